Source: an optimization exercise on an open RTL-to-GDS flow (aim: small area, a short achievable clock period and few clock cycles per item). Production flows keep margins and buffers that such runs may drop. The RTL was checked by simulation tests, not by an equivalence proof against the original design. Runs are listed by start time; runs that overlapped did not see each other's results, and the first one shown may already differ from the original design. Not every run is shown, and edits may drop behaviour that the tests do not exercise. No activity file was given, so power comes from the tool's default toggle rates.

==> flow/design.v <==
module Reg_0 (
    input wire clk,
    input wire rst,
    input wire en_0,
    input wire [15:0] d_in,
    output reg [15:0] d_out
);
    always @(posedge clk or posedge rst) begin
        if (rst) begin
            d_out <= 16'b0;
        end else if (en_0) begin
            d_out <= d_in;
        end
    end
endmodule
module mux (
    input [3:0] sel,          
    input [15:0] d_out_0,     
    input [15:0] d_out_1,     
    input [15:0] d_out_2,     
    input [15:0] d_out_3,     
    input [15:0] d_out_4,     
    input [15:0] d_out_5,     
    input [15:0] d_out_6,     
    input [15:0] d_out_7,     
    input [15:0] immediate_value,
    output reg [15:0] out     
);
  always @(*) begin
    case (sel)
        4'b0000: out = d_out_0;
        4'b0001: out = d_out_1;
        4'b0010: out = d_out_2;
        4'b0011: out = d_out_3;
        4'b0100: out = d_out_4;
        4'b0101: out = d_out_5;
        4'b0110: out = d_out_6;
        4'b0111: out = d_out_7;
        4'b1000: out = immediate_value;
        default: out = 16'hFFFF;
    endcase
  end
endmodule
module ARITHM(
  input wire [15:0] in_a,
  input wire [15:0] in_b,
  input wire [2:0] select,
  output reg [15:0] alu_out
);
  reg [15:0] temp_result;
always @(*) begin      
    temp_result = 16'b0;
case (select)
    3'b000: temp_result = (in_a) + (in_b);
    3'b001: temp_result = (in_a) - (in_b);
    3'b010: temp_result = (in_a) & (in_b);
    3'b011: temp_result = (in_a) | (in_b);
    3'b100: temp_result = (in_a) ^ (in_b);
    3'b101: temp_result = (in_a) << (in_b);
    3'b110: temp_result = (in_a) >> (in_b);
    3'b111: begin
    if (in_a == in_b) temp_result = 16'd0;
    else if (in_a > in_b) temp_result = 16'd1;
    else if (in_a < in_b) temp_result = 16'd2;
    end
    default: temp_result = 16'b0;
    endcase
    alu_out = temp_result;
end
  endmodule
module Control_Unit(
    input clk,
    input rst,
    input [15:0] instruction,
    output reg [2:0] alu_sel,
    output reg [3:0] mux_sel,
    output reg ctrl_enable_0,
    output reg ctrl_enable_1,
    output reg ctrl_enable_2,
    output reg ctrl_enable_3,
    output reg ctrl_enable_4,
    output reg ctrl_enable_5,
    output reg ctrl_enable_6,
    output reg ctrl_enable_7,
    output reg ctrl_enable_i,
    output reg ctrl_enable_s,
    output reg ctrl_enable_c,
    output reg [15:0] immediate_value,
    output reg ctrl_done_out
);
	wire run;
    parameter STATE_0 = 2'b00;
    parameter STATE_1 = 2'b01;
    parameter STATE_2 = 2'b10;
    parameter STATE_3 = 2'b11;
    reg [1:0] current_state, next_state;
    reg [3:0] mux_sel_rx;  
    assign run = instruction[1:0]!=2'b10;
    always @(posedge clk or posedge rst) begin
        if (rst) begin
            current_state <= STATE_0;
        end else begin
            current_state <= next_state;
        end
    end
    always @(*) begin
    case (current_state)
        STATE_0: begin
            if (run)
                next_state = STATE_1;
            else
                next_state = STATE_0;  
        end
        STATE_1: next_state = STATE_2;
        STATE_2: next_state = STATE_3;
        STATE_3: next_state = STATE_0;
        default: next_state = STATE_0;
    endcase
end
    always @(*) begin
        ctrl_done_out = 1'b0;
        ctrl_enable_0 = 1'b0;
        ctrl_enable_1 = 1'b0;
        ctrl_enable_2 = 1'b0;
        ctrl_enable_3 = 1'b0;
        ctrl_enable_4 = 1'b0;
        ctrl_enable_5 = 1'b0;
        ctrl_enable_6 = 1'b0;
        ctrl_enable_7 = 1'b0;
        ctrl_enable_s = 1'b0;
        ctrl_enable_c = 1'b0;
        ctrl_enable_i = 1'b0;
        immediate_value = 16'b0;
        mux_sel_rx = 4'b0000;
        mux_sel = 4'b0000;
        alu_sel = 3'b000;
        case (current_state)
            STATE_0: begin
            if (run) begin
                ctrl_enable_i = 1'b1;
                ctrl_enable_s = 1'b1;
                mux_sel = {1'b0, instruction[15:13]};
                end
            end
            STATE_1: begin
                ctrl_enable_c = 1'b1;
                alu_sel = instruction[4:2];
                if (instruction[1:0] == 2'b01) begin
                    immediate_value[15:0] = {{8{1'b0}}, instruction[12:5]};
                    mux_sel = 4'b1000;
                end else if (instruction[1:0] == 2'b10) begin
                    immediate_value[15:0] = {8'b0, instruction[11:4]};
                end else begin
                    mux_sel = {1'b0, instruction[12:10]};
                end
            end
            STATE_2: begin
                mux_sel_rx = instruction[15:13];
                case (mux_sel_rx)
                    4'b0000: ctrl_enable_0 = 1'b1;
                    4'b0001: ctrl_enable_1 = 1'b1;
                    4'b0010: ctrl_enable_2 = 1'b1;
                    4'b0011: ctrl_enable_3 = 1'b1;
                    4'b0100: ctrl_enable_4 = 1'b1;
                    4'b0101: ctrl_enable_5 = 1'b1;
                    4'b0110: ctrl_enable_6 = 1'b1;
                    4'b0111: ctrl_enable_7 = 1'b1;
                endcase
            end
            STATE_3: begin
                ctrl_done_out = 1'b1;
            end
            default: begin
                ctrl_done_out = 1'b0;  
            end
        endcase
    end
endmodule
module top (
  input wire clk,        
  input wire reset,             
  input wire [15:0] instruction, 
  output done,
  	output wire [15:0] d_out_c,
	 output wire [15:0] d_out_0,
   	 output wire [15:0] d_out_1,
   	 output wire [15:0] d_out_2,
   	 output wire [15:0] d_out_3,
   	 output wire [15:0] d_out_4,
   	 output wire [15:0] d_out_5,
   	 output wire [15:0] d_out_6,
  	 output wire [15:0] d_out_7
);
	wire [15:0] immediate_value;
	wire [15:0] d_out_i;
   	wire [15:0] mux_out_rx;
   	wire [2:0] alu_sel;
   	wire [3:0] mux_sel;
 	wire [15:0] d_out_s;
	wire [15:0] alu_out;
  	wire ctrl_enable_0, ctrl_enable_7;
   	wire ctrl_enable_i, ctrl_enable_s, ctrl_enable_c;
	wire ctrl_enable_1, ctrl_enable_2, ctrl_enable_3, ctrl_enable_4, ctrl_enable_5, ctrl_enable_6;
Control_Unit control_unit (
    .clk(clk),
    .rst(reset),
    .immediate_value(immediate_value),
    .ctrl_done_out(done),
    .instruction(instruction),
    .mux_sel(mux_sel),
    .alu_sel(alu_sel),
    .ctrl_enable_0(ctrl_enable_0),
    .ctrl_enable_1(ctrl_enable_1),
    .ctrl_enable_2(ctrl_enable_2),
    .ctrl_enable_3(ctrl_enable_3),
    .ctrl_enable_4(ctrl_enable_4),
    .ctrl_enable_5(ctrl_enable_5),
    .ctrl_enable_6(ctrl_enable_6),
    .ctrl_enable_7(ctrl_enable_7),   
    .ctrl_enable_i(ctrl_enable_i),
    .ctrl_enable_s(ctrl_enable_s),
    .ctrl_enable_c(ctrl_enable_c)
);
  Reg_0 reg0 (.clk(clk), .rst(reset), .en_0(ctrl_enable_0), .d_in(d_out_c), .d_out(d_out_0));
  Reg_0 reg1 (.clk(clk), .rst(reset), .en_0(ctrl_enable_1), .d_in(d_out_c), .d_out(d_out_1));
  Reg_0 reg2 (.clk(clk), .rst(reset), .en_0(ctrl_enable_2), .d_in(d_out_c), .d_out(d_out_2));
  Reg_0 reg3 (.clk(clk), .rst(reset), .en_0(ctrl_enable_3), .d_in(d_out_c), .d_out(d_out_3));
  Reg_0 reg4 (.clk(clk), .rst(reset), .en_0(ctrl_enable_4), .d_in(d_out_c), .d_out(d_out_4));
  Reg_0 reg5 (.clk(clk), .rst(reset), .en_0(ctrl_enable_5), .d_in(d_out_c), .d_out(d_out_5));
  Reg_0 reg6 (.clk(clk), .rst(reset), .en_0(ctrl_enable_6), .d_in(d_out_c), .d_out(d_out_6));
  Reg_0 reg7 (.clk(clk), .rst(reset), .en_0(ctrl_enable_7), .d_in(d_out_c), .d_out(d_out_7));
  Reg_0 regS (.clk(clk), .rst(reset), .en_0(ctrl_enable_s), .d_in(mux_out_rx), .d_out(d_out_s));
  Reg_0 regC (.clk(clk), .rst(reset), .en_0(ctrl_enable_c), .d_in(alu_out), .d_out(d_out_c));
  Reg_0 regi (.clk(clk), .rst(reset), .en_0(ctrl_enable_i), .d_in(instruction), .d_out(d_out_i));
  mux my_mux_rx (
    .sel(mux_sel),
    .d_out_0(d_out_0),
    .d_out_1(d_out_1),
    .d_out_2(d_out_2),
    .d_out_3(d_out_3),
    .d_out_4(d_out_4),
    .d_out_5(d_out_5),
    .d_out_6(d_out_6),
    .d_out_7(d_out_7),
    .immediate_value(immediate_value),
    .out(mux_out_rx)
);
ARITHM my_alu (
    .in_a(d_out_s),      
    .in_b(mux_out_rx),       
    .select(alu_sel),     
    .alu_out(alu_out)
);
endmodule
==> flow/run.sh <==
#!/bin/bash
# synth_recipe.tcl (not shown) runs the flow's synth.tcl, then flattens the netlist and writes it again
# the make line also repeats each setting of config.mk as NAME=value (left out here)
make -C /OpenROAD-flow-scripts/flow DESIGN_CONFIG=/design/flow/config.mk WORK_HOME=/design/flow/orfs CLKGATE_MAP_FILE= SYNTH_SCRIPT=/design/flow/synth_recipe.tcl finish
==> flow/config.mk <==
export PLATFORM = sky130hd
export DESIGN_NAME = top
export DESIGN_NICKNAME = top
export VERILOG_FILES = /design/flow/design.v
export SDC_FILE = /design/flow/constraint.sdc
export NUM_CORES = 4
export LEC_CHECK = 0
export CAP_MARGIN = 20
export CORE_MARGIN = 2
export CORE_UTILIZATION = 40
export SLEW_MARGIN = 20
==> flow/constraint.sdc <==
create_clock -name core_clock -period 6.0 [get_ports {clk}]
set_input_delay 1.2000 -clock core_clock [delete_from_list [all_inputs] [get_ports {clk}]]
set_output_delay 1.2000 -clock core_clock [all_outputs]
set_load 0.01 [all_outputs]
==> run summary, run 1 <==
* Buffers and inverters on the worst path at 3
* Routed WL per cell at 25.16 um
* GR Overflow Total at 0
* # nets final at 1502
* Final hold violations at 0
* Routed vias/inst at 6.147
* Initial Util at 0.4045
* Clk latency of the worst-skew pair at 440 ps
* Area share of the largest cell type after synthesis at 0.3618
* RSZ-0062 raised after global routing: no
* DRT Wirelength at 46050 um
* Min-Delay Path Class: register to register
* Setup WS pre-CTS at -158.0 ps
* Top Ports at 163
* Cts hold-fix bufs at 0
* # H-tree levels at 4
* CP arrival at 6030 ps
* Multi-input gate area at 6701 um2
* Fmax at 174.8 MHz
* Least-Margin Pin Slew at 1171 ps
* CP endpoint kind: register
* Gpl congestion at 1.017
* Final critical-path required period at 5722 ps
* YS warnings at 4
* Max stage delay cell, worst path: clkdlybuf4s50_1
* Crit path cell chain: clkdlybuf4s50_1, nand2_1, o21ai_1, buf_4, nand3_1, a21oi_1, o32a_1, nor2_4, ha_1, o21bai_1, a21oi_1, o21bai_1, a21oi_1, and2_1, o32a_1, o32ai_1, buf_4, nand3_1, a31oi_2, xnor2_1, a221oi_1, a21oi_1
* EDFF count, synth at 0
* Post-Synth Adder-Cell Area at 0.05270
* GRT Resource Usage Total at 0.3149
* Mux share of post-synthesis cell area at 0.1578
* Post-cts resize count at 0
* Startpoint Class: input pin
* Largest net degree at the start of global routing at 100
* Clk sink count at 162
* Die H at 171.4 um
* Die W at 171.4 um
* Register area at 4054 um2
* Port Buffers at 162
* Net Count, Synth at 1273
* Slowest stage delay, CP at 710 ps
* Final period utilization at 0.9537
* Post-synthesis compound-gate area fraction at 0.2357
* Area growth syn-to-layout at 30.67%
* Mapped Avg Cell Area at 9.269 um2
* Required time of the worst setup path at 6310 ps
* Synth top area cells: dfrtp_1, mux2_2, ha_1
* Layout cells sized above 1 at 0.2323
* Largest family of logic cells by synthesized area: compound AO/OA/AOI/OAI gates
* Cell mode on critical path: a21oi_1
* Core area at 27710 um2
* Area share of xor/xnor cells in the synthesized design at 0.01407
* Root buffer cell: clkbuf_16
* Max-slew violations at 0
* Worst Clk Skew at 12.27 ps
* Max_slew headroom at 0.2194
* Cell count after synthesis at 1209
* Pre-antenna DRT Iters at 7
* Buffer depth of the longest clock path at 2
* Initial antenna violation count at 0
* Total CTS buffers at 17
* # Post-CTS Setup Buffers at 0
* Asr flop ratio synth at 1.000
* CTS tree: built
* Top FF cell, synth: dfrtp_1
* Sequential fraction of the synthesis area at 0.3618
* Largest area contributor in the synthesized netlist: dfrtp_1
* Die ar. at 29370 um2
* Final WS setup at 277.7 ps
* Simple-gate area share of the yosys netlist at 0.1312
* Netlist cell types at 87
* CP Class: input pin to register
* Fillers at 2623
* Most frequent cells in the layout: dfrtp_1, clkdlybuf4s50_1, mux2_2, buf_4, nand2_1
* Worst-path fanout max at 6
* First-pass GRT wire length at 68900 um
* Number of global-route vias before repair at 10843
* Setup violations, final at 0
* CP top delay family: compound AO/OA/AOI/OAI gates
* Detail Route Antenna Nets at 0
* Clock-pin slew on the worst setup and hold paths at 70 ps
* Yosys reg bits at 162
* Cell area after synthesis at 11210 um2
* DP Wirelength at 34630 um
* Via count at 11249
* Max-Cap Viols at 0
* DRC at 0
* # rows at 61
* Outcome: timing/DRC/antenna clean
* Initial DRC Count at 1080
-- state kept, by name (all words and copies together) (netlist names) --
signal / flops
control_unit.current_state: 2
regS.d_out: 16
reg4.d_out: 16
reg2.d_out: 16
reg1.d_out: 16
reg3.d_out: 16
regC.d_out: 16
reg0.d_out: 16
reg7.d_out: 16
reg6.d_out: 16
reg5.d_out: 16
-- final cells by class --
| class | instances | area share |
|---|---|---|
| clock buffers | 18 | 0.02931 |
| well taps | 378 | 0.03230 |
| clock inverters | 14 | 0.01179 |
| flip-flops and latches | 162 | 0.2769 |
| diodes | 1 | 0.0001709 |
| multi-input cells | 916 | 0.4577 |
| inverters | 56 | 0.01470 |
| repair buffers | 285 | 0.1772 |
-- stage by stage --
stage / instances / utilization / setup TNS (ps) / instance area (um2) / hold WS, ps
after floorplan: 1209 / - / 0 / 11210 / 520.7
after global placement: 1797 / 0.5054 / -420.2 / 14000 / 514.0
after detailed placement: 1797 / 0.5054 / -475.2 / 14000 / 518.9
after CTS: 1829 / 0.5272 / 0 / 14610 / 533.6
after global routing: 1829 / 0.5284 / 0 / 14640 / 550.9
final: 1830 / 0.5285 / 0 / 14640 / 533.6
-- cell usage after synthesis (all sizes together) (7+ instances only) --
cell    count
dfrtp     162
mux2      131
o21ai      99
nand2      92
a21oi      87
nor2       81
inv        55
clkbuf     50
ha         44
nand3      40
buf        25
a31oi      22
a22oi      21
mux2i      18
nor3       18
o211ai     15
xnor2      15
and3       13
a211oi     12
a221oi     11
a22o       11
nor2b      11
o22ai      11
a32o        9
o221ai      9
a21o        8
and2        8
nand4       8
o21bai      8
or3         8
or2         7
-- path summary, 6_finish.rpt --
path | startpoint | to | slack [ps] | cells past startpoint
worst min-delay path | reg7.d_out[3] | reg7.d_out[3] | 530 | 1
max in group asynchronous | reset | reg0.d_out[14] | 3800 | 3
worst min register to register | reg7.d_out[3] | reg7.d_out[3] | 530 | 1
worst max-delay path | instruction[12] | regC.d_out[15] | 280 | 22
min in group asynchronous | reset | reg3.d_out[7] | 1230 | 2
worst max register to register | control_unit.current_state[1] | regC.d_out[15] | 680 | 24
-- cell families (layout without fill, tap and decap cells) --
family                   after synthesis  after routing
adder cells (fa/ha/maj)               46             46
other                                  0              1
multiplexers                         154            154
AND/OR/NAND/NOR                      306            306
AO/OA/AOI/OAI                        392            392
buffers and inverters                131            373
flip-flops                           162            162
XOR/XNOR                              18             18
-- worst register-to-register path, stage by stage (launching register included) --
cell	delay, ps
dfrtp_1	400
inv_1	90
ha_2	320
buf_4	300
nand2_1	90
o21ai_1	410
buf_4	240
nand3_1	80
a21oi_1	160
o32a_1	250
nor2_4	80
ha_1	360
o21bai_1	160
a21oi_1	130
o21bai_1	150
a21oi_1	90
and2_1	160
o32a_1	320
o32ai_1	340
buf_4	190
nand3_1	130
a31oi_2	220
xnor2_1	100
a221oi_1	310
a21oi_1	120
-- layer usage --
metal / wire (um) / up-vias / track usage / part of all wire
met1: 20230 / 5597 / 0.4357 / 0.44
met2: 21060 / 555 / 0.5019 / 0.46
met3: 3257 / 109 / 0.04832 / 0.071
met5: 0 / - / 0 / 0
li1: - / 4988 / - / -
met4: 1497 / 0 / 0.1105 / 0.033
Testbench counts, summed over its fixed seeds: cycles 12,800, insns 3,200.
Power of run 1 is not shown: the default activity estimate is doubtful for this run.
==> run 2: changes to the inputs <==
==> flow/design.v (replaced) <==
module Reg_0 (
  input  wire        clk,
  input  wire        rst,
  input  wire        en_0,
  input  wire [15:0] d_in,
  output reg  [15:0] q,
  output wire [15:0] d_out
);
  assign d_out = en_0 ? d_in : q;
  always @(posedge clk or posedge rst) begin
    if (rst)
      q <= 16'b0;
    else
      q <= d_out;
  end
endmodule
module mux (
  input  wire [2:0]  sel,
  input  wire        imm_sel,
  input  wire [7:0]  imm,
  input  wire [15:0] d0, d1, d2, d3, d4, d5, d6, d7,
  output reg  [15:0] out
);
  always @(*) begin
    if (imm_sel)
      out = {8'b0, imm};
    else
      case (sel)
        3'd0: out = d0;
        3'd1: out = d1;
        3'd2: out = d2;
        3'd3: out = d3;
        3'd4: out = d4;
        3'd5: out = d5;
        3'd6: out = d6;
        default: out = d7;
      endcase
  end
endmodule
module ARITHM (
  input  wire [15:0] in_a,
  input  wire [15:0] in_b,
  input  wire [2:0]  select,
  output reg  [15:0] alu_out
);
  always @(*) begin
    case (select)
      3'd0: alu_out = in_a + in_b;
      3'd1: alu_out = in_a - in_b;
      3'd2: alu_out = in_a & in_b;
      3'd3: alu_out = in_a | in_b;
      3'd4: alu_out = in_a ^ in_b;
      3'd5: alu_out = in_a << in_b;
      3'd6: alu_out = in_a >> in_b;
      default: alu_out = (in_a == in_b) ? 16'd0 : ((in_a > in_b) ? 16'd1 : 16'd2);
    endcase
  end
endmodule
module Control_Unit (
  input  wire        rst,
  input  wire [15:0] instruction,
  output wire [7:0]  wr_en,
  output wire        wr_c,
  output wire        use_imm,
  output wire [2:0]  alu_sel,
  output wire        done
);
  wire run = (instruction[1:0] != 2'b10) & ~rst;
  assign done    = run;
  assign wr_c    = run;
  assign wr_en   = {8{run}} & (8'b1 << instruction[15:13]);
  assign use_imm = instruction[0] & ~instruction[1];
  assign alu_sel = instruction[4:2];
endmodule
module top (
  input  wire        clk,
  input  wire        reset,
  input  wire [15:0] instruction,
  output wire        done,
  output wire [15:0] d_out_c,
  output wire [15:0] d_out_0,
  output wire [15:0] d_out_1,
  output wire [15:0] d_out_2,
  output wire [15:0] d_out_3,
  output wire [15:0] d_out_4,
  output wire [15:0] d_out_5,
  output wire [15:0] d_out_6,
  output wire [15:0] d_out_7
);
  wire [7:0]  wr_en;
  wire        wr_c;
  wire        use_imm;
  wire [2:0]  alu_sel;
  wire [15:0] q0, q1, q2, q3, q4, q5, q6, q7, qc;
  wire [15:0] a, b, alu_out;
  Control_Unit control_unit (
    .rst(reset), .instruction(instruction),
    .wr_en(wr_en), .wr_c(wr_c), .use_imm(use_imm), .alu_sel(alu_sel),
    .done(done)
  );
  mux mux_a (.sel(instruction[15:13]), .imm_sel(1'b0), .imm(8'b0),
             .d0(q0), .d1(q1), .d2(q2), .d3(q3), .d4(q4), .d5(q5), .d6(q6), .d7(q7),
             .out(a));
  mux mux_b (.sel(instruction[12:10]), .imm_sel(use_imm), .imm(instruction[12:5]),
             .d0(q0), .d1(q1), .d2(q2), .d3(q3), .d4(q4), .d5(q5), .d6(q6), .d7(q7),
             .out(b));
  ARITHM my_alu (.in_a(a), .in_b(b), .select(alu_sel), .alu_out(alu_out));
  Reg_0 reg0 (.clk(clk), .rst(reset), .en_0(wr_en[0]), .d_in(alu_out), .q(q0), .d_out(d_out_0));
  Reg_0 reg1 (.clk(clk), .rst(reset), .en_0(wr_en[1]), .d_in(alu_out), .q(q1), .d_out(d_out_1));
  Reg_0 reg2 (.clk(clk), .rst(reset), .en_0(wr_en[2]), .d_in(alu_out), .q(q2), .d_out(d_out_2));
  Reg_0 reg3 (.clk(clk), .rst(reset), .en_0(wr_en[3]), .d_in(alu_out), .q(q3), .d_out(d_out_3));
  Reg_0 reg4 (.clk(clk), .rst(reset), .en_0(wr_en[4]), .d_in(alu_out), .q(q4), .d_out(d_out_4));
  Reg_0 reg5 (.clk(clk), .rst(reset), .en_0(wr_en[5]), .d_in(alu_out), .q(q5), .d_out(d_out_5));
  Reg_0 reg6 (.clk(clk), .rst(reset), .en_0(wr_en[6]), .d_in(alu_out), .q(q6), .d_out(d_out_6));
  Reg_0 reg7 (.clk(clk), .rst(reset), .en_0(wr_en[7]), .d_in(alu_out), .q(q7), .d_out(d_out_7));
  Reg_0 regC (.clk(clk), .rst(reset), .en_0(wr_c),     .d_in(alu_out), .q(qc), .d_out(d_out_c));
endmodule
==> run summary, run 2 <==
* GRT Resource Usage Total at 0.4165 (+0.1016)
* Required time of the worst setup path at 4800 ps (-1510 ps)
* Reg-to-Reg End: reg2.q[7]
* Die ar. at 34200 um2 (+16%)
* Sequential fraction of the synthesis area at 0.2752 (-0.08659)
* Max-slew violations at 0 (unchanged)
* Number of global-route vias before repair at 16837 (+55%)
* Routed vias/inst at 6.423 (+4.5%)
* Routed WL per cell at 27.24 um (+8.3%)
* Final period utilization at 1.056 (+0.1025)
* CP startpoint: instruction[15]
* Inst Count DP at 2499 (+39%)
* CP Class: input pin to output pin
* Buffer depth of the longest clock path at 2 (unchanged)
* DP Wirelength at 49340 um (+42%)
* Layout Cells excl Fill at 2764 (+51%)
* Final critical-path required period at 6337 ps (+615.1 ps)
* Initial Util at 0.4045 (about the same)
* Final WS setup at -337.4 ps (-615.1 ps)
* Asr flop ratio synth at 1.000 (unchanged)
* Initial antenna violation count at 1 (+1)
* DRC at 0 (unchanged)
* Peak supply drop at 313.2 uV
* Min-Delay Path Class: register to register
* Violated checks: negative setup slack
* Area share of the largest cell type after synthesis at 0.2752 (-0.08659)
* Clk latency of the worst-skew pair at 440 ps (about the same)
* Clock-pin slew on the worst setup and hold paths at 60 ps (about the same)
* Fmax at 157.8 MHz (-9.7%)
* GR Overflow Total at 0 (unchanged)
* Total CTS buffers at 17 (unchanged)
* # H-tree levels at 4 (unchanged)
* Layout cells sized above 1 at 0.5730 (+0.3408)
* Power per cell area at 401.6 nW/um2
* Max-Cap Viols at 0 (unchanged)
* Cell count after synthesis at 1586 (+31%)
* Startpoint Class: input pin
* CP endpoint kind: output pin
* Most common cell after layout, fill and taps aside: buf_4
* Netlist cell types at 92 (+5.7%)
* Mapped Avg Cell Area at 8.257 um2 (-11%)
* Largest area contributor in the synthesized netlist: dfrtp_1
* # rows at 66 (+8.2%)
* DRT Wirelength at 75300 um (+64%)
* Worst-path fanout max at 7 (+1)
* Initial DRC Count at 2092 (+94%)
* Setup WS pre-CTS at -1250 ps (-1092 ps)
* R2R Path Start: reg7.q[3]
* Clk sink count at 144 (-11%)
* Setup violations, final at 123 (+123)
* Die W at 184.9 um (+7.9%)
* Worst reg2reg setup slack at 510 ps (-170 ps)
* Commonest cells in the netlist: nor2_1, dfrtp_1, mux2i_1, a21oi_1, nand2_1
* Cell area after synthesis at 13100 um2 (+17%)
* EDFF count, synth at 0 (unchanged)
* Least-Margin Pin Slew at 1238 ps (+67.44 ps)
* YS warnings at 3 (-1)
* Largest net degree at the start of global routing at 108 (+8.0%)
* Slowest stage delay, CP at 350 ps (-360 ps)
* RSZ-0062 raised after global routing: yes
* Via count at 17753 (+58%)
* Core area at 32370 um2 (+17%)
* Top Ports at 163 (unchanged)
* Area growth syn-to-layout at 83.02%
* Total power at 9.626 mW
* Outcome: complete, but fails checks
* Worst Clk Skew at 7.841 ps (-4.432 ps)
* # nets final at 2379 (+58%)
* Most frequent cells in the layout: buf_4, dfrtp_1, buf_6, nor2_1, mux2i_1
* Max stage delay cell, worst path: fa_2
* Top FF cell, synth: dfrtp_1
* Die H at 184.9 um (+7.9%)
* CP endpoint: d_out_4[12]
* Most frequent cell after synthesis: nor2_1
* Gpl congestion at 0.9873 (-3.0%)
* Root buffer cell: clkbuf_16
* First-pass GRT wire length at 105700 um (+53%)
* Crit path cell chain: buf_8, buf_12, a21boi_1, a211o_1, a31oi_1, buf_4, buf_6, ha_4, inv_2, fa_2, o21ba_4, nor4_4, o311ai_4, a211oi_2, buf_4, nor2_1, o211a_1, o31ai_4, buf_6, o31ai_4, buf_4, mux2_4, buf_6
* Leak at 10.27 nW
* Detail Route Antenna Nets at 0 (unchanged)
* CTS tree: built
* Synth top area cells: dfrtp_1, mux2i_1, ha_1
* Port Buffers at 162 (unchanged)
* Net Count, Synth at 1656 (+30%)
* Yosys reg bits at 144 (-11%)
* Max_slew headroom at 0.1744 (-0.04496)
* Pre-antenna DRT Iters at 6 (-1)
* Final hold violations at 0 (unchanged)
* CP arrival at 5140 ps (-890 ps)
* R2R depth at 33 (+38%)
-- run 2: changes by cell type after synthesis, sizes merged, moves of 14 or more --
| cell | previous run | this run |
|---|---|---|
| nand3 | 40 | 67 |
| nor2 | 81 | 167 |
| a21oi | 87 | 116 |
| o211ai | 15 | 74 |
| nor3 | 18 | 61 |
| o22ai | 11 | 25 |
| mux2i | 18 | 111 |
| dfrtp | 162 | 144 |
| mux2 | 131 | 29 |
| o31ai | 4 | 44 |
| buf | 25 | 54 |
| clkbuf | 50 | 66 |
-- run 2: power breakdown --
group	total (mW)	switching, mW	internal [mW]	leakage (nW)
Clock	1.03	0.445	0.586	0.261
Combinational	6.86	3.55	3.31	8.24
Sequential	1.73	0.401	1.33	1.77
-- run 2: kinds of logic (layout without fill, tap and decap cells) --
family                     Yosys count  after routing  synth area share
other                                0              1                 0
AOI/OAI and AO/OA                  539            542            0.2978
DFF                                144            144            0.2752
muxes                              148            148            0.1241
xor gates and xnor gates             6              6          0.004013
adders and majority gates           52             52           0.05083
and+or+nand+nor                    505            506            0.1850
buffers and inverters              192            923           0.06306
-- run 2: area by class of cell --
class                      count  area, um2
clock buffer                  21      460.4
sequential                   144       3603
inverter                      72      291.5
antenna                        1      2.502
fill                        2306       8404
timing repair buffer         820       7111
multi-input combinational   1254      11860
tap                          442      553.0
clock inverter                10      88.84
-- run 2: worst min path at each step --
stage | end | slack (ps) | from | depth (start not counted)
after floorplan | regC.q[13] | 490 | regC.q[13] | 2
after global placement | regC.q[0] | 460 | regC.q[0] | 2
after detailed placement | regC.q[8] | 470 | regC.q[8] | 2
after CTS | regC.q[7] | 490 | regC.q[7] | 2
after global routing | regC.q[4] | 510 | regC.q[4] | 2
final | regC.q[4] | 490 | regC.q[4] | 2
-- run 2: per-layer routing --
| metal | share of wire | track usage |
|---|---|---|
| met4 | 0.064 | 0.2400 |
| met2 | 0.46 | 0.6509 |
| met3 | 0.10 | 0.09261 |
| met5 | 0 | 0 |
| met1 | 0.38 | 0.5298 |
-- run 2: through the flow --
step                      area, um2  TNS, ps  utilization  hold slack [ps]
after global placement        18540  -133020       0.5727            459.7
after floorplan               13490    -2305            -            486.3
final                         23970   -20410       0.7404            491.3
after detailed placement      18540  -138040       0.5727            472.8
after global routing          23960   -30140       0.7403            513.7
after CTS                     22220   -12700       0.6864            488.7
-- run 2: repair_timing --
item,4_1_cts,5_1_grt
endpoints found under the hold margin,0,0
buffers inserted,155,94
cloned,18,2
hold buffers,0,0
endpoints found under the setup margin,144,146
gates resized for setup,1025,271
pin swaps,157,127
-- run 2: critical path, delay by kind of cell --
family | cells | cell delay, ps
buf+inv | 9 | 1160
simple gates | 2 | 280
mux | 1 | 260
compound gates | 9 | 1760
fa+ha+maj | 2 | 470
Testbench counts for the RTL of run 2, summed over its fixed seeds: cycles 3,200, insns 3,200.
==> run 3: changes to the inputs <==
--- a/flow/design.v
+++ b/flow/design.v
@@ -19,42 +19,73 @@
   input  wire        imm_sel,
   input  wire [7:0]  imm,
   input  wire [15:0] d0, d1, d2, d3, d4, d5, d6, d7,
-  output reg  [15:0] out
+  output wire [15:0] out
 );
-  always @(*) begin
-    if (imm_sel)
-      out = {8'b0, imm};
-    else
-      case (sel)
-        3'd0: out = d0;
-        3'd1: out = d1;
-        3'd2: out = d2;
-        3'd3: out = d3;
-        3'd4: out = d4;
-        3'd5: out = d5;
-        3'd6: out = d6;
-        default: out = d7;
-      endcase
-  end
+  wire [7:0] oh = imm_sel ? 8'b0 : (8'b1 << sel);
+  assign out = ({16{oh[0]}} & d0) | ({16{oh[1]}} & d1) | ({16{oh[2]}} & d2) |
+               ({16{oh[3]}} & d3) | ({16{oh[4]}} & d4) | ({16{oh[5]}} & d5) |
+               ({16{oh[6]}} & d6) | ({16{oh[7]}} & d7) |
+               {8'b0, imm_sel ? imm : 8'b0};
 endmodule
 module ARITHM (
   input  wire [15:0] in_a,
   input  wire [15:0] in_b,
   input  wire [2:0]  select,
-  output reg  [15:0] alu_out
+  output wire [15:0] alu_out
 );
+  wire op_add = select == 3'd0;
+  wire op_sub = select == 3'd1;
+  wire op_and = select == 3'd2;
+  wire op_or  = select == 3'd3;
+  wire op_xor = select == 3'd4;
+  wire op_shl = select == 3'd5;
+  wire op_shr = select == 3'd6;
+  wire op_cmp = select == 3'd7;
+  wire        sub = op_sub | op_cmp;
+  wire [15:0] bx  = in_b ^ {16{sub}};
+  wire [15:0] g0  = in_a & bx;
+  wire [15:0] p0  = in_a ^ bx;
+  reg [15:0] g, p, gn, pn;
+  integer i, l;
   always @(*) begin
-    case (select)
-      3'd0: alu_out = in_a + in_b;
-      3'd1: alu_out = in_a - in_b;
-      3'd2: alu_out = in_a & in_b;
-      3'd3: alu_out = in_a | in_b;
-      3'd4: alu_out = in_a ^ in_b;
-      3'd5: alu_out = in_a << in_b;
-      3'd6: alu_out = in_a >> in_b;
-      default: alu_out = (in_a == in_b) ? 16'd0 : ((in_a > in_b) ? 16'd1 : 16'd2);
-    endcase
+    g = g0; p = p0;
+    for (l = 0; l < 4; l = l + 1) begin
+      gn = g; pn = p;
+      for (i = 0; i < 16; i = i + 1)
+        if ((i >> l) & 1) begin
+          gn[i] = g[i] | (p[i] & g[((i >> l) << l) - 1]);
+          pn[i] = p[i] & p[((i >> l) << l) - 1];
+        end
+      g = gn; p = pn;
+    end
   end
+  wire [15:0] c   = {g[14:0] | (p[14:0] & {15{sub}}), sub};
+  wire [15:0] sum = p0 ^ c;
+  wire        gt  = g[15];               
+  wire        eq  = p[15];               
+  wire        lt  = ~(g[15] | p[15]);
+  wire [15:0] ar;
+  wire [15:0] sr;
+  genvar k;
+  generate
+    for (k = 0; k < 16; k = k + 1) begin : rev
+      assign ar[k] = op_shl ? in_a[15-k] : in_a[k];
+    end
+  endgenerate
+  assign sr = ar >> in_b[3:0];
+  wire big = |in_b[15:4];
+  wire [15:0] srl;
+  generate
+    for (k = 0; k < 16; k = k + 1) begin : rev2
+      assign srl[k] = sr[15-k];
+    end
+  endgenerate
+  assign alu_out = ({16{op_add | op_sub}} & sum) |
+                   ({16{op_and | op_or}} & g0) |
+                   ({16{op_or | op_xor}} & p0) |
+                   ({16{op_shr & ~big}} & sr) |
+                   ({16{op_shl & ~big}} & srl) |
+                   {14'b0, op_cmp & lt, op_cmp & gt};
 endmodule
 module Control_Unit (
   input  wire        rst,
==> flow/flow/run.sh (new file) <==
#!/bin/bash
set -euo pipefail
export BUFFER_PORTS_ARGS="-buffer_cell sky130_fd_sc_hd__buf_1"
bash standard.sh > flow_standard.log 2>&1
==> flow/standard.sh (new file) <==
#!/bin/bash
# synth_recipe.tcl (not shown) runs the flow's synth.tcl, then flattens the netlist and writes it again
# the make line also repeats each setting of config.mk as NAME=value (left out here)
make -C /OpenROAD-flow-scripts/flow DESIGN_CONFIG=/design/flow/config.mk WORK_HOME=/design/flow/orfs CLKGATE_MAP_FILE= SYNTH_SCRIPT=/design/flow/synth_recipe.tcl "${@:-finish}"
removed: flow/run.sh
==> run summary, run 3 <==
* Area growth syn-to-layout at 56.42%
* Root buffer cell: clkbuf_16
* Fmax at 153.6 MHz (-2.7%)
* Clock power share at 0.139 (+0.032)
* GR Overflow Total at 0 (unchanged)
* Sw Share at 0.4430 (-0.01344)
* Leak at 7.185 nW (-30%)
* # nets final at 1461 (-39%)
* Number of global-route vias before repair at 10959 (-35%)
* Port Buffers at 162 (unchanged)
* Clk latency of the worst-skew pair at 450 ps (about the same)
* Mapped Avg Cell Area at 10.00 um2 (+21%)
* Pre-antenna DRT Iters at 5 (-1)
* Required time of the worst setup path at 4800 ps (about the same)
* Mux share of post-synthesis cell area at 0.2478 (+0.1237)
* Max-Cap Viols at 0 (unchanged)
* YS warnings at 2 (-1)
* Routed WL per cell at 26.66 um (-2.1%)
* Initial DRC Count at 1282 (-39%)
* Setup violations, final at 144 (+17%)
* Final hold violations at 0 (unchanged)
* Outcome: complete, but fails checks
* Layout Cells excl Fill at 1770 (-36%)
* Sequential Power Share at 0.213 (+0.033)
* Synth top area cells: dfrtp_1, mux2_2, mux4_2
* Startpoint Class: input pin
* DRC at 0 (unchanged)
* Cts hold-fix bufs at 0 (unchanged)
* Clock-pin slew on the worst setup and hold paths at 70 ps (about the same)
* Detail Route Antenna Nets at 0 (unchanged)
* # H-tree levels at 4 (unchanged)
* R2R Path Start: reg4.q[4]
* Cell count after synthesis at 1027 (-35%)
* Final WS setup at -512.5 ps (-175.1 ps)
* # rows at 58 (-12%)
* Die ar. at 26980 um2 (-21%)
* Fillers at 1906 (-17%)
* Hold path endpoint: regC.q[7]
* Final critical-path required period at 6512 ps (+175.1 ps)
* Most common cell after layout, fill and taps aside: buf_4
* Violated checks: negative setup slack
* Total power at 8.177 mW (-15%)
* CP Class: input pin to output pin
* Setup WS pre-CTS at -813.2 ps (+436.9 ps)
* P_sw at 3.623 mW (-18%)
* Layout cells sized above 1 at 0.5410 (-0.03206)
* CP endpoint kind: output pin
* Gpl congestion at 0.9977 (+1.1%)
* DRT Wirelength at 47190 um (-37%)
* Post-layout util at 0.6382 (-0.1022)
* Worst reg2reg setup slack at 1540 ps (+1030 ps)
* Max-slew violations at 0 (unchanged)
* Power per cell area at 508.8 nW/um2 (+27%)
* Sequential fraction of the synthesis area at 0.3507 (+0.07557)
* Netlist cell types at 82 (-11%)
* Die H at 164.3 um (-11%)
* Total CTS buffers at 17 (unchanged)
* Combinational fraction of design power at 0.647 (-0.066)
* Multi-input gate area at 7560 um2 (-36%)
* GRT Resource Usage Total at 0.3356 (-0.08092)
* Final period utilization at 1.085 (+0.02918)
* Cell area after synthesis at 10270 um2 (-22%)
* Area share of xor/xnor cells in the synthesized design at 0.02387 (+0.01986)
* HP Start: regC.q[7]
* Worst-path fanout max at 6 (-1)
* Post-Synth Adder-Cell Area at 0.01949 (-0.03135)
* Least-Margin Pin Slew at 1036 ps (-202.0 ps)
* Post-synthesis compound-gate area fraction at 0.1789 (-0.1189)
* Top Ports at 163 (unchanged)
* Core area at 25180 um2 (-22%)
* DP Wirelength at 32540 um (-34%)
* Worst Clk Skew at 19.06 ps (+11.21 ps)
* Peak supply drop at 285.6 uV (-8.8%)
* Net Count, Synth at 1061 (-36%)
* Most frequent cells in the layout: buf_4, dfrtp_1, buf_6, nor2_1, mux2_2
* R2R depth at 18 (-45%)
* Largest area contributor in the synthesized netlist: dfrtp_1
* Commonest cells in the netlist: dfrtp_1, mux2_2, a21oi_1, nor2_1, nand2_1
* Asr flop ratio synth at 1.000 (unchanged)
* Reg-to-Reg End: reg7.q[10]
* EDFF count, synth at 0 (unchanged)
* First-pass GRT wire length at 67260 um (-36%)
* Area share of the largest cell type after synthesis at 0.3507 (+0.07557)
* Initial antenna violation count at 0 (-1)
* Cell Int Power at 4.554 mW (-13%)
* CTS tree: built
* Largest net degree at the start of global routing at 95 (-12%)
* Initial Util at 0.4080 (+0.003450)
* Buffer depth of the longest clock path at 2 (unchanged)
* Inst Count DP at 1664 (-33%)
* Routed vias/inst at 6.389 (-0.53%)
* N_diodes at 0 (-1)
* Via count at 11308 (-36%)
* Largest family of logic cells by synthesized area: multiplexers
* Min-Delay Path Class: register to register
* Simple-gate area share of the yosys netlist at 0.1413 (-0.04371)
* Clk sink count at 144 (unchanged)
* Most frequent cell after synthesis: dfrtp_1
* Die W at 164.3 um (-11%)
* CP arrival at 5310 ps (+170 ps)
* Top FF cell, synth: dfrtp_1
* Hold Path Cell Cnt at 2 (unchanged)
* Yosys reg bits at 144 (unchanged)
* Max_slew headroom at 0.3069 (+0.1325)
* RSZ-0062 raised after global routing: yes
* Register area at 3603 um2 (unchanged)
-- run 3: changes by cell type after synthesis, sizes merged, moves of 35 or more --
cell and delta:
nor2 -81, nand2 -36, o21ai -56, nand3 -45
inv -62, mux2i -67, mux2 +80, o211ai -61
nor3 -35
-- run 3: critical path, stage by stage --
cell and delay, ps:
clkbuf_16 140, buf_12 140, buf_6 120, mux2_4 300
a32oi_1 180, nor2_1 110, a211o_1 340, xnor2_2 170
ha_1 320, nand4_1 130, or2_4 290, or4_4 480
nor4b_4 150, a2111oi_4 240, buf_4 180, o31ai_4 60
a211oi_4 320, buf_12 180, a21oi_4 60, buf_2 170
-- run 3: area by class of cell --
type                            count  area share
Clock inverter                     15     0.01137
Multi-Input combinational cell    795      0.4704
Tap cell                          330     0.02569
Timing Repair Buffer              462      0.2399
Sequential cell                   144      0.2242
Clock buffer                       17     0.02647
Inverter                            7    0.001946
-- run 3: routing by layer --
layer  track usage  up-vias  wire length [um]
met1        0.4548     5595             18410
met4        0.1559        0              2630
li1              -     4750                 -
met3       0.05505      214              4508
met5             0        -                 0
met2        0.5261      749             21640
-- run 3: worst max path at each step --
stage	from	endpoint	depth (start not counted)
floorplan	instruction[10]	d_out_0[12]	19
global placement	instruction[11]	d_out_3[14]	18
detailed placement	instruction[11]	d_out_3[14]	18
CTS	instruction[0]	d_out_6[10]	21
global route	instruction[12]	d_out_7[1]	20
finish	instruction[12]	d_out_7[1]	20
-- run 3: power groups by stage --
stage                     Sequential, mW  Combinational [mW]  Clock (mW)
final                               1.75                5.29        1.14
after global routing                1.77                5.55        1.18
after CTS                           1.71                4.58        1.14
after detailed placement            1.72                4.01           0
after global placement              1.70                3.98           0
after floorplan                     1.55                2.42           0
-- run 3: kinds of logic (layout without fill, tap and decap cells) --
kind of cell               after synthesis  after routing
AOI/OAI and AO/OA                      271            272
adders and majority gates               16             16
muxes                                  192            192
buffers and inverters                   90            501
and+or+nand+nor                        286            287
xor gates and xnor gates                28             28
DFF                                    144            144
-- run 3: timing repair --
action | CTS | global route
pin swaps | 57 | 66
setup buffers | 43 | 22
endpoints found under the hold margin | 0 | 0
endpoints found under the setup margin | 144 | 144
cloned | 8 | 6
gates resized for setup | 191 | 278
-- run 3: through the flow --
stage | setup TNS (ps) | hold WS, ps | instance area [um2]
after floorplan | -1372 | 476.7 | 10670
after global placement | -74030 | 446.9 | 13150
after global routing | -55180 | 499.7 | 16070
after CTS | -27180 | 477.3 | 14980
final | -42170 | 478.4 | 16070
after detailed placement | -76370 | 455.4 | 13150
Testbench counts for the RTL of run 3, summed over its fixed seeds: cycles 3,200, insns 3,200.
==> run 4: changes to the inputs <==
--- a/flow/config.mk
+++ b/flow/config.mk
@@ -5,7 +5,9 @@
 export SDC_FILE = /design/flow/constraint.sdc
 export NUM_CORES = 4
 export LEC_CHECK = 0
+export ABC_AREA = 1
 export CAP_MARGIN = 20
 export CORE_MARGIN = 2
 export CORE_UTILIZATION = 40
+export SETUP_SLACK_MARGIN = 0.5
 export SLEW_MARGIN = 20
==> run summary, run 4 <==
* Routed vias/inst at 5.641 (-12%)
* Cell mode on critical path: nand2_4
* Area share of the largest cell type after synthesis at 0.3459 (-0.004845)
* Most frequent cell after synthesis: nand2_1
* Leak at 7.633 nW (+6.2%)
* CP endpoint kind: output pin
* Design area at 14300 um2 (-11%)
* Cts hold-fix bufs at 0 (unchanged)
* Max-slew violations at 0 (unchanged)
* Final WS setup at 285.4 ps (+797.9 ps)
* Core area at 25840 um2 (+2.6%)
* Clk sink count at 144 (unchanged)
* Cell area after synthesis at 10420 um2 (+1.4%)
* Mapped Avg Cell Area at 6.223 um2 (-38%)
* # H-tree levels at 4 (unchanged)
* Post-layout util at 0.5536 (-0.08462)
* Sequential fraction of the synthesis area at 0.3459 (-0.004845)
* Largest area contributor in the synthesized netlist: dfrtp_1
* Top FF cell, synth: dfrtp_1
* Placed cell area at 11710 um2 (-11%)
* Peak supply drop at 267.9 uV (-6.2%)
* DRC at 0 (unchanged)
* First-pass GRT wire length at 69550 um (+3.4%)
* Die W at 165.4 um (+0.68%)
* Slowest stage delay, CP at 310 ps (-170 ps)
* Max-Cap Viols at 0 (unchanged)
* Fmax at 175.0 MHz (+14%)
* Net Count, Synth at 1708 (+61%)
* Number of global-route vias before repair at 11355 (+3.6%)
* RSZ-0062 raised after global routing: yes
* Cell count after synthesis at 1674 (+63%)
* Register area at 3603 um2 (unchanged)
* EDFF count, synth at 0 (unchanged)
* Final hold violations at 0 (unchanged)
* CTS tree: built
* Port Buffers at 162 (unchanged)
* DP Wirelength at 34350 um (+5.6%)
* Via count at 12776 (+13%)
* Total power at 6.374 mW (-22%)
* Setup violations, final at 0 (-100%)
* Most frequent cells in the layout: nand2_1, nand3_1, dfrtp_1, buf_4, nand2_2
* YS warnings at 2 (unchanged)
* Die ar. at 27350 um2 (+1.4%)
* Buffer depth of the longest clock path at 2 (unchanged)
* Die H at 165.4 um (+0.68%)
* Power per cell area at 445.7 nW/um2 (-12%)
* GRT Resource Usage Total at 0.3412 (+0.005626)
* Commonest cells in the netlist: nand2_1, nand3_1, dfrtp_1, nor2_1, inv_1
* Max_slew headroom at 0.4348 (+0.1279)
* # nets final at 1951 (+34%)
* Netlist cell types at 40 (-51%)
* Initial Util at 0.4032 (-0.004784)
* Pre-antenna DRT Iters at 5 (unchanged)
* Max stage delay cell, worst path: ha_1
* Routed WL per cell at 21.17 um (-21%)
* N_diodes at 0 (unchanged)
* Worst-path fanout max at 7 (+1)
* Clk latency of the worst-skew pair at 430 ps (-20 ps)
* Asr flop ratio synth at 1.000 (unchanged)
* Final critical-path required period at 5715 ps (-797.9 ps)
* Final period utilization at 0.9524 (-0.1330)
* Root buffer cell: clkbuf_16
* Synth top area cells: dfrtp_1, nand2_1, nand3_1
* Gpl congestion at 0.9806 (-1.7%)
* GR Overflow Total at 0 (unchanged)
* Setup WS pre-CTS at -24.56 ps (+788.6 ps)
* R2R depth at 21 (+3)
* Initial DRC Count at 1670 (+30%)
* DRT Wirelength at 47960 um (+1.6%)
* Clock-pin slew on the worst setup and hold paths at 70 ps (about the same)
* Area growth syn-to-layout at 37.29%
* Hold Path Cell Cnt at 2 (unchanged)
* Required time of the worst setup path at 4800 ps (about the same)
* Most common cell after layout, fill and taps aside: nand2_1
* # rows at 59 (+1.7%)
* Total CTS buffers at 17 (unchanged)
* CP Class: input pin to output pin
* Detail Route Antenna Nets at 0 (unchanged)
* CP arrival at 4510 ps (-800 ps)
* Layout cells sized above 1 at 0.2725 (-0.2684)
* Largest net degree at the start of global routing at 90 (-5.3%)
* Startpoint Class: input pin
* Outcome: timing/DRC/antenna clean
* Multi-input gate area at 7246 um2 (-4.2%)
* Yosys reg bits at 144 (unchanged)
* Least-Margin Pin Slew at 845.5 ps (-190.9 ps)
* Worst Clk Skew at 10.62 ps (-8.439 ps)
* Fillers at 2639 (+38%)
* Initial antenna violation count at 0 (unchanged)
* Top Ports at 163 (unchanged)
* Min-Delay Path Class: register to register
-- run 4: cell types whose count changed in the layout (fill, tap and decap cells not counted), sizes merged, moves of 56 or more --
cell and change:
nand2 +757, buf -159, nand3 +154, mux2 -109, inv +94, a21oi -77
nand4 +63, nor2 +56
-- run 4: worst max-delay path, delay by kind of cell --
| kind | cells | cell delay (ps) |
|---|---|---|
| AO/OA/AOI/OAI | 4 | 570 |
| adder cells (fa/ha/maj) | 1 | 310 |
| XOR/XNOR | 1 | 210 |
| AND/OR/NAND/NOR | 15 | 1240 |
| buffers and inverters | 8 | 950 |
-- run 4: logic make-up after synthesis --
| group | share of synthesized area |
|---|---|
| compound gates | 0.06101 |
| fa+ha+maj | 0.01922 |
| simple gates | 0.4891 |
| buf+inv | 0.07218 |
| xor+xnor | 0.01261 |
| flops | 0.3459 |
-- run 4: routing by layer --
| layer | track usage | vias to the layer above | wire [um] |
|---|---|---|---|
| li1 | - | 5885 | - |
| met1 | 0.4698 | 6135 | 20150 |
| met2 | 0.5409 | 665 | 21840 |
| met3 | 0.06394 | 91 | 4376 |
| met4 | 0.1132 | 0 | 1597 |
| met5 | 0 | - | 0 |
-- run 4: final timing paths --
path	startpoint	end	slack [ps]
setup reg to reg	reg2.q[3]	reg4.q[10]	2660
setup / recovery	instruction[1]	d_out_6[14]	290
max in group asynchronous	reset	reg1.q[5]	3840
hold reg to reg	regC.q[11]	regC.q[11]	480
min in group asynchronous	reset	regC.q[7]	940
hold / removal	regC.q[11]	regC.q[11]	480
-- run 4: what timing repair did --
action / in CTS / in global routing
setup endpoints to repair: 144 / 144
gates cloned: 6 / 3
pin swaps: 56 / 95
resized for setup: 207 / 307
buffers inserted: 25 / 21
-- run 4: final cells by class --
cell class / instances / share of cell area
multi-input cells: 1363 / 0.5066
flip-flops and latches: 144 / 0.2519
repair buffers: 288 / 0.1418
clock buffers: 17 / 0.02974
well taps: 335 / 0.02931
inverters: 103 / 0.02922
clock inverters: 15 / 0.01137
-- run 4: power by group --
group          internal (mW)  switching [mW]  total (mW)  leakage [nW]
Combinational           1.26            2.28        3.55          5.43
Clock                  0.593           0.507        1.10         0.289
Sequential              1.35           0.380        1.73          1.92
-- run 4: metrics by stage --
step / TNS, ps / hold WS [ps] / std cells
after global placement: -36.68 / 457.9 / 2178
after detailed placement: -32.07 / 461.7 / 2178
after CTS: 0 / 479.6 / 2241
after global routing: 0 / 492.2 / 2265
after floorplan: 0 / 505.7 / 1674
final: 0 / 478.4 / 2265
==> run 5: changes to the inputs <==
--- a/flow/config.mk
+++ b/flow/config.mk
@@ -8,6 +8,6 @@
 export ABC_AREA = 1
 export CAP_MARGIN = 20
 export CORE_MARGIN = 2
-export CORE_UTILIZATION = 40
-export SETUP_SLACK_MARGIN = 0.5
+export CORE_UTILIZATION = 50
+export SETUP_SLACK_MARGIN = 0.3
 export SLEW_MARGIN = 20
==> run summary, run 5 <==
* Most frequent cells in the layout: nand2_1, nand3_1, dfrtp_1, buf_1, nor2_1
* Clock-pin slew on the worst setup and hold paths at 80 ps (about the same)
* Sequential fraction of the synthesis area at 0.3459 (unchanged)
* Outcome: timing/DRC/antenna clean
* Final critical-path required period at 5640 ps (-74.68 ps)
* Initial Util at 0.5116 (+0.1084)
* Routed vias/inst at 5.986 (+6.1%)
* DRC at 0 (unchanged)
* Largest family of logic cells by synthesized area: simple AND/OR/NAND/NOR gates
* Final hold violations at 0 (unchanged)
* Cell Int Power at 2.848 mW (-11%)
* Commonest cells in the netlist: nand2_1, nand3_1, dfrtp_1, nor2_1, inv_1
* # H-tree levels at 4 (unchanged)
* Most frequent cell after synthesis: nand2_1
* Hold Path Cell Cnt at 2 (unchanged)
* P_sw at 3.036 mW (-4.2%)
* R2R depth at 19 (-9.5%)
* Clk sink count at 144 (unchanged)
* Mapped Avg Cell Area at 6.223 um2 (unchanged)
* # rows at 52 (-12%)
* DRT Wirelength at 46120 um (-3.8%)
* # nets final at 1896 (-2.8%)
* Netlist cell types at 40 (unchanged)
* CP top delay family: simple AND/OR/NAND/NOR gates
* Area share of the largest cell type after synthesis at 0.3459 (unchanged)
* Net Count, Synth at 1708 (unchanged)
* Least-Margin Pin Slew at 845.1 ps (-0.3592 ps)
* YS warnings at 2 (unchanged)
* Die ar. at 22010 um2 (-20%)
* Setup violations, final at 0 (unchanged)
* Slowest stage delay, CP at 370 ps (+60 ps)
* Peak supply drop at 329.3 uV (+23%)
* Post-Synth Adder-Cell Area at 0.01922 (unchanged)
* Top FF cell, synth: dfrtp_1
* Initial DRC Count at 1467 (-12%)
* Post-synthesis compound-gate area fraction at 0.06101 (unchanged)
* Total CTS buffers at 17 (unchanged)
* Largest net degree at the start of global routing at 93 (+3.3%)
* Detail Route Antenna Nets at 0 (unchanged)
* DP Wirelength at 33690 um (-1.9%)
* Port Buffers at 162 (unchanged)
* Final period utilization at 0.9400 (-0.01245)
* Max stage delay cell, worst path: ha_1
* Startpoint Class: input pin
* CP Class: input pin to output pin
* Pre-antenna DRT Iters at 5 (unchanged)
* GRT Resource Usage Total at 0.4044 (+0.06313)
* Sw Share at 0.5160 (+0.01869)
* Max-slew violations at 0 (unchanged)
* Buffers and inverters on the worst path at 6 (-2)
* Area growth syn-to-layout at 24.32%
* HP Start: regC.q[1]
* Mux share of post-synthesis cell area at 0 (unchanged)
* Area share of xor/xnor cells in the synthesized design at 0.01261 (unchanged)
* Most common cell after layout, fill and taps aside: nand2_1
* Core area at 20360 um2 (-21%)
* Power per cell area at 454.3 nW/um2 (+1.9%)
* Fmax at 177.3 MHz (+1.3%)
* Gpl congestion at 1.091 (+11%)
* Largest area contributor in the synthesized netlist: dfrtp_1
* Worst reg2reg setup slack at 2750 ps (+90 ps)
* Buffer depth of the longest clock path at 2 (unchanged)
* Number of global-route vias before repair at 11750 (+3.5%)
* Required time of the worst setup path at 4800 ps (about the same)
* Layout cells sized above 1 at 0.1573 (-0.1152)
* Combinational fraction of design power at 0.510 (-0.046)
* Die H at 148.3 um (-10%)
* Max_slew headroom at 0.4366 (+0.001819)
* Sequential Power Share at 0.301 (+0.030)
* EDFF count, synth at 0 (unchanged)
* Crit path cell chain: buf_2, nor2_2, buf_12, nand3_1, nand2_1, nor2_2, nand2_1, ha_1, a21oi_2, o21ai_4, inv_1, o21ai_1, buf_4, a21o_1, nand2_1, nand2_1, o21ai_2, inv_2, nand3_4, nand2_1, nand2_1, buf_1
* Worst-path fanout max at 24 (+17)
* Max-Cap Viols at 0 (unchanged)
* CP endpoint kind: output pin
* Clk latency of the worst-skew pair at 440 ps (about the same)
* Via count at 12839 (+0.49%)
* Initial antenna violation count at 0 (unchanged)
* Simple-gate area share of the yosys netlist at 0.4891 (unchanged)
* Post-layout util at 0.6360 (+0.08241)
* Cell area after synthesis at 10420 um2 (unchanged)
* Hold path endpoint: regC.q[1]
* Leak at 6.875 nW (-9.9%)
* Cell mode on critical path: nand2_1
* Fillers at 1944 (-26%)
* Setup TNS at 0 ps (unchanged)
* GR Overflow Total at 0 (unchanged)
* Die W at 148.3 um (-10%)
* Yosys reg bits at 144 (unchanged)
* Routed WL per cell at 21.50 um (+1.5%)
* Cell count after synthesis at 1674 (unchanged)
* CTS tree: built
* Root buffer cell: clkbuf_16
* R2R Path Start: reg4.q[7]
* Clock power share at 0.189 (+0.016)
* Worst Clk Skew at 15.82 ps (+5.208 ps)
* N_diodes at 0 (unchanged)
* RSZ-0062 raised after global routing: yes
* Worst hold slack at 476.0 ps (-2.412 ps)
* Cts hold-fix bufs at 0 (unchanged)
* First-pass GRT wire length at 68120 um (-2.1%)
* Reg-to-Reg End: reg4.q[14]
* Top Ports at 163 (unchanged)
* CP arrival at 4440 ps (-70 ps)
* Asr flop ratio synth at 1.000 (unchanged)
* Synth top area cells: dfrtp_1, nand2_1, nand3_1
* Min-Delay Path Class: register to register
run 5: kinds of logic (layout without fill, tap and decap cells):
| family | Yosys count | after routing |
|---|---|---|
| AND/OR/NAND/NOR | 1210 | 1215 |
| buffers and inverters | 176 | 372 |
| flip-flops | 144 | 144 |
| AO/OA/AOI/OAI | 113 | 113 |
| adder cells (fa/ha/maj) | 16 | 16 |
| XOR/XNOR | 15 | 15 |
run 5: power groups by stage:
stage	Combinational, mW	Sequential, mW	Clock (mW)
detailed placement	2.57	1.75	0
CTS	2.65	1.74	1.12
global placement	2.55	1.75	0
global route	3.25	1.79	1.15
finish	3.00	1.77	1.11
floorplan	1.69	1.56	0
run 5: per-stage QoR:
step           setup WS [ps]  power [mW]  area (um2)  std cells
2_1_floorplan          603.5       3.248       10420       1674
3_3_place_gp           40.54       4.301       11400       2082
3_5_place_dp           12.54       4.317       11400       2082
4_1_cts                297.9       5.505       12180       2120
5_1_grt                179.1       6.189       12950       2145
6_report               360.1       5.884       12950       2145
run 5: worst max path at each step:
stage                     from     endpoint  slack, ps  depth (start not counted)
4_1_cts         instruction[1]  d_out_4[10]        300                         28
3_3_place_gp   instruction[11]   d_out_4[8]         40                         24
6_report       instruction[13]   d_out_0[8]        360                         22
3_5_place_dp   instruction[11]   d_out_4[8]         10                         24
5_1_grt        instruction[11]  d_out_4[15]        180                         25
2_1_floorplan   instruction[4]  d_out_c[11]        600                         23
run 5: final cells by class:
class | instances | area, um2 | share of cell area
multi-input combinational | 1359 | 6653 | 0.5137
inverter | 103 | 425.4 | 0.03285
clock buffer | 17 | 425.4 | 0.03285
tap | 270 | 337.8 | 0.02608
clock inverter | 15 | 180.2 | 0.01391
timing repair buffer | 237 | 1326 | 0.1024
sequential | 144 | 3603 | 0.2782
run 5: per-layer routing:
layer  track usage  vias to the layer above  part of all wire
met4        0.2014                        0             0.053
met1        0.5634                     5976              0.40
met5             0                        -                 0
li1              -                     5777                 -
met2        0.6021                      924              0.43
met3       0.07914                      162              0.12
run 5: repair_timing:
action	4_1_cts	5_1_grt
gates cloned	2	4
pin swaps	7	48
resized for setup	36	186
buffers inserted	4	21
endpoints found under the setup margin	111	135
run 5: worst register-to-register path, cell delays in order, from the launching register on:
cell and delay [ps]:
dfrtp_1 450, a21oi_1 190, o21ai_0 170, nor2_1 120
nand2_1 110, xor2_1 160, ha_2 400, buf_6 110
nand3_2 80, nor3_2 140, buf_4 190, nand3_4 80
nand3_2 70, nand2_2 50, nand3_2 50, o211ai_1 130
nor2_4 230, nand2_4 160, nand2_2 120, nand2_2 100
==> run 6: changes to the inputs <==
--- a/flow/design.v
+++ b/flow/design.v
@@ -2,11 +2,17 @@
   input  wire        clk,
   input  wire        rst,
   input  wire        en_0,
+  input  wire        en_n,
   input  wire [15:0] d_in,
   output reg  [15:0] q,
   output wire [15:0] d_out
 );
-  assign d_out = en_0 ? d_in : q;
+  genvar i;
+  generate
+    for (i = 0; i < 16; i = i + 1) begin : bit_
+      cell_ao22 u (.a1(en_0), .a2(d_in[i]), .b1(en_n), .b2(q[i]), .y(d_out[i]));
+    end
+  endgenerate
   always @(posedge clk or posedge rst) begin
     if (rst)
       q <= 16'b0;
@@ -14,18 +20,39 @@
       q <= d_out;
   end
 endmodule
-module mux (
-  input  wire [2:0]  sel,
-  input  wire        imm_sel,
-  input  wire [7:0]  imm,
+module mux #(parameter EXT = 1) (
+  input  wire [7:0]  oh,
+  input  wire        ext_sel,
+  input  wire [7:0]  ext,
   input  wire [15:0] d0, d1, d2, d3, d4, d5, d6, d7,
   output wire [15:0] out
 );
-  wire [7:0] oh = imm_sel ? 8'b0 : (8'b1 << sel);
-  assign out = ({16{oh[0]}} & d0) | ({16{oh[1]}} & d1) | ({16{oh[2]}} & d2) |
-               ({16{oh[3]}} & d3) | ({16{oh[4]}} & d4) | ({16{oh[5]}} & d5) |
-               ({16{oh[6]}} & d6) | ({16{oh[7]}} & d7) |
-               {8'b0, imm_sel ? imm : 8'b0};
+  genvar i;
+  generate
+    for (i = 0; i < 16; i = i + 1) begin : bit_
+      wire n0, n1, n2;
+      cell_ao222n u0 (.a1(oh[0]), .a2(d0[i]), .b1(oh[1]), .b2(d1[i]), .c1(oh[2]), .c2(d2[i]), .y(n0));
+      cell_ao222n u1 (.a1(oh[3]), .a2(d3[i]), .b1(oh[4]), .b2(d4[i]), .c1(oh[5]), .c2(d5[i]), .y(n1));
+      if (EXT && i < 8) begin : lo
+        cell_ao222n u2 (.a1(oh[6]), .a2(d6[i]), .b1(oh[7]), .b2(d7[i]), .c1(ext_sel), .c2(ext[i]), .y(n2));
+      end else begin : hi
+        cell_ao22n  u2 (.a1(oh[6]), .a2(d6[i]), .b1(oh[7]), .b2(d7[i]), .y(n2));
+      end
+      cell_nand3 u3 (.a(n0), .b(n1), .c(n2), .y(out[i]));
+    end
+  endgenerate
+endmodule
+module cell_ao222n (input wire a1, a2, b1, b2, c1, c2, output wire y);
+  assign y = ~((a1 & a2) | (b1 & b2) | (c1 & c2));
+endmodule
+module cell_ao22n (input wire a1, a2, b1, b2, output wire y);
+  assign y = ~((a1 & a2) | (b1 & b2));
+endmodule
+module cell_ao22 (input wire a1, a2, b1, b2, output wire y);
+  assign y = (a1 & a2) | (b1 & b2);
+endmodule
+module cell_nand3 (input wire a, b, c, output wire y);
+  assign y = ~(a & b & c);
 endmodule
 module ARITHM (
   input  wire [15:0] in_a,
@@ -91,16 +118,24 @@
   input  wire        rst,
   input  wire [15:0] instruction,
   output wire [7:0]  wr_en,
+  output wire [7:0]  wr_en_n,
   output wire        wr_c,
+  output wire        wr_c_n,
+  output wire [7:0]  oh_a,
+  output wire [7:0]  oh_b,
   output wire        use_imm,
   output wire [2:0]  alu_sel,
   output wire        done
 );
   wire run = (instruction[1:0] != 2'b10) & ~rst;
+  assign use_imm = instruction[0] & ~instruction[1];
+  assign oh_a    = 8'b1 << instruction[15:13];
+  assign oh_b    = use_imm ? 8'b0 : (8'b1 << instruction[12:10]);
   assign done    = run;
   assign wr_c    = run;
-  assign wr_en   = {8{run}} & (8'b1 << instruction[15:13]);
-  assign use_imm = instruction[0] & ~instruction[1];
+  assign wr_c_n  = ~run;
+  assign wr_en   = {8{run}} & oh_a;
+  assign wr_en_n = ~wr_en;
   assign alu_sel = instruction[4:2];
 endmodule
 module top (
@@ -118,31 +153,32 @@
   output wire [15:0] d_out_6,
   output wire [15:0] d_out_7
 );
-  wire [7:0]  wr_en;
-  wire        wr_c;
+  wire [7:0]  wr_en, wr_en_n, oh_a, oh_b;
+  wire        wr_c, wr_c_n;
   wire        use_imm;
   wire [2:0]  alu_sel;
   wire [15:0] q0, q1, q2, q3, q4, q5, q6, q7, qc;
   wire [15:0] a, b, alu_out;
   Control_Unit control_unit (
     .rst(reset), .instruction(instruction),
-    .wr_en(wr_en), .wr_c(wr_c), .use_imm(use_imm), .alu_sel(alu_sel),
+    .wr_en(wr_en), .wr_en_n(wr_en_n), .wr_c(wr_c), .wr_c_n(wr_c_n),
+    .oh_a(oh_a), .oh_b(oh_b), .use_imm(use_imm), .alu_sel(alu_sel),
     .done(done)
   );
-  mux mux_a (.sel(instruction[15:13]), .imm_sel(1'b0), .imm(8'b0),
+  mux #(.EXT(0)) mux_a (.oh(oh_a), .ext_sel(1'b0), .ext(8'b0),
              .d0(q0), .d1(q1), .d2(q2), .d3(q3), .d4(q4), .d5(q5), .d6(q6), .d7(q7),
              .out(a));
-  mux mux_b (.sel(instruction[12:10]), .imm_sel(use_imm), .imm(instruction[12:5]),
+  mux mux_b (.oh(oh_b), .ext_sel(use_imm), .ext(instruction[12:5]),
              .d0(q0), .d1(q1), .d2(q2), .d3(q3), .d4(q4), .d5(q5), .d6(q6), .d7(q7),
              .out(b));
   ARITHM my_alu (.in_a(a), .in_b(b), .select(alu_sel), .alu_out(alu_out));
-  Reg_0 reg0 (.clk(clk), .rst(reset), .en_0(wr_en[0]), .d_in(alu_out), .q(q0), .d_out(d_out_0));
-  Reg_0 reg1 (.clk(clk), .rst(reset), .en_0(wr_en[1]), .d_in(alu_out), .q(q1), .d_out(d_out_1));
-  Reg_0 reg2 (.clk(clk), .rst(reset), .en_0(wr_en[2]), .d_in(alu_out), .q(q2), .d_out(d_out_2));
-  Reg_0 reg3 (.clk(clk), .rst(reset), .en_0(wr_en[3]), .d_in(alu_out), .q(q3), .d_out(d_out_3));
-  Reg_0 reg4 (.clk(clk), .rst(reset), .en_0(wr_en[4]), .d_in(alu_out), .q(q4), .d_out(d_out_4));
-  Reg_0 reg5 (.clk(clk), .rst(reset), .en_0(wr_en[5]), .d_in(alu_out), .q(q5), .d_out(d_out_5));
-  Reg_0 reg6 (.clk(clk), .rst(reset), .en_0(wr_en[6]), .d_in(alu_out), .q(q6), .d_out(d_out_6));
-  Reg_0 reg7 (.clk(clk), .rst(reset), .en_0(wr_en[7]), .d_in(alu_out), .q(q7), .d_out(d_out_7));
-  Reg_0 regC (.clk(clk), .rst(reset), .en_0(wr_c),     .d_in(alu_out), .q(qc), .d_out(d_out_c));
+  Reg_0 reg0 (.clk(clk), .rst(reset), .en_0(wr_en[0]), .en_n(wr_en_n[0]), .d_in(alu_out), .q(q0), .d_out(d_out_0));
+  Reg_0 reg1 (.clk(clk), .rst(reset), .en_0(wr_en[1]), .en_n(wr_en_n[1]), .d_in(alu_out), .q(q1), .d_out(d_out_1));
+  Reg_0 reg2 (.clk(clk), .rst(reset), .en_0(wr_en[2]), .en_n(wr_en_n[2]), .d_in(alu_out), .q(q2), .d_out(d_out_2));
+  Reg_0 reg3 (.clk(clk), .rst(reset), .en_0(wr_en[3]), .en_n(wr_en_n[3]), .d_in(alu_out), .q(q3), .d_out(d_out_3));
+  Reg_0 reg4 (.clk(clk), .rst(reset), .en_0(wr_en[4]), .en_n(wr_en_n[4]), .d_in(alu_out), .q(q4), .d_out(d_out_4));
+  Reg_0 reg5 (.clk(clk), .rst(reset), .en_0(wr_en[5]), .en_n(wr_en_n[5]), .d_in(alu_out), .q(q5), .d_out(d_out_5));
+  Reg_0 reg6 (.clk(clk), .rst(reset), .en_0(wr_en[6]), .en_n(wr_en_n[6]), .d_in(alu_out), .q(q6), .d_out(d_out_6));
+  Reg_0 reg7 (.clk(clk), .rst(reset), .en_0(wr_en[7]), .en_n(wr_en_n[7]), .d_in(alu_out), .q(q7), .d_out(d_out_7));
+  Reg_0 regC (.clk(clk), .rst(reset), .en_0(wr_c),     .en_n(wr_c_n),     .d_in(alu_out), .q(qc), .d_out(d_out_c));
 endmodule
==> flow/flow/run.sh (replaced) <==
#!/bin/bash
# The standard layout (standard.sh), with two changes:
#  - synthesis first maps the design's small AND-OR cells (cell_* modules in
#    rtl/mux.v) one-to-one onto library cells (flow/cells_map.v); the rest of
#    synthesis is ORFS's synth.tcl run by the standard flow's own synth_recipe.tcl, so the
#    registers and their names are those of the standard synthesis;
#  - the port buffers are plain buf_1 cells (repair may resize them).
set -euo pipefail
W=$(pwd)
F=$W/flow
sed "/^hierarchy -check -top/a techmap -map $F/cells_map.v" \
  "$FLOW_HOME/scripts/synth.tcl" > "$W/synth_cells.tcl"
grep -q "cells_map.v" "$W/synth_cells.tcl"
sed "s#source \$::env(SCRIPTS_DIR)/synth.tcl#source $W/synth_cells.tcl#" \
  "$W/synth_recipe.tcl" > "$W/synth_top.tcl"
grep -q "synth_cells.tcl" "$W/synth_top.tcl"
sed "s#SYNTH_SCRIPT=[^ ]*#SYNTH_SCRIPT=$W/synth_top.tcl#" "$W/standard.sh" > "$W/standard_cells.sh"
grep -q "synth_top.tcl" "$W/standard_cells.sh"
export BUFFER_PORTS_ARGS="-buffer_cell sky130_fd_sc_hd__buf_1"
bash "$W/standard_cells.sh" > "$W/flow_layout.log" 2>&1
==> flow/flow/cells_map.v (new file) <==
// Maps the design's small AND-OR cells onto library cells before synthesis.
module cell_ao222n (input wire a1, a2, b1, b2, c1, c2, output wire y);
  sky130_fd_sc_hd__a222oi_1 _TECHMAP_REPLACE_ (.A1(a1), .A2(a2), .B1(b1), .B2(b2), .C1(c1), .C2(c2), .Y(y));
endmodule
module cell_ao22n (input wire a1, a2, b1, b2, output wire y);
  sky130_fd_sc_hd__a22oi_1 _TECHMAP_REPLACE_ (.A1(a1), .A2(a2), .B1(b1), .B2(b2), .Y(y));
endmodule
module cell_ao22 (input wire a1, a2, b1, b2, output wire y);
  sky130_fd_sc_hd__a22o_1 _TECHMAP_REPLACE_ (.A1(a1), .A2(a2), .B1(b1), .B2(b2), .X(y));
endmodule
module cell_nand3 (input wire a, b, c, output wire y);
  sky130_fd_sc_hd__nand3_1 _TECHMAP_REPLACE_ (.A(a), .B(b), .C(c), .Y(y));
endmodule
==> run summary, run 6 <==
* Gpl congestion at 0.9346 (-14%)
* Mux share of post-synthesis cell area at 0 (unchanged)
* HP Start: regC.q[6]
* CP endpoint kind: output pin
* Final critical-path required period at 6225 ps (+584.6 ps)
* Root buffer cell: clkbuf_16
* Largest area contributor in the synthesized netlist: dfrtp_1
* Synth top area cells: dfrtp_1, a22o_1, nand3_1
* Peak supply drop at 373.6 uV (+13%)
* Clock-pin slew on the worst setup and hold paths at 70 ps (about the same)
* EDFF count, synth at 0 (unchanged)
* Core area at 17780 um2 (-13%)
* Die W at 138.1 um (-6.9%)
* Via count at 10788 (-16%)
* Sequential fraction of the synthesis area at 0.4009 (+0.05504)
* CP arrival at 5020 ps (+580 ps)
* CP startpoint: instruction[0]
* Max_slew headroom at 0.3722 (-0.06439)
* Detail Route Antenna Nets at 0 (unchanged)
* Asr flop ratio synth at 1.000 (unchanged)
* Initial DRC Count at 1816 (+24%)
* Layout Cells excl Fill at 1619 (-25%)
* Top Ports at 163 (unchanged)
* Net Count, Synth at 1036 (-39%)
* Worst Clk Skew at 10.25 ps (-5.573 ps)
* RSZ-0062 raised after global routing: yes
* Area share of the largest cell type after synthesis at 0.4009 (+0.05504)
* Cell count after synthesis at 1002 (-40%)
* Max-Cap Viols at 0 (unchanged)
* DRT Wirelength at 39490 um (-14%)
* Routed WL per cell at 24.39 um (+13%)
* First-pass GRT wire length at 59110 um (-13%)
* Most frequent cells in the layout: buf_4, nand2_1, dfrtp_1, nand3_1, a22o_1
* Cell area after synthesis at 8987 um2 (-14%)
* Netlist cell types at 39 (-2.5%)
* Required time of the worst setup path at 4800 ps (about the same)
* Leak at 6.931 nW (+0.83%)
* Mapped Avg Cell Area at 8.969 um2 (+44%)
* Top FF cell, synth: dfrtp_1
* Area share of xor/xnor cells in the synthesized design at 0.01462 (+0.002007)
* Most common cell after layout, fill and taps aside: buf_4
* Post-Synth Adder-Cell Area at 0.02227 (+0.003058)
* Cts hold-fix bufs at 0 (unchanged)
* Most frequent cell after synthesis: nand2_1
* Pre-antenna DRT Iters at 10 (+5)
* Final WS setup at -224.6 ps (-584.6 ps)
* Fmax at 160.7 MHz (-9.4%)
* Die H at 138.1 um (-6.9%)
* Power per cell area at 574.2 nW/um2 (+26%)
* GRT Resource Usage Total at 0.3945 (-0.009818)
* R2R Path Start: reg3.q[3]
* Total CTS buffers at 17 (unchanged)
* Outcome: complete, but fails checks
* Buffer depth of the longest clock path at 2 (unchanged)
* Die ar. at 19060 um2 (-13%)
* Min-Delay Path Class: register to register
* Violated checks: negative setup slack
* Post-synthesis compound-gate area fraction at 0.2697 (+0.2087)
* GR Overflow Total at 0 (unchanged)
* Simple-gate area share of the yosys netlist at 0.2354 (-0.2537)
* Worst-path fanout max at 6 (-75%)
* DP Wirelength at 27170 um (-19%)
* YS warnings at 2 (unchanged)
* Total power at 7.571 mW (+29%)
* Routed vias/inst at 6.663 (+11%)
* Largest family of logic cells by synthesized area: compound AO/OA/AOI/OAI gates
* Max-slew violations at 0 (unchanged)
* Least-Margin Pin Slew at 941.7 ps (+96.58 ps)
* Clk sink count at 144 (unchanged)
* Post-layout util at 0.7416 (+0.1056)
* Layout cells sized above 1 at 0.3885 (+0.2312)
* Initial Util at 0.5055 (-0.006062)
* Commonest cells in the netlist: nand2_1, nand3_1, a22o_1, dfrtp_1, inv_1
* Setup violations, final at 116 (+116)
* Area growth syn-to-layout at 46.71%
* Inst Count DP at 1538 (-26%)
* CTS tree: built
* DRC at 0 (unchanged)
* CP Class: input pin to output pin
* Number of global-route vias before repair at 10266 (-13%)
* Initial antenna violation count at 0 (unchanged)
* Startpoint Class: input pin
* Final hold violations at 0 (unchanged)
* N_diodes at 0 (unchanged)
* # H-tree levels at 4 (unchanged)
* Yosys reg bits at 144 (unchanged)
* # nets final at 1411 (-26%)
* Clk latency of the worst-skew pair at 430 ps (about the same)
* Final period utilization at 1.037 (+0.09744)
* Largest net degree at the start of global routing at 104 (+12%)
* Port Buffers at 162 (unchanged)
* # rows at 49 (-5.8%)
-- run 6: cell types whose count changed after synthesis, sizes merged, moves of 5 or more --
cell,before,now
nand4,71,17
nor3,4,10
nand3,174,166
inv,102,78
o21ai,64,8
a21oi,23,18
a22o,0,145
a22oi,9,31
nand2,816,194
buf,39,22
clkbuf,34,4
a222oi,0,72
nor2,142,49
-- run 6: cell type report --
type / count / area (um2)
clock buffers: 18 / 439.2
clock inverters: 14 / 133.9
fillers: 1349 / 4594
inverters: 79 / 304.0
multi-input cells: 754 / 5528
flip-flops and latches: 144 / 3603
well taps: 229 / 286.5
repair buffers: 381 / 2890
-- run 6: metal layers --
metal / vias to the layer above / routed length, um / global-route usage
li1: 4623 / - / -
met3: 159 / 4519 / 0.07932
met5: - / 0 / 0
met1: 5149 / 15310 / 0.5355
met4: 0 / 1925 / 0.1719
met2: 857 / 17740 / 0.6178
-- run 6: cells by family (layout without fill, tap and decap cells) --
group | after synthesis | in the layout
AO/OA/AOI/OAI | 284 | 284
XOR/XNOR | 15 | 15
adder cells (fa/ha/maj) | 16 | 16
buffers and inverters | 105 | 492
flip-flops | 144 | 144
AND/OR/NAND/NOR | 438 | 439
-- run 6: critical path: stages --
cell and delay [ps]:
buf_1 100, inv_2 60, buf_6 120, nor2_4 80, or2_4 160, nor2_4 70, buf_4 160, a222oi_1 440
nand3_1 290, xor2_1 240, ha_1 310, nand2_2 110, inv_1 80, a21oi_4 240, nand3_4 180, buf_12 190
nand2_4 50, nand2_1 40, nand3_1 70, nand2_1 70, inv_2 80, nand3_4 100, buf_6 160, a22o_1 270
buf_2 150
-- run 6: what timing repair did --
action / 4_1_cts / 5_1_grt
cloned: 7 / 4
resized for setup: 221 / 108
setup endpoints to repair: 144 / 144
pin swaps: 67 / 41
hold endpoints to repair: 0 / 0
buffers inserted: 25 / 13
-- run 6: final timing paths --
check                              end  slack [ps]  cells past startpoint
min                          regC.q[6]         490                      1
min reg2reg                  regC.q[6]         490                      1
max reg2reg                 reg3.q[13]        2320                     20
max                        d_out_6[11]        -220                     25
min in group asynchronous    reg4.q[8]        1010                      2
max in group asynchronous   reg2.q[11]        3830                      3
-- run 6: report_power, final --
part / internal, mW / switching [mW]
combinational: 2.11 / 2.54
clock: 0.563 / 0.484
sequential: 1.44 / 0.443
-- run 6: stage by stage --
stage                     worst slack (ps)  cell area, um2  TNS, ps  hold slack (ps)
after floorplan                      319.5            9025        0            532.3
after global placement              -447.5           11170   -35600            479.4
after detailed placement            -514.1           11170   -43310            481.7
after CTS                           -9.219           12690   -11.09            497.5
after global routing                -346.3           13190   -33870            512.8
final                               -224.6           13190   -14700            493.9
Testbench counts for the RTL of run 6, summed over its fixed seeds: cycles 3,200, insns 3,200.
==> run 7: changes to the inputs <==
==> flow/design.v (replaced) <==
module Reg_0 (
  input  wire        clk,
  input  wire        rst,
  input  wire        en_0,
  input  wire        en_n,
  input  wire [15:0] d_in,
  output reg  [15:0] q,
  output wire [15:0] d_out
);
  genvar i;
  generate
    for (i = 0; i < 16; i = i + 1) begin : bit_
      cell_a22o u (.A1(en_0), .A2(d_in[i]), .B1(en_n), .B2(q[i]), .X(d_out[i]));
    end
  endgenerate
  always @(posedge clk or posedge rst) begin
    if (rst)
      q <= 16'b0;
    else
      q <= d_out;
  end
endmodule
module mux #(parameter EXT = 1) (
  input  wire [7:0]  oh,
  input  wire        ext_sel,
  input  wire [7:0]  ext,
  input  wire [15:0] d0, d1, d2, d3, d4, d5, d6, d7,
  output wire [15:0] out
);
  genvar i;
  generate
    for (i = 0; i < 16; i = i + 1) begin : bit_
      wire n0, n1, n2;
      cell_a222oi u0 (.A1(oh[0]), .A2(d0[i]), .B1(oh[1]), .B2(d1[i]), .C1(oh[2]), .C2(d2[i]), .Y(n0));
      cell_a222oi u1 (.A1(oh[3]), .A2(d3[i]), .B1(oh[4]), .B2(d4[i]), .C1(oh[5]), .C2(d5[i]), .Y(n1));
      if (EXT && i < 8) begin : lo
        cell_a222oi u2 (.A1(oh[6]), .A2(d6[i]), .B1(oh[7]), .B2(d7[i]), .C1(ext_sel), .C2(ext[i]), .Y(n2));
      end else begin : hi
        cell_a22oi  u2 (.A1(oh[6]), .A2(d6[i]), .B1(oh[7]), .B2(d7[i]), .Y(n2));
      end
      cell_nand3 u3 (.A(n0), .B(n1), .C(n2), .Y(out[i]));
    end
  endgenerate
endmodule
module ARITHM (
  input  wire [15:0] in_a,
  input  wire [15:0] in_b,
  input  wire [2:0]  select,
  output wire [15:0] alu_out
);
  wire op_shl  = select == 3'd5;
  wire op_shr  = select == 3'd6;
  wire op_cmp  = select == 3'd7;
  wire sub     = (select == 3'd1) | op_cmp;
  wire sub_n   = ~sub;
  wire arith   = ~select[2] & ~select[1];         
  wire c_and_n = ~((select == 3'd2) | (select == 3'd3));
  wire c_xor_n = ~((select == 3'd3) | (select == 3'd4));
  wire big     = |in_b[15:4];                     
  wire shr_e   = op_shr & ~big;
  wire shl_e   = op_shl & ~big;
  wire bx0;
  wire pn0;
  wire gn0;
  wire bx1;
  wire pn1;
  wire gn1;
  wire bx2;
  wire pn2;
  wire gn2;
  wire bx3;
  wire pn3;
  wire gn3;
  wire bx4;
  wire pn4;
  wire gn4;
  wire bx5;
  wire pn5;
  wire gn5;
  wire bx6;
  wire pn6;
  wire gn6;
  wire bx7;
  wire pn7;
  wire gn7;
  wire bx8;
  wire pn8;
  wire gn8;
  wire bx9;
  wire pn9;
  wire gn9;
  wire bx10;
  wire pn10;
  wire gn10;
  wire bx11;
  wire pn11;
  wire gn11;
  wire bx12;
  wire pn12;
  wire gn12;
  wire bx13;
  wire pn13;
  wire gn13;
  wire bx14;
  wire pn14;
  wire gn14;
  wire bx15;
  wire pn15;
  wire gn15;
  wire G0;
  wire G1_1;
  wire G1_3;
  wire P1_3;
  wire G1_5;
  wire P1_5;
  wire G1_7;
  wire P1_7;
  wire G1_9;
  wire P1_9;
  wire G1_11;
  wire P1_11;
  wire G1_13;
  wire P1_13;
  wire G1_15;
  wire P1_15;
  wire i_2_2_hg;
  wire i_2_2_hp;
  wire G2_2;
  wire G2_3;
  wire i_2_6_hg;
  wire i_2_6_hp;
  wire G2_6;
  wire P2_6;
  wire G2_7;
  wire P2_7;
  wire i_2_10_hg;
  wire i_2_10_hp;
  wire G2_10;
  wire P2_10;
  wire G2_11;
  wire P2_11;
  wire i_2_14_hg;
  wire i_2_14_hp;
  wire G2_14;
  wire P2_14;
  wire G2_15;
  wire P2_15;
  wire G3_4;
  wire i_3_5_hg;
  wire i_3_5_hp;
  wire G3_5;
  wire G3_6;
  wire G3_7;
  wire G3_12;
  wire P3_12;
  wire i_3_13_hg;
  wire i_3_13_hp;
  wire G3_13;
  wire P3_13;
  wire G3_14;
  wire P3_14;
  wire G3_15;
  wire P3_15;
  wire i_4_8_hg;
  wire i_4_8_hp;
  wire G4_8;
  wire G4_9;
  wire i_4_10_hg;
  wire i_4_10_hp;
  wire G4_10;
  wire i_4_11_hg;
  wire i_4_11_hp;
  wire G4_11;
  wire G4_12;
  wire G4_13;
  wire G4_14;
  wire G4_15;
  wire s0;
  wire s1;
  wire s2;
  wire s3;
  wire s4;
  wire s5;
  wire s6;
  wire s7;
  wire s8;
  wire s9;
  wire s10;
  wire s11;
  wire s12;
  wire s13;
  wire s14;
  wire s15;
  wire rv0;
  wire rv1;
  wire rv2;
  wire rv3;
  wire rv4;
  wire rv5;
  wire rv6;
  wire rv7;
  wire rv8;
  wire rv9;
  wire rv10;
  wire rv11;
  wire rv12;
  wire rv13;
  wire rv14;
  wire rv15;
  wire sh0_0;
  wire sh0_1;
  wire sh0_2;
  wire sh0_3;
  wire sh0_4;
  wire sh0_5;
  wire sh0_6;
  wire sh0_7;
  wire sh0_8;
  wire sh0_9;
  wire sh0_10;
  wire sh0_11;
  wire sh0_12;
  wire sh0_13;
  wire sh0_14;
  wire sh0_15;
  wire sh1_0;
  wire sh1_1;
  wire sh1_2;
  wire sh1_3;
  wire sh1_4;
  wire sh1_5;
  wire sh1_6;
  wire sh1_7;
  wire sh1_8;
  wire sh1_9;
  wire sh1_10;
  wire sh1_11;
  wire sh1_12;
  wire sh1_13;
  wire sh1_14;
  wire sh1_15;
  wire sh2_0;
  wire sh2_1;
  wire sh2_2;
  wire sh2_3;
  wire sh2_4;
  wire sh2_5;
  wire sh2_6;
  wire sh2_7;
  wire sh2_8;
  wire sh2_9;
  wire sh2_10;
  wire sh2_11;
  wire sh2_12;
  wire sh2_13;
  wire sh2_14;
  wire sh2_15;
  wire sh3_0;
  wire sh3_1;
  wire sh3_2;
  wire sh3_3;
  wire sh3_4;
  wire sh3_5;
  wire sh3_6;
  wire sh3_7;
  wire sh3_8;
  wire sh3_9;
  wire sh3_10;
  wire sh3_11;
  wire sh3_12;
  wire sh3_13;
  wire sh3_14;
  wire sh3_15;
  wire tl0;
  wire ts0;
  wire ta0;
  wire tl1;
  wire ts1;
  wire ta1;
  wire tl2;
  wire ts2;
  wire ta2;
  wire tl3;
  wire ts3;
  wire ta3;
  wire tl4;
  wire ts4;
  wire ta4;
  wire tl5;
  wire ts5;
  wire ta5;
  wire tl6;
  wire ts6;
  wire ta6;
  wire tl7;
  wire ts7;
  wire ta7;
  wire tl8;
  wire ts8;
  wire ta8;
  wire tl9;
  wire ts9;
  wire ta9;
  wire tl10;
  wire ts10;
  wire ta10;
  wire tl11;
  wire ts11;
  wire ta11;
  wire tl12;
  wire ts12;
  wire ta12;
  wire tl13;
  wire ts13;
  wire ta13;
  wire tl14;
  wire ts14;
  wire ta14;
  wire tl15;
  wire ts15;
  wire ta15;
  cell_xor2 u_bx0 (.A(in_b[0]), .B(sub), .X(bx0));
  cell_xnor2 u_pn0 (.A(in_a[0]), .B(bx0), .Y(pn0));
  cell_nand2 u_gn0 (.A(in_a[0]), .B(bx0), .Y(gn0));
  cell_xor2 u_bx1 (.A(in_b[1]), .B(sub), .X(bx1));
  cell_xnor2 u_pn1 (.A(in_a[1]), .B(bx1), .Y(pn1));
  cell_nand2 u_gn1 (.A(in_a[1]), .B(bx1), .Y(gn1));
  cell_xor2 u_bx2 (.A(in_b[2]), .B(sub), .X(bx2));
  cell_xnor2 u_pn2 (.A(in_a[2]), .B(bx2), .Y(pn2));
  cell_nand2 u_gn2 (.A(in_a[2]), .B(bx2), .Y(gn2));
  cell_xor2 u_bx3 (.A(in_b[3]), .B(sub), .X(bx3));
  cell_xnor2 u_pn3 (.A(in_a[3]), .B(bx3), .Y(pn3));
  cell_nand2 u_gn3 (.A(in_a[3]), .B(bx3), .Y(gn3));
  cell_xor2 u_bx4 (.A(in_b[4]), .B(sub), .X(bx4));
  cell_xnor2 u_pn4 (.A(in_a[4]), .B(bx4), .Y(pn4));
  cell_nand2 u_gn4 (.A(in_a[4]), .B(bx4), .Y(gn4));
  cell_xor2 u_bx5 (.A(in_b[5]), .B(sub), .X(bx5));
  cell_xnor2 u_pn5 (.A(in_a[5]), .B(bx5), .Y(pn5));
  cell_nand2 u_gn5 (.A(in_a[5]), .B(bx5), .Y(gn5));
  cell_xor2 u_bx6 (.A(in_b[6]), .B(sub), .X(bx6));
  cell_xnor2 u_pn6 (.A(in_a[6]), .B(bx6), .Y(pn6));
  cell_nand2 u_gn6 (.A(in_a[6]), .B(bx6), .Y(gn6));
  cell_xor2 u_bx7 (.A(in_b[7]), .B(sub), .X(bx7));
  cell_xnor2 u_pn7 (.A(in_a[7]), .B(bx7), .Y(pn7));
  cell_nand2 u_gn7 (.A(in_a[7]), .B(bx7), .Y(gn7));
  cell_xor2 u_bx8 (.A(in_b[8]), .B(sub), .X(bx8));
  cell_xnor2 u_pn8 (.A(in_a[8]), .B(bx8), .Y(pn8));
  cell_nand2 u_gn8 (.A(in_a[8]), .B(bx8), .Y(gn8));
  cell_xor2 u_bx9 (.A(in_b[9]), .B(sub), .X(bx9));
  cell_xnor2 u_pn9 (.A(in_a[9]), .B(bx9), .Y(pn9));
  cell_nand2 u_gn9 (.A(in_a[9]), .B(bx9), .Y(gn9));
  cell_xor2 u_bx10 (.A(in_b[10]), .B(sub), .X(bx10));
  cell_xnor2 u_pn10 (.A(in_a[10]), .B(bx10), .Y(pn10));
  cell_nand2 u_gn10 (.A(in_a[10]), .B(bx10), .Y(gn10));
  cell_xor2 u_bx11 (.A(in_b[11]), .B(sub), .X(bx11));
  cell_xnor2 u_pn11 (.A(in_a[11]), .B(bx11), .Y(pn11));
  cell_nand2 u_gn11 (.A(in_a[11]), .B(bx11), .Y(gn11));
  cell_xor2 u_bx12 (.A(in_b[12]), .B(sub), .X(bx12));
  cell_xnor2 u_pn12 (.A(in_a[12]), .B(bx12), .Y(pn12));
  cell_nand2 u_gn12 (.A(in_a[12]), .B(bx12), .Y(gn12));
  cell_xor2 u_bx13 (.A(in_b[13]), .B(sub), .X(bx13));
  cell_xnor2 u_pn13 (.A(in_a[13]), .B(bx13), .Y(pn13));
  cell_nand2 u_gn13 (.A(in_a[13]), .B(bx13), .Y(gn13));
  cell_xor2 u_bx14 (.A(in_b[14]), .B(sub), .X(bx14));
  cell_xnor2 u_pn14 (.A(in_a[14]), .B(bx14), .Y(pn14));
  cell_nand2 u_gn14 (.A(in_a[14]), .B(bx14), .Y(gn14));
  cell_xor2 u_bx15 (.A(in_b[15]), .B(sub), .X(bx15));
  cell_xnor2 u_pn15 (.A(in_a[15]), .B(bx15), .Y(pn15));
  cell_nand2 u_gn15 (.A(in_a[15]), .B(bx15), .Y(gn15));
  cell_o21a u_G0 (.A1(pn0), .A2(sub_n), .B1(gn0), .X(G0));
  cell_o21ai u_G1_1 (.A1(pn1), .A2(G0), .B1(gn1), .Y(G1_1));
  cell_o21ai u_G1_3 (.A1(pn3), .A2(gn2), .B1(gn3), .Y(G1_3));
  cell_nor2 u_P1_3 (.A(pn3), .B(pn2), .Y(P1_3));
  cell_o21ai u_G1_5 (.A1(pn5), .A2(gn4), .B1(gn5), .Y(G1_5));
  cell_nor2 u_P1_5 (.A(pn5), .B(pn4), .Y(P1_5));
  cell_o21ai u_G1_7 (.A1(pn7), .A2(gn6), .B1(gn7), .Y(G1_7));
  cell_nor2 u_P1_7 (.A(pn7), .B(pn6), .Y(P1_7));
  cell_o21ai u_G1_9 (.A1(pn9), .A2(gn8), .B1(gn9), .Y(G1_9));
  cell_nor2 u_P1_9 (.A(pn9), .B(pn8), .Y(P1_9));
  cell_o21ai u_G1_11 (.A1(pn11), .A2(gn10), .B1(gn11), .Y(G1_11));
  cell_nor2 u_P1_11 (.A(pn11), .B(pn10), .Y(P1_11));
  cell_o21ai u_G1_13 (.A1(pn13), .A2(gn12), .B1(gn13), .Y(G1_13));
  cell_nor2 u_P1_13 (.A(pn13), .B(pn12), .Y(P1_13));
  cell_o21ai u_G1_15 (.A1(pn15), .A2(gn14), .B1(gn15), .Y(G1_15));
  cell_nor2 u_P1_15 (.A(pn15), .B(pn14), .Y(P1_15));
  cell_inv u_i_2_2_hg (.A(gn2), .Y(i_2_2_hg));
  cell_inv u_i_2_2_hp (.A(pn2), .Y(i_2_2_hp));
  cell_a21oi u_G2_2 (.A1(i_2_2_hp), .A2(G1_1), .B1(i_2_2_hg), .Y(G2_2));
  cell_a21oi u_G2_3 (.A1(P1_3), .A2(G1_1), .B1(G1_3), .Y(G2_3));
  cell_inv u_i_2_6_hg (.A(gn6), .Y(i_2_6_hg));
  cell_inv u_i_2_6_hp (.A(pn6), .Y(i_2_6_hp));
  cell_a21oi u_G2_6 (.A1(i_2_6_hp), .A2(G1_5), .B1(i_2_6_hg), .Y(G2_6));
  cell_nand2 u_P2_6 (.A(i_2_6_hp), .B(P1_5), .Y(P2_6));
  cell_a21oi u_G2_7 (.A1(P1_7), .A2(G1_5), .B1(G1_7), .Y(G2_7));
  cell_nand2 u_P2_7 (.A(P1_7), .B(P1_5), .Y(P2_7));
  cell_inv u_i_2_10_hg (.A(gn10), .Y(i_2_10_hg));
  cell_inv u_i_2_10_hp (.A(pn10), .Y(i_2_10_hp));
  cell_a21oi u_G2_10 (.A1(i_2_10_hp), .A2(G1_9), .B1(i_2_10_hg), .Y(G2_10));
  cell_nand2 u_P2_10 (.A(i_2_10_hp), .B(P1_9), .Y(P2_10));
  cell_a21oi u_G2_11 (.A1(P1_11), .A2(G1_9), .B1(G1_11), .Y(G2_11));
  cell_nand2 u_P2_11 (.A(P1_11), .B(P1_9), .Y(P2_11));
  cell_inv u_i_2_14_hg (.A(gn14), .Y(i_2_14_hg));
  cell_inv u_i_2_14_hp (.A(pn14), .Y(i_2_14_hp));
  cell_a21oi u_G2_14 (.A1(i_2_14_hp), .A2(G1_13), .B1(i_2_14_hg), .Y(G2_14));
  cell_nand2 u_P2_14 (.A(i_2_14_hp), .B(P1_13), .Y(P2_14));
  cell_a21oi u_G2_15 (.A1(P1_15), .A2(G1_13), .B1(G1_15), .Y(G2_15));
  cell_nand2 u_P2_15 (.A(P1_15), .B(P1_13), .Y(P2_15));
  cell_o21ai u_G3_4 (.A1(pn4), .A2(G2_3), .B1(gn4), .Y(G3_4));
  cell_inv u_i_3_5_hg (.A(G1_5), .Y(i_3_5_hg));
  cell_inv u_i_3_5_hp (.A(P1_5), .Y(i_3_5_hp));
  cell_o21ai u_G3_5 (.A1(i_3_5_hp), .A2(G2_3), .B1(i_3_5_hg), .Y(G3_5));
  cell_o21ai u_G3_6 (.A1(P2_6), .A2(G2_3), .B1(G2_6), .Y(G3_6));
  cell_o21ai u_G3_7 (.A1(P2_7), .A2(G2_3), .B1(G2_7), .Y(G3_7));
  cell_o21ai u_G3_12 (.A1(pn12), .A2(G2_11), .B1(gn12), .Y(G3_12));
  cell_nor2 u_P3_12 (.A(pn12), .B(P2_11), .Y(P3_12));
  cell_inv u_i_3_13_hg (.A(G1_13), .Y(i_3_13_hg));
  cell_inv u_i_3_13_hp (.A(P1_13), .Y(i_3_13_hp));
  cell_o21ai u_G3_13 (.A1(i_3_13_hp), .A2(G2_11), .B1(i_3_13_hg), .Y(G3_13));
  cell_nor2 u_P3_13 (.A(i_3_13_hp), .B(P2_11), .Y(P3_13));
  cell_o21ai u_G3_14 (.A1(P2_14), .A2(G2_11), .B1(G2_14), .Y(G3_14));
  cell_nor2 u_P3_14 (.A(P2_14), .B(P2_11), .Y(P3_14));
  cell_o21ai u_G3_15 (.A1(P2_15), .A2(G2_11), .B1(G2_15), .Y(G3_15));
  cell_nor2 u_P3_15 (.A(P2_15), .B(P2_11), .Y(P3_15));
  cell_inv u_i_4_8_hg (.A(gn8), .Y(i_4_8_hg));
  cell_inv u_i_4_8_hp (.A(pn8), .Y(i_4_8_hp));
  cell_a21oi u_G4_8 (.A1(i_4_8_hp), .A2(G3_7), .B1(i_4_8_hg), .Y(G4_8));
  cell_a21oi u_G4_9 (.A1(P1_9), .A2(G3_7), .B1(G1_9), .Y(G4_9));
  cell_inv u_i_4_10_hg (.A(G2_10), .Y(i_4_10_hg));
  cell_inv u_i_4_10_hp (.A(P2_10), .Y(i_4_10_hp));
  cell_a21oi u_G4_10 (.A1(i_4_10_hp), .A2(G3_7), .B1(i_4_10_hg), .Y(G4_10));
  cell_inv u_i_4_11_hg (.A(G2_11), .Y(i_4_11_hg));
  cell_inv u_i_4_11_hp (.A(P2_11), .Y(i_4_11_hp));
  cell_a21oi u_G4_11 (.A1(i_4_11_hp), .A2(G3_7), .B1(i_4_11_hg), .Y(G4_11));
  cell_a21oi u_G4_12 (.A1(P3_12), .A2(G3_7), .B1(G3_12), .Y(G4_12));
  cell_a21oi u_G4_13 (.A1(P3_13), .A2(G3_7), .B1(G3_13), .Y(G4_13));
  cell_a21oi u_G4_14 (.A1(P3_14), .A2(G3_7), .B1(G3_14), .Y(G4_14));
  cell_a21oi u_G4_15 (.A1(P3_15), .A2(G3_7), .B1(G3_15), .Y(G4_15));
  cell_xnor2 u_s0 (.A(pn0), .B(sub), .Y(s0));
  cell_xor2 u_s1 (.A(pn1), .B(G0), .X(s1));
  cell_xnor2 u_s2 (.A(pn2), .B(G1_1), .Y(s2));
  cell_xor2 u_s3 (.A(pn3), .B(G2_2), .X(s3));
  cell_xor2 u_s4 (.A(pn4), .B(G2_3), .X(s4));
  cell_xnor2 u_s5 (.A(pn5), .B(G3_4), .Y(s5));
  cell_xnor2 u_s6 (.A(pn6), .B(G3_5), .Y(s6));
  cell_xnor2 u_s7 (.A(pn7), .B(G3_6), .Y(s7));
  cell_xnor2 u_s8 (.A(pn8), .B(G3_7), .Y(s8));
  cell_xor2 u_s9 (.A(pn9), .B(G4_8), .X(s9));
  cell_xor2 u_s10 (.A(pn10), .B(G4_9), .X(s10));
  cell_xor2 u_s11 (.A(pn11), .B(G4_10), .X(s11));
  cell_xor2 u_s12 (.A(pn12), .B(G4_11), .X(s12));
  cell_xor2 u_s13 (.A(pn13), .B(G4_12), .X(s13));
  cell_xor2 u_s14 (.A(pn14), .B(G4_13), .X(s14));
  cell_xor2 u_s15 (.A(pn15), .B(G4_14), .X(s15));
  cell_mux2 u_rv0 (.A0(in_a[0]), .A1(in_a[15]), .S(op_shl), .X(rv0));
  cell_mux2 u_rv1 (.A0(in_a[1]), .A1(in_a[14]), .S(op_shl), .X(rv1));
  cell_mux2 u_rv2 (.A0(in_a[2]), .A1(in_a[13]), .S(op_shl), .X(rv2));
  cell_mux2 u_rv3 (.A0(in_a[3]), .A1(in_a[12]), .S(op_shl), .X(rv3));
  cell_mux2 u_rv4 (.A0(in_a[4]), .A1(in_a[11]), .S(op_shl), .X(rv4));
  cell_mux2 u_rv5 (.A0(in_a[5]), .A1(in_a[10]), .S(op_shl), .X(rv5));
  cell_mux2 u_rv6 (.A0(in_a[6]), .A1(in_a[9]), .S(op_shl), .X(rv6));
  cell_mux2 u_rv7 (.A0(in_a[7]), .A1(in_a[8]), .S(op_shl), .X(rv7));
  cell_mux2 u_rv8 (.A0(in_a[8]), .A1(in_a[7]), .S(op_shl), .X(rv8));
  cell_mux2 u_rv9 (.A0(in_a[9]), .A1(in_a[6]), .S(op_shl), .X(rv9));
  cell_mux2 u_rv10 (.A0(in_a[10]), .A1(in_a[5]), .S(op_shl), .X(rv10));
  cell_mux2 u_rv11 (.A0(in_a[11]), .A1(in_a[4]), .S(op_shl), .X(rv11));
  cell_mux2 u_rv12 (.A0(in_a[12]), .A1(in_a[3]), .S(op_shl), .X(rv12));
  cell_mux2 u_rv13 (.A0(in_a[13]), .A1(in_a[2]), .S(op_shl), .X(rv13));
  cell_mux2 u_rv14 (.A0(in_a[14]), .A1(in_a[1]), .S(op_shl), .X(rv14));
  cell_mux2 u_rv15 (.A0(in_a[15]), .A1(in_a[0]), .S(op_shl), .X(rv15));
  cell_mux2 u_sh0_0 (.A0(rv0), .A1(rv1), .S(in_b[0]), .X(sh0_0));
  cell_mux2 u_sh0_1 (.A0(rv1), .A1(rv2), .S(in_b[0]), .X(sh0_1));
  cell_mux2 u_sh0_2 (.A0(rv2), .A1(rv3), .S(in_b[0]), .X(sh0_2));
  cell_mux2 u_sh0_3 (.A0(rv3), .A1(rv4), .S(in_b[0]), .X(sh0_3));
  cell_mux2 u_sh0_4 (.A0(rv4), .A1(rv5), .S(in_b[0]), .X(sh0_4));
  cell_mux2 u_sh0_5 (.A0(rv5), .A1(rv6), .S(in_b[0]), .X(sh0_5));
  cell_mux2 u_sh0_6 (.A0(rv6), .A1(rv7), .S(in_b[0]), .X(sh0_6));
  cell_mux2 u_sh0_7 (.A0(rv7), .A1(rv8), .S(in_b[0]), .X(sh0_7));
  cell_mux2 u_sh0_8 (.A0(rv8), .A1(rv9), .S(in_b[0]), .X(sh0_8));
  cell_mux2 u_sh0_9 (.A0(rv9), .A1(rv10), .S(in_b[0]), .X(sh0_9));
  cell_mux2 u_sh0_10 (.A0(rv10), .A1(rv11), .S(in_b[0]), .X(sh0_10));
  cell_mux2 u_sh0_11 (.A0(rv11), .A1(rv12), .S(in_b[0]), .X(sh0_11));
  cell_mux2 u_sh0_12 (.A0(rv12), .A1(rv13), .S(in_b[0]), .X(sh0_12));
  cell_mux2 u_sh0_13 (.A0(rv13), .A1(rv14), .S(in_b[0]), .X(sh0_13));
  cell_mux2 u_sh0_14 (.A0(rv14), .A1(rv15), .S(in_b[0]), .X(sh0_14));
  cell_and2b u_sh0_15 (.A_N(in_b[0]), .B(rv15), .X(sh0_15));
  cell_mux2 u_sh1_0 (.A0(sh0_0), .A1(sh0_2), .S(in_b[1]), .X(sh1_0));
  cell_mux2 u_sh1_1 (.A0(sh0_1), .A1(sh0_3), .S(in_b[1]), .X(sh1_1));
  cell_mux2 u_sh1_2 (.A0(sh0_2), .A1(sh0_4), .S(in_b[1]), .X(sh1_2));
  cell_mux2 u_sh1_3 (.A0(sh0_3), .A1(sh0_5), .S(in_b[1]), .X(sh1_3));
  cell_mux2 u_sh1_4 (.A0(sh0_4), .A1(sh0_6), .S(in_b[1]), .X(sh1_4));
  cell_mux2 u_sh1_5 (.A0(sh0_5), .A1(sh0_7), .S(in_b[1]), .X(sh1_5));
  cell_mux2 u_sh1_6 (.A0(sh0_6), .A1(sh0_8), .S(in_b[1]), .X(sh1_6));
  cell_mux2 u_sh1_7 (.A0(sh0_7), .A1(sh0_9), .S(in_b[1]), .X(sh1_7));
  cell_mux2 u_sh1_8 (.A0(sh0_8), .A1(sh0_10), .S(in_b[1]), .X(sh1_8));
  cell_mux2 u_sh1_9 (.A0(sh0_9), .A1(sh0_11), .S(in_b[1]), .X(sh1_9));
  cell_mux2 u_sh1_10 (.A0(sh0_10), .A1(sh0_12), .S(in_b[1]), .X(sh1_10));
  cell_mux2 u_sh1_11 (.A0(sh0_11), .A1(sh0_13), .S(in_b[1]), .X(sh1_11));
  cell_mux2 u_sh1_12 (.A0(sh0_12), .A1(sh0_14), .S(in_b[1]), .X(sh1_12));
  cell_mux2 u_sh1_13 (.A0(sh0_13), .A1(sh0_15), .S(in_b[1]), .X(sh1_13));
  cell_and2b u_sh1_14 (.A_N(in_b[1]), .B(sh0_14), .X(sh1_14));
  cell_and2b u_sh1_15 (.A_N(in_b[1]), .B(sh0_15), .X(sh1_15));
  cell_mux2 u_sh2_0 (.A0(sh1_0), .A1(sh1_4), .S(in_b[2]), .X(sh2_0));
  cell_mux2 u_sh2_1 (.A0(sh1_1), .A1(sh1_5), .S(in_b[2]), .X(sh2_1));
  cell_mux2 u_sh2_2 (.A0(sh1_2), .A1(sh1_6), .S(in_b[2]), .X(sh2_2));
  cell_mux2 u_sh2_3 (.A0(sh1_3), .A1(sh1_7), .S(in_b[2]), .X(sh2_3));
  cell_mux2 u_sh2_4 (.A0(sh1_4), .A1(sh1_8), .S(in_b[2]), .X(sh2_4));
  cell_mux2 u_sh2_5 (.A0(sh1_5), .A1(sh1_9), .S(in_b[2]), .X(sh2_5));
  cell_mux2 u_sh2_6 (.A0(sh1_6), .A1(sh1_10), .S(in_b[2]), .X(sh2_6));
  cell_mux2 u_sh2_7 (.A0(sh1_7), .A1(sh1_11), .S(in_b[2]), .X(sh2_7));
  cell_mux2 u_sh2_8 (.A0(sh1_8), .A1(sh1_12), .S(in_b[2]), .X(sh2_8));
  cell_mux2 u_sh2_9 (.A0(sh1_9), .A1(sh1_13), .S(in_b[2]), .X(sh2_9));
  cell_mux2 u_sh2_10 (.A0(sh1_10), .A1(sh1_14), .S(in_b[2]), .X(sh2_10));
  cell_mux2 u_sh2_11 (.A0(sh1_11), .A1(sh1_15), .S(in_b[2]), .X(sh2_11));
  cell_and2b u_sh2_12 (.A_N(in_b[2]), .B(sh1_12), .X(sh2_12));
  cell_and2b u_sh2_13 (.A_N(in_b[2]), .B(sh1_13), .X(sh2_13));
  cell_and2b u_sh2_14 (.A_N(in_b[2]), .B(sh1_14), .X(sh2_14));
  cell_and2b u_sh2_15 (.A_N(in_b[2]), .B(sh1_15), .X(sh2_15));
  cell_mux2 u_sh3_0 (.A0(sh2_0), .A1(sh2_8), .S(in_b[3]), .X(sh3_0));
  cell_mux2 u_sh3_1 (.A0(sh2_1), .A1(sh2_9), .S(in_b[3]), .X(sh3_1));
  cell_mux2 u_sh3_2 (.A0(sh2_2), .A1(sh2_10), .S(in_b[3]), .X(sh3_2));
  cell_mux2 u_sh3_3 (.A0(sh2_3), .A1(sh2_11), .S(in_b[3]), .X(sh3_3));
  cell_mux2 u_sh3_4 (.A0(sh2_4), .A1(sh2_12), .S(in_b[3]), .X(sh3_4));
  cell_mux2 u_sh3_5 (.A0(sh2_5), .A1(sh2_13), .S(in_b[3]), .X(sh3_5));
  cell_mux2 u_sh3_6 (.A0(sh2_6), .A1(sh2_14), .S(in_b[3]), .X(sh3_6));
  cell_mux2 u_sh3_7 (.A0(sh2_7), .A1(sh2_15), .S(in_b[3]), .X(sh3_7));
  cell_and2b u_sh3_8 (.A_N(in_b[3]), .B(sh2_8), .X(sh3_8));
  cell_and2b u_sh3_9 (.A_N(in_b[3]), .B(sh2_9), .X(sh3_9));
  cell_and2b u_sh3_10 (.A_N(in_b[3]), .B(sh2_10), .X(sh3_10));
  cell_and2b u_sh3_11 (.A_N(in_b[3]), .B(sh2_11), .X(sh3_11));
  cell_and2b u_sh3_12 (.A_N(in_b[3]), .B(sh2_12), .X(sh3_12));
  cell_and2b u_sh3_13 (.A_N(in_b[3]), .B(sh2_13), .X(sh3_13));
  cell_and2b u_sh3_14 (.A_N(in_b[3]), .B(sh2_14), .X(sh3_14));
  cell_and2b u_sh3_15 (.A_N(in_b[3]), .B(sh2_15), .X(sh3_15));
  cell_o22a u_tl0 (.A1(c_and_n), .A2(gn0), .B1(c_xor_n), .B2(pn0), .X(tl0));
  cell_a22oi u_ts0 (.A1(shr_e), .A2(sh3_0), .B1(shl_e), .B2(sh3_15), .Y(ts0));
  cell_nand2 u_ta0 (.A(arith), .B(s0), .Y(ta0));
  cell_nand4 u_r0 (.A(tl0), .B(ts0), .C(ta0), .D(tc0), .Y(alu_out[0]));
  cell_o22a u_tl1 (.A1(c_and_n), .A2(gn1), .B1(c_xor_n), .B2(pn1), .X(tl1));
  cell_a22oi u_ts1 (.A1(shr_e), .A2(sh3_1), .B1(shl_e), .B2(sh3_14), .Y(ts1));
  cell_nand2 u_ta1 (.A(arith), .B(s1), .Y(ta1));
  cell_nand4 u_r1 (.A(tl1), .B(ts1), .C(ta1), .D(tc1), .Y(alu_out[1]));
  cell_o22a u_tl2 (.A1(c_and_n), .A2(gn2), .B1(c_xor_n), .B2(pn2), .X(tl2));
  cell_a22oi u_ts2 (.A1(shr_e), .A2(sh3_2), .B1(shl_e), .B2(sh3_13), .Y(ts2));
  cell_nand2 u_ta2 (.A(arith), .B(s2), .Y(ta2));
  cell_nand3 u_r2 (.A(tl2), .B(ts2), .C(ta2), .Y(alu_out[2]));
  cell_o22a u_tl3 (.A1(c_and_n), .A2(gn3), .B1(c_xor_n), .B2(pn3), .X(tl3));
  cell_a22oi u_ts3 (.A1(shr_e), .A2(sh3_3), .B1(shl_e), .B2(sh3_12), .Y(ts3));
  cell_nand2 u_ta3 (.A(arith), .B(s3), .Y(ta3));
  cell_nand3 u_r3 (.A(tl3), .B(ts3), .C(ta3), .Y(alu_out[3]));
  cell_o22a u_tl4 (.A1(c_and_n), .A2(gn4), .B1(c_xor_n), .B2(pn4), .X(tl4));
  cell_a22oi u_ts4 (.A1(shr_e), .A2(sh3_4), .B1(shl_e), .B2(sh3_11), .Y(ts4));
  cell_nand2 u_ta4 (.A(arith), .B(s4), .Y(ta4));
  cell_nand3 u_r4 (.A(tl4), .B(ts4), .C(ta4), .Y(alu_out[4]));
  cell_o22a u_tl5 (.A1(c_and_n), .A2(gn5), .B1(c_xor_n), .B2(pn5), .X(tl5));
  cell_a22oi u_ts5 (.A1(shr_e), .A2(sh3_5), .B1(shl_e), .B2(sh3_10), .Y(ts5));
  cell_nand2 u_ta5 (.A(arith), .B(s5), .Y(ta5));
  cell_nand3 u_r5 (.A(tl5), .B(ts5), .C(ta5), .Y(alu_out[5]));
  cell_o22a u_tl6 (.A1(c_and_n), .A2(gn6), .B1(c_xor_n), .B2(pn6), .X(tl6));
  cell_a22oi u_ts6 (.A1(shr_e), .A2(sh3_6), .B1(shl_e), .B2(sh3_9), .Y(ts6));
  cell_nand2 u_ta6 (.A(arith), .B(s6), .Y(ta6));
  cell_nand3 u_r6 (.A(tl6), .B(ts6), .C(ta6), .Y(alu_out[6]));
  cell_o22a u_tl7 (.A1(c_and_n), .A2(gn7), .B1(c_xor_n), .B2(pn7), .X(tl7));
  cell_a22oi u_ts7 (.A1(shr_e), .A2(sh3_7), .B1(shl_e), .B2(sh3_8), .Y(ts7));
  cell_nand2 u_ta7 (.A(arith), .B(s7), .Y(ta7));
  cell_nand3 u_r7 (.A(tl7), .B(ts7), .C(ta7), .Y(alu_out[7]));
  cell_o22a u_tl8 (.A1(c_and_n), .A2(gn8), .B1(c_xor_n), .B2(pn8), .X(tl8));
  cell_a22oi u_ts8 (.A1(shr_e), .A2(sh3_8), .B1(shl_e), .B2(sh3_7), .Y(ts8));
  cell_nand2 u_ta8 (.A(arith), .B(s8), .Y(ta8));
  cell_nand3 u_r8 (.A(tl8), .B(ts8), .C(ta8), .Y(alu_out[8]));
  cell_o22a u_tl9 (.A1(c_and_n), .A2(gn9), .B1(c_xor_n), .B2(pn9), .X(tl9));
  cell_a22oi u_ts9 (.A1(shr_e), .A2(sh3_9), .B1(shl_e), .B2(sh3_6), .Y(ts9));
  cell_nand2 u_ta9 (.A(arith), .B(s9), .Y(ta9));
  cell_nand3 u_r9 (.A(tl9), .B(ts9), .C(ta9), .Y(alu_out[9]));
  cell_o22a u_tl10 (.A1(c_and_n), .A2(gn10), .B1(c_xor_n), .B2(pn10), .X(tl10));
  cell_a22oi u_ts10 (.A1(shr_e), .A2(sh3_10), .B1(shl_e), .B2(sh3_5), .Y(ts10));
  cell_nand2 u_ta10 (.A(arith), .B(s10), .Y(ta10));
  cell_nand3 u_r10 (.A(tl10), .B(ts10), .C(ta10), .Y(alu_out[10]));
  cell_o22a u_tl11 (.A1(c_and_n), .A2(gn11), .B1(c_xor_n), .B2(pn11), .X(tl11));
  cell_a22oi u_ts11 (.A1(shr_e), .A2(sh3_11), .B1(shl_e), .B2(sh3_4), .Y(ts11));
  cell_nand2 u_ta11 (.A(arith), .B(s11), .Y(ta11));
  cell_nand3 u_r11 (.A(tl11), .B(ts11), .C(ta11), .Y(alu_out[11]));
  cell_o22a u_tl12 (.A1(c_and_n), .A2(gn12), .B1(c_xor_n), .B2(pn12), .X(tl12));
  cell_a22oi u_ts12 (.A1(shr_e), .A2(sh3_12), .B1(shl_e), .B2(sh3_3), .Y(ts12));
  cell_nand2 u_ta12 (.A(arith), .B(s12), .Y(ta12));
  cell_nand3 u_r12 (.A(tl12), .B(ts12), .C(ta12), .Y(alu_out[12]));
  cell_o22a u_tl13 (.A1(c_and_n), .A2(gn13), .B1(c_xor_n), .B2(pn13), .X(tl13));
  cell_a22oi u_ts13 (.A1(shr_e), .A2(sh3_13), .B1(shl_e), .B2(sh3_2), .Y(ts13));
  cell_nand2 u_ta13 (.A(arith), .B(s13), .Y(ta13));
  cell_nand3 u_r13 (.A(tl13), .B(ts13), .C(ta13), .Y(alu_out[13]));
  cell_o22a u_tl14 (.A1(c_and_n), .A2(gn14), .B1(c_xor_n), .B2(pn14), .X(tl14));
  cell_a22oi u_ts14 (.A1(shr_e), .A2(sh3_14), .B1(shl_e), .B2(sh3_1), .Y(ts14));
  cell_nand2 u_ta14 (.A(arith), .B(s14), .Y(ta14));
  cell_nand3 u_r14 (.A(tl14), .B(ts14), .C(ta14), .Y(alu_out[14]));
  cell_o22a u_tl15 (.A1(c_and_n), .A2(gn15), .B1(c_xor_n), .B2(pn15), .X(tl15));
  cell_a22oi u_ts15 (.A1(shr_e), .A2(sh3_15), .B1(shl_e), .B2(sh3_0), .Y(ts15));
  cell_nand2 u_ta15 (.A(arith), .B(s15), .Y(ta15));
  cell_nand3 u_r15 (.A(tl15), .B(ts15), .C(ta15), .Y(alu_out[15]));
  wire ge = ~G4_15;
  wire eq = ~|{pn15, pn14, pn13, pn12, pn11, pn10, pn9, pn8, pn7, pn6, pn5, pn4, pn3, pn2, pn1, pn0};
  wire tc0 = ~(op_cmp & ge & ~eq);                
  wire tc1 = ~(op_cmp & ~ge);                     
endmodule
module cell_inv (input wire A, output wire Y);
  assign Y = ~A;
endmodule
module cell_nand2 (input wire A, B, output wire Y);
  assign Y = ~(A & B);
endmodule
module cell_nor2 (input wire A, B, output wire Y);
  assign Y = ~(A | B);
endmodule
module cell_and2 (input wire A, B, output wire X);
  assign X = A & B;
endmodule
module cell_and2b (input wire A_N, B, output wire X);
  assign X = ~A_N & B;
endmodule
module cell_nand2b (input wire A_N, B, output wire Y);
  assign Y = A_N | ~B;
endmodule
module cell_xor2 (input wire A, B, output wire X);
  assign X = A ^ B;
endmodule
module cell_xnor2 (input wire A, B, output wire Y);
  assign Y = ~(A ^ B);
endmodule
module cell_nand3 (input wire A, B, C, output wire Y);
  assign Y = ~(A & B & C);
endmodule
module cell_nand4 (input wire A, B, C, D, output wire Y);
  assign Y = ~(A & B & C & D);
endmodule
module cell_and3 (input wire A, B, C, output wire X);
  assign X = A & B & C;
endmodule
module cell_and4 (input wire A, B, C, D, output wire X);
  assign X = A & B & C & D;
endmodule
module cell_a21oi (input wire A1, A2, B1, output wire Y);
  assign Y = ~((A1 & A2) | B1);
endmodule
module cell_o21ai (input wire A1, A2, B1, output wire Y);
  assign Y = ~((A1 | A2) & B1);
endmodule
module cell_a22oi (input wire A1, A2, B1, B2, output wire Y);
  assign Y = ~((A1 & A2) | (B1 & B2));
endmodule
module cell_a22o (input wire A1, A2, B1, B2, output wire X);
  assign X = (A1 & A2) | (B1 & B2);
endmodule
module cell_o21a (input wire A1, A2, B1, output wire X);
  assign X = (A1 | A2) & B1;
endmodule
module cell_o22a (input wire A1, A2, B1, B2, output wire X);
  assign X = (A1 | A2) & (B1 | B2);
endmodule
module cell_a222oi (input wire A1, A2, B1, B2, C1, C2, output wire Y);
  assign Y = ~((A1 & A2) | (B1 & B2) | (C1 & C2));
endmodule
module cell_mux2 (input wire A0, A1, S, output wire X);
  assign X = S ? A1 : A0;
endmodule
module Control_Unit (
  input  wire        rst,
  input  wire [15:0] instruction,
  output wire [7:0]  wr_en,
  output wire [7:0]  wr_en_n,
  output wire        wr_c,
  output wire        wr_c_n,
  output wire [7:0]  oh_a,
  output wire [7:0]  oh_b,
  output wire        use_imm,
  output wire [2:0]  alu_sel,
  output wire        done
);
  wire run = (instruction[1:0] != 2'b10) & ~rst;
  wire reg_fmt;                        
  wire [2:0] rx = instruction[15:13], ry = instruction[12:10];
  wire [2:0] rx_n, ry_n;
  cell_nand2b u_fmt (.A_N(instruction[1]), .B(instruction[0]), .Y(reg_fmt));
  genvar j, k;
  generate
    for (j = 0; j < 3; j = j + 1) begin : lit
      cell_inv u_rx (.A(rx[j]), .Y(rx_n[j]));
      cell_inv u_ry (.A(ry[j]), .Y(ry_n[j]));
    end
    for (k = 0; k < 8; k = k + 1) begin : dec
      cell_and3 u_a (.A(k & 1 ? rx[0] : rx_n[0]), .B(k & 2 ? rx[1] : rx_n[1]),
                     .C(k & 4 ? rx[2] : rx_n[2]), .X(oh_a[k]));
      cell_and4 u_b (.A(k & 1 ? ry[0] : ry_n[0]), .B(k & 2 ? ry[1] : ry_n[1]),
                     .C(k & 4 ? ry[2] : ry_n[2]), .D(reg_fmt), .X(oh_b[k]));
    end
  endgenerate
  assign use_imm = ~reg_fmt;
  assign done    = run;
  assign wr_c    = run;
  assign wr_c_n  = ~run;
  assign wr_en   = {8{run}} & oh_a;
  assign wr_en_n = ~wr_en;
  assign alu_sel = instruction[4:2];
endmodule
module top (
  input  wire        clk,
  input  wire        reset,
  input  wire [15:0] instruction,
  output wire        done,
  output wire [15:0] d_out_c,
  output wire [15:0] d_out_0,
  output wire [15:0] d_out_1,
  output wire [15:0] d_out_2,
  output wire [15:0] d_out_3,
  output wire [15:0] d_out_4,
  output wire [15:0] d_out_5,
  output wire [15:0] d_out_6,
  output wire [15:0] d_out_7
);
  wire [7:0]  wr_en, wr_en_n, oh_a, oh_b;
  wire        wr_c, wr_c_n;
  wire        use_imm;
  wire [2:0]  alu_sel;
  wire [15:0] q0, q1, q2, q3, q4, q5, q6, q7, qc;
  wire [15:0] a, b, alu_out;
  Control_Unit control_unit (
    .rst(reset), .instruction(instruction),
    .wr_en(wr_en), .wr_en_n(wr_en_n), .wr_c(wr_c), .wr_c_n(wr_c_n),
    .oh_a(oh_a), .oh_b(oh_b), .use_imm(use_imm), .alu_sel(alu_sel),
    .done(done)
  );
  mux #(.EXT(0)) mux_a (.oh(oh_a), .ext_sel(1'b0), .ext(8'b0),
             .d0(q0), .d1(q1), .d2(q2), .d3(q3), .d4(q4), .d5(q5), .d6(q6), .d7(q7),
             .out(a));
  mux mux_b (.oh(oh_b), .ext_sel(use_imm), .ext(instruction[12:5]),
             .d0(q0), .d1(q1), .d2(q2), .d3(q3), .d4(q4), .d5(q5), .d6(q6), .d7(q7),
             .out(b));
  ARITHM my_alu (.in_a(a), .in_b(b), .select(alu_sel), .alu_out(alu_out));
  Reg_0 reg0 (.clk(clk), .rst(reset), .en_0(wr_en[0]), .en_n(wr_en_n[0]), .d_in(alu_out), .q(q0), .d_out(d_out_0));
  Reg_0 reg1 (.clk(clk), .rst(reset), .en_0(wr_en[1]), .en_n(wr_en_n[1]), .d_in(alu_out), .q(q1), .d_out(d_out_1));
  Reg_0 reg2 (.clk(clk), .rst(reset), .en_0(wr_en[2]), .en_n(wr_en_n[2]), .d_in(alu_out), .q(q2), .d_out(d_out_2));
  Reg_0 reg3 (.clk(clk), .rst(reset), .en_0(wr_en[3]), .en_n(wr_en_n[3]), .d_in(alu_out), .q(q3), .d_out(d_out_3));
  Reg_0 reg4 (.clk(clk), .rst(reset), .en_0(wr_en[4]), .en_n(wr_en_n[4]), .d_in(alu_out), .q(q4), .d_out(d_out_4));
  Reg_0 reg5 (.clk(clk), .rst(reset), .en_0(wr_en[5]), .en_n(wr_en_n[5]), .d_in(alu_out), .q(q5), .d_out(d_out_5));
  Reg_0 reg6 (.clk(clk), .rst(reset), .en_0(wr_en[6]), .en_n(wr_en_n[6]), .d_in(alu_out), .q(q6), .d_out(d_out_6));
  Reg_0 reg7 (.clk(clk), .rst(reset), .en_0(wr_en[7]), .en_n(wr_en_n[7]), .d_in(alu_out), .q(q7), .d_out(d_out_7));
  Reg_0 regC (.clk(clk), .rst(reset), .en_0(wr_c),     .en_n(wr_c_n),     .d_in(alu_out), .q(qc), .d_out(d_out_c));
endmodule
==> flow/flow/cells_map.v (replaced) <==
// Maps each cell_* module of the design onto its library cell.
module cell_inv (input wire A, output wire Y);
  sky130_fd_sc_hd__inv_1 _TECHMAP_REPLACE_ (.A(A), .Y(Y));
endmodule
module cell_nand2 (input wire A, B, output wire Y);
  sky130_fd_sc_hd__nand2_1 _TECHMAP_REPLACE_ (.A(A), .B(B), .Y(Y));
endmodule
module cell_nor2 (input wire A, B, output wire Y);
  sky130_fd_sc_hd__nor2_1 _TECHMAP_REPLACE_ (.A(A), .B(B), .Y(Y));
endmodule
module cell_and2 (input wire A, B, output wire X);
  sky130_fd_sc_hd__and2_1 _TECHMAP_REPLACE_ (.A(A), .B(B), .X(X));
endmodule
module cell_and2b (input wire A_N, B, output wire X);
  sky130_fd_sc_hd__and2b_1 _TECHMAP_REPLACE_ (.A_N(A_N), .B(B), .X(X));
endmodule
module cell_nand2b (input wire A_N, B, output wire Y);
  sky130_fd_sc_hd__nand2b_1 _TECHMAP_REPLACE_ (.A_N(A_N), .B(B), .Y(Y));
endmodule
module cell_xor2 (input wire A, B, output wire X);
  sky130_fd_sc_hd__xor2_1 _TECHMAP_REPLACE_ (.A(A), .B(B), .X(X));
endmodule
module cell_xnor2 (input wire A, B, output wire Y);
  sky130_fd_sc_hd__xnor2_1 _TECHMAP_REPLACE_ (.A(A), .B(B), .Y(Y));
endmodule
module cell_nand3 (input wire A, B, C, output wire Y);
  sky130_fd_sc_hd__nand3_1 _TECHMAP_REPLACE_ (.A(A), .B(B), .C(C), .Y(Y));
endmodule
module cell_nand4 (input wire A, B, C, D, output wire Y);
  sky130_fd_sc_hd__nand4_1 _TECHMAP_REPLACE_ (.A(A), .B(B), .C(C), .D(D), .Y(Y));
endmodule
module cell_and3 (input wire A, B, C, output wire X);
  sky130_fd_sc_hd__and3_1 _TECHMAP_REPLACE_ (.A(A), .B(B), .C(C), .X(X));
endmodule
module cell_and4 (input wire A, B, C, D, output wire X);
  sky130_fd_sc_hd__and4_1 _TECHMAP_REPLACE_ (.A(A), .B(B), .C(C), .D(D), .X(X));
endmodule
module cell_a21oi (input wire A1, A2, B1, output wire Y);
  sky130_fd_sc_hd__a21oi_1 _TECHMAP_REPLACE_ (.A1(A1), .A2(A2), .B1(B1), .Y(Y));
endmodule
module cell_o21ai (input wire A1, A2, B1, output wire Y);
  sky130_fd_sc_hd__o21ai_1 _TECHMAP_REPLACE_ (.A1(A1), .A2(A2), .B1(B1), .Y(Y));
endmodule
module cell_a22oi (input wire A1, A2, B1, B2, output wire Y);
  sky130_fd_sc_hd__a22oi_1 _TECHMAP_REPLACE_ (.A1(A1), .A2(A2), .B1(B1), .B2(B2), .Y(Y));
endmodule
module cell_a22o (input wire A1, A2, B1, B2, output wire X);
  sky130_fd_sc_hd__a22o_1 _TECHMAP_REPLACE_ (.A1(A1), .A2(A2), .B1(B1), .B2(B2), .X(X));
endmodule
module cell_o21a (input wire A1, A2, B1, output wire X);
  sky130_fd_sc_hd__o21a_1 _TECHMAP_REPLACE_ (.A1(A1), .A2(A2), .B1(B1), .X(X));
endmodule
module cell_o22a (input wire A1, A2, B1, B2, output wire X);
  sky130_fd_sc_hd__o22a_1 _TECHMAP_REPLACE_ (.A1(A1), .A2(A2), .B1(B1), .B2(B2), .X(X));
endmodule
module cell_a222oi (input wire A1, A2, B1, B2, C1, C2, output wire Y);
  sky130_fd_sc_hd__a222oi_1 _TECHMAP_REPLACE_ (.A1(A1), .A2(A2), .B1(B1), .B2(B2), .C1(C1), .C2(C2), .Y(Y));
endmodule
module cell_mux2 (input wire A0, A1, S, output wire X);
  sky130_fd_sc_hd__mux2_1 _TECHMAP_REPLACE_ (.A0(A0), .A1(A1), .S(S), .X(X));
endmodule
==> run summary, run 7 <==
* CP arrival at 5030 ps (about the same)
* Area growth syn-to-layout at 56.37%
* Largest net degree at the start of global routing at 88 (-15%)
* DRC at 0 (unchanged)
* Most common cell after layout, fill and taps aside: dfrtp_1
* Layout cells sized above 1 at 0.4728 (+0.08435)
* Gpl congestion at 0.9401 (+0.59%)
* Outcome: complete, but fails checks
* Detail Route Antenna Nets at 0 (unchanged)
* Pre-antenna DRT Iters at 14 (+4)
* DP Wirelength at 24390 um (-10%)
* Largest family of logic cells by synthesized area: compound AO/OA/AOI/OAI gates
* Startpoint Class: input pin
* Worst Clk Skew at 11.58 ps (+1.332 ps)
* Routed vias/inst at 7.186 (+7.8%)
* Fmax at 160.6 MHz (about the same)
* Routed WL per cell at 28.25 um (+16%)
* CTS tree: built
* Initial DRC Count at 1961 (+8.0%)
* Required time of the worst setup path at 4800 ps (about the same)
* Top FF cell, synth: dfrtp_1
* Die H at 133.4 um (-3.4%)
* Crit path cell chain: buf_2, inv_1, and4_4, buf_6, a222oi_1, buf_4, nand3_1, xor2_1, xnor2_1, nor2_1, nand2_1, o21ai_4, buf_12, buf_6, a21oi_4, xor2_1, nand2_1, nand3_2, buf_6, a22o_1, clkbuf_2
* Die W at 133.4 um (-3.4%)
* Slowest stage delay, CP at 470 ps (+30 ps)
* Final hold violations at 0 (unchanged)
* # nets final at 1183 (-16%)
* Total CTS buffers at 17 (unchanged)
* GRT Resource Usage Total at 0.4118 (+0.01725)
* Clock-pin slew on the worst setup and hold paths at 60 ps (about the same)
* DRT Wirelength at 39490 um (unchanged)
* Cts hold-fix bufs at 0 (unchanged)
* Yosys reg bits at 144 (unchanged)
* Min-Delay Path Class: register to register
* Max-slew violations at 0 (unchanged)
* Layout Cells excl Fill at 1398 (-14%)
* CP endpoint kind: output pin
* Net Count, Synth at 798 (-23%)
* Area share of the largest cell type after synthesis at 0.4304 (+0.02948)
* CP Class: input pin to output pin
* Final critical-path required period at 6227 ps (+1.955 ps)
* Largest area contributor in the synthesized netlist: dfrtp_1
* Final WS setup at -226.5 ps (-1.955 ps)
* Sequential fraction of the synthesis area at 0.4304 (+0.02948)
* Leak at 6.558 nW (-5.4%)
* YS warnings at 1 (-1)
* Port Buffers at 162 (unchanged)
* RSZ-0062 raised after global routing: yes
* Max-Cap Viols at 0 (unchanged)
* Clk latency of the worst-skew pair at 420 ps (about the same)
* First-pass GRT wire length at 55900 um (-5.4%)
* Power per cell area at 568.2 nW/um2 (-1.1%)
* Inst Count DP at 1285 (-16%)
* Initial Util at 0.5084 (+0.002946)
* Number of global-route vias before repair at 9408 (-8.4%)
* Max_slew headroom at 0.3315 (-0.04068)
* Synth top area cells: dfrtp_1, a22o_1, mux2_1
* Commonest cells in the netlist: a22o_1, dfrtp_1, a222oi_1, mux2_1, nand2_1
* # H-tree levels at 4 (unchanged)
* Simple-gate area share of the yosys netlist at 0.1045 (-0.1309)
* Setup violations, final at 144 (+24%)
* Via count at 10046 (-6.9%)
* Final period utilization at 1.038 (about the same)
* Die ar. at 17790 um2 (-6.7%)
* Post-Synth Adder-Cell Area at 0 (-0.02227)
* GR Overflow Total at 0 (unchanged)
* Violated checks: negative setup slack
* Mapped Avg Cell Area at 10.73 um2 (+20%)
* Peak supply drop at 396.3 uV (+6.1%)
* Cell mode on critical path: buf_6
* Design area at 13090 um2 (-0.71%)
* # rows at 47 (-4.1%)
* Cell area after synthesis at 8372 um2 (-6.8%)
* Cell count after synthesis at 780 (-22%)
* Asr flop ratio synth at 1.000 (unchanged)
* Placed cell area at 10460 um2 (-6.4%)
* Mux share of post-synthesis cell area at 0.08743 (+0.08743)
* Clk sink count at 144 (unchanged)
* Root buffer cell: clkbuf_16
* EDFF count, synth at 0 (unchanged)
* Netlist cell types at 27 (-31%)
* N_diodes at 0 (unchanged)
* Worst-path fanout max at 12 (+6)
* Least-Margin Pin Slew at 1002 ps (+59.91 ps)
* Area share of xor/xnor cells in the synthesized design at 0.05022 (+0.03560)
* Core area at 16470 um2 (-7.4%)
* Max stage delay cell, worst path: xor2_1
* Post-synthesis compound-gate area fraction at 0.3100 (+0.04030)
* Most frequent cells in the layout: dfrtp_1, buf_4, a22o_1, buf_2, a222oi_1
* Initial antenna violation count at 0 (unchanged)
* Buffer depth of the longest clock path at 2 (unchanged)
* Top Ports at 163 (unchanged)
* Fillers at 1042 (-23%)
* Setup WS pre-CTS at -480.1 ps (+33.99 ps)
run 7: changes by cell type in the layout (fill, tap and decap cells not counted), moves of 16 or more:
cell | previous run | this run
buf_4 | 168 | 140
inv_1 | 66 | 33
nand2_1 | 144 | 44
nand2_2 | 36 | 7
nand3_1 | 138 | 29
o22a_1 | 0 | 16
ha_1 | 16 | 0
clkbuf_2 | 30 | 49
mux2_4 | 0 | 59
run 7: kinds of logic after synthesis:
group / Yosys count
buffers and inverters: 39
multiplexers: 65
AO/OA/AOI/OAI: 306
XOR/XNOR: 48
flip-flops: 144
AND/OR/NAND/NOR: 178
run 7: repair_timing:
action                     CTS  global route
pin swaps                   58            61
gates resized for setup    237           195
gates cloned                 8             6
setup endpoints to repair  144           144
setup buffers               34            33
run 7: worst paths after layout:
kind | from | cells past startpoint | endpoint | slack (ps)
setup / recovery | instruction[12] | 21 | d_out_0[15] | -230
setup reg to reg | reg3.q[13] | 14 | reg4.q[0] | 2090
hold reg to reg | regC.q[4] | 1 | regC.q[4] | 500
hold / removal | regC.q[4] | 1 | regC.q[4] | 500
max in group asynchronous | reset | 4 | reg0.q[1] | 3720
min in group asynchronous | reset | 3 | regC.q[7] | 1030
run 7: where the power goes:
part	total [mW]	leakage, nW	internal [mW]	switching [mW]
Combinational	4.59	4.41	2.29	2.30
Clock	1.06	0.259	0.614	0.442
Sequential	1.79	1.89	1.38	0.409
Total	7.44	6.56	4.29	3.15
run 7: final cells by class:
cell class	instances	area, um2	share of cell area
flip-flops and latches	144	3603	0.2753
well taps	220	275.3	0.02103
clock buffers	20	436.7	0.03336
clock inverters	12	136.4	0.01042
multi-input cells	597	5602	0.4279
inverters	39	176.4	0.01348
repair buffers	366	2861	0.2186
run 7: through the flow:
| stage | utilization | TNS, ps | total power [mW] | hold slack (ps) |
|---|---|---|---|---|
| finish | 0.7951 | -18110 | 7.438 | 500.6 |
| global placement | 0.6353 | -34970 | 4.799 | 480.9 |
| global route | 0.7951 | -23910 | 7.719 | 520.9 |
| CTS | 0.7386 | -747.3 | 6.648 | 501.3 |
| floorplan | - | -42850 | 3.468 | 532.3 |
| detailed placement | 0.6353 | -39860 | 4.854 | 478.7 |
run 7: per-layer routing:
layer  global-route usage  vias up  part of all wire
met5                    0        -                 0
met4               0.1939        0             0.070
met3               0.1008      241              0.12
met2               0.6521      920              0.45
met1               0.5346     4884              0.36
li1                     -     4001                 -
run 7: critical path: cells and delay by family:
| kind | cells | cell delay (ps) |
|---|---|---|
| compound gates | 4 | 990 |
| xor+xnor | 3 | 770 |
| buf+inv | 8 | 1190 |
| simple gates | 6 | 850 |
Testbench counts for the RTL of run 7, summed over its fixed seeds: cycles 3,200, insns 3,200.
==> run 8: changes to the inputs <==
--- a/flow/design.v
+++ b/flow/design.v
@@ -30,15 +30,16 @@
   genvar i;
   generate
     for (i = 0; i < 16; i = i + 1) begin : bit_
-      wire n0, n1, n2;
-      cell_a222oi u0 (.A1(oh[0]), .A2(d0[i]), .B1(oh[1]), .B2(d1[i]), .C1(oh[2]), .C2(d2[i]), .Y(n0));
-      cell_a222oi u1 (.A1(oh[3]), .A2(d3[i]), .B1(oh[4]), .B2(d4[i]), .C1(oh[5]), .C2(d5[i]), .Y(n1));
+      wire n0, n1, n2, n3;
+      cell_a22oi u0 (.A1(oh[0]), .A2(d0[i]), .B1(oh[1]), .B2(d1[i]), .Y(n0));
+      cell_a22oi u1 (.A1(oh[2]), .A2(d2[i]), .B1(oh[3]), .B2(d3[i]), .Y(n1));
+      cell_a22oi u2 (.A1(oh[4]), .A2(d4[i]), .B1(oh[5]), .B2(d5[i]), .Y(n2));
       if (EXT && i < 8) begin : lo
-        cell_a222oi u2 (.A1(oh[6]), .A2(d6[i]), .B1(oh[7]), .B2(d7[i]), .C1(ext_sel), .C2(ext[i]), .Y(n2));
+        cell_a222oi u3 (.A1(oh[6]), .A2(d6[i]), .B1(oh[7]), .B2(d7[i]), .C1(ext_sel), .C2(ext[i]), .Y(n3));
       end else begin : hi
-        cell_a22oi  u2 (.A1(oh[6]), .A2(d6[i]), .B1(oh[7]), .B2(d7[i]), .Y(n2));
+        cell_a22oi  u3 (.A1(oh[6]), .A2(d6[i]), .B1(oh[7]), .B2(d7[i]), .Y(n3));
       end
-      cell_nand3 u3 (.A(n0), .B(n1), .C(n2), .Y(out[i]));
+      cell_nand4 u4 (.A(n0), .B(n1), .C(n2), .D(n3), .Y(out[i]));
     end
   endgenerate
 endmodule
==> run summary, run 8 <==
* Outcome: complete, but fails checks
* Violated checks: negative setup slack
* N_diodes at 0 (unchanged)
* Leak at 6.308 nW (-3.8%)
* RSZ-0062 raised after global routing: yes
* Top FF cell, synth: dfrtp_1
* CP endpoint kind: output pin
* Largest net degree at the start of global routing at 78 (-11%)
* Worst Clk Skew at 9.048 ps (-2.536 ps)
* YS warnings at 1 (unchanged)
* Sequential Power Share at 0.256 (+0.015)
* Final period utilization at 1.008 (-0.03019)
* Die H at 134.3 um (+0.69%)
* Least-Margin Pin Slew at 1049 ps (+47.77 ps)
* Layout Cells excl Fill at 1398 (unchanged)
* GR Overflow Total at 0 (unchanged)
* Cell Int Power at 4.029 mW (-6.1%)
* Buffer depth of the longest clock path at 2 (unchanged)
* Setup violations, final at 16 (-89%)
* Clock power share at 0.161 (+0.019)
* Fmax at 165.4 MHz (+3.0%)
* Synth top area cells: dfrtp_1, a22o_1, a22oi_1
* Total CTS buffers at 17 (unchanged)
* Yosys reg bits at 144 (unchanged)
* Power per cell area at 551.2 nW/um2 (-3.0%)
* Max_slew headroom at 0.2996 (-0.03189)
* Sw Share at 0.4302 (+0.007177)
* Peak supply drop at 419.0 uV (+5.7%)
* Post-layout util at 0.7736 (-0.02148)
* Min-Delay Path Class: register to register
* Inst Count DP at 1277 (-0.62%)
* Initial Util at 0.5121 (+0.003637)
* Cts hold-fix bufs at 0 (unchanged)
* Initial antenna violation count at 0 (unchanged)
* Die ar. at 18040 um2 (+1.4%)
* # rows at 47 (unchanged)
* Most common cell after layout, fill and taps aside: dfrtp_1
* Startpoint Class: input pin
* Sequential fraction of the synthesis area at 0.4243 (-0.006088)
* Port Buffers at 162 (unchanged)
* CP startpoint: instruction[13]
* Cell area after synthesis at 8492 um2 (+1.4%)
* DP Wirelength at 24680 um (+1.2%)
* Core area at 16580 um2 (+0.71%)
* Required time of the worst setup path at 4800 ps (about the same)
* Final hold violations at 0 (unchanged)
* Cell count after synthesis at 812 (+4.1%)
* Asr flop ratio synth at 1.000 (unchanged)
* Detail Route Antenna Nets at 0 (unchanged)
* Initial DRC Count at 1421 (-28%)
* Pre-antenna DRT Iters at 8 (-6)
* Commonest cells in the netlist: a22o_1, dfrtp_1, a22oi_1, mux2_1, nand2_1
* CP arrival at 4850 ps (-180 ps)
* # H-tree levels at 4 (unchanged)
* CP Class: input pin to output pin
* GRT Resource Usage Total at 0.4399 (+0.02808)
* Routed WL per cell at 29.88 um (+5.8%)
* # nets final at 1183 (unchanged)
* Routed vias/inst at 7.197 (+0.15%)
* Root buffer cell: clkbuf_16
* First-pass GRT wire length at 59110 um (+5.7%)
* DRC at 0 (unchanged)
* R2R depth at 15 (+1)
* Clock-pin slew on the worst setup and hold paths at 70 ps (about the same)
* Final WS setup at -45.40 ps (+181.1 ps)
* R2R Path Start: reg6.q[0]
* Clk sink count at 144 (unchanged)
* Max-slew violations at 0 (unchanged)
* Largest area contributor in the synthesized netlist: dfrtp_1
* CTS tree: built
* Top Ports at 163 (unchanged)
* Design area at 12830 um2 (-2.0%)
* Reg-to-Reg End: reg5.q[1]
* Combinational fraction of design power at 0.583 (-0.034)
* Max-Cap Viols at 0 (unchanged)
* Netlist cell types at 27 (unchanged)
* Placed cell area at 10300 um2 (-1.6%)
* Net Count, Synth at 830 (+4.0%)
* Clk latency of the worst-skew pair at 440 ps (+20 ps)
* Worst reg2reg setup slack at 2190 ps (+100 ps)
* Number of global-route vias before repair at 9859 (+4.8%)
* Die W at 134.3 um (+0.69%)
* Final critical-path required period at 6045 ps (-181.1 ps)
* Mapped Avg Cell Area at 10.46 um2 (-2.6%)
* Area share of the largest cell type after synthesis at 0.4243 (-0.006088)
* CP endpoint: d_out_6[0]
* Via count at 10061 (+0.15%)
* EDFF count, synth at 0 (unchanged)
* Worst-path fanout max at 17 (+5)
* Layout cells sized above 1 at 0.4474 (-0.02547)
* Gpl congestion at 0.9870 (+5.0%)
* Setup TNS at -350.3 ps (+17760 ps)
* Area growth syn-to-layout at 51.07%
* DRT Wirelength at 41780 um (+5.8%)
* P_sw at 3.042 mW (-3.3%)
* Most frequent cells in the layout: dfrtp_1, a22o_1, buf_2, buf_4, a22oi_1
==> run 8: cell types whose count changed in the layout (fill, tap and decap cells not counted), moves of 16 or more <==
cell / change
a222oi_1: -64
a22oi_1: +73
a22oi_2: +23
buf_2: +37
buf_4: -26
buf_6: -16
clkbuf_2: -24
nand3_1: -26
nand4_1: +32
==> run 8: what timing repair did <==
item,CTS,global route
gates cloned,8,8
endpoints found under the setup margin,144,144
resized for setup,179,300
pin swaps,51,63
buffers inserted,32,41
==> run 8: worst max-delay path: stages <==
cell and delay [ps]:
buf_6 90, inv_1 80, and3_1 190, buf_12 170
a22oi_1 190, nand4_1 290, mux2_4 380, mux2_2 300
mux2_4 270, mux2_4 270, mux2_4 290, a22oi_2 280
nand4_1 230, buf_2 210, a22o_1 250, buf_2 150
==> run 8: logic make-up after synthesis <==
group | share of synthesized area
simple gates | 0.1077
buf+inv | 0.01724
mux | 0.08619
compound gates | 0.3150
xor+xnor | 0.04951
flops | 0.4243
==> run 8: cell type report <==
class	count	area, um2
Inverter	39	176.4
Clock buffer	17	425.4
Tap cell	220	275.3
Sequential cell	144	3603
Multi-Input combinational cell	632	5633
Fill cell	1111	3755
Clock inverter	15	190.2
Timing Repair Buffer	331	2525
==> run 8: worst min-delay path by stage <==
stage                    from   endpoint  depth (start not counted)
detailed placement  regC.q[0]  regC.q[0]                          1
CTS                 regC.q[0]  regC.q[0]                          1
finish              regC.q[4]  regC.q[4]                          1
global placement    regC.q[6]  regC.q[6]                          1
floorplan           regC.q[0]  regC.q[0]                          1
global route        regC.q[0]  regC.q[0]                          1
==> run 8: routing by layer <==
metal	part of all wire	GRT usage	up-vias
met5	0	0	-
met4	0.068	0.2427	0
met3	0.15	0.1776	272
met2	0.43	0.6624	933
met1	0.35	0.5388	4846
li1	-	-	4010
==> run 8: per-stage QoR <==
step | power [mW] | hold slack (ps) | setup slack, ps
finish | 7.071 | 503.2 | -45.40
detailed placement | 4.652 | 478.8 | -288.7
floorplan | 3.484 | 532.3 | -347.3
global placement | 4.607 | 480.4 | -341.6
CTS | 6.331 | 503.3 | 97.32
global route | 7.335 | 512.8 | -90.29
==> run 8: power by group through the flow <==
stage | Clock, mW | Sequential [mW] | Combinational [mW]
2_1_floorplan | 0 | 1.62 | 1.86
3_3_place_gp | 0 | 1.74 | 2.86
3_5_place_dp | 0 | 1.75 | 2.90
4_1_cts | 1.14 | 1.76 | 3.44
5_1_grt | 1.18 | 1.84 | 4.31
6_report | 1.13 | 1.81 | 4.12
Testbench counts for the RTL of run 8, summed over its fixed seeds: cycles 3,200, insns 3,200.
==> run 9: changes to the inputs <==
==> flow/design.v (replaced) <==
module Reg_0 (
  input  wire        clk,
  input  wire        rst,
  input  wire        en_0,
  input  wire        en_n,
  input  wire [15:0] d_in,
  output reg  [15:0] q,
  output wire [15:0] d_out
);
  genvar i;
  generate
    for (i = 0; i < 16; i = i + 1) begin : bit_
      cell_a22o u (.A1(en_0), .A2(d_in[i]), .B1(en_n), .B2(q[i]), .X(d_out[i]));
    end
  endgenerate
  always @(posedge clk or posedge rst) begin
    if (rst)
      q <= 16'b0;
    else
      q <= d_out;
  end
endmodule
module mux #(parameter EXT = 1) (
  input  wire [7:0]  oh,
  input  wire        ext_sel,
  input  wire [7:0]  ext,
  input  wire [15:0] d0, d1, d2, d3, d4, d5, d6, d7,
  output wire [15:0] out
);
  genvar i;
  generate
    for (i = 0; i < 16; i = i + 1) begin : bit_
      wire n0, n1, n2, n3;
      cell_a22oi u0 (.A1(oh[0]), .A2(d0[i]), .B1(oh[1]), .B2(d1[i]), .Y(n0));
      cell_a22oi u1 (.A1(oh[2]), .A2(d2[i]), .B1(oh[3]), .B2(d3[i]), .Y(n1));
      cell_a22oi u2 (.A1(oh[4]), .A2(d4[i]), .B1(oh[5]), .B2(d5[i]), .Y(n2));
      if (EXT && i < 8) begin : lo
        cell_a222oi u3 (.A1(oh[6]), .A2(d6[i]), .B1(oh[7]), .B2(d7[i]), .C1(ext_sel), .C2(ext[i]), .Y(n3));
      end else begin : hi
        cell_a22oi  u3 (.A1(oh[6]), .A2(d6[i]), .B1(oh[7]), .B2(d7[i]), .Y(n3));
      end
      cell_nand4 u4 (.A(n0), .B(n1), .C(n2), .D(n3), .Y(out[i]));
    end
  endgenerate
endmodule
module ARITHM (
  input  wire [15:0] in_a,
  input  wire [15:0] in_b,
  input  wire [2:0]  select,
  output wire [15:0] alu_out
);
  wire op_add = select == 3'd0;
  wire op_sub = select == 3'd1;
  wire op_and = select == 3'd2;
  wire op_or  = select == 3'd3;
  wire op_xor = select == 3'd4;
  wire op_shl = select == 3'd5;
  wire op_shr = select == 3'd6;
  wire op_cmp = select == 3'd7;
  wire        sub = op_sub | op_cmp;
  wire [15:0] bx  = in_b ^ {16{sub}};
  wire [15:0] g0  = in_a & bx;
  wire [15:0] p0  = in_a ^ bx;
  reg [15:0] g, p, gn, pn;
  integer i, l;
  always @(*) begin
    g = g0; p = p0;
    for (l = 0; l < 4; l = l + 1) begin
      gn = g; pn = p;
      for (i = 0; i < 16; i = i + 1)
        if ((i >> l) & 1) begin
          gn[i] = g[i] | (p[i] & g[((i >> l) << l) - 1]);
          pn[i] = p[i] & p[((i >> l) << l) - 1];
        end
      g = gn; p = pn;
    end
  end
  wire [15:0] c   = {g[14:0] | (p[14:0] & {15{sub}}), sub};
  wire [15:0] sum = p0 ^ c;
  wire        gt  = g[15];               
  wire        eq  = p[15];               
  wire        lt  = ~(g[15] | p[15]);
  wire [15:0] ar;
  wire [15:0] sr;
  genvar k;
  generate
    for (k = 0; k < 16; k = k + 1) begin : rev
      assign ar[k] = op_shl ? in_a[15-k] : in_a[k];
    end
  endgenerate
  assign sr = ar >> in_b[3:0];
  wire big = |in_b[15:4];
  wire [15:0] srl;
  generate
    for (k = 0; k < 16; k = k + 1) begin : rev2
      assign srl[k] = sr[15-k];
    end
  endgenerate
  assign alu_out = ({16{op_add | op_sub}} & sum) |
                   ({16{op_and | op_or}} & g0) |
                   ({16{op_or | op_xor}} & p0) |
                   ({16{op_shr & ~big}} & sr) |
                   ({16{op_shl & ~big}} & srl) |
                   {14'b0, op_cmp & lt, op_cmp & gt};
endmodule
module cell_inv (input wire A, output wire Y);
  assign Y = ~A;
endmodule
module cell_nand2 (input wire A, B, output wire Y);
  assign Y = ~(A & B);
endmodule
module cell_nor2 (input wire A, B, output wire Y);
  assign Y = ~(A | B);
endmodule
module cell_and2 (input wire A, B, output wire X);
  assign X = A & B;
endmodule
module cell_and2b (input wire A_N, B, output wire X);
  assign X = ~A_N & B;
endmodule
module cell_nand2b (input wire A_N, B, output wire Y);
  assign Y = A_N | ~B;
endmodule
module cell_xor2 (input wire A, B, output wire X);
  assign X = A ^ B;
endmodule
module cell_xnor2 (input wire A, B, output wire Y);
  assign Y = ~(A ^ B);
endmodule
module cell_nand3 (input wire A, B, C, output wire Y);
  assign Y = ~(A & B & C);
endmodule
module cell_nand4 (input wire A, B, C, D, output wire Y);
  assign Y = ~(A & B & C & D);
endmodule
module cell_and3 (input wire A, B, C, output wire X);
  assign X = A & B & C;
endmodule
module cell_and4 (input wire A, B, C, D, output wire X);
  assign X = A & B & C & D;
endmodule
module cell_a21oi (input wire A1, A2, B1, output wire Y);
  assign Y = ~((A1 & A2) | B1);
endmodule
module cell_o21ai (input wire A1, A2, B1, output wire Y);
  assign Y = ~((A1 | A2) & B1);
endmodule
module cell_a22oi (input wire A1, A2, B1, B2, output wire Y);
  assign Y = ~((A1 & A2) | (B1 & B2));
endmodule
module cell_a22o (input wire A1, A2, B1, B2, output wire X);
  assign X = (A1 & A2) | (B1 & B2);
endmodule
module cell_o21a (input wire A1, A2, B1, output wire X);
  assign X = (A1 | A2) & B1;
endmodule
module cell_o22a (input wire A1, A2, B1, B2, output wire X);
  assign X = (A1 | A2) & (B1 | B2);
endmodule
module cell_a222oi (input wire A1, A2, B1, B2, C1, C2, output wire Y);
  assign Y = ~((A1 & A2) | (B1 & B2) | (C1 & C2));
endmodule
module cell_mux2 (input wire A0, A1, S, output wire X);
  assign X = S ? A1 : A0;
endmodule
module Control_Unit (
  input  wire        rst,
  input  wire [15:0] instruction,
  output wire [7:0]  wr_en,
  output wire [7:0]  wr_en_n,
  output wire        wr_c,
  output wire        wr_c_n,
  output wire [7:0]  oh_a,
  output wire [7:0]  oh_b,
  output wire        use_imm,
  output wire [2:0]  alu_sel,
  output wire        done
);
  wire run = (instruction[1:0] != 2'b10) & ~rst;
  wire reg_fmt;                        
  wire [2:0] rx = instruction[15:13], ry = instruction[12:10];
  wire [2:0] rx_n, ry_n;
  cell_nand2b u_fmt (.A_N(instruction[1]), .B(instruction[0]), .Y(reg_fmt));
  genvar j, k;
  generate
    for (j = 0; j < 3; j = j + 1) begin : lit
      cell_inv u_rx (.A(rx[j]), .Y(rx_n[j]));
      cell_inv u_ry (.A(ry[j]), .Y(ry_n[j]));
    end
    for (k = 0; k < 8; k = k + 1) begin : dec
      cell_and3 u_a (.A(k & 1 ? rx[0] : rx_n[0]), .B(k & 2 ? rx[1] : rx_n[1]),
                     .C(k & 4 ? rx[2] : rx_n[2]), .X(oh_a[k]));
      cell_and4 u_b (.A(k & 1 ? ry[0] : ry_n[0]), .B(k & 2 ? ry[1] : ry_n[1]),
                     .C(k & 4 ? ry[2] : ry_n[2]), .D(reg_fmt), .X(oh_b[k]));
    end
  endgenerate
  assign use_imm = ~reg_fmt;
  assign done    = run;
  assign wr_c    = run;
  assign wr_c_n  = ~run;
  assign wr_en   = {8{run}} & oh_a;
  assign wr_en_n = ~wr_en;
  assign alu_sel = instruction[4:2];
endmodule
module top (
  input  wire        clk,
  input  wire        reset,
  input  wire [15:0] instruction,
  output wire        done,
  output wire [15:0] d_out_c,
  output wire [15:0] d_out_0,
  output wire [15:0] d_out_1,
  output wire [15:0] d_out_2,
  output wire [15:0] d_out_3,
  output wire [15:0] d_out_4,
  output wire [15:0] d_out_5,
  output wire [15:0] d_out_6,
  output wire [15:0] d_out_7
);
  wire [7:0]  wr_en, wr_en_n, oh_a, oh_b;
  wire        wr_c, wr_c_n;
  wire        use_imm;
  wire [2:0]  alu_sel;
  wire [15:0] q0, q1, q2, q3, q4, q5, q6, q7, qc;
  wire [15:0] a, b, alu_out;
  Control_Unit control_unit (
    .rst(reset), .instruction(instruction),
    .wr_en(wr_en), .wr_en_n(wr_en_n), .wr_c(wr_c), .wr_c_n(wr_c_n),
    .oh_a(oh_a), .oh_b(oh_b), .use_imm(use_imm), .alu_sel(alu_sel),
    .done(done)
  );
  mux #(.EXT(0)) mux_a (.oh(oh_a), .ext_sel(1'b0), .ext(8'b0),
             .d0(q0), .d1(q1), .d2(q2), .d3(q3), .d4(q4), .d5(q5), .d6(q6), .d7(q7),
             .out(a));
  mux mux_b (.oh(oh_b), .ext_sel(use_imm), .ext(instruction[12:5]),
             .d0(q0), .d1(q1), .d2(q2), .d3(q3), .d4(q4), .d5(q5), .d6(q6), .d7(q7),
             .out(b));
  ARITHM my_alu (.in_a(a), .in_b(b), .select(alu_sel), .alu_out(alu_out));
  Reg_0 reg0 (.clk(clk), .rst(reset), .en_0(wr_en[0]), .en_n(wr_en_n[0]), .d_in(alu_out), .q(q0), .d_out(d_out_0));
  Reg_0 reg1 (.clk(clk), .rst(reset), .en_0(wr_en[1]), .en_n(wr_en_n[1]), .d_in(alu_out), .q(q1), .d_out(d_out_1));
  Reg_0 reg2 (.clk(clk), .rst(reset), .en_0(wr_en[2]), .en_n(wr_en_n[2]), .d_in(alu_out), .q(q2), .d_out(d_out_2));
  Reg_0 reg3 (.clk(clk), .rst(reset), .en_0(wr_en[3]), .en_n(wr_en_n[3]), .d_in(alu_out), .q(q3), .d_out(d_out_3));
  Reg_0 reg4 (.clk(clk), .rst(reset), .en_0(wr_en[4]), .en_n(wr_en_n[4]), .d_in(alu_out), .q(q4), .d_out(d_out_4));
  Reg_0 reg5 (.clk(clk), .rst(reset), .en_0(wr_en[5]), .en_n(wr_en_n[5]), .d_in(alu_out), .q(q5), .d_out(d_out_5));
  Reg_0 reg6 (.clk(clk), .rst(reset), .en_0(wr_en[6]), .en_n(wr_en_n[6]), .d_in(alu_out), .q(q6), .d_out(d_out_6));
  Reg_0 reg7 (.clk(clk), .rst(reset), .en_0(wr_en[7]), .en_n(wr_en_n[7]), .d_in(alu_out), .q(q7), .d_out(d_out_7));
  Reg_0 regC (.clk(clk), .rst(reset), .en_0(wr_c),     .en_n(wr_c_n),     .d_in(alu_out), .q(qc), .d_out(d_out_c));
endmodule
==> run summary, run 9 <==
* Outcome: timing/DRC/antenna clean
* Required time of the worst setup path at 4800 ps (about the same)
* Clk sink count at 144 (unchanged)
* CP endpoint kind: output pin
* Top Ports at 163 (unchanged)
* Gpl congestion at 0.9883 (+0.13%)
* Least-Margin Pin Slew at 992.2 ps (-57.18 ps)
* Peak supply drop at 378.9 uV (-9.6%)
* DRC at 0 (unchanged)
* Max_slew headroom at 0.3378 (+0.03816)
* Cell area after synthesis at 8872 um2 (+4.5%)
* Root buffer cell: clkbuf_16
* Post-layout util at 0.7433 (-0.03031)
* Port Buffers at 162 (unchanged)
* Asr flop ratio synth at 1.000 (unchanged)
* Max stage delay cell, worst path: xor2_1
* CP arrival at 4680 ps (-170 ps)
* First-pass GRT wire length at 58580 um (-0.89%)
* Max-slew violations at 0 (unchanged)
* Initial DRC Count at 1568 (+10%)
* Die W at 137.2 um (+2.2%)
* Area growth syn-to-layout at 44.90%
* Min-Delay Path Class: register to register
* Yosys reg bits at 144 (unchanged)
* Most frequent cell after synthesis: nand2_1
* N_diodes at 0 (unchanged)
* Max-Cap Viols at 0 (unchanged)
* Crit path cell chain: buf_6, nand2b_4, and4_4, buf_8, buf_4, a22oi_1, nand4_1, xor2_1, ha_1, nand2_1, nand2_1, nand2_1, nand2_2, buf_6, a21oi_4, nand3_2, nand2_1, nor2_1, nor2_1, nand2_2, buf_6, a22o_1, buf_2
* Commonest cells in the netlist: nand2_1, a22o_1, dfrtp_1, a22oi_1, nand3_1
* EDFF count, synth at 0 (unchanged)
* Most frequent cells in the layout: nand2_1, dfrtp_1, buf_4, a22o_1, a22oi_1
* Power per cell area at 571.8 nW/um2 (+3.7%)
* GRT Resource Usage Total at 0.4247 (-0.01521)
* # nets final at 1416 (+20%)
* Total power at 7.351 mW (+4.0%)
* Number of global-route vias before repair at 9987 (+1.3%)
* Core area at 17300 um2 (+4.3%)
* Layout Cells excl Fill at 1620 (+16%)
* Layout cells sized above 1 at 0.3061 (-0.1413)
* Die ar. at 18830 um2 (+4.3%)
* Cell mode on critical path: nand2_1
* Routed vias/inst at 6.761 (-6.1%)
* CP Class: input pin to output pin
* Worst-path fanout max at 8 (-9)
* Total CTS buffers at 17 (unchanged)
* Hold Path Cell Cnt at 1 (unchanged)
* Startpoint Class: input pin
* Netlist cell types at 33 (+22%)
* Buffer depth of the longest clock path at 2 (unchanged)
* Die H at 137.2 um (+2.2%)
* # rows at 48 (+2.1%)
* GR Overflow Total at 0 (unchanged)
* Leak at 6.514 nW (+3.3%)
* Final critical-path required period at 5882 ps (-163.0 ps)
* Final period utilization at 0.9804 (-0.02716)
* Clk latency of the worst-skew pair at 430 ps (about the same)
* Pre-antenna DRT Iters at 8 (unchanged)
* R2R depth at 22 (+7)
* RSZ-0062 raised after global routing: yes
* Synth top area cells: dfrtp_1, a22o_1, a22oi_1
* Fmax at 170.0 MHz (+2.8%)
* Initial antenna violation count at 0 (unchanged)
* Inst Count DP at 1514 (+19%)
* Routed WL per cell at 25.58 um (-14%)
* DRT Wirelength at 41440 um (-0.81%)
* Via count at 10953 (+8.9%)
* Most common cell after layout, fill and taps aside: nand2_1
* Largest area contributor in the synthesized netlist: dfrtp_1
* Setup violations, final at 0 (-16)
* DP Wirelength at 27350 um (+11%)
* Final hold violations at 0 (unchanged)
* Largest net degree at the start of global routing at 94 (+21%)
* Detail Route Antenna Nets at 0 (unchanged)
* Worst Clk Skew at 9.457 ps (+0.4091 ps)
* Cell count after synthesis at 1035 (+27%)
* Top FF cell, synth: dfrtp_1
* Area share of the largest cell type after synthesis at 0.4061 (-0.01819)
* Cts hold-fix bufs at 0 (unchanged)
* Net Count, Synth at 1069 (+29%)
* Slowest stage delay, CP at 310 ps (-70 ps)
* Initial Util at 0.5129 (+0.0008767)
* Sequential fraction of the synthesis area at 0.4061 (-0.01819)
* CTS tree: built
* Mapped Avg Cell Area at 8.572 um2 (-18%)
* # H-tree levels at 4 (unchanged)
* YS warnings at 2 (+1)
* Clock-pin slew on the worst setup and hold paths at 60 ps (about the same)
==> run 9: path summary, 6_finish.rpt <==
check	to	start	slack, ps
min reg2reg	regC.q[15]	regC.q[15]	500
min in group asynchronous	reg5.q[6]	reset	960
max reg2reg	reg5.q[8]	reg6.q[0]	2510
min	regC.q[15]	regC.q[15]	500
max in group asynchronous	reg1.q[0]	reset	3870
max	d_out_7[13]	instruction[1]	120
==> run 9: layer usage <==
layer / GRT usage / routed length, um / vias up
met5: 0 / 0 / -
met4: 0.2520 / 2568 / 0
met3: 0.1166 / 5354 / 195
met2: 0.6177 / 17770 / 935
met1: 0.5658 / 15750 / 5166
li1: - / - / 4657
==> run 9: layout make-up <==
type / instances / area [um2]
clock buffer: 17 / 425.4
multi-input combinational: 792 / 5426
tap: 225 / 281.5
clock inverter: 15 / 173.9
inverter: 75 / 290.3
fill: 1359 / 4441
sequential: 144 / 3603
timing repair buffer: 352 / 2655
==> run 9: where the power goes <==
group	internal (mW)	switching, mW
Clock	0.625	0.465
Sequential	1.44	0.470
Combinational	1.92	2.44
==> run 9: cell families after synthesis <==
group	synth area share
simple gates	0.2262
xor+xnor	0.01481
buf+inv	0.04597
compound gates	0.2843
fa+ha+maj	0.02256
flops	0.4061
==> run 9: per-stage QoR <==
stage / TNS (ps) / area, um2 / hold slack (ps) / worst slack (ps)
2_1_floorplan: 0 / 8872 / 532.3 / 421.3
3_3_place_gp: -2859 / 10760 / 479.3 / -98.61
3_5_place_dp: -2734 / 10760 / 482.9 / -85.30
4_1_cts: 0 / 11880 / 500.9 / 266.7
5_1_grt: 0 / 12860 / 503.1 / 15.51
6_report: 0 / 12860 / 495.6 / 117.6
==> run 9: what timing repair did <==
item	CTS	global route
setup endpoints to repair	144	144
cloned	3	5
pin swaps	35	54
resized for setup	95	185
setup buffers	25	41
==> run 9: critical path: cells and delay by family <==
kind,cells,cell delay (ps)
and+or+nand+nor,12,1390
buffers and inverters,6,810
AOI/OAI and AO/OA,3,640
xor gates and xnor gates,1,310
adders and majority gates,1,310
Testbench counts for the RTL of run 9, summed over its fixed seeds: cycles 3,200, insns 3,200.
==> run 10: changes to the inputs <==
==> flow/design.v: back to that of run 3 <==
==> flow/flow/run.sh (replaced) <==
#!/bin/bash
# The standard layout (standard.sh) with two changes:
#  - no half/full-adder cell extraction in synthesis (ADDER_MAP_FILE empty), so
#    abc maps the adder's generate/propagate logic with the rest of the logic;
#  - the port buffers are plain buf_1 cells (repair may resize them).
# The synthesis script itself is the standard flow's, so the registers are the standard ones.
set -euo pipefail
export ADDER_MAP_FILE=
export BUFFER_PORTS_ARGS="-buffer_cell sky130_fd_sc_hd__buf_1"
bash standard.sh > flow_layout.log 2>&1
removed: flow/flow/cells_map.v
==> run summary, run 10 <==
* CP arrival at 4330 ps (-350 ps)
* Final critical-path required period at 5530 ps (-352.6 ps)
* Setup TNS at 0 ps (unchanged)
* Largest net degree at the start of global routing at 99 (+5.3%)
* Die W at 148.9 um (+8.5%)
* Buffer depth of the longest clock path at 2 (unchanged)
* GR Overflow Total at 0 (unchanged)
* Max-slew violations at 0 (unchanged)
* Fmax at 180.8 MHz (+6.4%)
* Reg-to-Reg End: reg6.q[1]
* R2R Path Start: reg3.q[0]
* Layout cells sized above 1 at 0.1028 (-0.2033)
* Mapped Avg Cell Area at 6.065 um2 (-29%)
* Synth top area cells: dfrtp_1, nand2_1, nand3_1
* Most common cell after layout, fill and taps aside: nand2_1
* Area share of the largest cell type after synthesis at 0.3432 (-0.06292)
* Outcome: timing/DRC/antenna clean
* DRC at 0 (unchanged)
* First-pass GRT wire length at 66010 um (+13%)
* Die H at 148.9 um (+8.5%)
* Min-Delay Path Class: register to register
* Root buffer cell: clkbuf_16
* CTS tree: built
* Hold path endpoint: regC.q[7]
* Slowest stage delay, CP at 360 ps (+50 ps)
* CP Class: input pin to output pin
* Top Ports at 163 (unchanged)
* Most frequent cell after synthesis: nand2_1
* Power per cell area at 396.2 nW/um2 (-31%)
* CP startpoint: instruction[3]
* Buffers and inverters on the worst path at 5 (-1)
* Detail Route Antenna Nets at 0 (unchanged)
* Startpoint Class: input pin
* Asr flop ratio synth at 1.000 (unchanged)
* Final period utilization at 0.9216 (-0.05877)
* Max stage delay cell, worst path: buf_4
* Cell area after synthesis at 10500 um2 (+18%)
* Netlist cell types at 42 (+27%)
* Leak at 6.502 nW (-0.18%)
* Area growth syn-to-layout at 17.71%
* Worst reg2reg setup slack at 2950 ps (+440 ps)
* CP endpoint kind: output pin
* R2R depth at 16 (-27%)
* Top FF cell, synth: dfrtp_1
* Max_slew headroom at 0.3938 (+0.05596)
* DP Wirelength at 33120 um (+21%)
* Routed vias/inst at 5.758 (-15%)
* DRT Wirelength at 44010 um (+6.2%)
* Pre-antenna DRT Iters at 6 (-2)
* Required time of the worst setup path at 4800 ps (about the same)
* Initial Util at 0.5042 (-0.008742)
* Commonest cells in the netlist: nand2_1, nand3_1, dfrtp_1, nor2_1, inv_1
* Via count at 12622 (+15%)
* Port Buffers at 162 (unchanged)
* Cts hold-fix bufs at 0 (unchanged)
* CP top delay family: simple AND/OR/NAND/NOR gates
* N_diodes at 0 (unchanged)
* HP Start: regC.q[7]
* Initial DRC Count at 1542 (-1.7%)
* # H-tree levels at 4 (unchanged)
* Core area at 20820 um2 (+20%)
* Yosys reg bits at 144 (unchanged)
* # nets final at 1922 (+36%)
* Setup violations, final at 0 (unchanged)
* Initial antenna violation count at 0 (unchanged)
* Sequential fraction of the synthesis area at 0.3432 (-0.06292)
* Peak supply drop at 234.1 uV (-38%)
* Least-Margin Pin Slew at 909.4 ps (-82.84 ps)
* Post-layout util at 0.5935 (-0.1498)
* YS warnings at 2 (unchanged)
* Worst-path fanout max at 30 (+22)
* Cell count after synthesis at 1731 (+67%)
* Max-Cap Viols at 0 (unchanged)
* Die ar. at 22170 um2 (+18%)
* Clk latency of the worst-skew pair at 440 ps (about the same)
* Total CTS buffers at 17 (unchanged)
* Clk sink count at 144 (unchanged)
* # rows at 53 (+10%)
* Final hold violations at 0 (unchanged)
* Net Count, Synth at 1749 (+64%)
* GRT Resource Usage Total at 0.3918 (-0.03285)
* Number of global-route vias before repair at 11250 (+13%)
* Largest area contributor in the synthesized netlist: dfrtp_1
* RSZ-0062 raised after global routing: yes
* Worst Clk Skew at 14.53 ps (+5.074 ps)
* EDFF count, synth at 0 (unchanged)
* Clock-pin slew on the worst setup and hold paths at 60 ps (about the same)
* Crit path cell chain: buf_1, nor2_4, inv_1, o21ai_2, buf_4, nand2_1, nand3_1, nand2_1, inv_2, nand2_1, nor2_1, nand2_2, nand2_4, nand3_2, nand3_1, nand3_4, nand2_1, nand2_1, buf_1
* Most frequent cells in the layout: nand2_1, nand3_1, buf_1, dfrtp_1, nor2_1
* Hold Path Cell Cnt at 2 (+1)
* Routed WL per cell at 20.08 um (-22%)
* Cell mode on critical path: nand2_1
* Gpl congestion at 1.047 (+6.0%)
-- run 10: changes by cell type after synthesis, sizes merged, moves of 21 or more --
cell   previous run  this run
nor2             44       137
a22oi           128         0
nand3           121       176
a22o            144         0
inv              74       123
o21ai            12        80
nand2           205       906
buf              13        34
-- run 10: how the worst max path moves through the flow --
stage | to | depth (start not counted)
final | d_out_6[1] | 19
after global routing | d_out_0[5] | 24
after CTS | d_out_4[15] | 20
after detailed placement | d_out_4[15] | 20
after global placement | d_out_0[8] | 20
after floorplan | reg0.q[0] | 1
-- run 10: power by group --
| part | internal (mW) | switching (mW) |
|---|---|---|
| registers | 1.26 | 0.308 |
| clock network | 0.639 | 0.524 |
| logic | 0.606 | 1.56 |
-- run 10: stage by stage --
stage          cells  total power, mW  worst slack, ps  area (um2)  hold slack, ps
2_1_floorplan   1731            2.795            933.7       10500           505.7
3_3_place_gp    2148            3.584            400.5       11460           456.1
3_5_place_dp    2148            3.601            339.2       11460           459.2
4_1_cts         2180            4.766            335.7       12080           478.6
5_1_grt         2192            5.160            269.6       12360           516.6
6_report        2192            4.897            470.2       12360           475.7
-- run 10: metal layers --
layer,part of all wire,track usage
met1,0.43,0.5774
met5,0,0
met2,0.43,0.5809
met3,0.10,0.05872
met4,0.041,0.1490
-- run 10: logic make-up after synthesis --
kind of cell,after synthesis,synth area share
buf+inv,181,0.07174
simple gates,1274,0.5160
flops,144,0.3432
compound gates,132,0.06900
-- run 10: cell type report --
cell class | count | area [um2]
inverter | 127 | 486.7
sequential | 144 | 3603
tap | 275 | 344.1
multi-input combinational | 1409 | 6329
timing repair buffer | 205 | 974.7
clock inverter | 15 | 195.2
clock buffer | 17 | 425.4
fill | 2086 | 8464
-- run 10: worst register-to-register path, stage by stage, from the launching register on --
cell and delay [ps]:
dfrtp_1 440, nand3_1 110, nand3_1 80, nor2_1 340, nand2_4 240, nand2_2 130
nand3_2 100, a21oi_1 220, nand2_1 80, nand2_1 140, nand2_2 150, nand2_4 150
nand3_2 90, nand3_1 180, nand3_4 230, nand2_1 120, nand2_1 100
-- run 10: repair_timing --
action,CTS,global route
setup buffers,0,9
gates resized for setup,0,46
setup endpoints to repair,0,144
Testbench counts for the RTL of run 10, summed over its fixed seeds: cycles 3,200, insns 3,200.
==> run 11: changes to the inputs <==
--- a/flow/config.mk
+++ b/flow/config.mk
@@ -9,5 +9,7 @@
 export CAP_MARGIN = 20
 export CORE_MARGIN = 2
 export CORE_UTILIZATION = 50
+export CTS_BUF_LIST = sky130_fd_sc_hd__clkbuf_8
+export CTS_CLUSTER_SIZE = 10
 export SETUP_SLACK_MARGIN = 0.3
 export SLEW_MARGIN = 20
==> run summary, run 11 <==
* Cell Int Power at 2.261 mW (-9.9%)
* # H-tree levels at 4 (unchanged)
* DRC at 0 (unchanged)
* Required time of the worst setup path at 4800 ps (about the same)
* Sw Share at 0.5097 (+0.02191)
* CP arrival at 4320 ps (about the same)
* DRT Wirelength at 44030 um (about the same)
* YS warnings at 2 (unchanged)
* Top FF cell, synth: dfrtp_1
* Sequential Power Share at 0.340 (+0.019)
* Least-Margin Pin Slew at 913.4 ps (+4.042 ps)
* Clk sink count at 144 (unchanged)
* Final WS setup at 477.2 ps (+6.957 ps)
* CTS tree: built
* Layout cells sized above 1 at 0.1032 (+0.0004678)
* Cell mode on critical path: nand2_1
* Worst Clk Skew at 19.75 ps (+5.218 ps)
* Power per cell area at 379.0 nW/um2 (-4.3%)
* Outcome: timing/DRC/antenna clean
* Synth top area cells: dfrtp_1, nand2_1, nand3_1
* Pre-antenna DRT Iters at 6 (unchanged)
* Initial Util at 0.5042 (unchanged)
* Leak at 6.423 nW (-1.2%)
* CP endpoint kind: output pin
* Area growth syn-to-layout at 15.86%
* Most frequent cell after synthesis: nand2_1
* RSZ-0062 raised after global routing: yes
* Slowest stage delay, CP at 240 ps (-120 ps)
* Asr flop ratio synth at 1.000 (unchanged)
* GR Overflow Total at 0 (unchanged)
* Cell count after synthesis at 1731 (unchanged)
* CP Class: input pin to output pin
* Die ar. at 22170 um2 (unchanged)
* Yosys reg bits at 144 (unchanged)
* Core area at 20820 um2 (unchanged)
* Setup TNS at 0 ps (unchanged)
* Routed vias/inst at 5.756 (about the same)
* N_diodes at 0 (unchanged)
* Commonest cells in the netlist: nand2_1, nand3_1, dfrtp_1, nor2_1, inv_1
* Setup WS pre-CTS at 339.2 ps (unchanged)
* Top Ports at 163 (unchanged)
* Root buffer cell: clkbuf_8
* Net Count, Synth at 1749 (unchanged)
* Final critical-path required period at 5523 ps (-6.957 ps)
* Most frequent cells in the layout: nand2_1, nand3_1, buf_1, dfrtp_1, nor2_1
* Fmax at 181.1 MHz (+0.13%)
* Max_slew headroom at 0.3911 (-0.002694)
* Final hold violations at 0 (unchanged)
* DP Wirelength at 33120 um (unchanged)
* Combinational fraction of design power at 0.469 (+0.027)
* Port Buffers at 162 (unchanged)
* Cell area after synthesis at 10500 um2 (unchanged)
* Max-Cap Viols at 0 (unchanged)
* Gpl congestion at 1.047 (unchanged)
* Initial antenna violation count at 0 (unchanged)
* EDFF count, synth at 0 (unchanged)
* Worst-path fanout max at 16 (-47%)
* Via count at 12623 (+0.0079%)
* Most common cell after layout, fill and taps aside: nand2_1
* Clk latency of the worst-skew pair at 480 ps (+40 ps)
* Peak supply drop at 235.0 uV (+0.42%)
* Crit path cell chain: buf_1, inv_1, nand2_2, buf_6, nand2_4, nor2_4, buf_4, nand2_1, o21ai_0, nor2_1, nand2_1, nor2_1, and3_1, nand2_2, nor2_4, inv_2, o21ai_1, nor3_4, nand2_2, nand2_1, nand2_1, buf_1
* Area share of the largest cell type after synthesis at 0.3432 (unchanged)
* # nets final at 1923 (+0.052%)
* Final period utilization at 0.9205 (-0.001159)
* Die H at 148.9 um (unchanged)
* P_sw at 2.350 mW (-1.6%)
* Largest net degree at the start of global routing at 99 (unchanged)
* Min-Delay Path Class: register to register
* Largest area contributor in the synthesized netlist: dfrtp_1
* Clock power share at 0.191 (-0.046)
* Die W at 148.9 um (unchanged)
* Netlist cell types at 42 (unchanged)
* # rows at 53 (unchanged)
* Setup violations, final at 0 (unchanged)
* GRT Resource Usage Total at 0.3903 (-0.001480)
* Sequential fraction of the synthesis area at 0.3432 (unchanged)
* Initial DRC Count at 1503 (-2.5%)
* Routed WL per cell at 20.08 um (about the same)
* Detail Route Antenna Nets at 0 (unchanged)
* Startpoint Class: input pin
* Number of global-route vias before repair at 11210 (-0.36%)
* Clock-pin slew on the worst setup and hold paths at 90 ps (+30 ps)
* Buffer depth of the longest clock path at 2 (unchanged)
* Mapped Avg Cell Area at 6.065 um2 (unchanged)
* First-pass GRT wire length at 65750 um (-0.40%)
* Total CTS buffers at 17 (unchanged)
* Max stage delay cell, worst path: nor2_1
* Max-slew violations at 0 (unchanged)
[run 11: cell counts after synthesis]
No cell type changed its count.
[run 11: path summary, 6_finish.rpt]
| kind | startpoint | endpoint | slack (ps) | cells after the start |
|---|---|---|---|---|
| min in group asynchronous | reset | reg4.q[4] | 930 | 2 |
| worst min register to register | regC.q[4] | regC.q[4] | 480 | 2 |
| worst min-delay path | regC.q[4] | regC.q[4] | 480 | 2 |
| worst max-delay path | instruction[1] | d_out_0[4] | 480 | 22 |
| worst max register to register | reg3.q[0] | reg6.q[1] | 2990 | 16 |
| max in group asynchronous | reset | reg3.q[4] | 3930 | 3 |
[run 11: stage by stage]
step	hold slack [ps]	instance area, um2	power (mW)	cells	utilization
after global placement	456.1	11460	3.584	2148	0.5502
after detailed placement	459.2	11460	3.601	2148	0.5502
final	481.9	12160	4.610	2193	0.5842
after global routing	523.8	12160	4.873	2193	0.5842
after CTS	484.4	11890	4.479	2180	0.5708
after floorplan	505.7	10500	2.795	1731	-
[run 11: metal layers]
| metal | GRT usage | part of all wire | up-vias |
|---|---|---|---|
| met1 | 0.5749 | 0.43 | 5913 |
| li1 | - | - | 5849 |
| met5 | 0 | 0 | - |
| met4 | 0.1476 | 0.036 | 0 |
| met3 | 0.06208 | 0.11 | 101 |
| met2 | 0.5767 | 0.43 | 760 |
[run 11: area by class of cell]
type | instances | area [um2]
clock inverters | 15 | 195.2
inverters | 127 | 486.7
flip-flops and latches | 144 | 3603
repair buffers | 205 | 975.9
clock buffers | 17 | 234.0
multi-input cells | 1410 | 6325
well taps | 275 | 344.1
fillers | 2121 | 8658
[run 11: cell families after synthesis]
| group | synth area share |
|---|---|
| flops | 0.3432 |
| buf+inv | 0.07174 |
| compound gates | 0.06900 |
| simple gates | 0.5160 |
[run 11: critical path, delay by kind of cell]
kind / cells / cell delay [ps]
compound gates: 2 / 340
simple gates: 14 / 1960
buf+inv: 6 / 810
[run 11: what timing repair did]
action	in CTS	in global routing
setup buffers	0	9
setup endpoints to repair	0	144
hold buffers	0	0
gates resized for setup	0	46
[run 11: power by group through the flow]
stage / combinational, mW / clock [mW] / sequential, mW
6_report: 2.16 / 0.881 / 1.57
5_1_grt: 2.37 / 0.922 / 1.59
4_1_cts: 2.05 / 0.882 / 1.55
3_5_place_dp: 2.04 / 0 / 1.56
3_3_place_gp: 2.03 / 0 / 1.56
2_1_floorplan: 1.37 / 0 / 1.43
==> run 12: changes to the inputs <==
==> flow/flow/run.sh (replaced) <==
#!/bin/bash
# The standard layout (standard.sh) with three changes:
#  - no half/full-adder cell extraction in synthesis (ADDER_MAP_FILE empty), so
#    abc maps the adder's generate/propagate logic with the rest of the logic;
#  - the port buffers are plain buf_1 cells (repair may resize them);
#  - clock tree synthesis inserts no dummy load cells (otherwise the same
#    arguments ORFS builds from config.mk's CTS_BUF_LIST and CTS_CLUSTER_SIZE).
# The synthesis script itself is the standard flow's, so the registers are the standard ones.
set -euo pipefail
export ADDER_MAP_FILE=
export BUFFER_PORTS_ARGS="-buffer_cell sky130_fd_sc_hd__buf_1"
export CTS_ARGS="-sink_clustering_enable -repair_clock_nets -sink_clustering_size 10 -buf_list sky130_fd_sc_hd__clkbuf_8 -dont_use_dummy_load"
bash standard.sh > flow_layout.log 2>&1
==> run summary, run 12 <==
* Outcome: timing/DRC/antenna clean
* Initial antenna violation count at 0 (unchanged)
* Leak at 6.347 nW (-1.2%)
* Sequential fraction of the synthesis area at 0.3432 (unchanged)
* Mux share of post-synthesis cell area at 0 (unchanged)
* Via count at 12676 (+0.42%)
* DRT Wirelength at 44000 um (about the same)
* Worst hold slack at 477.2 ps (-4.785 ps)
* Total CTS buffers at 17 (unchanged)
* CP arrival at 4340 ps (+20 ps)
* Area growth syn-to-layout at 14.30%
* N_diodes at 0 (unchanged)
* Clk latency of the worst-skew pair at 470 ps (about the same)
* Most frequent cell after synthesis: nand2_1
* Layout Cells excl Fill at 2183 (-0.46%)
* Least-Margin Pin Slew at 916.5 ps (+3.121 ps)
* Yosys reg bits at 144 (unchanged)
* Cell mode on critical path: nand2_1
* Gpl congestion at 1.047 (unchanged)
* Clk sink count at 144 (unchanged)
* Die W at 148.9 um (unchanged)
* Routed vias/inst at 5.807 (+0.88%)
* Final hold violations at 0 (unchanged)
* Setup WS pre-CTS at 339.2 ps (unchanged)
* Commonest cells in the netlist: nand2_1, nand3_1, dfrtp_1, nor2_1, inv_1
* Slowest stage delay, CP at 320 ps (+80 ps)
* # nets final at 1928 (+0.26%)
* Cell area after synthesis at 10500 um2 (unchanged)
* Worst Clk Skew at 44.52 ps (+24.77 ps)
* Sequential Power Share at 0.361 (+0.021)
* Placed cell area at 11460 um2 (unchanged)
* DP Wirelength at 33120 um (unchanged)
* Port Buffers at 162 (unchanged)
* Area share of the largest cell type after synthesis at 0.3432 (unchanged)
* YS warnings at 2 (unchanged)
* Max-slew violations at 0 (unchanged)
* Final period utilization at 0.9235 (+0.003067)
* Setup TNS at 0 ps (unchanged)
* Crit path cell chain: buf_1, inv_1, nand2_2, nand2_2, nor2_4, nand2_1, nand2_1, nor2_1, nand2_4, nand2_1, nand3_1, a21oi_1, nand2_1, nand2_1, nand2_2, nand2_4, nand2_1, nand4_1, nand3_1, nand2_4, nand2_1, nand2_1, buf_1
* # rows at 53 (unchanged)
* EDFF count, synth at 0 (unchanged)
* Top FF cell, synth: dfrtp_1
* Die H at 148.9 um (unchanged)
* Post-Synth Adder-Cell Area at 0 (unchanged)
* CTS tree: built
* Core area at 20820 um2 (unchanged)
* Buffer depth of the longest clock path at 2 (unchanged)
* Area share of xor/xnor cells in the synthesized design at 0 (unchanged)
* Peak supply drop at 228.4 uV (-2.8%)
* DRC at 0 (unchanged)
* RSZ-0062 raised after global routing: no
* Clock-pin slew on the worst setup and hold paths at 70 ps (-20 ps)
* Sw Share at 0.5127 (+0.003008)
* Clock power share at 0.142 (-0.049)
* Cell Int Power at 2.117 mW (-6.3%)
* # H-tree levels at 4 (unchanged)
* First-pass GRT wire length at 65450 um (-0.45%)
* Number of global-route vias before repair at 11193 (-0.15%)
* Largest net degree at the start of global routing at 99 (unchanged)
* Max stage delay cell, worst path: nor2_1
* Most frequent cells in the layout: nand2_1, nand3_1, buf_1, dfrtp_1, nor2_1
* Simple-gate area share of the yosys netlist at 0.5160 (unchanged)
* CP endpoint kind: output pin
* Inst Count DP at 2148 (unchanged)
* Required time of the worst setup path at 4800 ps (about the same)
* Netlist cell types at 42 (unchanged)
* Synth top area cells: dfrtp_1, nand2_1, nand3_1
* Largest family of logic cells by synthesized area: simple AND/OR/NAND/NOR gates
* GRT Resource Usage Total at 0.3894 (-0.0009166)
* Design area at 12000 um2 (-1.3%)
* Die ar. at 22170 um2 (unchanged)
* Max-Cap Viols at 0 (unchanged)
* Top Ports at 163 (unchanged)
* Initial Util at 0.5042 (unchanged)
* Layout cells sized above 1 at 0.09906 (-0.004176)
* Routed WL per cell at 20.15 um (+0.39%)
* Combinational fraction of design power at 0.497 (+0.028)
* Cell count after synthesis at 1731 (unchanged)
* Mapped Avg Cell Area at 6.065 um2 (unchanged)
* Detail Route Antenna Nets at 0 (unchanged)
* Startpoint Class: input pin
* Setup violations, final at 0 (unchanged)
* Final WS setup at 458.8 ps (-18.40 ps)
* Net Count, Synth at 1749 (unchanged)
* Largest area contributor in the synthesized netlist: dfrtp_1
* GR Overflow Total at 0 (unchanged)
* Most common cell after layout, fill and taps aside: nand2_1
* CP Class: input pin to output pin
* Final critical-path required period at 5541 ps (+18.40 ps)
* Max_slew headroom at 0.3890 (-0.002081)
* Root buffer cell: clkbuf_8
* Worst-path fanout max at 19 (+3)
* P_sw at 2.227 mW (-5.2%)
* Initial DRC Count at 1451 (-3.5%)
* Cts hold-fix bufs at 0 (unchanged)
* Min-Delay Path Class: register to register
* Post-synthesis compound-gate area fraction at 0.06900 (unchanged)
* Fmax at 180.5 MHz (-0.33%)
* Asr flop ratio synth at 1.000 (unchanged)
* Pre-antenna DRT Iters at 6 (unchanged)
* Power per cell area at 362.0 nW/um2 (-4.5%)
==> run 12: cell types whose count changed in the layout (fill, tap and decap cells not counted), sizes merged <==
cell      change
inv           -8
clkbuf        -1
nor2          +1
nand2         -1
clkinv        -4
clkinvlp      -1
bufinv        -2
buf           +6
==> run 12: area by class of cell <==
cell class,count,area (um2)
clock buffer,17,234.0
fill,2153,8822
inverter,127,486.7
multi-input combinational,1410,6332
sequential,144,3603
tap,275,344.1
timing repair buffer,210,999.7
==> run 12: worst max-delay path, delay by kind of cell <==
family,cells,cell delay (ps)
AOI/OAI and AO/OA,1,200
buffers and inverters,3,300
and+or+nand+nor,19,2610
==> run 12: power by group through the flow <==
stage / clock, mW / sequential (mW) / combinational (mW)
after floorplan: 0 / 1.43 / 1.37
after global placement: 0 / 1.56 / 2.03
after detailed placement: 0 / 1.56 / 2.04
after CTS: 0.616 / 1.55 / 2.05
after global routing: 0.652 / 1.59 / 2.36
final: 0.616 / 1.57 / 2.16
==> run 12: path summary, 6_finish.rpt <==
check                                    to           start  depth (start not counted)  slack, ps
worst max-delay path            d_out_4[15]  instruction[1]                         23        460
worst min-delay path              regC.q[7]       regC.q[7]                          2        480
worst max register to register    reg6.q[1]       reg3.q[0]                         16       2980
worst min register to register    regC.q[7]       regC.q[7]                          2        480
max in group asynchronous         reg3.q[4]           reset                          3       3880
min in group asynchronous         reg4.q[4]           reset                          2        940
==> run 12: through the flow <==
step                      power [mW]    util
after floorplan                2.795       -
final                          4.344  0.5763
after global routing           4.599  0.5763
after CTS                      4.214  0.5614
after global placement         3.584  0.5502
after detailed placement       3.601  0.5502
==> run 12: routing by layer <==
layer	GRT usage	share of wire	vias to the layer above	wire length (um)
li1	-	-	5848	-
met1	0.5742	0.43	5884	18770
met2	0.5756	0.43	814	18770
met3	0.06024	0.11	130	4682
met4	0.1481	0.040	0	1769
met5	0	0	-	0
==> run 12: kinds of logic (layout without fill, tap and decap cells) <==
family / Yosys count / in the layout
AO/OA/AOI/OAI: 132 / 132
buffers and inverters: 181 / 354
flip-flops: 144 / 144
AND/OR/NAND/NOR: 1274 / 1278
==> run 12: timing repair <==
action / in CTS / in global routing
setup buffers: 0 / 14
gates resized for setup: 0 / 47
endpoints found under the hold margin: 0 / 0
setup endpoints to repair: 0 / 144
==> run 13: changes to the inputs <==
--- a/flow/config.mk
+++ b/flow/config.mk
@@ -11,5 +11,6 @@
 export CORE_UTILIZATION = 50
 export CTS_BUF_LIST = sky130_fd_sc_hd__clkbuf_8
 export CTS_CLUSTER_SIZE = 10
+export PLACE_DENSITY_LB_ADDON = 0.2
 export SETUP_SLACK_MARGIN = 0.3
 export SLEW_MARGIN = 20
==> run summary, run 13 <==
* Area share of the largest cell type after synthesis at 0.3432 (unchanged)
* Cts hold-fix bufs at 0 (unchanged)
* Top Ports at 163 (unchanged)
* # rows at 53 (unchanged)
* Outcome: timing/DRC/antenna clean
* Number of global-route vias before repair at 11146 (-0.42%)
* Fmax at 181.0 MHz (+0.29%)
* Max stage delay cell, worst path: o21ai_0
* Final period utilization at 0.9209 (-0.002658)
* Net Count, Synth at 1749 (unchanged)
* CP top delay family: simple AND/OR/NAND/NOR gates
* Largest net degree at the start of global routing at 100 (+1.0%)
* Inst Count DP at 2144 (-0.19%)
* YS warnings at 2 (unchanged)
* Most common cell after layout, fill and taps aside: nand2_1
* Layout Cells excl Fill at 2172 (-0.50%)
* Max-slew violations at 0 (unchanged)
* Cell mode on critical path: nand2_1
* Synth top area cells: dfrtp_1, nand2_1, nand3_1
* DRT Wirelength at 42680 um (-3.0%)
* Worst-path fanout max at 9 (-10)
* Buffer depth of the longest clock path at 2 (unchanged)
* Layout cells sized above 1 at 0.09858 (-0.0004799)
* Startpoint Class: input pin
* CP arrival at 4330 ps (about the same)
* Clk sink count at 144 (unchanged)
* Die H at 148.9 um (unchanged)
* Largest area contributor in the synthesized netlist: dfrtp_1
* Multi-input gate area at 6304 um2 (-0.45%)
* Max_slew headroom at 0.4033 (+0.01433)
* Total power at 4.312 mW (-0.74%)
* Min-Delay Path Class: register to register
* Most frequent cells in the layout: nand2_1, nand3_1, buf_1, dfrtp_1, nor2_1
* # H-tree levels at 4 (unchanged)
* Top FF cell, synth: dfrtp_1
* Port Buffers at 162 (unchanged)
* Gpl congestion at 1.112 (+6.1%)
* Die ar. at 22170 um2 (unchanged)
* Most frequent cell after synthesis: nand2_1
* Worst reg2reg setup slack at 3050 ps (+70 ps)
* Register area at 3603 um2 (unchanged)
* Final WS setup at 474.7 ps (+15.95 ps)
* Final hold violations at 0 (unchanged)
* Mapped Avg Cell Area at 6.065 um2 (unchanged)
* Clock-pin slew on the worst setup and hold paths at 90 ps (+20 ps)
* Power per cell area at 362.3 nW/um2 (about the same)
* Via count at 12477 (-1.6%)
* Slowest stage delay, CP at 380 ps (+60 ps)
* Asr flop ratio synth at 1.000 (unchanged)
* RSZ-0062 raised after global routing: no
* Final critical-path required period at 5525 ps (-15.95 ps)
* Netlist cell types at 42 (unchanged)
* Clk latency of the worst-skew pair at 460 ps (about the same)
* DRC at 0 (unchanged)
* Initial antenna violation count at 0 (unchanged)
* Detail Route Antenna Nets at 0 (unchanged)
* Cell count after synthesis at 1731 (unchanged)
* CTS tree: built
* Least-Margin Pin Slew at 895.0 ps (-21.49 ps)
* Required time of the worst setup path at 4800 ps (about the same)
* CP Class: input pin to output pin
* Buffers and inverters on the worst path at 4 (+1)
* Commonest cells in the netlist: nand2_1, nand3_1, dfrtp_1, nor2_1, inv_1
* Leak at 6.298 nW (-0.77%)
* Total CTS buffers at 17 (unchanged)
* Sequential fraction of the synthesis area at 0.3432 (unchanged)
* Setup TNS at 0 ps (unchanged)
* Die W at 148.9 um (unchanged)
* Fillers at 2151 (-0.093%)
* Yosys reg bits at 144 (unchanged)
* Routed vias/inst at 5.744 (-1.1%)
* N_diodes at 0 (unchanged)
* # nets final at 1917 (-0.57%)
* Setup WS pre-CTS at 406.7 ps (+67.48 ps)
* Initial DRC Count at 1581 (+9.0%)
* Setup violations, final at 0 (unchanged)
* Worst Clk Skew at 43.70 ps (-0.8236 ps)
* Max-Cap Viols at 0 (unchanged)
* EDFF count, synth at 0 (unchanged)
* Cell area after synthesis at 10500 um2 (unchanged)
* Core area at 20820 um2 (unchanged)
* Initial Util at 0.5042 (unchanged)
* Crit path cell chain: clkbuf_2, inv_2, nor2_2, nand3_1, o21ai_0, nor2_1, nand2_1, nand2_1, nand3_1, nand2_1, inv_1, nand2_1, nor2_1, a21oi_1, a21o_1, nand2_2, nand2_1, nand2_1, buf_1
* First-pass GRT wire length at 63820 um (-2.5%)
* DP Wirelength at 32540 um (-1.8%)
* CP endpoint kind: output pin
* Root buffer cell: clkbuf_8
* Pre-antenna DRT Iters at 6 (unchanged)
* GR Overflow Total at 0 (unchanged)
* Peak supply drop at 232.0 uV (+1.6%)
* GRT Resource Usage Total at 0.3791 (-0.01032)
* Routed WL per cell at 19.65 um (-2.5%)
* Area growth syn-to-layout at 13.38%
==> run 13: cell types whose count changed in the layout (fill, tap and decap cells not counted), moves of 4 or more <==
| cell | change |
|---|---|
| buf_1 | -4 |
| buf_4 | -10 |
| clkbuf_2 | +4 |
| nor2_1 | -6 |
| nor2_2 | +7 |
| nor3_2 | -4 |
==> run 13: through the flow <==
stage | hold WS, ps | utilization | instance area (um2)
after floorplan | 505.7 | - | 10500
after global placement | 455.3 | 0.5481 | 11410
after CTS | 479.5 | 0.5594 | 11650
after global routing | 500.4 | 0.5717 | 11900
after detailed placement | 460.0 | 0.5481 | 11410
final | 476.8 | 0.5717 | 11900
==> run 13: cell families after synthesis <==
family / Yosys count / synth area share
buffers and inverters: 181 / 0.07174
flip-flops: 144 / 0.3432
AND/OR/NAND/NOR: 1274 / 0.5160
AO/OA/AOI/OAI: 132 / 0.06900
==> run 13: worst paths after layout <==
kind / end / start / cells past startpoint
min reg2reg: regC.q[9] / regC.q[9] / 2
max: d_out_3[0] / instruction[11] / 19
min in group asynchronous: reg1.q[3] / reset / 2
min: regC.q[9] / regC.q[9] / 2
max reg2reg: reg6.q[11] / reg2.q[11] / 16
max in group asynchronous: reg5.q[5] / reset / 3
==> run 13: worst reg2reg max path, cell delays in order, from the launching register on <==
cell and delay, ps:
dfrtp_1 430, nand2_1 80, o21ai_0 80, nor2_1 220, nand2_1 240, o21ai_1 250, nand2_1 110, nand3_1 140
nand3_1 100, o21ai_1 90, nand2_1 60, nand2_1 140, nor2_1 100, nor3_4 370, nand2_2 220, nand2_1 100
nand2_1 80
==> run 13: layout make-up <==
cell class,count,area share
tap,275,0.02890
inverter,127,0.04152
clock buffer,17,0.01966
timing repair buffer,200,0.07768
sequential,144,0.3027
multi-input combinational,1409,0.5295
==> run 13: routing by layer <==
metal  up-vias  track usage  part of all wire
met1      5769       0.5321              0.41
met5         -            0                 0
met2       789       0.5673              0.43
met3       100      0.09327              0.12
li1       5819            -                 -
met4         0       0.1414             0.038
==> run 13: what timing repair did <==
action                                  CTS  global route
endpoints found under the setup margin    0           142
resized for setup                         0            51
buffers inserted                          0             8
hold endpoints to repair                  0             0
==> run 13: report_power, final <==
group,internal (mW),switching [mW]
Clock,0.250,0.358
Sequential,1.26,0.294
Combinational,0.603,1.54
==> run 14: changes to the inputs <==
==> flow/flow/run.sh (replaced) <==
#!/bin/bash
# The standard layout (standard.sh) with four changes:
#  - no half/full-adder cell extraction in synthesis (ADDER_MAP_FILE empty), so
#    abc maps the adder's generate/propagate logic with the rest of the logic;
#  - abc sizes its gates for a 2 fF load (ABC_LOAD_IN_FF, 5 in the platform);
#  - the port buffers are plain buf_1 cells (repair may resize them);
#  - clock tree synthesis inserts no dummy load cells (otherwise the same
#    arguments ORFS builds from config.mk's CTS_BUF_LIST and CTS_CLUSTER_SIZE).
# The synthesis script itself is the standard flow's, so the registers are the standard ones.
set -euo pipefail
W=$(pwd)
export ADDER_MAP_FILE=
export BUFFER_PORTS_ARGS="-buffer_cell sky130_fd_sc_hd__buf_1"
export CTS_ARGS="-sink_clustering_enable -repair_clock_nets -sink_clustering_size 10 -buf_list sky130_fd_sc_hd__clkbuf_8 -dont_use_dummy_load"
sed "s#CLKGATE_MAP_FILE= #CLKGATE_MAP_FILE= ABC_LOAD_IN_FF=2 #" "$W/standard.sh" > "$W/standard_load.sh"
grep -q "ABC_LOAD_IN_FF=2" "$W/standard_load.sh"
bash "$W/standard_load.sh" > flow_layout.log 2>&1
==> run summary, run 14 <==
* N_diodes at 0 (unchanged)
* Top FF cell, synth: dfrtp_1
* Max stage delay cell, worst path: nor2_2
* Total power at 4.270 mW (-0.99%)
* Peak supply drop at 225.1 uV (-3.0%)
* Port Buffers at 162 (unchanged)
* Least-Margin Pin Slew at 909.3 ps (+14.29 ps)
* Largest net degree at the start of global routing at 99 (-1.0%)
* Gpl congestion at 1.084 (-2.5%)
* GRT met1 Usage at 0.5470 (+0.01485)
* Met3 Use GR at 0.08344 (-0.009837)
* CP Class: input pin to output pin
* # nets final at 1927 (+0.52%)
* Largest area contributor in the synthesized netlist: dfrtp_1
* Min-Delay Path Class: register to register
* Final period utilization at 0.9216 (about the same)
* Routed WL per cell at 19.53 um (-0.62%)
* Routed vias/inst at 5.757 (+0.21%)
* Mapped Avg Cell Area at 6.023 um2 (-0.70%)
* GRT Resource Usage Total at 0.3840 (+0.004872)
* Register area at 3603 um2 (unchanged)
* EDFF count, synth at 0 (unchanged)
* Fillers at 2088 (-2.9%)
* Area growth syn-to-layout at 13.48% (about the same)
* Worst Clk Skew at 44.28 ps (+0.5803 ps)
* Final critical-path required period at 5530 ps (+4.504 ps)
* First-pass GRT wire length at 64660 um (+1.3%)
* Total CTS buffers at 17 (unchanged)
* Cell area after synthesis at 10420 um2 (-0.70%)
* Post-layout util at 0.5809 (+0.009231)
* Cell mode on critical path: nand2_1
* Core area at 20360 um2 (-2.2%)
* Area share of the largest cell type after synthesis at 0.3457 (+0.002430)
* Worst-path fanout max at 15 (+6)
* RSZ-0062 raised after global routing: yes
* DRT Wirelength at 42520 um (-0.39%)
* Sw Share at 0.5053 (-0.003916)
* Power per cell area at 360.9 nW/um2 (-0.38%)
* Clock power share at 0.141 (about the same)
* Max_slew headroom at 0.3938 (-0.009526)
* Cell count after synthesis at 1731 (unchanged)
* CP arrival at 4330 ps (about the same)
* Startpoint Class: input pin
* Max-slew violations at 0 (unchanged)
* Crit path cell chain: buf_1, buf_4, nand2_4, nor2_2, nand2_1, nand3_1, nor2_1, nand2_1, nand2_1, nand3_1, nand2_1, nor2_1, nand2_1, nor2_4, nand3_1, nand4_1, nand3_2, nand2_4, nand2_1, nand2_1, buf_1
* Clock-pin slew on the worst setup and hold paths at 60 ps (-30 ps)
* Setup violations, final at 0 (unchanged)
* Root buffer cell: clkbuf_8
* Leak at 6.285 nW (-0.21%)
* Netlist cell types at 38 (-9.5%)
* Worst hold slack at 474.8 ps (-1.961 ps)
* Synth top area cells: dfrtp_1, nand2_1, nand3_1
* Pre-antenna DRT Iters at 9 (+3)
* Outcome: timing/DRC/antenna clean
* CTS tree: built
* Fmax at 180.8 MHz (about the same)
* Buffer depth of the longest clock path at 2 (unchanged)
* Most common cell after layout, fill and taps aside: nand2_1
* Layout cells sized above 1 at 0.08705 (-0.01153)
* Initial antenna violation count at 0 (unchanged)
* GR Overflow Total at 0 (unchanged)
* Asr flop ratio synth at 1.000 (unchanged)
* DRC at 0 (unchanged)
* Most frequent cell after synthesis: nand2_1
* Initial DRC Count at 1450 (-8.3%)
* Die ar. at 22020 um2 (-0.68%)
* Die H at 148.4 um (-0.34%)
* Top Ports at 163 (unchanged)
* # H-tree levels at 4 (unchanged)
* Setup TNS at 0 ps (unchanged)
* Clk latency of the worst-skew pair at 480 ps (+20 ps)
* Sequential fraction of the synthesis area at 0.3457 (+0.002430)
* Initial Util at 0.5119 (+0.007713)
* Required time of the worst setup path at 4800 ps (about the same)
* Die W at 148.4 um (-0.34%)
* Setup WS pre-CTS at 447.6 ps (+40.87 ps)
* Net Count, Synth at 1749 (unchanged)
* Number of global-route vias before repair at 11221 (+0.67%)
* Met2 Usage GRT at 0.5600 (-0.007327)
* CP endpoint kind: output pin
* GRT Max-Usage Layer: met2
* # rows at 52 (-1.9%)
* Clk sink count at 144 (unchanged)
* Final hold violations at 0 (unchanged)
* Commonest cells in the netlist: nand2_1, nand3_1, dfrtp_1, nor2_1, inv_1
* Multi-input gate area at 6156 um2 (-2.3%)
* Yosys reg bits at 144 (unchanged)
* Slowest stage delay, CP at 430 ps (+50 ps)
* Most frequent cells in the layout: nand2_1, nand3_1, buf_1, dfrtp_1, inv_1
* Via count at 12532 (+0.44%)
* DP Wirelength at 33080 um (+1.7%)
* Sequential Power Share at 0.367 (+0.006)
* Cts hold-fix bufs at 0 (unchanged)
* Cell Int Power at 2.112 mW (-0.20%)
* Detail Route Antenna Nets at 0 (unchanged)
* Final WS setup at 470.2 ps (-4.504 ps)
* Combinational fraction of design power at 0.492 (-0.006)
* Max-Cap Viols at 0 (unchanged)
* P_sw at 2.157 mW (-1.8%)
* YS warnings at 2 (unchanged)
## run 14: worst paths after layout
check | cells after the start | start | slack (ps) | endpoint
setup / recovery | 21 | instruction[12] | 470 | d_out_7[15]
hold / removal | 2 | regC.q[0] | 470 | regC.q[0]
max in group asynchronous | 3 | reset | 3890 | reg0.q[4]
min in group asynchronous | 2 | reset | 950 | reg1.q[15]
hold reg to reg | 2 | regC.q[0] | 470 | regC.q[0]
setup reg to reg | 18 | reg2.q[9] | 3160 | reg0.q[4]
## run 14: kinds of logic (layout without fill, tap and decap cells)
family	count (synthesis)	in the layout	synth area share
AOI/OAI and AO/OA	132	132	0.06877
buffers and inverters	181	357	0.07165
DFF	144	144	0.3457
and+or+nand+nor	1274	1274	0.5139
## run 14: routing by layer
layer  wire [um]  part of all wire  vias to the layer above
li1            -                 -                     5841
met1       17810              0.42                     5759
met2       18140              0.43                      808
met3        4628              0.11                      124
met4        1928             0.045                        0
met5           0                 0                        -
## run 14: area by class of cell
cell class	instances	area share
clock buffer	17	0.01978
timing repair buffer	213	0.08535
multi-input combinational	1406	0.5204
inverter	127	0.04135
tap	270	0.02856
sequential	144	0.3046
## run 14: per-stage QoR
stage                     cell area, um2  std cells
after floorplan                    10430       1731
after global placement             11470       2156
after detailed placement           11470       2156
after CTS                          11710       2173
after global routing               11830       2177
final                              11830       2177
## run 14: power groups by stage
stage / clock network, mW / logic, mW / registers, mW
floorplan: 0 / 1.34 / 1.43
global placement: 0 / 2.02 / 1.55
detailed placement: 0 / 2.03 / 1.56
CTS: 0.606 / 2.04 / 1.54
global route: 0.638 / 2.31 / 1.59
finish: 0.602 / 2.10 / 1.57
## run 14: repair_timing
item,CTS,global route
endpoints found under the hold margin,0,0
buffers inserted,0,4
setup endpoints to repair,0,140
resized for setup,0,29
## run 14: critical path, delay by kind of cell
family	cells	cell delay [ps]
buffers and inverters	3	560
and+or+nand+nor	18	2540

-- what the ideal ports hide --
In the flow no input, the clock included, has a driving cell. The finished layouts below were timed again as built, in two steps.
Step 1, drivers: a clkbuf_16 drives clk and a buf_2 each remaining input, both assumed.
Step 2 adds t to the input delays and takes it off the output delays; t is the mean of the earliest and latest rising clock arrival at the registers after step 1. Input paths then give back, and output paths get back, about the clock's delay inside the block.
Slacks: ideal / step 1 / step 2; pairs: ideal / step 1.
run	t (ns)	setup slack, ns	hold WS [ns]	latest minus earliest clock arrival (ns)	cell pins on the clock port's net
run 1	0.485	0.278 / 0.277 / -0.208	0.534 / 0.534 / 0.534	0.012 / 0.012	1
run 2	0.491	-0.337 / -0.381 / -0.635	0.491 / 0.491 / 0.491	0.008 / 0.008	1
run 3	0.488	-0.512 / -0.553 / -0.553	0.478 / 0.478 / 0.478	0.019 / 0.019	1
run 4	0.475	0.285 / 0.229 / 0.229	0.478 / 0.478 / 0.478	0.010 / 0.011	1
run 5	0.482	0.360 / 0.337 / 0.337	0.476 / 0.476 / 0.476	0.016 / 0.016	1
run 6	0.469	-0.225 / -0.246 / -0.246	0.494 / 0.494 / 0.494	0.010 / 0.010	1
run 7	0.466	-0.227 / -0.255 / -0.255	0.501 / 0.501 / 0.501	0.012 / 0.012	1
run 8	0.478	-0.045 / -0.088 / -0.088	0.503 / 0.503 / 0.503	0.009 / 0.009	1
run 9	0.477	0.118 / 0.087 / 0.087	0.496 / 0.496 / 0.496	0.010 / 0.009	1
run 10	0.478	0.470 / 0.433 / 0.433	0.476 / 0.476 / 0.476	0.015 / 0.015	1
run 11	0.513	0.477 / 0.457 / 0.457	0.482 / 0.482 / 0.482	0.019 / 0.020	1
run 12	0.491	0.459 / 0.415 / 0.415	0.477 / 0.477 / 0.477	0.045 / 0.044	1
run 13	0.488	0.475 / 0.440 / 0.440	0.477 / 0.477 / 0.477	0.044 / 0.044	1
run 14	0.502	0.470 / 0.445 / 0.445	0.475 / 0.475 / 0.475	0.045 / 0.044	1
With both steps, setup timing fails in run 1, where it was met with ideal ports. The setup slack of run 1, which loses most, moves by -0.001 ns with the drivers and by -0.486 ns with both steps.
